Source: an optimization exercise on an open RTL-to-GDS flow (aim: small area). Production flows keep margins and buffers that such runs may drop.
The RTL was checked by simulation tests, not by an equivalence proof against the original design.
The runs stand in the order in which they began. Some may have run side by side, so a run need not build on the results above it, and the first need not be the original design.
Not every run is shown, and edits may drop behaviour that the tests do not exercise.
The clock cells of runs 4 to 17, 19 and 20 come from the design's own scripts or RTL, not from TritonCTS.
No driver is modelled on the clock port, so clock power and skew are understated where the tree is cut down; a real chip needs a root buffer or a tree.

==> flow/design.v <==
module i2s_mask (
	input i2s_clk,  
	input i2s_data,     
	input [3:0] addr_x,
	input [3:0] addr_y,
	input rst_n,
	output reg[5:0] row_num,
	output led_clk,
	output led_data,
	output reg led_lat,
	output led_oe
	);
	reg data_ph;         
	reg [1:0] b;         
	reg [1:0] mlo;       
	reg [3:0] mhi;       
	reg [3:0] c;
	reg [3:0] cw;
	reg [5:0] mw;
	reg [3:0] nx;
	reg [5:0] h;
	reg led_clk_en;
	reg led_lat_needed;
	assign led_clk = led_clk_en;
	assign led_data = i2s_data;
	assign led_oe = 1'b1;
	wire blk_end = b[1] & b[0];
	wire c_zero = (c == 4'd0);
	wire cw_zero = (cw == 4'd0);
	wire row_end = blk_end & c_zero;
	wire frame_end = data_ph & row_end & (mlo == 2'd0) & (mhi == 4'd0);
	wire hdr_end = ~data_ph & blk_end & (mlo == 2'd0);
	always @(posedge i2s_clk or negedge rst_n) begin
		if (~rst_n) begin
			data_ph <= 1'b0;
			b <= 2'd0;
			mlo <= 2'b11;
			led_clk_en <= 1'b0;
			led_lat <= 1'b0;
			led_lat_needed <= 1'b0;
			row_num <= 6'd0;
		end else begin
			b <= b + 2'd1;
			if (hdr_end) data_ph <= 1'b1;
			if (frame_end) data_ph <= 1'b0;
			if (data_ph ? row_end : blk_end) mlo <= mlo - 2'd1;
			led_clk_en <= data_ph & cw_zero & (mw[5:2] == 4'd0);
			led_lat <= led_lat_needed;
			led_lat_needed <= frame_end;
			if (frame_end) row_num <= h;
		end
	end
	always @(posedge i2s_clk) begin
		if (data_ph) begin
			if (row_end & (mlo == 2'd0)) mhi <= mhi - 4'd1;
			if (blk_end) begin
				c <= c_zero ? nx : c - 4'd1;
				cw <= cw_zero ? nx : cw - 4'd1;
				if (cw_zero) mw <= mw - 6'd1;
			end
		end else begin
			h <= {h[4:0], i2s_data};
			if (mlo == 2'd3) nx <= {nx[2:0], i2s_data};
			if (mlo == 2'd2) mhi <= {mhi[2:0], i2s_data};
			c <= nx;
			cw <= addr_x;
			mw <= {addr_y, 2'b11};
		end
	end
endmodule
module top(
	input i2s_clk,
	input i2s_data,
	input [3:0] addr_x,
	input [3:0] addr_y,
	input rst_n,
	output [5:0] row_num,
	output led_clk,
	output led_data,
	output led_lat,
	output led_oe
	);
	i2s_mask mask(
		.i2s_data(i2s_data),
		.i2s_clk(i2s_clk),
		.addr_x(addr_x),
		.addr_y(addr_y),
		.rst_n(rst_n),
		.row_num(row_num),
		.led_clk(led_clk),
		.led_data(led_data),
		.led_lat(led_lat),
		.led_oe(led_oe)
		);
endmodule
==> flow/run.sh <==
#!/bin/bash
# synth_recipe.tcl (not shown) runs the flow's synth.tcl, then flattens the netlist and writes it again
# the make line also repeats each setting of config.mk as NAME=value (left out here)
make -C /OpenROAD-flow-scripts/flow DESIGN_CONFIG=/design/flow/config.mk WORK_HOME=/design/flow/orfs CLKGATE_MAP_FILE= SYNTH_SCRIPT=/design/flow/synth_recipe.tcl finish
==> flow/config.mk <==
export PLATFORM = sky130hd
export DESIGN_NAME = top
export DESIGN_NICKNAME = top
export VERILOG_FILES = /design/flow/design.v
export SDC_FILE = /design/flow/constraint.sdc
export NUM_CORES = 4
export LEC_CHECK = 0
export CAP_MARGIN = 20
export CORE_MARGIN = 2
export CORE_UTILIZATION = 40
export SLEW_MARGIN = 20
==> flow/constraint.sdc <==
create_clock -name core_clock -period 8.0 [get_ports {i2s_clk}]
set_input_delay 1.6000 -clock core_clock [delete_from_list [all_inputs] [get_ports {i2s_clk}]]
set_output_delay 1.6000 -clock core_clock [all_outputs]
set_load 0.01 [all_outputs]
==> results of run 1 <==
worst register-to-register path, stage by stage, from the launching register on:
cell and delay (ns):
dfrtp_1 0.84, inv_1 0.57, o21ai_0 0.46, mux2i_1 0.23
cells in the final DEF (no fill, tap or decap), types with 2 or more instances in the layout:
master	synthesis	routed
edfxtp_1	26	26
clkdlybuf4s50_1	0	19
inv_1	15	15
dfrtp_1	12	12
ha_1	9	9
nand2_1	8	8
nor2_1	8	8
o21ai_0	8	8
xnor2_1	7	7
mux2_4	6	6
nor3_1	5	5
a21oi_1	5	5
clkbuf_8	0	5
o2bb2ai_1	3	3
nand2b_1	3	3
a31oi_1	3	3
o211ai_1	2	2
mux2i_1	2	2
and3_1	2	2
nor2b_1	2	2
dfstp_2	2	2
dfxtp_1	2	2
worst paths after layout:
kind	startpoint	end	slack (ns)	cells past startpoint
min reg2reg	mask.led_lat_needed	mask.led_lat	0.36	0
min	mask.led_lat_needed	mask.led_lat	0.36	0
max in group asynchronous	rst_n	mask.row_num[0]	5.86	1
max	i2s_data	led_data	3.72	2
max reg2reg	mask.data_ph	mask.mlo[1]	5.83	3
min in group asynchronous	rst_n	mask.row_num[5]	1.71	1
registers in the layout, indices dropped and copies added (netlist names):
signal / cells
mask.mhi: 4
mask.row_num: 6
mask.data_ph: 1
mask.cw: 4
mask.led_clk_en: 1
mask.mw: 6
mask.led_lat: 1
mask.b: 2
mask.h: 6
mask.led_lat_needed: 1
mask.nx: 4
mask.c: 4
mask.mlo: 2
metal layers:
metal / wire length, um / global-route usage [%] / part of all wire (%) / vias up
met4: 38 / 4.76 / 1.1 / 0
li1: - / - / - / 595
met2: 1820 / 24.2 / 51 / 17
met5: 0 / 0 / 0 / -
met1: 1650 / 19.5 / 46 / 602
met3: 81 / 3.25 / 2.3 / 4
per-stage QoR:
stage               cell area, um^2  cells
finish                         2310    244
global placement               2220    236
floorplan                      1980    156
detailed placement             2220    236
global route                   2310    244
CTS                            2310    244
cell families after synthesis:
kind of cell | Yosys count | share of synthesized area (%)
AOI/OAI and AO/OA | 28 | 9.21
xor gates and xnor gates | 7 | 3.09
adders and majority gates | 9 | 5.67
buffers and inverters | 21 | 4.79
DFF | 42 | 59.1
muxes | 9 | 6.12
other | 1 | 0.189
and+or+nand+nor | 39 | 11.8
final cells by class:
type	instances	share of cell area, %
Multi-Input combinational cell	93	31.0
Timing Repair Buffer	19	8.23
Sequential cell	42	50.8
Inverter	15	2.44
Clock buffer	5	2.98
Tap cell	67	3.63
Clock inverter	3	0.921
==> flow_metrics.env, run 1 <==
export IMPL_dieArea_um2=5540
export IMPL_cp_common_cell="clkdlybuf4s50_1"
export IMPL_synth_flop_cell="edfxtp_1"
export IMPL_core_rowCount=25
export IMPL_fill_cells=441
export IMPL_drt_iter0_drc=58
export IMPL_netlist_area_leader_share_pct=39.3
export IMPL_worstSetupEndpointType="output port"
export IMPL_clk_transition_reported_paths_ns=0.08
export IMPL_pre_cts_ws_ns=3.69
export IMPL_slew_headroom_pct=49.1
export IMPL_drive_gt1_share_pct=11.9
export IMPL_status="no timing/DRC/antenna violations"
export IMPL_postRouteAntennaNets=0
export IMPL_grt_ovfl_total=0
export IMPL_fin_ws_ns=3.72
export IMPL_fp_dieW_um=74.4
export IMPL_synth_async_reset_ratio_pct=33.3
export IMPL_rsz0062_at_grt="no"
export IMPL_synth_cells=156
export IMPL_drt_wirelength_per_cell_um=14.7
export IMPL_yosys_area_top_type="edfxtp_1"
export IMPL_syn_nets=176
export IMPL_yosysMostFrequentCell="edfxtp_1"
export IMPL_crit_type="input pin to output port"
export IMPL_clockRootBuffer="clkbuf_8"
export IMPL_grt_usage_pct=14.7
export IMPL_vias_per_cell=4.99
export IMPL_firstDrtPassIters=4
export IMPL_synth_edf_count=26
export IMPL_crit_buf_inv=2
export IMPL_clk_path_buf_depth=2
export IMPL_arrival_ns=2.68
export IMPL_clk_latency_ns=0.29
export IMPL_pin_count=21
export IMPL_syn_area_per_cell_um2=12.7
export IMPL_antennaDiodeCount=0
export IMPL_portBuffers=19
export IMPL_fin_crit_ns=4.28
export IMPL_slew_viol_final=0
export IMPL_h_tree_depth=2
export IMPL_yosys_top_cells_area="edfxtp_1 39%, dfrtp_1 15%, ha_1 5.7%, mux2_4 4.5%, xnor2_1 3.1%"
export IMPL_route_detailed_drc=0
export IMPL_fin_worst_skew_ns=0.00793
export IMPL_multiInputGateArea_um2=716
export IMPL_grt_pass1_wl_um=6090
export IMPL_cts_tree="yes"
export IMPL_chipHeight_um=74.4
export IMPL_initial_utilization_pct=41.7
export IMPL_drv_cap=0
export IMPL_path_delay_family="buffers and inverters"
export IMPL_syn2layout_area_growth_pct=16.4
export IMPL_core_area_um2=4750
export IMPL_ys_ff_latch=42
export IMPL_ys_warnings_count=1
export IMPL_hold_path_class="register to register"
export IMPL_fin_nets=196
export IMPL_tns_ns=0
export IMPL_crit_chain="clkdlybuf4s50_1 -> clkdlybuf4s50_1"
export IMPL_max_clock_freq_ghz=0.234
export IMPL_slowest_delay_ns=0.56
export IMPL_synthTopCellsByCount="26 x edfxtp_1, 15 x inv_1, 12 x dfrtp_1"
export IMPL_hold_ws_ns=0.359
export IMPL_holdBufCountCts=0
export IMPL_post_dp_hpwl_um=2560
export IMPL_regArea_um2=1170
export IMPL_cts_sinks=42
export IMPL_startpoint_type="input pin"
export IMPL_crit_required_ns=6.40
export IMPL_slowest_stage="clkdlybuf4s50_1"
export IMPL_cts_made_buffers=5
export IMPL_synth_cell_types=45
export IMPL_grt_max_degree=25
export IMPL_fin_crit_sh_pct=53.5
export IMPL_antenna_found_initial=0
export IMPL_synth_area_um2=1980
export IMPL_place_congestion=0.802
export IMPL_worstMarginPinSlew_ns=0.763
export IMPL_path_max_fanout=4
export IMPL_postCtsSetupBuffers=0
export IMPL_final_core_util_pct=48.6
export IMPL_hold_violations=0
export IMPL_synth_seq_area_share_pct=59.1
export IMPL_wl_um=3600
export IMPL_vias=1218
export IMPL_grt_pass1_vias=1242
export IMPL_cts_resized=0
export IMPL_setup_violations=0
Power of run 1 is not shown: the default activity estimate is doubtful for this run.
==> inputs of run 2 (changes only) <==
--- a/flow/config.mk
+++ b/flow/config.mk
@@ -7,5 +7,6 @@
 export LEC_CHECK = 0
+export ABC_AREA = 1
 export CAP_MARGIN = 20
 export CORE_MARGIN = 2
-export CORE_UTILIZATION = 40
+export CORE_UTILIZATION = 70
 export SLEW_MARGIN = 20
==> flow_metrics.env, run 2 <==
export IMPL_antenna_found_initial=0
export IMPL_chipHeight_um=57.6
export IMPL_fin_crit_ns=4.30
export IMPL_place_congestion=0.766
export IMPL_largestRegisters="mask.h x6, mask.mw x6, mask.row_num x6"
export IMPL_firstDrtPassIters=7
export IMPL_hold_ws_ns=0.361
export IMPL_vias=1522
export IMPL_setup_violations=0
export IMPL_drt_wirelength_per_cell_um=13.4
export IMPL_holdBufCountCts=0
export IMPL_synth_cells=214
export IMPL_drive_gt1_share_pct=6.78
export IMPL_clk_transition_reported_paths_ns=0.12
export IMPL_ys_ff_latch=42
export IMPL_initial_utilization_pct=73.7
export IMPL_synth_seq_area_share_pct=58.3
export IMPL_clk_latency_ns=0.34
export IMPL_cts_resized=0
export IMPL_vias_per_cell=5.70
export IMPL_slowest_stage="clkdlybuf4s50_1"
export IMPL_core_area_um2=2730
export IMPL_tns_ns=0
export IMPL_postCtsSetupBuffers=0
export IMPL_route_detailed_drc=0
export IMPL_grt_ovfl_total=0
export IMPL_drv_cap=0
export IMPL_yosys_area_top_type="edfxtp_1"
export IMPL_worstSetupEndpointType="output port"
export IMPL_grt_usage_pct=24.6
export IMPL_slew_headroom_pct=45.1
export IMPL_path_delay_family="buffers and inverters"
export IMPL_yosysMostFrequentCell="nand2_1"
export IMPL_path_max_fanout=4
export IMPL_crit_buf_inv=2
export IMPL_slew_viol_final=0
export IMPL_max_clock_freq_ghz=0.232
export IMPL_postRouteAntennaNets=0
export IMPL_synth_flop_cell="edfxtp_1"
export IMPL_startpoint_type="input pin"
export IMPL_clk_path_buf_depth=2
export IMPL_synth_async_reset_ratio_pct=33.3
export IMPL_status="no timing/DRC/antenna violations"
export IMPL_wl_um=3580
export IMPL_post_dp_hpwl_um=2620
export IMPL_synth_cell_types=25
export IMPL_syn_nets=234
export IMPL_portBuffers=19
export IMPL_synth_area_um2=2010
export IMPL_hold_path_class="register to register"
export IMPL_yosys_top_cells_area="edfxtp_1 39%, dfrtp_1 15%, nand2_1 11%, nand3_1 5.7%, ha_1 5.6%"
export IMPL_layout_common_cells="59 x nand2_1, 29 x inv_1, 26 x edfxtp_1"
export IMPL_cts_made_buffers=5
export IMPL_fin_crit_sh_pct=53.8
export IMPL_ys_warnings_count=1
export IMPL_synthTopCellsByCount="59 x nand2_1, 29 x inv_1, 26 x edfxtp_1"
export IMPL_netlist_area_leader_share_pct=38.8
export IMPL_clockRootBuffer="clkbuf_4"
export IMPL_fp_dieW_um=57.6
export IMPL_arrival_ns=2.70
export IMPL_final_common_cell="nand2_1"
export IMPL_cp_common_cell="clkdlybuf4s50_1"
export IMPL_core_rowCount=19
export IMPL_crit_required_ns=6.40
export IMPL_syn2layout_area_growth_pct=12.9
export IMPL_synth_edf_count=26
export IMPL_antennaDiodeCount=0
export IMPL_pin_count=21
export IMPL_syn_area_per_cell_um2=9.41
export IMPL_grt_pass1_vias=1451
export IMPL_crit_chain="clkdlybuf4s50_1 -> clkdlybuf4s50_1"
export IMPL_grt_pass1_wl_um=6130
export IMPL_cts_sinks=42
export IMPL_fin_nets=255
export IMPL_grt_max_degree=28
export IMPL_rsz0062_at_grt="no"
export IMPL_worstMarginPinSlew_ns=0.823
export IMPL_slowest_delay_ns=0.56
export IMPL_h_tree_depth=2
export IMPL_cts_tree="yes"
export IMPL_drt_iter0_drc=105
export IMPL_crit_type="input pin to output port"
export IMPL_fin_worst_skew_ns=0.0112
export IMPL_dieArea_um2=3320
export IMPL_hold_violations=0
## run 2: worst paths after layout
kind	to	slack, ns	from	cells after the start
min in group asynchronous	mask.row_num[3]	1.62	rst_n	1
setup reg to reg	mask.mhi[1]	6.01	mask.data_ph	3
hold reg to reg	mask.led_lat	0.36	mask.led_lat_needed	0
max in group asynchronous	mask.b[1]	5.99	rst_n	1
setup / recovery	led_data	3.70	i2s_data	2
hold / removal	mask.led_lat	0.36	mask.led_lat_needed	0
## run 2: metal layers
| layer | global-route usage [%] | part of all wire [%] | vias up |
|---|---|---|---|
| li1 | - | - | 736 |
| met4 | 14.0 | 1.1 | 0 |
| met2 | 40.6 | 51 | 73 |
| met3 | 5.58 | 7.5 | 8 |
| met5 | 0 | 0 | - |
| met1 | 29.9 | 41 | 705 |
## run 2: area by class of cell
class | count | area, um^2
Tap cell | 31 | 38.8
Fill cell | 169 | 460
Clock buffer | 7 | 55.1
Multi-Input combinational cell | 136 | 694
Clock inverter | 1 | 5.00
Sequential cell | 42 | 1170
Inverter | 31 | 116
Timing Repair Buffer | 19 | 190
## run 2: cells by family (layout without fill, tap and decap cells)
| kind of cell | count (synthesis) | in the layout | synth area share [%] |
|---|---|---|---|
| simple gates | 107 | 107 | 23.4 |
| flops | 42 | 42 | 58.3 |
| buf+inv | 36 | 58 | 7.27 |
| compound gates | 17 | 17 | 4.41 |
| fa+ha+maj | 9 | 9 | 5.59 |
| xor+xnor | 2 | 2 | 0.870 |
| other cells | 1 | 1 | 0.186 |
## run 2: metrics by stage
stage          utilization (%)  area [um^2]  setup WS, ns  instances
2_1_floorplan                -         2010          4.68        214
3_3_place_gp              81.0         2210          3.72        259
3_5_place_dp              81.0         2210          3.70        259
4_1_cts                   83.2         2270          3.70        267
5_1_grt                   83.2         2270          3.67        267
6_report                  83.2         2270          3.70        267
Power of run 2 is not shown: the default activity estimate is doubtful for this run.
==> inputs of run 3 (changes only) <==
==> flow/flow/run.sh (new file) <==
#!/bin/bash
# Standard ORFS layout with two changes: the port buffers use the smallest
# buffer, and clock tree synthesis may use one large cluster.
set -e
export BUFFER_PORTS_ARGS="-buffer_cell sky130_fd_sc_hd__buf_1"
export CTS_ARGS="-sink_clustering_enable -repair_clock_nets -root_buf sky130_fd_sc_hd__clkbuf_16 -buf_list sky130_fd_sc_hd__clkbuf_16 -sink_clustering_size 64 -sink_clustering_max_diameter 400 -dont_use_dummy_load"
bash standard.sh > standard.log 2>&1
==> flow/standard.sh (new file) <==
#!/bin/bash
# synth_recipe.tcl (not shown) runs the flow's synth.tcl, then flattens the netlist and writes it again
# the make line also repeats each setting of config.mk as NAME=value (left out here)
make -C /OpenROAD-flow-scripts/flow DESIGN_CONFIG=/design/flow/config.mk WORK_HOME=/design/flow/orfs CLKGATE_MAP_FILE= SYNTH_SCRIPT=/design/flow/synth_recipe.tcl "${@:-finish}"
--- a/flow/config.mk
+++ b/flow/config.mk
@@ -7,6 +7,5 @@
 export LEC_CHECK = 0
-export ABC_AREA = 1
 export CAP_MARGIN = 20
 export CORE_MARGIN = 2
-export CORE_UTILIZATION = 70
+export CORE_UTILIZATION = 40
 export SLEW_MARGIN = 20
removed: flow/run.sh
==> flow_metrics.env, run 3 <==
export IMPL_regArea_um2=1170
export IMPL_cts_tree="yes"
export IMPL_layout_common_cells="26 x edfxtp_1, 19 x buf_1, 15 x inv_1"
export IMPL_fin_nets=196
export IMPL_synth_flop_cell="edfxtp_1"
export IMPL_grt_pass1_vias=1221
export IMPL_yosysMostFrequentCell="edfxtp_1"
export IMPL_clk_transition_reported_paths_ns=0.06
export IMPL_slowest_delay_ns=0.17
export IMPL_slew_viol_final=0
export IMPL_synth_async_reset_ratio_pct=33.3
export IMPL_top_layer_used="met4"
export IMPL_setup_violations=0
export IMPL_dieArea_um2=5540
export IMPL_vias=1206
export IMPL_core_rowCount=25
export IMPL_yosys_top_cells_area="edfxtp_1 39%, dfrtp_1 15%, ha_1 5.7%, mux2_4 4.5%, xnor2_1 3.1%"
export IMPL_syn_area_per_cell_um2=12.7
export IMPL_grt_ovfl_total=0
export IMPL_grt_pass1_wl_um=5730
export IMPL_crit_chain="buf_1 -> buf_1"
export IMPL_clk_path_buf_depth=2
export IMPL_wl_met2_um=1810
export IMPL_drive_gt1_share_pct=10.3
export IMPL_cts_made_buffers=5
export IMPL_met3_length_um=90
export IMPL_hp_start="mask.led_lat_needed"
export IMPL_synth_cells=156
export IMPL_initial_utilization_pct=41.7
export IMPL_arrival_ns=1.94
export IMPL_synth_edf_count=26
export IMPL_path_delay_family="buffers and inverters"
export IMPL_yosys_area_top_type="edfxtp_1"
export IMPL_path_max_fanout=4
export IMPL_dpl_cell_area_um2=2100
export IMPL_slew_headroom_pct=47.4
export IMPL_worstSetupEndpointType="output port"
export IMPL_rr_endpoint="mask.mlo[1]"
export IMPL_synth_mux_area_fraction_pct=6.12
export IMPL_largestRegisters="mask.h x6, mask.mw x6, mask.row_num x6"
export IMPL_hold_path_class="register to register"
export IMPL_holdPathStages=0
export IMPL_reg2reg_depth=3
export IMPL_synth_compound_area_share_pct=9.21
export IMPL_post_dp_hpwl_um=2530
export IMPL_drt_wirelength_per_cell_um=14.5
export IMPL_drv_cap=0
export IMPL_drt_iter0_drc=62
export IMPL_startpoint_type="input pin"
export IMPL_syn_nets=176
export IMPL_crit_required_ns=6.40
export IMPL_synth_top_family_by_area="simple AND/OR/NAND/NOR gates"
export IMPL_crit_buf_inv=2
export IMPL_synth_simple_area_share_pct=11.8
export IMPL_h_tree_depth=2
export IMPL_postCtsSetupBuffers=0
export IMPL_worstMarginPinSlew_ns=0.789
export IMPL_clk_latency_ns=0.28
export IMPL_synth_cell_types=45
export IMPL_multiInputGateArea_um2=716
export IMPL_ys_warnings_count=1
export IMPL_place_congestion=0.801
export IMPL_postRouteAntennaNets=0
export IMPL_clockRootBuffer="clkbuf_16"
export IMPL_fp_dieW_um=74.4
export IMPL_cts_resized=0
export IMPL_crit_type="input pin to output port"
export IMPL_final_common_cell="edfxtp_1"
export IMPL_r2r_setup_slack_ns=5.76
export IMPL_netlist_area_leader_share_pct=39.3
export IMPL_core_area_um2=4750
export IMPL_antennaDiodeCount=0
export IMPL_portBuffers=19
export IMPL_fill_cells=453
export IMPL_route_detailed_drc=0
export IMPL_fin_worst_skew_ns=0.0143
export IMPL_rsz0062_at_grt="no"
export IMPL_status="no timing/DRC/antenna violations"
export IMPL_holdPathEnd="mask.led_lat"
export IMPL_synth_area_um2=1980
export IMPL_slowest_stage="buf_1"
export IMPL_antenna_found_initial=0
export IMPL_vias_per_cell=5.00
export IMPL_tns_ns=0
export IMPL_chipHeight_um=74.4
export IMPL_hold_violations=0
export IMPL_stdcell_area_um2=2230
export IMPL_synthXorXnorAreaFrac_pct=3.09
export IMPL_fin_ws_ns=4.46
export IMPL_max_clock_freq_ghz=0.283
export IMPL_r2r_start="mask.data_ph"
export IMPL_grt_max_degree=25
export IMPL_wl_um=3500
export IMPL_firstDrtPassIters=4
export IMPL_synth_seq_area_share_pct=59.1
export IMPL_synthTopCellsByCount="26 x edfxtp_1, 15 x inv_1, 12 x dfrtp_1"
export IMPL_cp_common_cell="buf_1"
export IMPL_met1_length_um=1550
export IMPL_fin_crit_sh_pct=44.2
export IMPL_holdBufCountCts=0
export IMPL_synth_adder_area_share_pct=5.67
export IMPL_grt_usage_pct=14.3
export IMPL_ys_ff_latch=42
export IMPL_fin_crit_ns=3.54
export IMPL_cts_sinks=42
export IMPL_pre_cts_ws_ns=4.46
export IMPL_pin_count=21
export IMPL_syn2layout_area_growth_pct=12.2
-- run 3: cell types whose count changed in the layout (fill, tap and decap cells not counted), moves of 4 or more --
cell             delta
nand2_1            -51
nand3_1            -22
buf_1              +19
clkdlybuf4s50_1    -19
inv_1              -14
nor2_1              -7
mux2_4              +6
xnor2_1             +6
clkbuf_16           +5
clkbuf_4            -5
nor3_1              +4
-- run 3: worst max-delay path by stage --
| stage | to | slack, ns | from | depth (start not counted) |
|---|---|---|---|---|
| 2_1_floorplan | led_data | 4.68 | i2s_data | 1 |
| 6_report | led_data | 4.46 | i2s_data | 2 |
| 5_1_grt | led_data | 4.44 | i2s_data | 2 |
| 4_1_cts | led_data | 4.47 | i2s_data | 2 |
| 3_5_place_dp | led_data | 4.46 | i2s_data | 2 |
| 3_3_place_gp | led_data | 4.48 | i2s_data | 2 |
-- run 3: cell families (layout without fill, tap and decap cells) --
kind of cell	count (synthesis)	count (layout)
flops	42	42
simple gates	39	39
compound gates	28	28
buf+inv	21	39
fa+ha+maj	9	9
mux	9	9
xor+xnor	7	7
other cells	1	1
-- run 3: final cells by class --
| type | count | share of cell area (%) |
|---|---|---|
| Timing Repair Buffer | 19 | 3.20 |
| Tap cell | 67 | 3.77 |
| Clock buffer | 5 | 5.62 |
| Inverter | 15 | 2.53 |
| Multi-Input combinational cell | 93 | 32.2 |
| Sequential cell | 42 | 52.7 |
-- run 3: metrics by stage --
stage,hold slack (ns),util (%),instances
final,0.347,46.8,241
after global routing,0.377,46.8,241
after CTS,0.353,46.8,241
after detailed placement,0.339,44.2,236
after global placement,0.336,44.2,236
after floorplan,0.331,-,156
-- run 3: per-layer routing --
metal  GRT usage (%)  vias up
met4            5.36        0
met5               0        -
met2            24.1       11
met1            17.5      599
li1                -      590
met3            4.07        6
-- run 3: worst reg2reg max path, delay by kind of cell (launching register included) --
kind / cells / cell delay, ns
flip-flops: 1 / 0.85
buffers and inverters: 1 / 0.58
AO/OA/AOI/OAI: 1 / 0.49
multiplexers: 1 / 0.23
Power of run 3 is not shown: the default activity estimate is doubtful for this run.
==> inputs of run 4 (changes only) <==
==> flow/flow/run.sh (replaced) <==
#!/bin/bash
# Standard ORFS layout with two changes: the port buffers use the smallest
# buffer, and the clock tree is a few clock buffers placed at the centres of
# the registers they drive (flow/cts.tcl) instead of TritonCTS's H-tree.
set -e
export BUFFER_PORTS_ARGS="-buffer_cell sky130_fd_sc_hd__buf_1"
export PRE_CTS_TCL="$PWD/flow/cts.tcl"
export FLOW_CLK_NBUF=${FLOW_CLK_NBUF:-4}
export FLOW_CLK_BUF=${FLOW_CLK_BUF:-sky130_fd_sc_hd__clkbuf_4}
bash standard.sh > standard.log 2>&1
==> flow/flow/cts.tcl (new file) <==
# Clock tree for a small design: the clock port drives a few clock buffers,
# each placed at the centre of the registers it drives (sinks split along the
# wider side of their bounding box). Replaces TritonCTS's H-tree.
proc my_clock_buffers {} {
  set nbuf $::env(FLOW_CLK_NBUF)
  set cell $::env(FLOW_CLK_BUF)
  set block [ord::get_db_block]
  set dbu [$block getDbUnitsPerMicron]
  foreach src [get_property [lindex [all_clocks] 0] sources] {
    set net [get_nets [get_full_name $src]]
    set sinks {}
    foreach p [get_pins -of_objects $net] {
      if {[get_property $p direction] != "input"} { continue }
      set inst [sta::sta_to_db_inst [get_cells -of_objects $p]]
      set loc [$inst getLocation]
      set m [$inst getMaster]
      set x [expr {[lindex $loc 0] + [$m getWidth] / 2.0}]
      set y [expr {[lindex $loc 1] + [$m getHeight] / 2.0}]
      lappend sinks [list [get_full_name $p] $x $y]
    }
    # recursive bisection: a group meant for n buffers is cut along the wider
    # side of its bounding box in proportion floor(n/2) : ceil(n/2)
    set todo [list [list $nbuf $sinks]]
    set groups {}
    while {[llength $todo] > 0} {
      lassign [lindex $todo 0] n g
      set todo [lrange $todo 1 end]
      if {$n <= 1} { lappend groups $g; continue }
      set xs [lmap s $g {lindex $s 1}]; set ys [lmap s $g {lindex $s 2}]
      set dx [expr {[tcl::mathfunc::max {*}$xs] - [tcl::mathfunc::min {*}$xs]}]
      set dy [expr {[tcl::mathfunc::max {*}$ys] - [tcl::mathfunc::min {*}$ys]}]
      set idx [expr {$dx >= $dy ? 1 : 2}]
      set g [lsort -real -index $idx $g]
      set n1 [expr {$n / 2}]
      set h [expr {([llength $g] * $n1 + $n / 2) / $n}]
      lappend todo [list $n1 [lrange $g 0 [expr {$h - 1}]]] [list [expr {$n - $n1}] [lrange $g $h end]]
    }
    set k 0
    foreach g $groups {
      set sx 0.0; set sy 0.0; set pins {}
      foreach s $g {
        lappend pins [get_pins [lindex $s 0]]
        set sx [expr {$sx + [lindex $s 1]}]; set sy [expr {$sy + [lindex $s 2]}]
      }
      set cx [expr {$sx / [llength $g] / $dbu}]; set cy [expr {$sy / [llength $g] / $dbu}]
      puts "clock buffer $k: [llength $g] sinks at ($cx, $cy)"
      insert_buffer -buffer_cell $cell -net [get_full_name $net] -load_pins $pins \
        -location [list $cx $cy] -buffer_name clkbuf_leaf_$k -net_name clknet_leaf_$k
      incr k
    }
  }
}

proc clock_tree_synthesis {args} {
  puts "clock_tree_synthesis $args replaced by my_clock_buffers"
  my_clock_buffers
}
--- a/flow/config.mk
+++ b/flow/config.mk
@@ -9,3 +9,3 @@
 export CORE_MARGIN = 2
-export CORE_UTILIZATION = 40
+export CORE_UTILIZATION = 70
 export SLEW_MARGIN = 20
==> flow_metrics.env, run 4 <==
export IMPL_fin_ws_ns=4.49
export IMPL_post_dp_hpwl_um=2300
export IMPL_worstSetupEndpointType="output port"
export IMPL_regArea_um2=1170
export IMPL_path_delay_family="buffers and inverters"
export IMPL_stdcell_area_um2=2090
export IMPL_ys_warnings_count=1
export IMPL_synth_area_um2=1980
export IMPL_chipHeight_um=57.2
export IMPL_crit_type="input pin to output port"
export IMPL_largestRegisters="mask.h x6, mask.mw x6, mask.row_num x6"
export IMPL_wl_um=3110
export IMPL_cp_common_cell="buf_1"
export IMPL_grt_pass1_vias=1171
export IMPL_fill_cells=179
export IMPL_ys_ff_latch=42
export IMPL_syn2layout_area_growth_pct=5.11
export IMPL_grt_ovfl_total=0
export IMPL_hold_path_class="register to register"
export IMPL_synth_flop_cell="edfxtp_1"
export IMPL_fin_crit_sh_pct=43.8
export IMPL_yosys_top_cells_area="edfxtp_1 39%, dfrtp_1 15%, ha_1 5.7%, mux2_4 4.5%, xnor2_1 3.1%"
export IMPL_crit_buf_inv=2
export IMPL_synth_edf_count=26
export IMPL_arrival_ns=1.91
export IMPL_dpl_cell_area_um2=2060
export IMPL_synth_cells=156
export IMPL_route_detailed_drc=0
export IMPL_synth_compound_area_share_pct=9.21
export IMPL_synth_adder_area_share_pct=5.67
export IMPL_syn_nets=176
export IMPL_place_inst=200
export IMPL_worstMarginPinSlew_ns=0.759
export IMPL_core_area_um2=2730
export IMPL_max_clock_freq_ghz=0.285
export IMPL_slew_headroom_pct=49.4
export IMPL_synth_simple_area_share_pct=11.8
export IMPL_pre_cts_ws_ns=4.49
export IMPL_crit_required_ns=6.40
export IMPL_startpoint_type="input pin"
export IMPL_tns_ns=0
export IMPL_fp_dieW_um=57.2
export IMPL_portBuffers=19
export IMPL_cts_resized=0
export IMPL_final_common_cell="edfxtp_1"
export IMPL_drt_iter0_drc=55
export IMPL_clk_transition_reported_paths_ns=0.09
export IMPL_synth_cell_types=45
export IMPL_slowest_stage="buf_1"
export IMPL_synth_seq_area_share_pct=59.1
export IMPL_holdBufCountCts=0
export IMPL_synthXorXnorAreaFrac_pct=3.09
export IMPL_hold_violations=0
export IMPL_synth_top_family_by_area="simple AND/OR/NAND/NOR gates"
export IMPL_grt_usage_pct=20.6
export IMPL_vias_per_cell=5.83
export IMPL_core_rowCount=19
export IMPL_rsz0062_at_grt="no"
export IMPL_antenna_found_initial=0
export IMPL_firstDrtPassIters=4
export IMPL_syn_area_per_cell_um2=12.7
export IMPL_netlist_area_leader_share_pct=39.3
export IMPL_postRouteAntennaNets=0
export IMPL_synthTopCellsByCount="26 x edfxtp_1, 15 x inv_1, 12 x dfrtp_1"
export IMPL_drv_cap=0
export IMPL_slew_viol_final=0
export IMPL_place_congestion=0.772
export IMPL_setup_violations=0
export IMPL_synth_mux_area_fraction_pct=6.12
export IMPL_slowest_delay_ns=0.17
export IMPL_fin_crit_ns=3.51
export IMPL_synth_async_reset_ratio_pct=33.3
export IMPL_fin_nets=195
export IMPL_grt_max_degree=25
export IMPL_multiInputGateArea_um2=716
export IMPL_clk_latency_ns=0.17
export IMPL_status="no timing/DRC/antenna violations"
export IMPL_initial_utilization_pct=72.6
export IMPL_dieArea_um2=3280
export IMPL_grt_pass1_wl_um=5410
export IMPL_crit_chain="buf_1 -> buf_1"
export IMPL_antennaDiodeCount=0
export IMPL_layout_common_cells="26 x edfxtp_1, 19 x buf_1, 15 x inv_1"
export IMPL_yosys_area_top_type="edfxtp_1"
export IMPL_instances_no_fill=204
export IMPL_drive_gt1_share_pct=9.83
export IMPL_path_max_fanout=4
export IMPL_yosysMostFrequentCell="edfxtp_1"
export IMPL_drt_wirelength_per_cell_um=15.3
export IMPL_postCtsSetupBuffers=0
export IMPL_fin_worst_skew_ns=0.0134
export IMPL_pin_count=21
export IMPL_vias=1189
-- run 4: cell counts after synthesis --
Identical to the previous run, type by type.
-- run 4: final timing paths --
check,to,slack [ns],cells past startpoint,from
worst max-delay path,led_data,4.49,2,i2s_data
worst min-delay path,mask.led_lat,0.36,0,mask.led_lat_needed
worst max register to register,mask.mlo[1],5.84,3,mask.data_ph
worst min register to register,mask.led_lat,0.36,0,mask.led_lat_needed
max in group asynchronous,mask.b[0],6.05,1,rst_n
min in group asynchronous,mask.led_clk_en,1.47,1,rst_n
-- run 4: logic make-up after synthesis --
group,after synthesis
DFF,42
other,1
and+or+nand+nor,39
buffers and inverters,21
adders and majority gates,9
xor gates and xnor gates,7
muxes,9
AOI/OAI and AO/OA,28
-- run 4: metrics by stage --
| step | hold slack, ns | utilization [%] |
|---|---|---|
| 2_1_floorplan | 0.331 | - |
| 3_3_place_gp | 0.334 | 75.2 |
| 3_5_place_dp | 0.340 | 75.2 |
| 4_1_cts | 0.340 | 76.3 |
| 5_1_grt | 0.363 | 76.3 |
| 6_report | 0.360 | 76.3 |
-- run 4: metal layers --
layer,GRT usage [%],vias up,routed length (um)
met4,2.66,0,29
met3,1.36,4,101
met5,0,-,0
li1,-,588,-
met2,33.3,20,1500
met1,32.2,577,1480
-- run 4: area by class of cell, clock buffers not listed --
cell class | instances | share of cell area (%)
repair buffers | 19 | 3.42
well taps | 31 | 1.86
inverters | 15 | 2.70
flip-flops and latches | 42 | 56.3
multi-input cells | 93 | 34.3
Power of run 4 is not shown: the default activity estimate is doubtful for this run.
==> inputs of run 5 (changes only) <==
--- a/flow/flow/run.sh
+++ b/flow/flow/run.sh
@@ -7,4 +7,4 @@
 export PRE_CTS_TCL="$PWD/flow/cts.tcl"
-export FLOW_CLK_NBUF=${FLOW_CLK_NBUF:-4}
-export FLOW_CLK_BUF=${FLOW_CLK_BUF:-sky130_fd_sc_hd__clkbuf_4}
+export FLOW_CLK_NBUF=${FLOW_CLK_NBUF:-2}
+export FLOW_CLK_BUF=${FLOW_CLK_BUF:-sky130_fd_sc_hd__clkbuf_8}
 bash standard.sh > standard.log 2>&1
==> flow_metrics.env, run 5 <==
export IMPL_synth_mux_area_fraction_pct=6.12
export IMPL_place_congestion=0.772
export IMPL_r2r_setup_slack_ns=5.84
export IMPL_fin_nets=193
export IMPL_worstMarginPinSlew_ns=0.761
export IMPL_slew_headroom_pct=49.2
export IMPL_pin_count=21
export IMPL_synthTopCellsByCount="26 x edfxtp_1, 15 x inv_1, 12 x dfrtp_1"
export IMPL_route_detailed_drc=0
export IMPL_synth_async_reset_ratio_pct=33.3
export IMPL_startpoint_type="input pin"
export IMPL_path_delay_family="buffers and inverters"
export IMPL_yosysMostFrequentCell="edfxtp_1"
export IMPL_place_inst=200
export IMPL_postRouteAntennaNets=0
export IMPL_drive_gt1_share_pct=8.77
export IMPL_chipHeight_um=57.2
export IMPL_hp_start="mask.led_lat_needed"
export IMPL_crit_type="input pin to output port"
export IMPL_core_area_um2=2730
export IMPL_syn_area_per_cell_um2=12.7
export IMPL_synth_flop_cell="edfxtp_1"
export IMPL_fin_worst_skew_ns=0.0122
export IMPL_cts_resized=0
export IMPL_vias=1187
export IMPL_wl_um=3090
export IMPL_largestRegisters="mask.h x6, mask.mw x6, mask.row_num x6"
export IMPL_postCtsSetupBuffers=0
export IMPL_r2r_start="mask.data_ph"
export IMPL_holdBufCountCts=0
export IMPL_hold_violations=0
export IMPL_slowest_stage="buf_1"
export IMPL_layout_common_cells="26 x edfxtp_1, 19 x buf_1, 15 x inv_1"
export IMPL_synth_top_family_by_area="simple AND/OR/NAND/NOR gates"
export IMPL_syn2layout_area_growth_pct=4.98
export IMPL_grt_pass1_wl_um=5370
export IMPL_final_common_cell="edfxtp_1"
export IMPL_grt_max_degree=25
export IMPL_antennaDiodeCount=0
export IMPL_vias_per_cell=5.88
export IMPL_holdPathEnd="mask.led_lat"
export IMPL_drt_wirelength_per_cell_um=15.3
export IMPL_drt_iter0_drc=57
export IMPL_crit_chain="buf_1 -> buf_1"
export IMPL_syn_nets=176
export IMPL_arrival_ns=1.90
export IMPL_reg2reg_depth=3
export IMPL_clk_latency_ns=0.18
export IMPL_fin_crit_sh_pct=43.8
export IMPL_fp_dieW_um=57.2
export IMPL_portBuffers=19
export IMPL_drv_cap=0
export IMPL_slew_viol_final=0
export IMPL_synth_area_um2=1980
export IMPL_post_dp_hpwl_um=2300
export IMPL_synth_simple_area_share_pct=11.8
export IMPL_netlist_area_leader_share_pct=39.3
export IMPL_slowest_delay_ns=0.17
export IMPL_synth_edf_count=26
export IMPL_cp_common_cell="buf_1"
export IMPL_fin_crit_ns=3.50
export IMPL_antenna_found_initial=0
export IMPL_max_clock_freq_ghz=0.286
export IMPL_synth_cell_types=45
export IMPL_dieArea_um2=3280
export IMPL_synth_cells=156
export IMPL_hold_path_class="register to register"
export IMPL_yosys_area_top_type="edfxtp_1"
export IMPL_setup_violations=0
export IMPL_firstDrtPassIters=4
export IMPL_rr_endpoint="mask.mlo[1]"
export IMPL_synth_seq_area_share_pct=59.1
export IMPL_fin_ws_ns=4.50
export IMPL_hold_ws_ns=0.364
export IMPL_ys_warnings_count=1
export IMPL_ys_ff_latch=42
export IMPL_synth_compound_area_share_pct=9.21
export IMPL_clk_transition_reported_paths_ns=0.11
export IMPL_crit_buf_inv=2
export IMPL_holdPathStages=0
export IMPL_synthXorXnorAreaFrac_pct=3.09
export IMPL_grt_pass1_vias=1147
export IMPL_yosys_top_cells_area="edfxtp_1 39%, dfrtp_1 15%, ha_1 5.7%, mux2_4 4.5%, xnor2_1 3.1%"
export IMPL_grt_usage_pct=20.4
export IMPL_rsz0062_at_grt="no"
export IMPL_worstSetupEndpointType="output port"
export IMPL_instances_no_fill=202
export IMPL_tns_ns=0
export IMPL_core_rowCount=19
export IMPL_initial_utilization_pct=72.6
export IMPL_synth_adder_area_share_pct=5.67
export IMPL_grt_ovfl_total=0
export IMPL_crit_required_ns=6.40
export IMPL_pre_cts_ws_ns=4.49
export IMPL_path_max_fanout=4
export IMPL_status="no timing/DRC/antenna violations"
## run 5: cell counts after synthesis
Identical to the previous run, type by type.
## run 5: final cells by class, clock buffers not listed
cell class | count | area [um^2]
fill | 178 | 651
inverter | 15 | 56.3
multi-input combinational | 93 | 716
sequential | 42 | 1170
tap | 31 | 38.8
timing repair buffer | 19 | 71.3
## run 5: cell families (layout without fill, tap and decap cells)
logic type / count (synthesis) / count (layout)
buffers and inverters: 21 / 36
AOI/OAI and AO/OA: 28 / 28
and+or+nand+nor: 39 / 39
adders and majority gates: 9 / 9
muxes: 9 / 9
DFF: 42 / 42
xor gates and xnor gates: 7 / 7
other: 1 / 1
## run 5: worst max-delay path by stage
stage,from,to,slack (ns),cells after the start
4_1_cts,i2s_data,led_data,4.49,2
3_5_place_dp,i2s_data,led_data,4.49,2
5_1_grt,i2s_data,led_data,4.45,2
2_1_floorplan,i2s_data,led_data,4.68,1
3_3_place_gp,i2s_data,led_data,4.52,2
6_report,i2s_data,led_data,4.50,2
## run 5: metal layers
metal | vias to the layer above | GRT usage, % | wire length [um]
met5 | - | 0 | 0
met2 | 25 | 33.0 | 1470
met1 | 572 | 32.7 | 1490
met3 | 4 | 0.907 | 102
li1 | 586 | - | -
met4 | 0 | 1.66 | 29
## run 5: through the flow
step / area, um^2 / util, %
finish: 2080 / 76.2
global route: 2080 / 76.2
CTS: 2080 / 76.2
detailed placement: 2060 / 75.2
global placement: 2060 / 75.2
floorplan: 1980 / -
Power of run 5 is not shown: the default activity estimate is doubtful for this run.
==> inputs of run 6 (changes only) <==
--- a/flow/flow/run.sh
+++ b/flow/flow/run.sh
@@ -4,2 +4,4 @@
 # the registers they drive (flow/cts.tcl) instead of TritonCTS's H-tree.
+# Before repair_design every cell is set to its smallest drive strength
+# (flow/downsize.tcl); repair_design then sizes up what needs it.
 set -e
@@ -7,4 +9,5 @@
 export PRE_CTS_TCL="$PWD/flow/cts.tcl"
-export FLOW_CLK_NBUF=${FLOW_CLK_NBUF:-2}
-export FLOW_CLK_BUF=${FLOW_CLK_BUF:-sky130_fd_sc_hd__clkbuf_8}
+export PRE_RESIZE_TCL="$PWD/flow/downsize.tcl"
+export FLOW_CLK_NBUF=${FLOW_CLK_NBUF:-4}
+export FLOW_CLK_BUF=${FLOW_CLK_BUF:-sky130_fd_sc_hd__clkbuf_4}
 bash standard.sh > standard.log 2>&1
==> flow/flow/downsize.tcl (new file) <==
# Area recovery before the resizer's repair_design: every standard cell is
# swapped for the smallest drive strength of the same cell (same function and
# pins, name differing only in the _N suffix). The design has several ns of
# slack; repair_design and the later timing repairs size up what needs it.
proc my_downsize {} {
  set dont_use {}
  if {[info exists ::env(DONT_USE_CELLS)]} { set dont_use $::env(DONT_USE_CELLS) }
  set n 0
  set saved 0.0
  foreach inst [get_cells *] {
    set name [get_property $inst ref_name]
    if {![regexp {^(sky130_fd_sc_hd__[a-z0-9]+)_([0-9]+)$} $name -> base drive]} { continue }
    if {[regexp {__(tap|fill|decap|conb|diode)} $name]} { continue }
    set lc [get_lib_cells $name]
    if {$lc == ""} { continue }
    set best $name
    set best_area [get_property $lc area]
    foreach cand [get_lib_cells ${base}_*] {
      set cn [get_name $cand]
      if {![regexp "^${base}_\[0-9\]+\$" $cn]} { continue }
      set skip 0
      foreach d $dont_use { if {[string match $d $cn]} { set skip 1 } }
      if {$skip} { continue }
      set a [get_property $cand area]
      if {$a < $best_area - 1e-6} { set best $cn; set best_area $a }
    }
    if {$best != $name} {
      set saved [expr {$saved + [get_property $lc area] - $best_area}]
      replace_cell [get_full_name $inst] $best
      incr n
    }
  }
  puts "my_downsize: $n cells downsized, [format %.2f $saved] um2 saved"
}
my_downsize
==> flow_metrics.env, run 6 <==
export IMPL_ys_ff_latch=42
export IMPL_drive_gt1_share_pct=5.20
export IMPL_antenna_found_initial=0
export IMPL_clk_transition_reported_paths_ns=0.09
export IMPL_pre_cts_ws_ns=4.50
export IMPL_pin_count=21
export IMPL_postCtsSetupBuffers=0
export IMPL_crit_required_ns=6.40
export IMPL_crit_buf_inv=2
export IMPL_fin_crit_ns=3.50
export IMPL_crit_type="input pin to output port"
export IMPL_drt_iter0_drc=35
export IMPL_status="no timing/DRC/antenna violations"
export IMPL_initial_utilization_pct=72.6
export IMPL_fin_nets=195
export IMPL_grt_use_met1_pct=30.7
export IMPL_synth_async_reset_ratio_pct=33.3
export IMPL_fp_dieW_um=57.2
export IMPL_place_congestion=0.772
export IMPL_clk_latency_ns=0.17
export IMPL_fin_ws_ns=4.50
export IMPL_yosys_top_cells_area="edfxtp_1 39%, dfrtp_1 15%, ha_1 5.7%, mux2_4 4.5%, xnor2_1 3.1%"
export IMPL_core_rowCount=19
export IMPL_portBuffers=19
export IMPL_yosysMostFrequentCell="edfxtp_1"
export IMPL_worstSetupEndpointType="output port"
export IMPL_grt_max_degree=25
export IMPL_synthTopCellsByCount="26 x edfxtp_1, 15 x inv_1, 12 x dfrtp_1"
export IMPL_slew_viol_final=0
export IMPL_arrival_ns=1.90
export IMPL_hold_violations=0
export IMPL_final_common_cell="edfxtp_1"
export IMPL_firstDrtPassIters=4
export IMPL_setup_violations=0
export IMPL_startpoint_type="input pin"
export IMPL_place_inst=200
export IMPL_hold_path_class="register to register"
export IMPL_path_delay_family="buffers and inverters"
export IMPL_ys_warnings_count=1
export IMPL_gr_usage_met2_pct=31.7
export IMPL_drv_cap=0
export IMPL_post_dp_hpwl_um=2220
export IMPL_syn2layout_area_growth_pct=3.15
export IMPL_rsz0062_at_grt="no"
export IMPL_tns_ns=0
export IMPL_cts_resized=0
export IMPL_synth_cell_types=45
export IMPL_synth_cells=156
export IMPL_grt_pass1_vias=1146
export IMPL_dieArea_um2=3280
export IMPL_yosys_area_top_type="edfxtp_1"
export IMPL_drt_wirelength_per_cell_um=14.7
export IMPL_vias=1174
export IMPL_synth_area_um2=1980
export IMPL_layout_common_cells="26 x edfxtp_1, 19 x buf_1, 15 x inv_1"
export IMPL_slew_headroom_pct=50.7
export IMPL_syn_nets=176
export IMPL_grt_usage_pct=19.8
export IMPL_worstMarginPinSlew_ns=0.740
export IMPL_met3_usage_pct=1.36
export IMPL_largestRegisters="mask.h x6, mask.mw x6, mask.row_num x6"
export IMPL_hold_ws_ns=0.362
export IMPL_wl_um=3000
export IMPL_fin_worst_skew_ns=0.0156
export IMPL_busiest_layer="met2"
export IMPL_synth_flop_cell="edfxtp_1"
export IMPL_grt_ovfl_total=0
export IMPL_holdBufCountCts=0
export IMPL_vias_per_cell=5.75
export IMPL_core_area_um2=2730
export IMPL_slowest_stage="buf_1"
export IMPL_instances_no_fill=204
export IMPL_postRouteAntennaNets=0
export IMPL_synth_seq_area_share_pct=59.1
export IMPL_max_clock_freq_ghz=0.286
export IMPL_synth_edf_count=26
export IMPL_route_detailed_drc=0
export IMPL_syn_area_per_cell_um2=12.7
export IMPL_fin_crit_sh_pct=43.7
export IMPL_antennaDiodeCount=0
export IMPL_cp_common_cell="buf_1"
export IMPL_slowest_delay_ns=0.17
export IMPL_chipHeight_um=57.2
export IMPL_path_max_fanout=4
export IMPL_grt_pass1_wl_um=5170
export IMPL_netlist_area_leader_share_pct=39.3
export IMPL_crit_chain="buf_1 -> buf_1"
run 6: kinds of logic after synthesis:
kind of cell / count (synthesis) / share of synthesized area [%]
other: 1 / 0.189
adders and majority gates: 9 / 5.67
AOI/OAI and AO/OA: 28 / 9.21
and+or+nand+nor: 39 / 11.8
DFF: 42 / 59.1
xor gates and xnor gates: 7 / 3.09
muxes: 9 / 6.12
buffers and inverters: 21 / 4.79
run 6: metal layers:
| layer | wire length [um] | vias to the layer above |
|---|---|---|
| met3 | 100 | 2 |
| met4 | 27 | 0 |
| met2 | 1430 | 20 |
| met1 | 1440 | 561 |
| li1 | - | 591 |
| met5 | 0 | - |
run 6: final cells by class, clock buffers not listed:
cell class / instances / area [um^2]
fillers: 181 / 687
inverters: 15 / 56.3
multi-input cells: 93 / 677
flip-flops and latches: 42 / 1170
well taps: 31 / 38.8
repair buffers: 19 / 71.3
run 6: worst paths after layout:
| kind | from | to | slack, ns | depth (start not counted) |
|---|---|---|---|---|
| worst max-delay path | i2s_data | led_data | 4.50 | 2 |
| worst min-delay path | mask.led_lat_needed | mask.led_lat | 0.36 | 0 |
| worst max register to register | mask.c[0] | mask.row_num[4] | 5.73 | 5 |
| worst min register to register | mask.led_lat_needed | mask.led_lat | 0.36 | 0 |
| max in group asynchronous | rst_n | mask.row_num[4] | 6.07 | 1 |
| min in group asynchronous | rst_n | mask.row_num[3] | 1.45 | 1 |
run 6: per-stage QoR:
stage	area, um^2	utilization, %
after detailed placement	2020	73.8
after global placement	2060	75.2
after floorplan	1980	-
after global routing	2050	74.9
after CTS	2050	74.9
final	2050	74.9
Power of run 6 is not shown: the default activity estimate is doubtful for this run.
==> inputs of run 7 (changes only) <==
--- a/flow/design.v
+++ b/flow/design.v
@@ -9,3 +9,3 @@
 	output led_data,
-	output reg led_lat,
+	output led_lat,
 	output led_oe
@@ -15,3 +15,4 @@
 	reg [1:0] mlo;       
-	reg [3:0] mhi;       
+	reg m5;              
+	reg [2:0] m42;       
 	reg [3:0] c;
@@ -22,3 +23,3 @@
 	reg led_clk_en;
-	reg led_lat_needed;
+	wire [3:0] mhi = {m5, m42};
 	assign led_clk = led_clk_en;
@@ -26,2 +27,3 @@
 	assign led_oe = 1'b1;
+	assign led_lat = ~data_ph & (mlo == 2'd3) & (b == 2'd1) & m5;
 	wire blk_end = b[1] & b[0];
@@ -30,4 +32,7 @@
 	wire row_end = blk_end & c_zero;
-	wire frame_end = data_ph & row_end & (mlo == 2'd0) & (mhi == 4'd0);
+	wire mhi_dec = data_ph & row_end & (mlo == 2'd0);
+	wire frame_end = mhi_dec & (mhi == 4'd0);
 	wire hdr_end = ~data_ph & blk_end & (mlo == 2'd0);
+	wire [3:0] mhi_next = data_ph ? mhi - 4'd1 : {mhi[2:0], i2s_data};
+	wire mhi_en = data_ph ? mhi_dec : (mlo == 2'd2);
 	always @(posedge i2s_clk or negedge rst_n) begin
@@ -37,5 +42,4 @@
 			mlo <= 2'b11;
+			m5 <= 1'b0;
 			led_clk_en <= 1'b0;
-			led_lat <= 1'b0;
-			led_lat_needed <= 1'b0;
 			row_num <= 6'd0;
@@ -46,5 +50,4 @@
 			if (data_ph ? row_end : blk_end) mlo <= mlo - 2'd1;
+			if (mhi_en) m5 <= mhi_next[3];
 			led_clk_en <= data_ph & cw_zero & (mw[5:2] == 4'd0);
-			led_lat <= led_lat_needed;
-			led_lat_needed <= frame_end;
 			if (frame_end) row_num <= h;
@@ -53,4 +56,4 @@
 	always @(posedge i2s_clk) begin
+		if (mhi_en) m42 <= mhi_next[2:0];
 		if (data_ph) begin
-			if (row_end & (mlo == 2'd0)) mhi <= mhi - 4'd1;
 			if (blk_end) begin
@@ -63,3 +66,2 @@
 			if (mlo == 2'd3) nx <= {nx[2:0], i2s_data};
-			if (mlo == 2'd2) mhi <= {mhi[2:0], i2s_data};
 			c <= nx;
--- a/flow/config.mk
+++ b/flow/config.mk
@@ -8,4 +8,4 @@
 export CAP_MARGIN = 20
-export CORE_MARGIN = 2
-export CORE_UTILIZATION = 70
+export CORE_AREA = 2 2 59 59
+export DIE_AREA = 0 0 61 61
 export SLEW_MARGIN = 20
==> flow_metrics.env, run 7 <==
export IMPL_holdBufCountCts=0
export IMPL_hold_violations=0
export IMPL_antennaDiodeCount=0
export IMPL_dpl_cell_area_um2=2020
export IMPL_slowest_delay_ns=0.17
export IMPL_pin_count=21
export IMPL_fin_nets=198
export IMPL_route_detailed_drc=0
export IMPL_place_congestion=0.865
export IMPL_reg2reg_depth=5
export IMPL_cp_common_cell="buf_1"
export IMPL_fin_worst_skew_ns=0.0118
export IMPL_synth_simple_area_share_pct=12.9
export IMPL_synth_mux_area_fraction_pct=6.15
export IMPL_final_common_cell="edfxtp_1"
export IMPL_clk_latency_ns=0.17
export IMPL_setup_violations=0
export IMPL_vias=1209
export IMPL_syn2layout_area_growth_pct=4.99
export IMPL_startpoint_type="input pin"
export IMPL_drive_gt1_share_pct=8.57
export IMPL_post_dp_hpwl_um=2400
export IMPL_drt_wirelength_per_cell_um=14.9
export IMPL_synthTopCellsByCount="25 x edfxtp_1, 17 x inv_1, 11 x dfrtp_1"
export IMPL_fin_crit_ns=3.51
export IMPL_holdPathStages=0
export IMPL_crit_buf_inv=2
export IMPL_grt_pass1_wl_um=5660
export IMPL_worstSetupEndpointType="output port"
export IMPL_grt_usage_pct=19.7
export IMPL_synthXorXnorAreaFrac_pct=3.14
export IMPL_synth_edf_count=25
export IMPL_cts_resized=0
export IMPL_synth_area_um2=1950
export IMPL_crit_chain="buf_1 -> buf_1"
export IMPL_worstMarginPinSlew_ns=0.872
export IMPL_portBuffers=19
export IMPL_antenna_found_initial=0
export IMPL_place_inst=215
export IMPL_synth_cell_types=42
export IMPL_drv_cap=0
export IMPL_crit_type="input pin to output port"
export IMPL_slew_viol_final=0
export IMPL_critPathLaunch="i2s_data"
export IMPL_r2r_start="mask.c[0]"
export IMPL_netlist_area_leader_share_pct=38.4
export IMPL_firstDrtPassIters=4
export IMPL_wl_um=3270
export IMPL_drt_iter0_drc=69
export IMPL_slowest_stage="buf_1"
export IMPL_yosysMostFrequentCell="edfxtp_1"
export IMPL_core_rowCount=20
export IMPL_synth_cells=157
export IMPL_grt_ovfl_total=0
export IMPL_chipHeight_um=61
export IMPL_ys_warnings_count=1
export IMPL_largestRegisters="mask.h x6, mask.mw x6, mask.row_num x6"
export IMPL_rsz0062_at_grt="no"
export IMPL_syn_area_per_cell_um2=12.4
export IMPL_hold_path_class="register to register"
export IMPL_core_area_um2=3080
export IMPL_synth_adder_area_share_pct=6.40
export IMPL_r2r_setup_slack_ns=5.53
export IMPL_yosys_top_cells_area="edfxtp_1 38%, dfrtp_1 14%, ha_1 6.4%, mux2_2 4.6%, inv_1 3.3%"
export IMPL_hold_ws_ns=0.448
export IMPL_path_delay_family="buffers and inverters"
export IMPL_postRouteAntennaNets=0
export IMPL_instances_no_fill=219
export IMPL_stdcell_area_um2=2050
export IMPL_dieArea_um2=3720
export IMPL_syn_nets=178
export IMPL_fin_crit_sh_pct=43.8
export IMPL_grt_max_degree=24
export IMPL_ys_ff_latch=40
export IMPL_grt_pass1_vias=1237
export IMPL_holdPathEnd="mask.h[5]"
export IMPL_synth_compound_area_share_pct=9.35
export IMPL_yosys_area_top_type="edfxtp_1"
export IMPL_synth_top_family_by_area="simple AND/OR/NAND/NOR gates"
export IMPL_postCtsSetupBuffers=0
export IMPL_layout_common_cells="25 x edfxtp_1, 19 x buf_1, 17 x inv_1"
export IMPL_status="no timing/DRC/antenna violations"
export IMPL_rr_endpoint="mask.row_num[3]"
export IMPL_arrival_ns=1.91
export IMPL_path_max_fanout=4
export IMPL_tns_ns=0
export IMPL_hp_start="mask.h[4]"
export IMPL_synth_seq_area_share_pct=57.2
export IMPL_synth_async_reset_ratio_pct=32.5
export IMPL_synth_flop_cell="edfxtp_1"
export IMPL_initial_utilization_pct=63.5
export IMPL_slew_headroom_pct=41.7
export IMPL_clk_transition_reported_paths_ns=0.11
export IMPL_fp_dieW_um=61
export IMPL_crit_required_ns=6.40
export IMPL_max_clock_freq_ghz=0.285
export IMPL_vias_per_cell=5.52
[run 7: area by class of cell, clock buffers not listed]
class,instances,area (um^2)
sequential,40,1120
fill,248,1030
multi-input combinational,95,713
timing repair buffer,19,71.3
inverter,17,63.8
tap,44,55.1
[run 7: kinds of logic (layout without fill, tap and decap cells)]
| group | count (synthesis) | in the layout |
|---|---|---|
| buffers and inverters | 22 | 40 |
| AOI/OAI and AO/OA | 27 | 27 |
| muxes | 11 | 11 |
| other | 1 | 1 |
| and+or+nand+nor | 39 | 39 |
| xor gates and xnor gates | 7 | 7 |
| adders and majority gates | 10 | 10 |
| DFF | 40 | 40 |
[run 7: how the worst max path moves through the flow]
stage	end	cells past startpoint
floorplan	led_data	1
global placement	led_data	2
detailed placement	led_data	2
CTS	led_data	2
global route	led_data	2
finish	led_data	2
[run 7: through the flow]
step / setup slack [ns] / utilization (%)
final: 4.49 / 66.7
after global routing: 4.46 / 66.7
after CTS: 4.50 / 66.7
after detailed placement: 4.50 / 65.7
after global placement: 4.50 / 66.7
after floorplan: 4.68 / -
[run 7: per-layer routing]
metal,up-vias,routed length [um],track usage [%]
met5,-,0,0
met4,0,37,3.11
met3,5,139,2.13
met2,32,1600,34.1
met1,580,1490,27.6
li1,592,-,-
Power of run 7 is not shown: the default activity estimate is doubtful for this run.
==> inputs of run 8 (changes only) <==
--- a/flow/design.v
+++ b/flow/design.v
@@ -20,3 +20,3 @@
 	reg [5:0] mw;
-	reg [3:0] nx;
+	reg [3:0] nx;        
 	reg [5:0] h;
@@ -27,12 +27,12 @@
 	assign led_oe = 1'b1;
-	assign led_lat = ~data_ph & (mlo == 2'd3) & (b == 2'd1) & m5;
+	assign led_lat = ~data_ph & (mlo == 2'd0) & (b == 2'd1) & ~m5;
 	wire blk_end = b[1] & b[0];
-	wire c_zero = (c == 4'd0);
-	wire cw_zero = (cw == 4'd0);
-	wire row_end = blk_end & c_zero;
-	wire mhi_dec = data_ph & row_end & (mlo == 2'd0);
-	wire frame_end = mhi_dec & (mhi == 4'd0);
-	wire hdr_end = ~data_ph & blk_end & (mlo == 2'd0);
-	wire [3:0] mhi_next = data_ph ? mhi - 4'd1 : {mhi[2:0], i2s_data};
-	wire mhi_en = data_ph ? mhi_dec : (mlo == 2'd2);
+	wire c_wrap = (c == 4'd15);
+	wire cw_wrap = (cw == 4'd15);
+	wire row_end = blk_end & c_wrap;
+	wire mhi_inc = data_ph & row_end & (mlo == 2'd3);
+	wire frame_end = mhi_inc & (mhi == 4'd15);
+	wire hdr_end = ~data_ph & blk_end & (mlo == 2'd3);
+	wire [3:0] mhi_next = data_ph ? mhi + 4'd1 : {mhi[2:0], ~i2s_data};
+	wire mhi_en = data_ph ? mhi_inc : (mlo == 2'd1);
 	always @(posedge i2s_clk or negedge rst_n) begin
@@ -41,4 +41,4 @@
 			b <= 2'd0;
-			mlo <= 2'b11;
-			m5 <= 1'b0;
+			mlo <= 2'd0;
+			m5 <= 1'b1;
 			led_clk_en <= 1'b0;
@@ -49,5 +49,5 @@
 			if (frame_end) data_ph <= 1'b0;
-			if (data_ph ? row_end : blk_end) mlo <= mlo - 2'd1;
+			if (data_ph ? row_end : blk_end) mlo <= mlo + 2'd1;
 			if (mhi_en) m5 <= mhi_next[3];
-			led_clk_en <= data_ph & cw_zero & (mw[5:2] == 4'd0);
+			led_clk_en <= data_ph & cw_wrap & (mw[5:2] == addr_y);
 			if (frame_end) row_num <= h;
@@ -59,5 +59,5 @@
 			if (blk_end) begin
-				c <= c_zero ? nx : c - 4'd1;
-				cw <= cw_zero ? nx : cw - 4'd1;
-				if (cw_zero) mw <= mw - 6'd1;
+				c <= c_wrap ? nx : c + 4'd1;
+				cw <= cw_wrap ? nx : cw + 4'd1;
+				if (cw_wrap) mw <= mw + 6'd1;
 			end
@@ -65,6 +65,6 @@
 			h <= {h[4:0], i2s_data};
-			if (mlo == 2'd3) nx <= {nx[2:0], i2s_data};
+			if (mlo == 2'd0) nx <= {nx[2:0], ~i2s_data};
 			c <= nx;
-			cw <= addr_x;
-			mw <= {addr_y, 2'b11};
+			cw <= ~addr_x;
+			mw <= 6'd0;
 		end
==> flow_metrics.env, run 8 <==
export IMPL_status="no timing/DRC/antenna violations"
export IMPL_worstMarginPinSlew_ns=0.954
export IMPL_slowest_delay_ns=0.17
export IMPL_antennaDiodeCount=0
export IMPL_synth_area_um2=1900
export IMPL_synth_async_reset_ratio_pct=32.5
export IMPL_netlist_area_leader_share_pct=33.2
export IMPL_path_delay_family="buffers and inverters"
export IMPL_drt_iter0_drc=35
export IMPL_cts_resized=0
export IMPL_post_dp_hpwl_um=2200
export IMPL_clk_transition_reported_paths_ns=0.11
export IMPL_r2r_start="mask.data_ph"
export IMPL_setup_violations=0
export IMPL_antenna_found_initial=0
export IMPL_syn2layout_area_growth_pct=4.42
export IMPL_drive_gt1_share_pct=10.1
export IMPL_fin_crit_sh_pct=44.1
export IMPL_cp_common_cell="buf_1"
export IMPL_rsz0062_at_grt="no"
export IMPL_cp_depth=2
export IMPL_ys_warnings_count=1
export IMPL_arrival_ns=1.93
export IMPL_fin_crit_ns=3.53
export IMPL_portBuffers=19
export IMPL_layout_common_cells="21 x edfxtp_1, 19 x buf_1, 12 x dfrtp_1"
export IMPL_syn_area_per_cell_um2=12.5
export IMPL_slew_viol_final=0
export IMPL_synth_seq_area_share_pct=56.8
export IMPL_yosys_top_cells_area="edfxtp_1 33%, dfrtp_1 16%, dfxtp_1 6.3%, ha_1 5.9%, mux2_2 5.9%"
export IMPL_grt_pass1_vias=1154
export IMPL_drt_wirelength_per_cell_um=14.3
export IMPL_final_common_cell="edfxtp_1"
export IMPL_grt_usage_pct=18.3
export IMPL_rr_endpoint="mask.row_num[2]"
export IMPL_worstSetupEndpointType="output port"
export IMPL_synth_cells=152
export IMPL_ys_ff_latch=40
export IMPL_startpoint_type="input pin"
export IMPL_grt_pass1_wl_um=5240
export IMPL_holdBufCountCts=0
export IMPL_pin_count=21
export IMPL_core_area_um2=3080
export IMPL_tns_ns=0
export IMPL_synthTopCellsByCount="21 x edfxtp_1, 12 x dfrtp_1, 10 x a21oi_1, 10 x mux2_2"
export IMPL_slew_headroom_pct=35.9
export IMPL_max_clock_freq_ghz=0.283
export IMPL_crit_buf_inv=2
export IMPL_path_max_fanout=4
export IMPL_slowest_stage="buf_1"
export IMPL_dieArea_um2=3720
export IMPL_syn_nets=172
export IMPL_crit_required_ns=6.40
export IMPL_chipHeight_um=61
export IMPL_fin_worst_skew_ns=0.0116
export IMPL_postCtsSetupBuffers=0
export IMPL_fin_nets=190
export IMPL_vias=1182
export IMPL_vias_per_cell=5.58
export IMPL_synth_edf_count=21
export IMPL_initial_utilization_pct=61.6
export IMPL_wl_um=3040
export IMPL_synth_flop_cell="edfxtp_1"
export IMPL_grt_ovfl_total=0
export IMPL_r2r_setup_slack_ns=5.56
export IMPL_endpoint="led_data"
export IMPL_fill_cells=264
export IMPL_postRouteAntennaNets=0
export IMPL_grt_max_degree=23
export IMPL_synth_cell_types=43
export IMPL_hold_path_class="register to register"
export IMPL_firstDrtPassIters=4
export IMPL_reg2reg_depth=3
export IMPL_hold_violations=0
export IMPL_fp_dieW_um=61
export IMPL_clk_latency_ns=0.17
export IMPL_drv_cap=0
export IMPL_critPathLaunch="i2s_data"
export IMPL_core_rowCount=20
export IMPL_crit_chain="buf_1 -> buf_1"
export IMPL_route_detailed_drc=0
export IMPL_crit_type="input pin to output port"
export IMPL_largestRegisters="mask.h x6, mask.mw x6, mask.row_num x6"
export IMPL_yosys_area_top_type="edfxtp_1"
export IMPL_place_congestion=0.803
export IMPL_yosysMostFrequentCell="edfxtp_1"
run 8: changes by cell type after synthesis, sizes merged, moves of 4 or more:
cell / before / now
dfxtp: 2 / 6
a21oi: 3 / 10
o21ai: 8 / 3
xnor2: 7 / 3
xor2: 0 / 6
edfxtp: 25 / 21
inv: 17 / 9
nand3: 1 / 10
run 8: final cells by class, clock buffers not listed:
type	instances	area, um^2	share of cell area (%)
multi-input combinational	96	713	36.0
inverter	9	33.8	1.71
timing repair buffer	19	71.3	3.60
sequential	40	1080	54.4
tap	44	55.1	2.78
run 8: cell families (layout without fill, tap and decap cells):
| family | after synthesis | count (layout) | synth area share, % |
|---|---|---|---|
| adders and majority gates | 9 | 9 | 5.94 |
| muxes | 14 | 14 | 8.05 |
| xor gates and xnor gates | 9 | 9 | 4.16 |
| AOI/OAI and AO/OA | 26 | 26 | 8.84 |
| other | 1 | 1 | 0.198 |
| DFF | 40 | 40 | 56.8 |
| buffers and inverters | 16 | 32 | 3.76 |
| and+or+nand+nor | 37 | 37 | 12.3 |
run 8: per-layer routing:
| metal | track usage [%] | part of all wire, % | wire, um | vias up |
|---|---|---|---|---|
| met2 | 29.6 | 46 | 1390 | 22 |
| met1 | 28.0 | 49 | 1500 | 572 |
| met5 | 0 | 0 | 0 | - |
| met4 | 1.86 | 1.1 | 33 | 0 |
| met3 | 1.92 | 3.8 | 115 | 4 |
| li1 | - | - | - | 584 |
run 8: worst min path at each step:
| stage | slack, ns | cells past startpoint | startpoint | endpoint |
|---|---|---|---|---|
| finish | 0.45 | 0 | mask.h[3] | mask.h[4] |
| global route | 0.47 | 0 | mask.h[4] | mask.h[5] |
| CTS | 0.43 | 0 | mask.h[4] | mask.h[5] |
| detailed placement | 0.43 | 0 | mask.h[4] | mask.h[5] |
| global placement | 0.42 | 0 | mask.h[3] | mask.h[4] |
| floorplan | 0.42 | 0 | mask.h[0] | mask.h[1] |
run 8: metrics by stage:
step / hold slack [ns] / utilization [%] / std cells / instance area [um^2] / setup WS, ns
final: 0.449 / 64.3 / 212 / 1980 / 4.47
after global routing: 0.467 / 64.3 / 212 / 1980 / 4.44
after CTS: 0.435 / 64.3 / 212 / 1980 / 4.47
after detailed placement: 0.435 / 63.4 / 208 / 1950 / 4.47
after global placement: 0.424 / 64.5 / 208 / 1990 / 4.50
after floorplan: 0.420 / - / 152 / 1900 / 4.68
Power of run 8 is not shown: the default activity estimate is doubtful for this run.
==> inputs of run 9 (changes only) <==
--- a/flow/design.v
+++ b/flow/design.v
@@ -51,3 +51,3 @@
 			if (mhi_en) m5 <= mhi_next[3];
-			led_clk_en <= data_ph & cw_wrap & (mw[5:2] == addr_y);
+			led_clk_en <= data_ph & cw_wrap & (mw[5:2] == 4'd15);
 			if (frame_end) row_num <= h;
@@ -68,3 +68,3 @@
 			cw <= ~addr_x;
-			mw <= 6'd0;
+			mw <= {~addr_y, 2'b00};
 		end
==> flow_metrics.env, run 9 <==
export IMPL_portBuffers=19
export IMPL_rsz0062_at_grt="no"
export IMPL_hold_path_class="register to register"
export IMPL_arrival_ns=1.90
export IMPL_tns_ns=0
export IMPL_grt_max_degree=24
export IMPL_grt_pass1_vias=1152
export IMPL_fp_dieW_um=61
export IMPL_stdcell_area_um2=1970
export IMPL_holdPathStages=0
export IMPL_antenna_found_initial=0
export IMPL_chipHeight_um=61
export IMPL_drive_gt1_share_pct=9.41
export IMPL_worstMarginPinSlew_ns=0.815
export IMPL_postCtsSetupBuffers=0
export IMPL_slew_headroom_pct=45.6
export IMPL_reg2reg_depth=4
export IMPL_netlist_area_leader_share_pct=40.6
export IMPL_synthTopCellsByCount="25 x edfxtp_1, 20 x nand2_1, 12 x dfrtp_1, 12 x nand3_1"
export IMPL_slowest_delay_ns=0.17
export IMPL_yosysMostFrequentCell="edfxtp_1"
export IMPL_crit_chain="buf_1 -> buf_1"
export IMPL_ys_ff_latch=40
export IMPL_fin_worst_skew_ns=0.0129
export IMPL_crit_buf_inv=2
export IMPL_holdPathEnd="mask.h[3]"
export IMPL_final_common_cell="edfxtp_1"
export IMPL_synth_cell_types=32
export IMPL_synth_cells=152
export IMPL_fin_crit_sh_pct=43.8
export IMPL_route_detailed_drc=0
export IMPL_cp_common_cell="buf_1"
export IMPL_drt_wirelength_per_cell_um=13.2
export IMPL_synth_seq_area_share_pct=60.4
export IMPL_crit_required_ns=6.40
export IMPL_fin_nets=192
export IMPL_core_rowCount=20
export IMPL_setup_violations=0
export IMPL_r2r_start="mask.data_ph"
export IMPL_syn2layout_area_growth_pct=6.56
export IMPL_largestRegisters="mask.h x6, mask.mw x6, mask.row_num x6"
export IMPL_layout_common_cells="25 x edfxtp_1, 20 x nand2_1, 19 x buf_1"
export IMPL_startpoint_type="input pin"
export IMPL_crit_type="input pin to output port"
export IMPL_yosys_area_top_type="edfxtp_1"
export IMPL_rr_endpoint="mask.row_num[2]"
export IMPL_syn_nets=172
export IMPL_drv_cap=0
export IMPL_synth_async_reset_ratio_pct=32.5
export IMPL_cts_resized=0
export IMPL_status="no timing/DRC/antenna violations"
export IMPL_vias_per_cell=5.32
export IMPL_clk_latency_ns=0.17
export IMPL_initial_utilization_pct=60.1
export IMPL_core_area_um2=3080
export IMPL_grt_usage_pct=16.6
export IMPL_antennaDiodeCount=0
export IMPL_slew_viol_final=0
export IMPL_post_dp_hpwl_um=2090
export IMPL_ys_warnings_count=1
export IMPL_hold_violations=0
export IMPL_clk_transition_reported_paths_ns=0.09
export IMPL_synth_flop_cell="edfxtp_1"
export IMPL_path_max_fanout=4
export IMPL_hp_start="mask.h[2]"
export IMPL_wl_um=2820
export IMPL_instances_no_fill=214
export IMPL_fin_crit_ns=3.50
export IMPL_r2r_setup_slack_ns=5.31
export IMPL_synth_edf_count=25
export IMPL_place_inst=210
export IMPL_grt_pass1_wl_um=4790
export IMPL_drt_iter0_drc=23
export IMPL_dieArea_um2=3720
export IMPL_slowest_stage="buf_1"
export IMPL_worstSetupEndpointType="output port"
export IMPL_yosys_top_cells_area="edfxtp_1 41%, dfrtp_1 16%, ha_1 6.1%, mux2_2 5.5%, nand2_1 4.1%"
export IMPL_synth_area_um2=1850
export IMPL_firstDrtPassIters=4
export IMPL_place_congestion=0.793
export IMPL_pin_count=21
export IMPL_postRouteAntennaNets=0
export IMPL_path_delay_family="buffers and inverters"
export IMPL_grt_ovfl_total=0
export IMPL_max_clock_freq_ghz=0.285
export IMPL_holdBufCountCts=0
export IMPL_dpl_cell_area_um2=1940
export IMPL_syn_area_per_cell_um2=12.2
export IMPL_vias=1138
-- run 9: cells by family (layout without fill, tap and decap cells) --
family | count (synthesis) | count (layout) | share of synthesized area [%]
buf+inv | 13 | 31 | 3.11
flops | 40 | 40 | 60.4
other cells | 1 | 1 | 0.203
compound gates | 19 | 19 | 5.82
mux | 14 | 14 | 8.19
xor+xnor | 9 | 9 | 4.26
fa+ha+maj | 9 | 9 | 6.09
simple gates | 47 | 47 | 11.9
-- run 9: worst max-delay path by stage --
stage,start,to,cells past startpoint
detailed placement,i2s_data,led_data,2
floorplan,i2s_data,led_data,1
CTS,i2s_data,led_data,2
global placement,i2s_data,led_data,2
global route,i2s_data,led_data,2
finish,i2s_data,led_data,2
-- run 9: per-layer routing --
metal | up-vias | track usage [%] | routed length (um)
li1 | 573 | - | -
met1 | 533 | 21.0 | 1170
met2 | 27 | 31.0 | 1440
met3 | 5 | 1.28 | 150
met4 | 0 | 3.73 | 52
met5 | - | 0 | 0
-- run 9: per-stage QoR --
step,utilization [%],hold WS [ns],setup slack [ns]
global placement,63.3,0.423,4.50
global route,64.0,0.473,4.47
finish,64.0,0.456,4.50
detailed placement,63.0,0.431,4.49
floorplan,-,0.420,4.68
CTS,64.0,0.431,4.49
-- run 9: area by class of cell, clock buffers not listed --
class	count	area [um^2]
well taps	44	55.1
fillers	265	1110
flip-flops and latches	40	1120
repair buffers	19	71.3
multi-input cells	99	667
inverters	8	30.0
Power of run 9 is not shown: the default activity estimate is doubtful for this run.
==> inputs of run 10 (changes only) <==
--- a/flow/flow/run.sh
+++ b/flow/flow/run.sh
@@ -10,4 +10,4 @@
 export PRE_RESIZE_TCL="$PWD/flow/downsize.tcl"
-export FLOW_CLK_NBUF=${FLOW_CLK_NBUF:-4}
-export FLOW_CLK_BUF=${FLOW_CLK_BUF:-sky130_fd_sc_hd__clkbuf_4}
+export FLOW_CLK_NBUF=${FLOW_CLK_NBUF:-2}
+export FLOW_CLK_BUF=${FLOW_CLK_BUF:-sky130_fd_sc_hd__clkbuf_8}
 bash standard.sh > standard.log 2>&1
--- a/flow/config.mk
+++ b/flow/config.mk
@@ -10,2 +10,3 @@
 export DIE_AREA = 0 0 61 61
+export PLACE_DENSITY = 0.85
 export SLEW_MARGIN = 20
==> flow_metrics.env, run 10 <==
export IMPL_status="no timing/DRC/antenna violations"
export IMPL_synth_flop_cell="edfxtp_1"
export IMPL_layout_common_cells="25 x edfxtp_1, 20 x nand2_1, 19 x buf_1"
export IMPL_crit_buf_inv=2
export IMPL_synth_async_reset_ratio_pct=32.5
export IMPL_postRouteAntennaNets=0
export IMPL_max_clock_freq_ghz=0.285
export IMPL_clk_transition_reported_paths_ns=0.11
export IMPL_ys_ff_latch=40
export IMPL_cp_common_cell="buf_1"
export IMPL_synth_seq_area_share_pct=60.4
export IMPL_largestRegisters="mask.h x6, mask.mw x6, mask.row_num x6"
export IMPL_crit_chain="buf_1 -> buf_1"
export IMPL_yosys_area_top_type="edfxtp_1"
export IMPL_crit_type="input pin to output port"
export IMPL_r2r_start="mask.data_ph"
export IMPL_vias=1155
export IMPL_fin_nets=190
export IMPL_holdBufCountCts=0
export IMPL_core_area_um2=3080
export IMPL_fp_dieW_um=61
export IMPL_pin_count=21
export IMPL_antenna_found_initial=0
export IMPL_netlist_area_leader_share_pct=40.6
export IMPL_synth_edf_count=25
export IMPL_syn_nets=172
export IMPL_hold_path_class="register to register"
export IMPL_fin_worst_skew_ns=0.00731
export IMPL_final_common_cell="edfxtp_1"
export IMPL_fin_crit_sh_pct=43.8
export IMPL_grt_ovfl_total=0
export IMPL_hp_start="mask.h[4]"
export IMPL_slowest_delay_ns=0.17
export IMPL_chipHeight_um=61
export IMPL_syn2layout_area_growth_pct=6.43
export IMPL_path_max_fanout=4
export IMPL_cts_resized=0
export IMPL_drive_gt1_share_pct=8.33
export IMPL_place_congestion=0.799
export IMPL_startpoint_type="input pin"
export IMPL_tns_ns=0
export IMPL_antennaDiodeCount=0
export IMPL_setup_violations=0
export IMPL_post_dp_hpwl_um=2280
export IMPL_synth_area_um2=1850
export IMPL_vias_per_cell=5.45
export IMPL_hold_violations=0
export IMPL_rsz0062_at_grt="no"
export IMPL_route_detailed_drc=0
export IMPL_grt_pass1_vias=1091
export IMPL_fin_crit_ns=3.51
export IMPL_wl_um=2970
export IMPL_drt_iter0_drc=58
export IMPL_syn_area_per_cell_um2=12.2
export IMPL_slew_headroom_pct=48.1
export IMPL_core_rowCount=20
export IMPL_synthTopCellsByCount="25 x edfxtp_1, 20 x nand2_1, 12 x dfrtp_1, 12 x nand3_1"
export IMPL_slowest_stage="buf_1"
export IMPL_dieArea_um2=3720
export IMPL_synth_cells=152
export IMPL_synth_cell_types=32
export IMPL_portBuffers=19
export IMPL_clk_latency_ns=0.17
export IMPL_grt_pass1_wl_um=4930
export IMPL_holdPathStages=0
export IMPL_yosysMostFrequentCell="edfxtp_1"
export IMPL_slew_viol_final=0
export IMPL_r2r_setup_slack_ns=5.33
export IMPL_yosys_top_cells_area="edfxtp_1 41%, dfrtp_1 16%, ha_1 6.1%, mux2_2 5.5%, nand2_1 4.1%"
export IMPL_holdPathEnd="mask.h[5]"
export IMPL_drt_wirelength_per_cell_um=14.0
export IMPL_initial_utilization_pct=60.1
export IMPL_crit_required_ns=6.40
export IMPL_worstSetupEndpointType="output port"
export IMPL_grt_usage_pct=17.3
export IMPL_worstMarginPinSlew_ns=0.778
export IMPL_rr_endpoint="mask.row_num[2]"
export IMPL_grt_max_degree=24
export IMPL_postCtsSetupBuffers=0
export IMPL_firstDrtPassIters=4
export IMPL_path_delay_family="buffers and inverters"
export IMPL_ys_warnings_count=1
export IMPL_reg2reg_depth=4
export IMPL_arrival_ns=1.91
export IMPL_drv_cap=0
-- run 10: final cells by class, clock buffers not listed --
| class | count | area [um^2] |
|---|---|---|
| fillers | 251 | 1110 |
| inverters | 8 | 30.0 |
| multi-input cells | 99 | 667 |
| flip-flops and latches | 40 | 1120 |
| well taps | 44 | 55.1 |
| repair buffers | 19 | 71.3 |
-- run 10: kinds of logic after synthesis --
| logic type | count (synthesis) | share of synthesized area (%) |
|---|---|---|
| multiplexers | 14 | 8.19 |
| flip-flops | 40 | 60.4 |
| XOR/XNOR | 9 | 4.26 |
| other | 1 | 0.203 |
| AO/OA/AOI/OAI | 19 | 5.82 |
| AND/OR/NAND/NOR | 47 | 11.9 |
| buffers and inverters | 13 | 3.11 |
| adder cells (fa/ha/maj) | 9 | 6.09 |
-- run 10: how the worst max path moves through the flow --
| stage | from | endpoint | slack [ns] | cells after the start |
|---|---|---|---|---|
| 6_report | i2s_data | led_data | 4.49 | 2 |
| 5_1_grt | i2s_data | led_data | 4.47 | 2 |
| 4_1_cts | i2s_data | led_data | 4.49 | 2 |
| 3_5_place_dp | i2s_data | led_data | 4.47 | 2 |
| 3_3_place_gp | i2s_data | led_data | 4.50 | 2 |
| 2_1_floorplan | i2s_data | led_data | 4.68 | 1 |
-- run 10: layer usage --
layer / part of all wire (%) / GRT usage (%) / up-vias
li1: - / - / 564
met1: 46 / 24.7 / 570
met2: 50 / 30.6 / 19
met3: 2.9 / 0.853 / 2
met4: 1.3 / 2.17 / 0
met5: 0 / 0 / -
-- run 10: worst register-to-register path, stage by stage, from the launching register on --
cell	delay, ns
dfrtp_1	0.87
inv_2	0.30
or3_1	0.51
nor2_1	0.48
mux2_2	0.41
-- run 10: per-stage QoR --
step           setup slack [ns]  instance area (um^2)  hold WS [ns]  util, %  instances
2_1_floorplan              4.68                  1850         0.420        -        152
3_3_place_gp               4.50                  1950         0.423     63.3        210
3_5_place_dp               4.47                  1940         0.437     63.0        210
4_1_cts                    4.49                  1970         0.437     63.9        212
5_1_grt                    4.47                  1970         0.482     63.9        212
6_report                   4.49                  1970         0.463     63.9        212
Power of run 10 is not shown: the default activity estimate is doubtful for this run.
==> inputs of run 11 (changes only) <==
--- a/flow/design.v
+++ b/flow/design.v
@@ -19,3 +19,4 @@
 	reg [3:0] cw;
-	reg [5:0] mw;
+	reg [1:0] mwl;       
+	reg [3:0] mwh;
 	reg [3:0] nx;        
@@ -28,3 +29,3 @@
 	assign led_lat = ~data_ph & (mlo == 2'd0) & (b == 2'd1) & ~m5;
-	wire blk_end = b[1] & b[0];
+	wire blk_end = b[1] & ~b[0];
 	wire c_wrap = (c == 4'd15);
@@ -32,5 +33,5 @@
 	wire row_end = blk_end & c_wrap;
-	wire mhi_inc = data_ph & row_end & (mlo == 2'd3);
+	wire mhi_inc = data_ph & row_end & (mlo == 2'b10);
 	wire frame_end = mhi_inc & (mhi == 4'd15);
-	wire hdr_end = ~data_ph & blk_end & (mlo == 2'd3);
+	wire hdr_end = ~data_ph & blk_end & (mlo == 2'b10);
 	wire [3:0] mhi_next = data_ph ? mhi + 4'd1 : {mhi[2:0], ~i2s_data};
@@ -46,8 +47,8 @@
 		end else begin
-			b <= b + 2'd1;
+			b <= {b[0], ~b[1]};
 			if (hdr_end) data_ph <= 1'b1;
 			if (frame_end) data_ph <= 1'b0;
-			if (data_ph ? row_end : blk_end) mlo <= mlo + 2'd1;
+			if (data_ph ? row_end : blk_end) mlo <= {mlo[0], ~mlo[1]};
 			if (mhi_en) m5 <= mhi_next[3];
-			led_clk_en <= data_ph & cw_wrap & (mw[5:2] == 4'd15);
+			led_clk_en <= data_ph & cw_wrap & (mwh == 4'd15);
 			if (frame_end) row_num <= h;
@@ -61,3 +62,6 @@
 				cw <= cw_wrap ? nx : cw + 4'd1;
-				if (cw_wrap) mw <= mw + 6'd1;
+				if (cw_wrap) begin
+					mwl <= {mwl[0], ~mwl[1]};
+					if (mwl == 2'b10) mwh <= mwh + 4'd1;
+				end
 			end
@@ -68,3 +72,4 @@
 			cw <= ~addr_x;
-			mw <= {~addr_y, 2'b00};
+			mwl <= 2'b00;
+			mwh <= ~addr_y;
 		end
--- a/flow/flow/run.sh
+++ b/flow/flow/run.sh
@@ -10,4 +10,4 @@
 export PRE_RESIZE_TCL="$PWD/flow/downsize.tcl"
-export FLOW_CLK_NBUF=${FLOW_CLK_NBUF:-2}
-export FLOW_CLK_BUF=${FLOW_CLK_BUF:-sky130_fd_sc_hd__clkbuf_8}
+export FLOW_CLK_NBUF=${FLOW_CLK_NBUF:-4}
+export FLOW_CLK_BUF=${FLOW_CLK_BUF:-sky130_fd_sc_hd__clkbuf_4}
 bash standard.sh > standard.log 2>&1
--- a/flow/config.mk
+++ b/flow/config.mk
@@ -10,3 +10,2 @@
 export DIE_AREA = 0 0 61 61
-export PLACE_DENSITY = 0.85
 export SLEW_MARGIN = 20
==> flow_metrics.env, run 11 <==
export IMPL_synth_async_reset_ratio_pct=32.5
export IMPL_synth_cell_types=37
export IMPL_fin_nets=170
export IMPL_holdBufCountCts=0
export IMPL_fin_crit_sh_pct=45.9
export IMPL_worstMarginPinSlew_ns=0.981
export IMPL_firstDrtPassIters=4
export IMPL_crit_required_ns=6.40
export IMPL_synth_cells=135
export IMPL_yosysMostFrequentCell="edfxtp_1"
export IMPL_clk_latency_ns=0.16
export IMPL_slowest_stage="dfrtp_1"
export IMPL_synth_edf_count=25
export IMPL_synth_area_um2=1800
export IMPL_fin_crit_ns=3.67
export IMPL_syn2layout_area_growth_pct=5.55
export IMPL_vias_per_cell=5.57
export IMPL_grt_max_degree=30
export IMPL_synth_flop_cell="edfxtp_1"
export IMPL_dieArea_um2=3720
export IMPL_antennaDiodeCount=0
export IMPL_max_clock_freq_ghz=0.272
export IMPL_pin_count=21
export IMPL_drt_iter0_drc=81
export IMPL_rsz0062_at_grt="no"
export IMPL_route_detailed_drc=0
export IMPL_vias=1098
export IMPL_core_rowCount=20
export IMPL_setup_violations=0
export IMPL_yosys_area_top_type="edfxtp_1"
export IMPL_chipHeight_um=61
export IMPL_drv_cap=0
export IMPL_grt_pass1_wl_um=4840
export IMPL_synthTopCellsByCount="25 x edfxtp_1, 12 x dfrtp_1, 11 x mux2_2"
export IMPL_wl_um=2920
export IMPL_ys_warnings_count=1
export IMPL_ys_ff_latch=40
export IMPL_slew_viol_final=0
export IMPL_grt_ovfl_total=0
export IMPL_antenna_found_initial=0
export IMPL_hold_violations=0
export IMPL_syn_nets=150
export IMPL_syn_area_per_cell_um2=13.4
export IMPL_drive_gt1_share_pct=11.1
export IMPL_startpoint_type="register"
export IMPL_largestRegisters="mask.h x6, mask.row_num x6"
export IMPL_arrival_ns=2.07
export IMPL_hold_path_class="register to register"
export IMPL_netlist_area_leader_share_pct=41.6
export IMPL_final_common_cell="edfxtp_1"
export IMPL_tns_ns=0
export IMPL_clk_transition_reported_paths_ns=0.10
export IMPL_fp_dieW_um=61
export IMPL_fin_worst_skew_ns=0.00641
export IMPL_slew_headroom_pct=34.6
export IMPL_slowest_delay_ns=0.75
export IMPL_synth_seq_area_share_pct=61.9
export IMPL_layout_common_cells="25 x edfxtp_1, 19 x buf_1, 12 x dfrtp_1"
export IMPL_portBuffers=19
export IMPL_crit_chain="nor3_1 -> and3_1 -> buf_1"
export IMPL_crit_type="register to output port"
export IMPL_yosys_top_cells_area="edfxtp_1 42%, dfrtp_1 17%, mux2_2 6.9%, mux2i_1 4.4%, a21oi_1 2.8%"
export IMPL_drt_wirelength_per_cell_um=14.8
export IMPL_place_congestion=0.743
export IMPL_core_area_um2=3080
export IMPL_grt_pass1_vias=1002
export IMPL_cts_resized=0
export IMPL_postRouteAntennaNets=0
export IMPL_worstSetupEndpointType="output port"
export IMPL_path_max_fanout=29
export IMPL_initial_utilization_pct=58.6
export IMPL_post_dp_hpwl_um=2040
export IMPL_status="no timing/DRC/antenna violations"
export IMPL_postCtsSetupBuffers=0
export IMPL_grt_usage_pct=17.3
[run 11: cells by family (layout without fill, tap and decap cells)]
logic type | Yosys count | after routing | share of synthesized area [%]
DFF | 40 | 40 | 61.9
adders and majority gates | 4 | 4 | 2.77
and+or+nand+nor | 33 | 33 | 11.2
other | 1 | 1 | 0.208
muxes | 19 | 19 | 11.3
AOI/OAI and AO/OA | 22 | 22 | 7.35
xor gates and xnor gates | 5 | 5 | 2.43
buffers and inverters | 11 | 29 | 2.84
[run 11: per-layer routing]
layer / wire length [um] / up-vias / track usage, %
li1: - / 542 / -
met2: 1390 / 23 / 28.3
met1: 1370 / 530 / 26.2
met3: 136 / 3 / 1.92
met5: 0 / - / 0
met4: 29 / 0 / 1.55
[run 11: path summary, 6_finish.rpt]
path / start / endpoint / slack (ns) / cells past startpoint
max reg2reg: mask.data_ph / mask.row_num[2] / 5.35 / 3
min reg2reg: mask.b[0] / mask.b[1] / 0.45 / 0
max: mask.data_ph / led_lat / 4.33 / 3
min in group asynchronous: rst_n / mask.led_clk_en / 1.47 / 1
min: mask.b[0] / mask.b[1] / 0.45 / 0
max in group asynchronous: rst_n / mask.row_num[2] / 6.04 / 1
[run 11: area by class of cell, clock buffers not listed]
type | count | area (um^2)
fillers | 258 | 1170
inverters | 6 | 22.5
multi-input cells | 84 | 608
flip-flops and latches | 40 | 1120
well taps | 44 | 55.1
repair buffers | 19 | 71.3
[run 11: critical path: cells and delay by family (launching register included)]
kind	cells	cell delay (ns)
and+or+nand+nor	2	0.99
DFF	1	0.75
buffers and inverters	1	0.15
[run 11: per-stage QoR]
stage / util (%) / std cells / cell area [um^2] / hold WS [ns] / worst slack (ns)
global placement: 61.8 / 193 / 1900 / 0.422 / 4.51
global route: 61.9 / 197 / 1900 / 0.471 / 4.10
CTS: 61.9 / 197 / 1900 / 0.432 / 4.49
floorplan: - / 135 / 1800 / 0.391 / 4.68
finish: 61.9 / 197 / 1900 / 0.451 / 4.33
detailed placement: 60.9 / 193 / 1870 / 0.432 / 4.49
Power of run 11 is not shown: the default activity estimate is doubtful for this run.
==> inputs of run 12 (changes only) <==
--- a/flow/config.mk
+++ b/flow/config.mk
@@ -7,2 +7,3 @@
 export LEC_CHECK = 0
+export ABC_AREA = 1
 export CAP_MARGIN = 20
==> flow_metrics.env, run 12 <==
export IMPL_rsz0062_at_grt="no"
export IMPL_clk_latency_ns=0.16
export IMPL_ys_warnings_count=1
export IMPL_grt_pass1_wl_um=4810
export IMPL_fp_dieW_um=61
export IMPL_chipHeight_um=61
export IMPL_synth_area_um2=1790
export IMPL_place_congestion=0.729
export IMPL_synth_top_family_by_area="simple AND/OR/NAND/NOR gates"
export IMPL_initial_utilization_pct=58.3
export IMPL_crit_buf_inv=2
export IMPL_startpoint_type="input pin"
export IMPL_setup_violations=0
export IMPL_synth_cell_types=29
export IMPL_fin_crit_ns=3.51
export IMPL_synth_edf_count=25
export IMPL_cp_common_cell="buf_1"
export IMPL_path_max_fanout=4
export IMPL_syn2layout_area_growth_pct=4.40
export IMPL_worstSetupEndpointType="output port"
export IMPL_synth_mux_area_fraction_pct=1.12
export IMPL_largestRegisters="mask.h x6, mask.row_num x6"
export IMPL_synth_simple_area_share_pct=15.9
export IMPL_yosysMostFrequentCell="nand2_1"
export IMPL_ys_ff_latch=40
export IMPL_final_common_cell="nand2_1"
export IMPL_drv_cap=0
export IMPL_drt_iter0_drc=34
export IMPL_grt_ovfl_total=0
export IMPL_grt_usage_pct=16.8
export IMPL_synth_compound_area_share_pct=9.70
export IMPL_hold_violations=0
export IMPL_arrival_ns=1.91
export IMPL_firstDrtPassIters=4
export IMPL_route_detailed_drc=0
export IMPL_crit_chain="buf_1 -> buf_1"
export IMPL_postRouteAntennaNets=0
export IMPL_fin_worst_skew_ns=0.0107
export IMPL_grt_max_degree=25
export IMPL_netlist_area_leader_share_pct=41.9
export IMPL_fin_nets=203
export IMPL_slew_viol_final=0
export IMPL_yosys_top_cells_area="edfxtp_1 42%, dfrtp_1 17%, nand2_1 7.7%, nand3_1 3.6%, o21ai_0 3.6%"
export IMPL_slowest_stage="buf_1"
export IMPL_synthXorXnorAreaFrac_pct=1.95
export IMPL_holdBufCountCts=0
export IMPL_syn_area_per_cell_um2=10.6
export IMPL_synthTopCellsByCount="37 x nand2_1, 25 x edfxtp_1, 17 x inv_1"
export IMPL_fin_crit_sh_pct=43.9
export IMPL_core_rowCount=20
export IMPL_pin_count=21
export IMPL_yosys_area_top_type="edfxtp_1"
export IMPL_antenna_found_initial=0
export IMPL_worstMarginPinSlew_ns=0.725
export IMPL_core_area_um2=3080
export IMPL_grt_pass1_vias=1094
export IMPL_fill_cells=277
export IMPL_antennaDiodeCount=0
export IMPL_clk_transition_reported_paths_ns=0.10
export IMPL_drt_wirelength_per_cell_um=12.3
export IMPL_vias_per_cell=5.03
export IMPL_post_dp_hpwl_um=2080
export IMPL_portBuffers=19
export IMPL_tns_ns=0
export IMPL_drive_gt1_share_pct=3.23
export IMPL_wl_um=2830
export IMPL_cts_resized=0
export IMPL_dieArea_um2=3720
export IMPL_postCtsSetupBuffers=0
export IMPL_synth_async_reset_ratio_pct=32.5
export IMPL_syn_nets=184
export IMPL_synth_cells=169
export IMPL_synth_seq_area_share_pct=62.3
export IMPL_max_clock_freq_ghz=0.285
export IMPL_status="no timing/DRC/antenna violations"
export IMPL_crit_required_ns=6.40
export IMPL_slowest_delay_ns=0.17
export IMPL_synth_adder_area_share_pct=2.79
export IMPL_path_delay_family="buffers and inverters"
export IMPL_hold_path_class="register to register"
export IMPL_crit_type="input pin to output port"
export IMPL_slew_headroom_pct=51.6
export IMPL_vias=1158
export IMPL_synth_flop_cell="edfxtp_1"
export IMPL_layout_common_cells="38 x nand2_1, 25 x edfxtp_1, 19 x o21ai_0, 19 x buf_1, 17 x inv_1"
## run 12: final timing paths
path                              start         endpoint  slack, ns  cells past startpoint
max in group asynchronous         rst_n  mask.row_num[2]       6.08                      1
hold reg to reg               mask.b[0]        mask.b[1]       0.40                      0
min in group asynchronous         rst_n      mask.mlo[1]       1.46                      1
setup reg to reg           mask.data_ph  mask.row_num[5]       5.94                      4
hold / removal                mask.b[0]        mask.b[1]       0.40                      0
setup / recovery               i2s_data         led_data       4.49                      2
## run 12: layout make-up, clock buffers not listed
class,count,area (um^2),share of cell area (%)
multi-input combinational,105,531,28.3
sequential,40,1120,59.7
timing repair buffer,19,71.3,3.81
inverter,18,67.6,3.61
tap,44,55.1,2.94
## run 12: cell families after synthesis
family          Yosys count
buf+inv                  24
fa+ha+maj                 4
xor+xnor                  4
mux                       2
flops                    40
compound gates           28
simple gates             66
other cells               1
## run 12: through the flow
stage / hold slack [ns] / setup slack (ns) / cells / cell area, um^2 / util [%]
after floorplan: 0.354 / 4.68 / 169 / 1790 / -
after global placement: 0.361 / 4.49 / 226 / 1880 / 61.1
after detailed placement: 0.370 / 4.49 / 226 / 1840 / 59.8
after CTS: 0.371 / 4.49 / 230 / 1870 / 60.8
after global routing: 0.407 / 4.45 / 230 / 1870 / 60.8
final: 0.402 / 4.49 / 230 / 1870 / 60.8
## run 12: routing by layer
layer	track usage, %	share of wire, %
met1	24.8	49
met2	28.1	47
met3	1.28	3.4
met4	2.17	1.1
met5	0	0
Power of run 12 is not shown: the default activity estimate is doubtful for this run.
==> inputs of run 13 (changes only) <==
--- a/flow/flow/run.sh
+++ b/flow/flow/run.sh
@@ -1,5 +1,7 @@
 #!/bin/bash
-# Standard ORFS layout with two changes: the port buffers use the smallest
+# Standard ORFS layout with these changes: the port buffers use the smallest
 # buffer, and the clock tree is a few clock buffers placed at the centres of
 # the registers they drive (flow/cts.tcl) instead of TritonCTS's H-tree.
+# After floorplanning, OpenROAD's restructure re-maps the combinational logic
+# for area (flow/restructure.tcl); registers are untouched.
 # Before repair_design every cell is set to its smallest drive strength
@@ -9,2 +11,3 @@
 export PRE_CTS_TCL="$PWD/flow/cts.tcl"
+export POST_FLOORPLAN_TCL="$PWD/flow/restructure.tcl"
 export PRE_RESIZE_TCL="$PWD/flow/downsize.tcl"
==> flow/flow/restructure.tcl (new file) <==
# Area recovery on the synthesized netlist: OpenROAD's restructure re-maps the
# combinational logic with ABC for area. Registers are not touched.
set rmp_dir $::env(OBJECTS_DIR)/restructure
file mkdir $rmp_dir
log_cmd report_design_area
log_cmd restructure -target area \
  -liberty_file [lindex $::env(LIB_FILES) 0] \
  -tielo_port [join $::env(TIELO_CELL_AND_PORT) /] \
  -tiehi_port [join $::env(TIEHI_CELL_AND_PORT) /] \
  -work_dir $rmp_dir -abc_logfile $rmp_dir/abc.log
log_cmd report_design_area
==> flow_metrics.env, run 13 <==
export IMPL_postRouteAntennaNets=0
export IMPL_drv_cap=0
export IMPL_synth_edf_count=25
export IMPL_drt_wirelength_per_cell_um=14.6
export IMPL_vias=1070
export IMPL_antenna_found_initial=0
export IMPL_clk_latency_ns=0.16
export IMPL_holdPathEnd="mask.b[1]"
export IMPL_antennaDiodeCount=0
export IMPL_max_clock_freq_ghz=0.284
export IMPL_startpoint_type="input pin"
export IMPL_synth_area_um2=1790
export IMPL_holdBufCountCts=0
export IMPL_grt_ovfl_total=0
export IMPL_clk_transition_reported_paths_ns=0.09
export IMPL_tns_ns=0
export IMPL_yosys_area_top_type="edfxtp_1"
export IMPL_synth_async_reset_ratio_pct=32.5
export IMPL_core_area_um2=3080
export IMPL_slowest_delay_ns=0.17
export IMPL_synthTopCellsByCount="37 x nand2_1, 25 x edfxtp_1, 17 x inv_1"
export IMPL_worstSetupEndpointType="output port"
export IMPL_final_core_util_pct=57.8
export IMPL_pin_count=21
export IMPL_path_delay_family="buffers and inverters"
export IMPL_fin_nets=166
export IMPL_holdPathStages=0
export IMPL_synth_cells=169
export IMPL_syn_nets=184
export IMPL_crit_buf_inv=2
export IMPL_yosys_top_cells_area="edfxtp_1 42%, dfrtp_1 17%, nand2_1 7.7%, nand3_1 3.6%, o21ai_0 3.6%"
export IMPL_rsz0062_at_grt="no"
export IMPL_synth_flop_cell="edfxtp_1"
export IMPL_reg2reg_depth=5
export IMPL_synth_cell_types=29
export IMPL_largestRegisters="mask.h x6, mask.row_num x6"
export IMPL_syn2layout_area_growth_pct=-0.767
export IMPL_crit_required_ns=6.40
export IMPL_syn_area_per_cell_um2=10.6
export IMPL_dieArea_um2=3720
export IMPL_hp_start="mask.b[0]"
export IMPL_grt_pass1_wl_um=4680
export IMPL_post_dp_hpwl_um=2110
export IMPL_drt_iter0_drc=37
export IMPL_core_rowCount=20
export IMPL_cp_common_cell="buf_1"
export IMPL_synth_seq_area_share_pct=62.3
export IMPL_crit_chain="buf_1 -> buf_1"
export IMPL_netlist_area_leader_share_pct=41.9
export IMPL_hold_path_class="register to register"
export IMPL_slew_headroom_pct=51.7
export IMPL_slew_viol_final=0
export IMPL_regArea_um2=1120
export IMPL_fin_crit_sh_pct=44.0
export IMPL_arrival_ns=1.92
export IMPL_worstMarginPinSlew_ns=0.724
export IMPL_drive_gt1_share_pct=3.27
export IMPL_firstDrtPassIters=4
export IMPL_final_common_cell="edfxtp_1"
export IMPL_grt_max_degree=24
export IMPL_path_max_fanout=4
export IMPL_setup_violations=0
export IMPL_grt_usage_pct=16.5
export IMPL_ys_warnings_count=1
export IMPL_ys_ff_latch=40
export IMPL_hold_violations=0
export IMPL_initial_utilization_pct=58.3
export IMPL_rr_endpoint="mask.c[1]"
export IMPL_fin_worst_skew_ns=0.0106
export IMPL_postCtsSetupBuffers=0
export IMPL_r2r_start="mask.data_ph"
export IMPL_grt_pass1_vias=1019
export IMPL_cts_resized=0
export IMPL_vias_per_cell=5.43
export IMPL_route_detailed_drc=0
export IMPL_multiInputGateArea_um2=445
export IMPL_crit_type="input pin to output port"
export IMPL_fp_dieW_um=61
export IMPL_fin_crit_ns=3.52
export IMPL_wl_um=2880
export IMPL_slowest_stage="buf_1"
export IMPL_layout_common_cells="25 x edfxtp_1, 20 x buf_1, 15 x clkinv_1"
export IMPL_fill_cells=270
export IMPL_chipHeight_um=61
export IMPL_portBuffers=19
export IMPL_place_congestion=0.745
export IMPL_status="no timing/DRC/antenna violations"
export IMPL_yosysMostFrequentCell="nand2_1"
export IMPL_r2r_setup_slack_ns=5.51
## run 13: logic make-up (layout without fill, tap and decap cells)
group	count (synthesis)	count (layout)	synth area share, %
and+or+nand+nor	66	25	15.9
xor gates and xnor gates	4	0	1.95
DFF	40	40	62.3
AOI/OAI and AO/OA	28	47	9.70
muxes	2	0	1.12
adders and majority gates	4	0	2.79
other	1	2	0.209
buffers and inverters	24	39	6.00
## run 13: layer usage
| metal | track usage, % | vias up | wire length [um] |
|---|---|---|---|
| li1 | - | 537 | - |
| met1 | 23.5 | 513 | 1330 |
| met2 | 28.3 | 18 | 1430 |
| met3 | 2.13 | 2 | 110 |
| met4 | 1.55 | 0 | 5 |
| met5 | 0 | - | 0 |
## run 13: how the worst max path moves through the flow
stage          endpoint  slack [ns]  depth (start not counted)         start
6_report       led_data        4.48                          2      i2s_data
5_1_grt         led_lat        4.39                          3  mask.data_ph
4_1_cts        led_data        4.47                          2      i2s_data
3_5_place_dp   led_data        4.48                          2      i2s_data
3_3_place_gp   led_data        4.50                          2      i2s_data
2_1_floorplan  led_data        4.68                          1      i2s_data
## run 13: cell type report, clock buffers not listed
cell class / instances / share of cell area [%]
inverter: 15 / 3.16
tap: 44 / 3.09
timing repair buffer: 20 / 4.22
sequential: 40 / 62.8
multi-input combinational: 74 / 25.0
## run 13: through the flow
step | worst slack (ns) | hold slack [ns] | instance area (um^2) | std cells
after floorplan | 4.68 | 0.354 | 1790 | 169
after global placement | 4.50 | 0.370 | 1750 | 193
after detailed placement | 4.48 | 0.380 | 1750 | 193
after CTS | 4.47 | 0.383 | 1780 | 197
after global routing | 4.39 | 0.412 | 1780 | 197
final | 4.48 | 0.402 | 1780 | 197
Power of run 13 is not shown: the default activity estimate is doubtful for this run.
==> inputs of run 14 (changes only) <==
--- a/flow/config.mk
+++ b/flow/config.mk
@@ -7,3 +7,2 @@
 export LEC_CHECK = 0
-export ABC_AREA = 1
 export CAP_MARGIN = 20
==> flow_metrics.env, run 14 <==
export IMPL_status="no timing/DRC/antenna violations"
export IMPL_portBuffers=19
export IMPL_synth_seq_area_share_pct=61.9
export IMPL_drt_iter0_drc=46
export IMPL_cts_resized=0
export IMPL_core_rowCount=20
export IMPL_chipHeight_um=61
export IMPL_drt_wirelength_per_cell_um=14.3
export IMPL_synth_async_reset_ratio_pct=32.5
export IMPL_postRouteAntennaNets=0
export IMPL_synth_edf_count=25
export IMPL_core_area_um2=3080
export IMPL_setup_violations=0
export IMPL_yosysMostFrequentCell="edfxtp_1"
export IMPL_slowest_delay_ns=0.17
export IMPL_final_common_cell="edfxtp_1"
export IMPL_route_detailed_drc=0
export IMPL_synth_cells=135
export IMPL_syn_nets=150
export IMPL_wl_um=2820
export IMPL_synth_flop_cell="edfxtp_1"
export IMPL_fin_nets=166
export IMPL_drive_gt1_share_pct=3.27
export IMPL_crit_type="input pin to output port"
export IMPL_largestRegisters="mask.h x6, mask.row_num x6"
export IMPL_path_delay_family="buffers and inverters"
export IMPL_arrival_ns=1.93
export IMPL_synthTopCellsByCount="25 x edfxtp_1, 12 x dfrtp_1, 11 x mux2_2"
export IMPL_vias=1045
export IMPL_initial_utilization_pct=58.6
export IMPL_grt_usage_pct=15.9
export IMPL_dieArea_um2=3720
export IMPL_grt_max_degree=28
export IMPL_startpoint_type="input pin"
export IMPL_fin_worst_skew_ns=0.00484
export IMPL_rsz0062_at_grt="no"
export IMPL_slew_headroom_pct=48.3
export IMPL_crit_chain="buf_1 -> buf_1"
export IMPL_tns_ns=0
export IMPL_netlist_area_leader_share_pct=41.6
export IMPL_max_clock_freq_ghz=0.283
export IMPL_hold_path_class="register to register"
export IMPL_antennaDiodeCount=0
export IMPL_fin_crit_ns=3.53
export IMPL_slowest_stage="buf_1"
export IMPL_synth_cell_types=37
export IMPL_yosys_area_top_type="edfxtp_1"
export IMPL_fp_dieW_um=61
export IMPL_clk_latency_ns=0.16
export IMPL_worstSetupEndpointType="output port"
export IMPL_layout_common_cells="25 x edfxtp_1, 20 x buf_1, 18 x clkinv_1"
export IMPL_yosys_top_cells_area="edfxtp_1 42%, dfrtp_1 17%, mux2_2 6.9%, mux2i_1 4.4%, a21oi_1 2.8%"
export IMPL_place_congestion=0.796
export IMPL_grt_pass1_wl_um=4530
export IMPL_crit_required_ns=6.40
export IMPL_firstDrtPassIters=4
export IMPL_vias_per_cell=5.30
export IMPL_post_dp_hpwl_um=2010
export IMPL_syn_area_per_cell_um2=13.4
export IMPL_fin_crit_sh_pct=44.1
export IMPL_cp_common_cell="buf_1"
export IMPL_hold_violations=0
export IMPL_grt_pass1_vias=1003
export IMPL_grt_ovfl_total=0
export IMPL_ys_warnings_count=1
export IMPL_postCtsSetupBuffers=0
export IMPL_drv_cap=0
export IMPL_pin_count=21
export IMPL_synth_area_um2=1800
export IMPL_clk_transition_reported_paths_ns=0.10
export IMPL_slew_viol_final=0
export IMPL_crit_buf_inv=2
export IMPL_path_max_fanout=4
export IMPL_ys_ff_latch=40
export IMPL_holdBufCountCts=0
export IMPL_antenna_found_initial=0
export IMPL_worstMarginPinSlew_ns=0.771
export IMPL_syn2layout_area_growth_pct=-0.902
## run 14: stage by stage
stage          hold slack [ns]  setup WS (ns)  utilization, %  std cells  area [um^2]
4_1_cts                  0.392           4.45            58.1        197         1790
3_5_place_dp             0.388           4.45            57.1        193         1760
6_report                 0.401           4.47            58.1        197         1790
2_1_floorplan            0.391           4.68               -        135         1800
3_3_place_gp             0.377           4.48            57.2        193         1760
5_1_grt                  0.426           4.38            58.1        197         1790
## run 14: final timing paths
path                         startpoint              end  slack, ns  cells past startpoint
min reg2reg                   mask.b[0]        mask.b[1]       0.40                      0
min                           mask.b[0]        mask.b[1]       0.40                      0
max                            i2s_data         led_data       4.47                      2
max reg2reg                mask.data_ph        mask.c[0]       5.42                      4
min in group asynchronous         rst_n      mask.mlo[0]       1.48                      1
max in group asynchronous         rst_n  mask.led_clk_en       6.04                      1
## run 14: area by class of cell, clock buffers not listed
type                    count  area [um^2]
repair buffers             20         75.1
flip-flops and latches     40         1120
inverters                  18         67.6
well taps                  44         55.1
fillers                   272         1290
multi-input cells          71          443
## run 14: logic make-up after synthesis
| family | after synthesis | share of synthesized area [%] |
|---|---|---|
| and+or+nand+nor | 33 | 11.2 |
| adders and majority gates | 4 | 2.77 |
| AOI/OAI and AO/OA | 22 | 7.35 |
| buffers and inverters | 11 | 2.84 |
| other | 1 | 0.208 |
| xor gates and xnor gates | 5 | 2.43 |
| muxes | 19 | 11.3 |
| DFF | 40 | 61.9 |
## run 14: per-layer routing
metal,routed length (um),GRT usage (%)
met2,1360,25.7
met5,0,0
met3,95,2.13
met1,1360,23.9
met4,0,1.86
Power of run 14 is not shown: the default activity estimate is doubtful for this run.
==> inputs of run 15 (changes only) <==
--- a/flow/design.v
+++ b/flow/design.v
@@ -56,13 +56,15 @@
 	end
+	wire c_load = ~data_ph | (blk_end & c_wrap);
+	wire cw_load = ~data_ph | (blk_end & cw_wrap);
+	wire mwh_inc = data_ph & blk_end & cw_wrap & (mwl == 2'b10);
+	wire [3:0] c_tog = {4{blk_end}} & {&c[2:0], &c[1:0], c[0], 1'b1};
+	wire [3:0] cw_tog = {4{blk_end}} & {&cw[2:0], &cw[1:0], cw[0], 1'b1};
+	wire [3:0] mwh_tog = {4{mwh_inc}} & {&mwh[2:0], &mwh[1:0], mwh[0], 1'b1};
 	always @(posedge i2s_clk) begin
 		if (mhi_en) m42 <= mhi_next[2:0];
+		c <= c_load ? nx : c ^ c_tog;
+		cw <= cw_load ? (data_ph ? nx : ~addr_x) : cw ^ cw_tog;
+		mwh <= data_ph ? mwh ^ mwh_tog : ~addr_y;
 		if (data_ph) begin
-			if (blk_end) begin
-				c <= c_wrap ? nx : c + 4'd1;
-				cw <= cw_wrap ? nx : cw + 4'd1;
-				if (cw_wrap) begin
-					mwl <= {mwl[0], ~mwl[1]};
-					if (mwl == 2'b10) mwh <= mwh + 4'd1;
-				end
-			end
+			if (blk_end & cw_wrap) mwl <= {mwl[0], ~mwl[1]};
 		end else begin
@@ -70,6 +72,3 @@
 			if (mlo == 2'd0) nx <= {nx[2:0], ~i2s_data};
-			c <= nx;
-			cw <= ~addr_x;
 			mwl <= 2'b00;
-			mwh <= ~addr_y;
 		end
--- a/flow/config.mk
+++ b/flow/config.mk
@@ -7,2 +7,3 @@
 export LEC_CHECK = 0
+export ABC_AREA = 1
 export CAP_MARGIN = 20
==> flow_metrics.env, run 15 <==
export IMPL_yosys_top_cells_area="edfxtp_1 22%, dfrtp_1 17%, dfxtp_1 16%, nand2_1 11%, o21ai_0 5.6%"
export IMPL_synth_cell_types=30
export IMPL_portBuffers=19
export IMPL_slowest_stage="buf_1"
export IMPL_hold_path_class="register to register"
export IMPL_route_detailed_drc=0
export IMPL_post_dp_hpwl_um=2090
export IMPL_max_clock_freq_ghz=0.281
export IMPL_core_area_um2=3080
export IMPL_synth_async_reset_ratio_pct=32.5
export IMPL_fin_crit_sh_pct=44.5
export IMPL_crit_required_ns=6.40
export IMPL_grt_usage_pct=16.9
export IMPL_wl_um=2880
export IMPL_chipHeight_um=61
export IMPL_rsz0062_at_grt="no"
export IMPL_final_common_cell="clkinv_1"
export IMPL_regArea_um2=997
export IMPL_path_delay_family="buffers and inverters"
export IMPL_place_inst=201
export IMPL_pin_count=21
export IMPL_grt_pass1_vias=1080
export IMPL_crit_buf_inv=2
export IMPL_place_congestion=0.770
export IMPL_cts_resized=0
export IMPL_yosysMostFrequentCell="nand2_1"
export IMPL_synth_edf_count=13
export IMPL_grt_pass1_wl_um=4780
export IMPL_setup_violations=0
export IMPL_core_rowCount=20
export IMPL_vias=1114
export IMPL_ys_warnings_count=1
export IMPL_multiInputGateArea_um2=467
export IMPL_synth_flop_cell="dfxtp_1"
export IMPL_dpl_cell_area_um2=1670
export IMPL_synth_seq_area_share_pct=55.8
export IMPL_postCtsSetupBuffers=0
export IMPL_synthTopCellsByCount="52 x nand2_1, 25 x inv_1, 20 x o21ai_0"
export IMPL_fp_dieW_um=61
export IMPL_drt_wirelength_per_cell_um=14.1
export IMPL_yosys_area_top_type="edfxtp_1"
export IMPL_drive_gt1_share_pct=3.11
export IMPL_syn_area_per_cell_um2=9.08
export IMPL_syn2layout_area_growth_pct=-5.18
export IMPL_dieArea_um2=3720
export IMPL_netlist_area_leader_share_pct=21.8
export IMPL_arrival_ns=1.96
export IMPL_holdBufCountCts=0
export IMPL_syn_nets=210
export IMPL_worstSetupEndpointType="output port"
export IMPL_initial_utilization_pct=58.1
export IMPL_slew_viol_final=0
export IMPL_crit_type="input pin to output port"
export IMPL_slowest_delay_ns=0.18
export IMPL_postRouteAntennaNets=0
export IMPL_path_max_fanout=4
export IMPL_hold_violations=0
export IMPL_grt_ovfl_total=0
export IMPL_tns_ns=0
export IMPL_largestRegisters="mask.h x6, mask.row_num x6"
export IMPL_ys_ff_latch=40
export IMPL_antenna_found_initial=0
export IMPL_worstMarginPinSlew_ns=0.722
export IMPL_clk_latency_ns=0.17
export IMPL_instances_no_fill=205
export IMPL_firstDrtPassIters=4
export IMPL_antennaDiodeCount=0
export IMPL_fin_worst_skew_ns=0.0137
export IMPL_slew_headroom_pct=51.9
export IMPL_synth_cells=197
export IMPL_drt_iter0_drc=29
export IMPL_fin_crit_ns=3.56
export IMPL_crit_chain="buf_1 -> buf_1"
export IMPL_drv_cap=0
export IMPL_fill_cells=297
export IMPL_stdcell_area_um2=1700
export IMPL_grt_max_degree=25
export IMPL_clk_transition_reported_paths_ns=0.09
export IMPL_layout_common_cells="20 x clkinv_1, 19 x buf_1, 14 x dfxtp_1"
export IMPL_cp_common_cell="buf_1"
export IMPL_vias_per_cell=5.43
export IMPL_status="no timing/DRC/antenna violations"
export IMPL_synth_area_um2=1790
export IMPL_fin_nets=174
export IMPL_startpoint_type="input pin"
run 15: cell families (layout without fill, tap and decap cells):
group           Yosys count  count (layout)  share of synthesized area [%]
buf+inv                  34              43                           8.54
fa+ha+maj                 2               0                           1.40
other cells               1               2                          0.210
compound gates           34              45                           11.1
simple gates             81              31                           20.6
flops                    40              40                           55.8
xor+xnor                  5               0                           2.45
run 15: path summary, 6_finish.rpt:
kind / startpoint / endpoint / slack (ns) / cells past startpoint
setup reg to reg: mask.data_ph / mask.mwh[2] / 5.11 / 6
setup / recovery: i2s_data / led_data / 4.44 / 2
hold reg to reg: mask.b[0] / mask.b[1] / 0.42 / 0
max in group asynchronous: rst_n / mask.b[1] / 6.08 / 1
hold / removal: mask.b[0] / mask.b[1] / 0.42 / 0
min in group asynchronous: rst_n / mask.data_ph / 1.45 / 1
run 15: layout make-up, clock buffers not listed:
type | instances | area share, %
multi-input combinational | 78 | 27.5
tap | 44 | 3.25
sequential | 40 | 58.8
inverter | 20 | 4.43
timing repair buffer | 19 | 4.21
run 15: metal layers:
layer	vias to the layer above	wire (um)	GRT usage (%)
met3	0	144	3.20
li1	563	-	-
met5	-	0	0
met2	27	1350	28.7
met4	0	0	2.80
met1	524	1390	23.2
run 15: stage by stage:
stage | util, % | hold slack, ns | setup slack [ns]
2_1_floorplan | - | 0.419 | 4.68
3_3_place_gp | 54.1 | 0.380 | 4.42
3_5_place_dp | 54.1 | 0.388 | 4.42
4_1_cts | 55.1 | 0.388 | 4.42
5_1_grt | 55.1 | 0.438 | 4.41
6_report | 55.1 | 0.416 | 4.44
Power of run 15 is not shown: the default activity estimate is doubtful for this run.
==> inputs of run 16 (changes only) <==
==> flow/design.v (replaced) <==
module i2s_mask (
	input i2s_clk,  
	input i2s_data,     
	input [3:0] addr_x,
	input [3:0] addr_y,
	input rst_n,
	output reg[5:0] row_num,
	output led_clk,
	output led_data,
	output led_lat,
	output led_oe
	);
	reg data_ph;         
	reg [1:0] b;         
	reg [1:0] mlo;       
	reg [3:0] mhi;       
	reg [3:0] c;
	reg [3:0] cw;
	reg [1:0] mwl;       
	reg [3:0] mwh;
	reg [3:0] nx;        
	reg [1:0] ha;        
	reg [3:0] hb;        
	reg led_clk_en;
	assign led_clk = led_clk_en;
	assign led_data = i2s_data;
	assign led_oe = 1'b1;
	assign led_lat = ~data_ph & (mlo == 2'd0) & (b == 2'd1) & ~mhi[3];
	wire blk_end = b[1] & ~b[0];
	wire c_wrap = (c == 4'd15);
	wire cw_wrap = (cw == 4'd15);
	wire row_end = blk_end & c_wrap;
	wire mhi_inc = data_ph & row_end & (mlo == 2'b10);
	wire frame_end = mhi_inc & (mhi == 4'd15);
	wire hdr_end = ~data_ph & blk_end & (mlo == 2'b10);
	wire [3:0] nx_blk = {nx[2:0], nx[3]};
	wire [5:0] row_new = {ha[0], ha[1], hb[2:0], hb[3]};
	wire c_load = ~data_ph | (blk_end & c_wrap);
	wire cw_load = ~data_ph | (blk_end & cw_wrap);
	wire mwh_inc = data_ph & blk_end & cw_wrap & (mwl == 2'b10);
	wire [3:0] c_tog = {4{blk_end}} & {&c[2:0], &c[1:0], c[0], 1'b1};
	wire [3:0] cw_tog = {4{blk_end}} & {&cw[2:0], &cw[1:0], cw[0], 1'b1};
	wire [3:0] mwh_tog = {4{mwh_inc}} & {&mwh[2:0], &mwh[1:0], mwh[0], 1'b1};
	wire [3:0] mhi_tog = {4{mhi_inc}} & {&mhi[2:0], &mhi[1:0], mhi[0], 1'b1};
	wire nx_in = (~data_ph & (mlo == 2'b00)) ? ~i2s_data : nx[3];
	wire mhi_in = (mlo == 2'b01) ? ~i2s_data : mhi[3];
	wire ha_in = (~data_ph & (mlo == 2'b11) & b[1]) ? i2s_data : ha[1];
	wire hb_in = (~data_ph & (mlo == 2'b10)) ? i2s_data : hb[3];
	always @(posedge i2s_clk or negedge rst_n) begin
		if (~rst_n) begin
			data_ph <= 1'b0;
			b <= 2'd0;
			mlo <= 2'd0;
			mhi[2] <= 1'b1;
			led_clk_en <= 1'b0;
			row_num <= 6'd0;
		end else begin
			b <= {b[0], ~b[1]};
			if (hdr_end) data_ph <= 1'b1;
			if (frame_end) data_ph <= 1'b0;
			if (data_ph ? row_end : blk_end) mlo <= {mlo[0], ~mlo[1]};
			mhi[2] <= data_ph ? mhi[2] ^ mhi_tog[2] : mhi[1];
			led_clk_en <= data_ph & cw_wrap & (mwh == 4'd15);
			if (frame_end) row_num <= row_new;
		end
	end
	always @(posedge i2s_clk) begin
		{mhi[3], mhi[1:0]} <= data_ph ? {mhi[3], mhi[1:0]} ^ {mhi_tog[3], mhi_tog[1:0]}
		                              : {mhi[2], mhi[0], mhi_in};
		c <= c_load ? nx_blk : c ^ c_tog;
		cw <= cw_load ? (data_ph ? nx_blk : ~addr_x) : cw ^ cw_tog;
		mwh <= data_ph ? mwh ^ mwh_tog : ~addr_y;
		mwl <= data_ph ? ((blk_end & cw_wrap) ? {mwl[0], ~mwl[1]} : mwl) : 2'b00;
		nx <= {nx[2:0], nx_in};
		ha <= {ha[0], ha_in};
		hb <= {hb[2:0], hb_in};
	end
endmodule
module top(
	input i2s_clk,
	input i2s_data,
	input [3:0] addr_x,
	input [3:0] addr_y,
	input rst_n,
	output [5:0] row_num,
	output led_clk,
	output led_data,
	output led_lat,
	output led_oe
	);
	i2s_mask mask(
		.i2s_data(i2s_data),
		.i2s_clk(i2s_clk),
		.addr_x(addr_x),
		.addr_y(addr_y),
		.rst_n(rst_n),
		.row_num(row_num),
		.led_clk(led_clk),
		.led_data(led_data),
		.led_lat(led_lat),
		.led_oe(led_oe)
		);
endmodule
==> flow_metrics.env, run 16 <==
export IMPL_fin_crit_ns=3.50
export IMPL_drt_wirelength_per_cell_um=12.9
export IMPL_rsz0062_at_grt="no"
export IMPL_core_rowCount=20
export IMPL_vias=1165
export IMPL_clk_transition_reported_paths_ns=0.09
export IMPL_grt_usage_pct=16.3
export IMPL_yosys_top_cells_area="dfxtp_1 32%, dfrtp_1 18%, nand2_1 15%, inv_1 4.1%, o21ai_0 3.9%"
export IMPL_fin_crit_sh_pct=43.7
export IMPL_chipHeight_um=61
export IMPL_yosysMostFrequentCell="nand2_1"
export IMPL_synth_cell_types=32
export IMPL_drt_iter0_drc=45
export IMPL_synth_area_um2=1670
export IMPL_drv_cap=0
export IMPL_antennaDiodeCount=0
export IMPL_ys_warnings_count=1
export IMPL_synth_flop_cell="dfxtp_1"
export IMPL_regMostFlops="mask.row_num"
export IMPL_holdBufCountCts=0
export IMPL_place_congestion=0.750
export IMPL_busiest_layer="met2"
export IMPL_postCtsSetupBuffers=0
export IMPL_gr_usage_met2_pct=28.3
export IMPL_tns_ns=0
export IMPL_largest_reg_flops=6
export IMPL_dpl_cell_area_um2=1580
export IMPL_dieArea_um2=3720
export IMPL_vias_per_cell=5.39
export IMPL_ys_ff_latch=40
export IMPL_initial_utilization_pct=54.1
export IMPL_cp_common_cell="buf_1"
export IMPL_grt_use_met1_pct=22.7
export IMPL_slew_headroom_pct=53.9
export IMPL_syn_area_per_cell_um2=7.97
export IMPL_portBuffers=19
export IMPL_yosys_area_top_type="dfxtp_1"
export IMPL_synthTopCellsByCount="66 x nand2_1, 27 x dfxtp_1, 18 x inv_1"
export IMPL_syn_nets=222
export IMPL_netlist_area_leader_share_pct=32.5
export IMPL_worstSetupEndpointType="output port"
export IMPL_pin_count=21
export IMPL_regArea_um2=867
export IMPL_hold_path_class="register to register"
export IMPL_route_detailed_drc=0
export IMPL_synth_edf_count=0
export IMPL_antenna_found_initial=0
export IMPL_final_common_cell="dfxtp_1"
export IMPL_path_max_fanout=3
export IMPL_crit_type="input pin to output port"
export IMPL_met3_usage_pct=1.49
export IMPL_core_area_um2=3080
export IMPL_postRouteAntennaNets=0
export IMPL_crit_required_ns=6.40
export IMPL_setup_violations=0
export IMPL_hold_violations=0
export IMPL_max_clock_freq_ghz=0.286
export IMPL_grt_pass1_vias=1053
export IMPL_layout_common_cells="27 x dfxtp_1, 26 x clkinv_1, 19 x buf_1"
export IMPL_post_dp_hpwl_um=2080
export IMPL_startpoint_type="input pin"
export IMPL_firstDrtPassIters=4
export IMPL_slew_viol_final=0
export IMPL_crit_buf_inv=2
export IMPL_synth_async_reset_ratio_pct=32.5
export IMPL_stdcell_area_um2=1610
export IMPL_fp_dieW_um=61
export IMPL_worstMarginPinSlew_ns=0.691
export IMPL_crit_chain="buf_1 -> buf_1"
export IMPL_grt_pass1_wl_um=4700
export IMPL_fin_nets=185
export IMPL_slowest_delay_ns=0.17
export IMPL_wl_um=2780
export IMPL_path_delay_family="buffers and inverters"
export IMPL_drive_gt1_share_pct=2.91
export IMPL_arrival_ns=1.90
export IMPL_multiInputGateArea_um2=489
export IMPL_syn2layout_area_growth_pct=-3.31
export IMPL_synth_cells=209
export IMPL_synth_seq_area_share_pct=52.1
export IMPL_slowest_stage="buf_1"
export IMPL_grt_max_degree=19
export IMPL_grt_ovfl_total=0
export IMPL_fill_cells=292
export IMPL_status="no timing/DRC/antenna violations"
export IMPL_cts_resized=0
export IMPL_clk_latency_ns=0.17
export IMPL_fin_worst_skew_ns=0.0137
run 16: cells by family (layout without fill, tap and decap cells):
group / after synthesis / count (layout) / share of synthesized area (%)
adder cells (fa/ha/maj): 2 / 0 / 1.50
buffers and inverters: 27 / 49 / 6.61
AND/OR/NAND/NOR: 104 / 29 / 27.7
other: 1 / 2 / 0.225
flip-flops: 40 / 40 / 52.1
AO/OA/AOI/OAI: 31 / 51 / 9.84
XOR/XNOR: 4 / 1 / 2.10
run 16: worst paths after layout:
| check | startpoint | to | slack [ns] | cells past startpoint |
|---|---|---|---|---|
| min | mask.hb[2] | mask.hb[3] | 0.36 | 0 |
| max in group asynchronous | rst_n | mask.row_num[1] | 6.11 | 1 |
| min in group asynchronous | rst_n | mask.mlo[1] | 1.44 | 1 |
| max reg2reg | mask.data_ph | mask.data_ph | 4.72 | 8 |
| min reg2reg | mask.hb[2] | mask.hb[3] | 0.36 | 0 |
| max | i2s_data | led_data | 4.50 | 2 |
run 16: cell type report, clock buffers not listed:
class / count / area share (%)
Timing Repair Buffer: 19 / 4.43
Multi-Input combinational cell: 83 / 30.4
Sequential cell: 40 / 53.8
Inverter: 26 / 6.06
Tap cell: 44 / 3.42
run 16: per-stage QoR:
stage                     instances  hold WS, ns  util [%]  setup WS, ns
after floorplan                 209        0.331         -          4.68
after global routing            216        0.366      52.3          4.39
final                           216        0.356      52.3          4.50
after global placement          212        0.335      51.3          4.52
after detailed placement        212        0.341      51.3          4.49
after CTS                       216        0.341      52.3          4.49
run 16: metal layers:
layer | up-vias | part of all wire [%]
met3 | 4 | 3.2
met2 | 24 | 48
met4 | 0 | 1.8
met1 | 549 | 47
met5 | - | 0
li1 | 588 | -
Power of run 16 is not shown: the default activity estimate is doubtful for this run.
==> inputs of run 17 (changes only) <==
--- a/flow/flow/run.sh
+++ b/flow/flow/run.sh
@@ -5,3 +5,4 @@
 # After floorplanning, OpenROAD's restructure re-maps the combinational logic
-# for area (flow/restructure.tcl); registers are untouched.
+# for area and unused tie cells are deleted (flow/restructure.tcl);
+# registers are untouched.
 # Before repair_design every cell is set to its smallest drive strength
--- a/flow/flow/restructure.tcl
+++ b/flow/flow/restructure.tcl
@@ -1,3 +1,4 @@
 # Area recovery on the synthesized netlist: OpenROAD's restructure re-maps the
-# combinational logic with ABC for area. Registers are not touched.
+# combinational logic with ABC for area. Registers are not
+# touched. Tie cells whose output drives nothing are deleted afterwards.
 set rmp_dir $::env(OBJECTS_DIR)/restructure
@@ -11 +12,24 @@
 log_cmd report_design_area
+set tie_cell [lindex $::env(TIEHI_CELL_AND_PORT) 0]
+foreach inst [[ord::get_db_block] getInsts] {
+  if {[[$inst getMaster] getName] != $tie_cell} { continue }
+  set used 0
+  foreach iterm [$inst getITerms] {
+    if {![$iterm isOutputSignal]} { continue }
+    set net [$iterm getNet]
+    if {$net == "NULL"} { continue }
+    if {[llength [$net getITerms]] > 1 || [llength [$net getBTerms]] > 0} { set used 1 }
+  }
+  if {!$used} {
+    puts "deleting unused tie cell [$inst getName]"
+    foreach iterm [$inst getITerms] {
+      set net [$iterm getNet]
+      if {$net != "NULL" && [$iterm isOutputSignal]} {
+        $iterm disconnect
+        if {[llength [$net getITerms]] == 0 && [llength [$net getBTerms]] == 0} { odb::dbNet_destroy $net }
+      }
+    }
+    odb::dbInst_destroy $inst
+  }
+}
+log_cmd report_design_area
==> flow_metrics.env, run 17 <==
export IMPL_slew_viol_final=0
export IMPL_fill_cells=302
export IMPL_hold_path_class="register to register"
export IMPL_fin_crit_sh_pct=43.6
export IMPL_crit_required_ns=6.40
export IMPL_cts_resized=0
export IMPL_drv_cap=0
export IMPL_drt_iter0_drc=33
export IMPL_slew_headroom_pct=55.0
export IMPL_chipHeight_um=61
export IMPL_grt_max_degree=19
export IMPL_rr_endpoint="mask.data_ph"
export IMPL_hold_violations=0
export IMPL_syn2layout_area_growth_pct=-3.53
export IMPL_wl_um=2730
export IMPL_startpoint_type="input pin"
export IMPL_path_delay_family="buffers and inverters"
export IMPL_firstDrtPassIters=4
export IMPL_stdcell_area_um2=1610
export IMPL_reg2reg_depth=8
export IMPL_r2r_start="mask.data_ph"
export IMPL_ys_warnings_count=1
export IMPL_synth_edf_count=0
export IMPL_holdPathEnd="mask.hb[2]"
export IMPL_antenna_found_initial=0
export IMPL_drt_wirelength_per_cell_um=12.7
export IMPL_grt_pass1_wl_um=4460
export IMPL_synth_cells=209
export IMPL_yosysMostFrequentCell="nand2_1"
export IMPL_tns_ns=0
export IMPL_grt_ovfl_total=0
export IMPL_vias_per_cell=5.25
export IMPL_holdBufCountCts=0
export IMPL_rsz0062_at_grt="no"
export IMPL_antennaDiodeCount=0
export IMPL_r2r_setup_slack_ns=4.86
export IMPL_clk_transition_reported_paths_ns=0.09
export IMPL_core_rowCount=20
export IMPL_vias=1128
export IMPL_synth_flop_cell="dfxtp_1"
export IMPL_grt_usage_pct=15.4
export IMPL_setup_violations=0
export IMPL_fin_worst_skew_ns=0.0155
export IMPL_fp_dieW_um=61
export IMPL_postRouteAntennaNets=0
export IMPL_crit_type="input pin to output port"
export IMPL_synth_seq_area_share_pct=52.1
export IMPL_route_detailed_drc=0
export IMPL_crit_buf_inv=2
export IMPL_cp_common_cell="buf_1"
export IMPL_pin_count=21
export IMPL_slowest_stage="buf_1"
export IMPL_max_clock_freq_ghz=0.287
export IMPL_status="no timing/DRC/antenna violations"
export IMPL_drive_gt1_share_pct=2.92
export IMPL_portBuffers=19
export IMPL_worstMarginPinSlew_ns=0.675
export IMPL_synth_area_um2=1670
export IMPL_synth_async_reset_ratio_pct=32.5
export IMPL_syn_nets=222
export IMPL_fin_crit_ns=3.49
export IMPL_final_common_cell="dfxtp_1"
export IMPL_regMostFlops="mask.row_num"
export IMPL_place_congestion=0.778
export IMPL_hold_ws_ns=0.360
export IMPL_dpl_cell_area_um2=1580
export IMPL_initial_utilization_pct=54.1
export IMPL_grt_pass1_vias=1028
export IMPL_syn_area_per_cell_um2=7.97
export IMPL_post_dp_hpwl_um=2030
export IMPL_clk_latency_ns=0.17
export IMPL_crit_chain="buf_1 -> buf_1"
export IMPL_netlist_area_leader_share_pct=32.5
export IMPL_largest_reg_flops=6
export IMPL_synthTopCellsByCount="66 x nand2_1, 27 x dfxtp_1, 18 x inv_1"
export IMPL_hp_start="mask.hb[1]"
export IMPL_synth_cell_types=32
export IMPL_yosys_top_cells_area="dfxtp_1 32%, dfrtp_1 18%, nand2_1 15%, inv_1 4.1%, o21ai_0 3.9%"
export IMPL_dieArea_um2=3720
export IMPL_yosys_area_top_type="dfxtp_1"
export IMPL_slowest_delay_ns=0.16
export IMPL_layout_common_cells="27 x dfxtp_1, 26 x clkinv_1, 19 x buf_1"
export IMPL_postCtsSetupBuffers=0
export IMPL_arrival_ns=1.89
export IMPL_core_area_um2=3080
export IMPL_worstSetupEndpointType="output port"
export IMPL_ys_ff_latch=40
export IMPL_fin_nets=184
export IMPL_holdPathStages=0
export IMPL_path_max_fanout=3
## run 17: worst max path at each step
stage                        start        to  slack, ns  depth (start not counted)
final                     i2s_data  led_data       4.51                          2
after global routing      i2s_data  led_data       4.48                          2
after CTS                 i2s_data  led_data       4.50                          2
after detailed placement  i2s_data  led_data       4.51                          2
after global placement    i2s_data  led_data       4.52                          2
after floorplan           i2s_data  led_data       4.68                          1
## run 17: through the flow
step / std cells / worst slack (ns) / util [%]
after floorplan: 209 / 4.68 / -
after CTS: 215 / 4.50 / 52.2
after global routing: 215 / 4.48 / 52.2
after global placement: 211 / 4.52 / 51.2
after detailed placement: 211 / 4.51 / 51.2
final: 215 / 4.51 / 52.2
## run 17: cell families (layout without fill, tap and decap cells)
group	count (synthesis)	after routing	synth area share [%]
simple gates	104	29	27.7
fa+ha+maj	2	0	1.50
compound gates	31	51	9.84
flops	40	40	52.1
buf+inv	27	49	6.61
other cells	1	1	0.225
xor+xnor	4	1	2.10
## run 17: cell type report, clock buffers not listed
cell class	instances	area, um^2	share of cell area [%]
Tap cell	44	55.1	3.43
Multi-Input combinational cell	82	485	30.2
Timing Repair Buffer	19	71.3	4.44
Inverter	26	97.6	6.07
Sequential cell	40	867	54.0
## run 17: per-layer routing
layer,routed length [um],track usage (%),vias to the layer above,share of wire [%]
met4,25,2.48,0,0.92
met2,1310,26.0,16,48
li1,-,-,590,-
met5,0,0,-,0
met1,1300,22.2,519,48
met3,91,1.28,3,3.3
Power of run 17 is not shown: the default activity estimate is doubtful for this run.
==> inputs of run 18 (changes only) <==
==> flow/flow/run.sh (replaced) <==
#!/bin/bash
# Standard ORFS layout with these changes:
# - after the standard synthesis, its combinational logic is re-mapped for
#   area with ABC (flow/comb2v.py turns every combinational cell into its
#   liberty function, flow/remap.ys maps them again; registers and tie cells
#   are kept instance for instance);
# - the port buffers use the smallest buffer;
# - the clock tree is a few clock buffers placed at the centres of the
#   registers they drive (flow/cts.tcl) instead of TritonCTS's H-tree;
# - before repair_design every cell is set to its smallest drive strength
#   (flow/downsize.tcl); repair_design then sizes up what needs it.
set -e
export BUFFER_PORTS_ARGS="-buffer_cell sky130_fd_sc_hd__buf_1"
export PRE_CTS_TCL="$PWD/flow/cts.tcl"
export PRE_RESIZE_TCL="$PWD/flow/downsize.tcl"
if [[ "${FLOW_RESTRUCTURE:-1}" == 1 ]]; then
  export POST_FLOORPLAN_TCL="$PWD/flow/restructure.tcl"
fi
export FLOW_CLK_NBUF=${FLOW_CLK_NBUF:-4}
export FLOW_CLK_BUF=${FLOW_CLK_BUF:-sky130_fd_sc_hd__clkbuf_4}

PLATFORM_DIR="$FLOW_HOME/platforms/$FLOW_PLATFORM"
LIB="$PLATFORM_DIR/lib/sky130_fd_sc_hd__tt_025C_1v80.lib"
RESULTS="orfs/results/$FLOW_PLATFORM/top/base"
YOSYS="$FLOW_HOME/../tools/install/yosys/bin/yosys"
DONT_USE=$(sed -n '/DONT_USE_CELLS/,/^$/p' "$PLATFORM_DIR/config.mk" | grep -oE 'sky130_fd_sc_hd__\w+' | sed 's/^/-dont_use /' | tr '\n' ' ')

bash standard.sh synth > standard_synth.log 2>&1
cp "$RESULTS/1_2_yosys.v" synth_netlist.v
python3 flow/comb2v.py "$LIB" synth_netlist.v remap_in.v > comb2v.log 2>&1
sed -e "s|@LIB@|$LIB|g" -e "s|@DONT_USE@|$DONT_USE|" flow/remap.ys.in > remap.ys
"$YOSYS" -l remap_yosys.log -q -s remap.ys > /dev/null 2>&1
cp remap_out.v "$RESULTS/1_2_yosys.v"
touch "$RESULTS/1_2_yosys.v"
bash standard.sh > standard.log 2>&1
==> flow/flow/comb2v.py (new file) <==
# Convert a gate-level sky130 netlist: combinational cells -> assign statements
# (from the liberty 'function'), sequential and tie cells kept as instances.
import re, sys
lib_path, net_in, net_out = sys.argv[1:4]
lib = open(lib_path).read()
funcs = {}   # cell -> {outpin: function}
seq = set()
for m in re.finditer(r'\n\s*cell\s*\(\s*"?(\w+)"?\s*\)\s*\{', lib):
    name = m.group(1)
    start = m.end()
    # find the cell body by brace matching
    depth = 1; i = start
    while depth:
        c = lib[i]
        if c == '{': depth += 1
        elif c == '}': depth -= 1
        i += 1
    body = lib[start:i]
    if re.search(r'\n\s*(ff|latch|statetable)\s*\(', body):
        seq.add(name); continue
    fs = {}
    for pm in re.finditer(r'pin\s*\(\s*"?(\w+)"?\s*\)\s*\{', body):
        pstart = pm.end(); d = 1; j = pstart
        while d:
            c = body[j]
            if c == '{': d += 1
            elif c == '}': d -= 1
            j += 1
        pb = body[pstart:j]
        if re.search(r'direction\s*:\s*"?output', pb):
            fm = re.search(r'function\s*:\s*"([^"]+)"', pb)
            if fm: fs[pm.group(1)] = fm.group(1)
    funcs[name] = fs
src = re.sub(r'\(\*.*?\*\)', '', open(net_in).read())
out = []
inst_re = re.compile(r'(sky130_fd_sc_hd__\w+)\s+(\S+)\s*\((.*?)\);', re.S)
pos = 0
for m in inst_re.finditer(src):
    cell, iname, pins = m.group(1), m.group(2), m.group(3)
    conns = dict((k, v.strip()) for k, v in re.findall(r'\.(\w+)\(([^()]*)\)', pins))
    out.append(src[pos:m.start()])
    pos = m.end()
    if cell in seq or cell not in funcs or not funcs[cell] or cell.endswith('conb_1'):
        out.append(m.group(0))
        continue
    for op, f in funcs[cell].items():
        if op not in conns or conns[op] == '': continue
        expr = f.replace('!', '~')
        expr = re.sub(r'\b([A-Z][A-Z0-9_]*)\b', lambda mm: '(' + conns.get(mm.group(1), "1'b0") + ' )', expr)
        out.append(f'assign {conns[op]} = {expr};\n')
out.append(src[pos:])
open(net_out, 'w').write(''.join(out))
==> flow/flow/remap.abc (new file) <==
&get -n
&st
&deepsyn -I 10 -J 200
&put
dch -f
amap
==> flow/flow/remap.ys.in (new file) <==
# Re-map the combinational logic of the standard synthesis netlist for area
# with ABC (registers and tie cells stay as they are, instance for instance).
read_liberty -lib @LIB@
read_verilog remap_in.v
hierarchy -top top
proc
opt -purge
techmap
opt -purge
abc -liberty @LIB@ @DONT_USE@ -script flow/remap.abc
opt_clean -purge
rename -enumerate -pattern remap_% w:$* c:$*
write_verilog -noattr -noexpr remap_out.v
==> flow_metrics.env, run 18 <==
export IMPL_post_dp_hpwl_um=1940
export IMPL_place_congestion=0.750
export IMPL_portBuffers=18
export IMPL_synth_area_um2=1440
export IMPL_ys_warnings_count=1
export IMPL_failing_step="global routing"
export IMPL_fp_dieW_um=61
export IMPL_syn_area_per_cell_um2=9.50
export IMPL_syn_nets=162
export IMPL_initial_utilization_pct=46.6
export IMPL_grt_max_degree=21
export IMPL_synth_cells=151
export IMPL_firstError="[ERROR RSZ-0074] Failed to build tree from global routes for pin 'i2s_data' and net 'i2s_data' at grid (3450, 51750): found route to 1 pins, expected 2"
export IMPL_postCtsSetupBuffers=0
export IMPL_status="stopped before the end"
export IMPL_cts_resized=0
export IMPL_chipHeight_um=61
export IMPL_core_rowCount=20
export IMPL_holdBufCountCts=0
export IMPL_pin_count=21
-- run 18: through the flow --
stage               instances  cell area [um^2]  setup slack [ns]  utilization [%]
floorplan                 151              1440              4.80                -
global placement          203              1550              4.13             50.4
detailed placement        203              1550              3.90             50.4
CTS                       207              1580              3.91             51.3
-- run 18: how the worst min path moves through the flow --
| stage | endpoint | slack [ns] | cells after the start |
|---|---|---|---|
| 3_5_place_dp | mask.ha[1] | 0.34 | 0 |
| 2_1_floorplan | mask.ha[1] | 0.33 | 0 |
| 4_1_cts | mask.ha[1] | 0.34 | 0 |
| 3_3_place_gp | mask.hb[2] | 0.34 | 0 |
==> inputs of run 19 (changes only) <==
--- a/flow/flow/run.sh
+++ b/flow/flow/run.sh
@@ -15,3 +15,3 @@
 export PRE_RESIZE_TCL="$PWD/flow/downsize.tcl"
-if [[ "${FLOW_RESTRUCTURE:-1}" == 1 ]]; then
+if [[ "${FLOW_RESTRUCTURE:-0}" == 1 ]]; then
   export POST_FLOORPLAN_TCL="$PWD/flow/restructure.tcl"
==> flow_metrics.env, run 19 <==
export IMPL_hold_violations=0
export IMPL_place_congestion=0.849
export IMPL_grt_pass1_wl_um=4500
export IMPL_arrival_ns=3.94
export IMPL_synth_area_um2=1440
export IMPL_vias_per_cell=5.06
export IMPL_slew_headroom_pct=52.1
export IMPL_regMostFlops="mask.row_num"
export IMPL_worstSetupEndpointType="register"
export IMPL_grt_pass1_vias=1009
export IMPL_path_delay_family="buffers and inverters"
export IMPL_final_common_cell="dfxtp_1"
export IMPL_hold_path_class="register to register"
export IMPL_postCtsSetupBuffers=0
export IMPL_postRouteAntennaNets=0
export IMPL_drv_cap=0
export IMPL_fp_dieW_um=61
export IMPL_startpoint_type="register"
export IMPL_cp_common_cell="clkinv_1"
export IMPL_core_rowCount=20
export IMPL_fin_ws_ns=4.11
export IMPL_holdBufCountCts=0
export IMPL_grt_ovfl_total=0
export IMPL_r2r_start="mask.data_ph"
export IMPL_antenna_found_initial=0
export IMPL_max_clock_freq_ghz=0.257
export IMPL_synth_cells=151
export IMPL_fin_nets=187
export IMPL_syn_area_per_cell_um2=9.50
export IMPL_tns_ns=0
export IMPL_core_area_um2=3080
export IMPL_portBuffers=19
export IMPL_vias=1104
export IMPL_crit_required_ns=8.05
export IMPL_chipHeight_um=61
export IMPL_clk_latency_ns=0.16
export IMPL_fin_crit_sh_pct=48.6
export IMPL_hp_start="mask.nx[0]"
export IMPL_layout_common_cells="27 x dfxtp_1, 22 x nor2_1, 21 x clkinv_1"
export IMPL_drt_iter0_drc=51
export IMPL_slowest_delay_ns=0.65
export IMPL_setup_violations=0
export IMPL_slew_viol_final=0
export IMPL_status="no timing/DRC/antenna violations"
export IMPL_clk_transition_reported_paths_ns=0.10
export IMPL_syn_nets=162
export IMPL_fin_worst_skew_ns=0.00852
export IMPL_initial_utilization_pct=46.6
export IMPL_drive_gt1_share_pct=2.87
export IMPL_fin_crit_ns=3.89
export IMPL_worstMarginPinSlew_ns=0.718
export IMPL_post_dp_hpwl_um=2050
export IMPL_pre_cts_ws_ns=4.22
export IMPL_crit_type="register to register"
export IMPL_path_max_fanout=17
export IMPL_drt_wirelength_per_cell_um=12.5
export IMPL_route_detailed_drc=0
export IMPL_antennaDiodeCount=0
export IMPL_firstDrtPassIters=4
export IMPL_ys_warnings_count=1
export IMPL_pin_count=21
export IMPL_crit_chain="clkinv_1 -> a21oi_1 -> clkinv_1 -> o21ai_0 -> clkinv_1 -> o21ai_0 -> nor2_1 -> clkinv_1 -> nor4_1 -> o21ai_0 -> nand2_1 -> and2_0 -> nand2_1 -> clkinv_1 -> o22a_1"
export IMPL_grt_usage_pct=15.6
export IMPL_rsz0062_at_grt="no"
export IMPL_slowest_stage="dfrtp_1"
export IMPL_critPathLaunch="mask.data_ph"
export IMPL_dieArea_um2=3720
export IMPL_cts_resized=0
export IMPL_largest_reg_flops=6
export IMPL_crit_buf_inv=5
export IMPL_wl_um=2730
export IMPL_syn2layout_area_growth_pct=10.9
export IMPL_grt_max_degree=18
run 19: worst paths after layout:
path	to	slack [ns]	cells past startpoint
max reg2reg	mask.row_num[3]	4.11	15
min reg2reg	mask.nx[1]	0.36	0
min in group asynchronous	mask.b[0]	1.45	1
max in group asynchronous	mask.b[1]	6.09	1
min	mask.nx[1]	0.36	0
max	mask.row_num[3]	4.11	15
run 19: metrics by stage:
stage	util (%)	area [um^2]	instances	hold WS [ns]
final	51.7	1590	218	0.361
after floorplan	-	1440	151	0.332
after detailed placement	50.7	1560	214	0.346
after CTS	51.7	1590	218	0.346
after global placement	50.7	1560	214	0.351
after global routing	51.7	1590	218	0.364
run 19: worst reg2reg max path, cell delays in order, from the launching register on:
cell      delay, ns
dfrtp_1        0.65
clkinv_1       0.55
a21oi_1        0.34
clkinv_1       0.12
o21ai_0        0.13
clkinv_1       0.14
o21ai_0        0.21
nor2_1         0.17
clkinv_1       0.13
nor4_1         0.08
o21ai_0        0.25
nand2_1        0.10
and2_0         0.17
nand2_1        0.21
clkinv_1       0.27
o22a_1         0.26
run 19: layer usage:
layer  vias up  wire [um]  global-route usage [%]
met5         -          0                       0
met4         0         38                    1.86
met3         4        100                    1.92
met1       508       1310                    23.1
met2        18       1280                    25.3
li1        574          -                       -
run 19: final cells by class, clock buffers not listed:
class | count | area, um^2
Tap cell | 44 | 55.1
Multi-Input combinational cell | 90 | 489
Timing Repair Buffer | 19 | 71.3
Fill cell | 298 | 1490
Inverter | 21 | 78.8
Sequential cell | 40 | 867
Power of run 19 is not shown: the default activity estimate is doubtful for this run.
==> inputs of run 20 (changes only) <==
--- a/flow/flow/run.sh
+++ b/flow/flow/run.sh
@@ -4,4 +4,4 @@
 #   area with ABC (flow/comb2v.py turns every combinational cell into its
-#   liberty function, flow/remap.ys maps them again; registers and tie cells
-#   are kept instance for instance);
+#   liberty function, flow/remap.ys.in maps them again; registers, tie cells
+#   and the buffers that drive ports are kept instance for instance);
 # - the port buffers use the smallest buffer;
@@ -15,5 +15,2 @@
 export PRE_RESIZE_TCL="$PWD/flow/downsize.tcl"
-if [[ "${FLOW_RESTRUCTURE:-0}" == 1 ]]; then
-  export POST_FLOORPLAN_TCL="$PWD/flow/restructure.tcl"
-fi
 export FLOW_CLK_NBUF=${FLOW_CLK_NBUF:-4}
--- a/flow/flow/comb2v.py
+++ b/flow/flow/comb2v.py
@@ -1,3 +1,4 @@
 # Convert a gate-level sky130 netlist: combinational cells -> assign statements
-# (from the liberty 'function'), sequential and tie cells kept as instances.
+# (from the liberty 'function'); sequential cells, tie cells and buffers that
+# drive a port are kept as instances.
 import re, sys
@@ -34,2 +35,6 @@
 src = re.sub(r'\(\*.*?\*\)', '', open(net_in).read())
+ports = set()
+for pm in re.finditer(r'\b(?:input|output)\s+(?:\[[^\]]*\]\s*)?([^;]+);', src):
+    for nm in pm.group(1).split(','):
+        ports.add(nm.strip())
 out = []
@@ -42,3 +47,4 @@
     pos = m.end()
-    if cell in seq or cell not in funcs or not funcs[cell] or cell.endswith('conb_1'):
+    port_buf = re.search(r'__(buf|clkbuf)_\d+$', cell) and re.sub(r'\[\d+\]$', '', conns.get('X', '')) in ports
+    if cell in seq or cell not in funcs or not funcs[cell] or cell.endswith('conb_1') or port_buf:
         out.append(m.group(0))
--- a/flow/flow/remap.ys.in
+++ b/flow/flow/remap.ys.in
@@ -1,3 +1,3 @@
 # Re-map the combinational logic of the standard synthesis netlist for area
-# with ABC (registers and tie cells stay as they are, instance for instance).
+# with ABC (registers, tie cells and port buffers stay as they are).
 read_liberty -lib @LIB@
removed: flow/flow/restructure.tcl
==> flow_metrics.env, run 20 <==
export IMPL_status="no timing/DRC/antenna violations"
export IMPL_hp_start="mask.hb[2]"
export IMPL_syn_area_per_cell_um2=9.41
export IMPL_cp_common_cell="clkinv_1"
export IMPL_fin_worst_skew_ns=0.0182
export IMPL_post_dp_hpwl_um=2010
export IMPL_synth_area_um2=1470
export IMPL_reg2reg_depth=15
export IMPL_multiInputGateArea_um2=503
export IMPL_max_clock_freq_ghz=0.262
export IMPL_crit_type="register to register"
export IMPL_drv_cap=0
export IMPL_regMostFlops="mask.row_num"
export IMPL_fill_cells=307
export IMPL_firstDrtPassIters=4
export IMPL_synth_cells=156
export IMPL_startpoint_type="register"
export IMPL_pin_count=21
export IMPL_core_area_um2=3080
export IMPL_route_detailed_drc=0
export IMPL_r2r_start="mask.data_ph"
export IMPL_worstMarginPinSlew_ns=0.718
export IMPL_arrival_ns=3.86
export IMPL_antennaDiodeCount=0
export IMPL_place_congestion=0.815
export IMPL_postRouteAntennaNets=0
export IMPL_holdPathStages=0
export IMPL_setup_violations=0
export IMPL_dieArea_um2=3720
export IMPL_slew_viol_final=0
export IMPL_largest_reg_flops=6
export IMPL_crit_buf_inv=5
export IMPL_drt_wirelength_per_cell_um=12.2
export IMPL_grt_ovfl_total=0
export IMPL_holdPathEnd="mask.hb[3]"
export IMPL_wl_um=2690
export IMPL_rsz0062_at_grt="no"
export IMPL_initial_utilization_pct=47.7
export IMPL_hold_violations=0
export IMPL_path_max_fanout=19
export IMPL_antenna_found_initial=0
export IMPL_drt_iter0_drc=79
export IMPL_cts_resized=0
export IMPL_stdcell_area_um2=1610
export IMPL_fp_dieW_um=61
export IMPL_grt_pass1_vias=1045
export IMPL_grt_max_degree=20
export IMPL_vias=1119
export IMPL_ys_warnings_count=1
export IMPL_vias_per_cell=5.06
export IMPL_clk_transition_reported_paths_ns=0.10
export IMPL_worstSetupEndpointType="register"
export IMPL_final_common_cell="dfxtp_1"
export IMPL_path_delay_family="compound AO/OA/AOI/OAI gates"
export IMPL_hold_path_class="register to register"
export IMPL_rr_endpoint="mask.row_num[4]"
export IMPL_syn_nets=167
export IMPL_chipHeight_um=61
export IMPL_dpl_cell_area_um2=1580
export IMPL_crit_chain="clkinv_1 -> a21oi_1 -> clkinv_1 -> o21ai_0 -> clkinv_1 -> o21ai_0 -> nor2_1 -> clkinv_1 -> nor4_1 -> o21ai_0 -> nand2_1 -> and2_0 -> nand2_1 -> clkinv_1 -> o22a_1"
export IMPL_holdBufCountCts=0
export IMPL_clk_latency_ns=0.17
export IMPL_slowest_delay_ns=0.63
export IMPL_grt_usage_pct=16.0
export IMPL_core_rowCount=20
export IMPL_grt_pass1_wl_um=4710
export IMPL_fin_crit_ns=3.81
export IMPL_syn2layout_area_growth_pct=9.63
export IMPL_hold_ws_ns=0.357
export IMPL_r2r_setup_slack_ns=4.19
export IMPL_layout_common_cells="27 x dfxtp_1, 26 x nor2_1, 22 x clkinv_1"
export IMPL_fin_nets=190
export IMPL_regArea_um2=867
export IMPL_crit_required_ns=8.05
export IMPL_slew_headroom_pct=52.1
export IMPL_tns_ns=0
export IMPL_fin_crit_sh_pct=47.6
export IMPL_portBuffers=19
export IMPL_postCtsSetupBuffers=0
export IMPL_drive_gt1_share_pct=2.82
export IMPL_slowest_stage="dfrtp_1"
run 20: worst register-to-register path, delay by kind of cell (launching register included):
| kind | cells | cell delay, ns |
|---|---|---|
| and+or+nand+nor | 5 | 0.72 |
| AOI/OAI and AO/OA | 5 | 1.21 |
| DFF | 1 | 0.63 |
| buffers and inverters | 5 | 1.18 |
run 20: worst max-delay path by stage:
stage	start	endpoint	slack (ns)	cells past startpoint
global placement	mask.data_ph	mask.row_num[0]	4.47	15
detailed placement	mask.data_ph	mask.row_num[4]	4.19	15
CTS	mask.data_ph	mask.row_num[4]	4.19	15
floorplan	i2s_data	led_data	4.68	1
global route	mask.data_ph	mask.row_num[4]	3.67	15
finish	mask.data_ph	mask.row_num[4]	4.19	15
run 20: metrics by stage:
step	setup WS, ns	std cells	utilization (%)
floorplan	4.68	156	-
global placement	4.47	217	51.3
detailed placement	4.19	217	51.3
CTS	4.19	221	52.3
global route	3.67	221	52.3
finish	4.19	221	52.3
run 20: area by class of cell, clock buffers not listed:
| cell class | instances | area share, % |
|---|---|---|
| Inverter | 22 | 5.13 |
| Tap cell | 44 | 3.42 |
| Sequential cell | 40 | 53.9 |
| Multi-Input combinational cell | 92 | 31.3 |
| Timing Repair Buffer | 19 | 4.43 |
run 20: per-layer routing:
metal | up-vias | routed length [um] | track usage [%]
met1 | 515 | 1260 | 23.2
met5 | - | 0 | 0
li1 | 580 | - | -
met3 | 2 | 129 | 2.13
met4 | 0 | 6 | 1.55
met2 | 22 | 1290 | 26.7
Power of run 20 is not shown: the default activity estimate is doubtful for this run.

[static timing again, ports no longer ideal]
The results above use ideal ports. As a check the final layouts listed here were re-extracted and re-timed, cells and wires unchanged. Step 1 (the two cells are an assumption about what drives the block):
set clk [get_ports {i2s_clk}]
set_driving_cell -lib_cell sky130_fd_sc_hd__clkbuf_16 $clk
set_driving_cell -lib_cell sky130_fd_sc_hd__buf_2 [delete_from_list [all_inputs] $clk]
Step 2 moves the port delays by t, midway between the first and last clock arrival at a register: inputs arrive t later, outputs are due t later. That takes back most of the time a late clock gives input paths. Three values: no drivers, after step 1, after step 2; two values: the first two.
run | t (ns) | setup WS [ns] | cell pins on the clock port's net
run 1 | 0.310 | 3.717 / 3.687 / 3.687 | 1
run 2 | 0.359 | 3.699 / 3.674 / 3.674 | 1
run 3 | 0.303 | 4.464 / 4.434 / 4.434 | 1
run 4 | 0.202 | 4.494 / 4.473 / 4.473 | 4
run 5 | 0.203 | 4.498 / 4.476 / 4.476 | 2
run 6 | 0.203 | 4.500 / 4.480 / 4.480 | 4
run 7 | 0.207 | 4.494 / 4.473 / 4.473 | 4
run 8 | 0.205 | 4.470 / 4.449 / 4.449 | 4
run 9 | 0.208 | 4.497 / 4.474 / 4.474 | 4
run 10 | 0.204 | 4.492 / 4.471 / 4.471 | 2
run 11 | 0.203 | 4.328 / 4.286 / 4.475 | 4
run 12 | 0.200 | 4.490 / 4.465 / 4.465 | 4
run 13 | 0.199 | 4.478 / 4.457 / 4.457 | 4
run 14 | 0.202 | 4.470 / 4.450 / 4.450 | 4
run 15 | 0.202 | 4.437 / 4.414 / 4.414 | 4
run 16 | 0.204 | 4.500 / 4.479 / 4.479 | 4
run 17 | 0.206 | 4.512 / 4.491 / 4.491 | 4
run 19 | 0.203 | 4.113 / 4.113 / 4.113 | 4
run 20 | 0.203 | 4.188 / 4.188 / 4.188 | 4
After both steps setup and hold are still met in every run listed.
